This design comes from an exercise in tuning for small area on the open sky130 flow, not from production work. The RTL was checked by simulation tests, not by an equivalence proof against the original design. Runs are listed by start time; runs that overlapped did not see each other's results, and the first one shown may already differ from the original design. Some runs may be left out. An edit can pass the tests and still lose a function that they never use.

==> design/flow/design.v <==
module FIRFilter #(
    parameter int COEFF_LENGTH = 23,   
    parameter int BITWIDTH = 24,   
    parameter logic [COEFF_LENGTH*BITWIDTH-1:0] COEFFS = '0
) (
    input clk_i,
    input reset_i,
    input tick_i,
    output logic done_o,
    input logic signed [BITWIDTH-1:0] signal_i,
    output logic signed [BITWIDTH-1:0] signal_o
);
  localparam int CoeffBitwidth = $clog2(COEFF_LENGTH);
  localparam logic [CoeffBitwidth-1:0] CoeffLengthReduced = CoeffBitwidth'(COEFF_LENGTH - 1);
  localparam logic signed [2*BITWIDTH-1:0] AccMax = {2'b01, {(2 * BITWIDTH - 2) {1'b0}}};
  localparam logic signed [2*BITWIDTH-1:0] AccMin = {2'b11, {(2 * BITWIDTH - 2) {1'b0}}};
  localparam logic signed [BITWIDTH-1:0] OutMax = {1'b0, {(BITWIDTH - 1) {1'b1}}};
  localparam logic signed [BITWIDTH-1:0] OutMin = {1'b1, {(BITWIDTH - 1) {1'b0}}};
  logic signed [BITWIDTH-1:0] data[COEFF_LENGTH];
  logic [CoeffBitwidth-1:0] count;
  logic signed [2*BITWIDTH-1:0] acc;
  logic signed [BITWIDTH-1:0] coeff_sel;
  logic done;
  localparam logic IDLE = 0;
  localparam logic RUN = 1;
  logic state;
  always_comb begin
    coeff_sel = '0;
    for (int k = 0; k < COEFF_LENGTH; k++) begin
      if (count == CoeffBitwidth'(k)) coeff_sel = COEFFS[k*BITWIDTH+:BITWIDTH];
    end
  end
  always @(posedge clk_i) begin : capture
    integer i;
    if (reset_i) begin
      for (i = 0; i < COEFF_LENGTH; i = i + 1) begin
        data[i] <= '0;
      end
    end
    else if (tick_i) begin
      for (i = 0; i < COEFF_LENGTH - 1; i = i + 1) begin
        data[i+1] <= data[i];
      end
      data[0] <= signal_i;
    end
  end
  always @(posedge clk_i) begin
    if (reset_i) begin
      state <= IDLE;
      done <= 1'b0;
    end
    else begin
      case (state)
        IDLE: begin
          done <= 1'b0;
          if (tick_i) begin
            count <= CoeffLengthReduced;
            acc <= 0;
            state <= RUN;
          end
        end
        RUN: begin
          count <= count - 1'b1;
          acc <= acc + data[count] * coeff_sel;
          if (count == 0) begin
            state <= IDLE;
            done <= 1'b1;
          end
        end
        default: begin
          state <= IDLE;
        end
      endcase
    end
  end
  always @(posedge clk_i) begin
    if (reset_i) begin
      signal_o <= '0;
      done_o <= 1'b0;
    end
    else begin
      done_o <= done;
      if (done) begin
        if (acc >= AccMax) begin
          signal_o <= OutMax;
        end
        else if (acc < AccMin) begin
          signal_o <= OutMin;
        end
        else begin
          signal_o <= acc[2*BITWIDTH-2:BITWIDTH-1];
        end
      end
    end
  end
endmodule
module LockInAmplifier #(
    parameter int NUM_BITS = 24
) (
    input logic clk_i,
    input logic reset_i,
    input logic tick_i,
    input logic signed [NUM_BITS-1:0] ch1_i,   
    input logic signed [NUM_BITS-1:0] ch2_i,   
    output logic signed [NUM_BITS-1:0] x_o,
    output logic signed [NUM_BITS-1:0] y_o,
    output done_o
);
  logic signed [NUM_BITS-1:0] ch1_shifted;
  logic signed [NUM_BITS-1:0] ch1_delayed;
  logic signed [NUM_BITS-1:0] ch2_delayed;
  logic signed [NUM_BITS*2-1:0] ch1_delayed_mult_ch2;
  logic signed [NUM_BITS*2-1:0] ch1_shifted_mult_ch2;
  HilbertTransformer shift1 (
      .clk_i(clk_i),
      .reset_i(reset_i),
      .tick_i(tick_i),
      .signal_i(ch1_i),
      .signal_o(ch1_shifted),
      .done_o()
  );
  DelayLine delay1 (
      .clk_i(clk_i),
      .reset_i(reset_i),
      .tick_i(tick_i),
      .signal_i(ch1_i),
      .signal_o(ch1_delayed),
      .done_o()
  );
  DelayLine delay2 (
      .clk_i(clk_i),
      .reset_i(reset_i),
      .tick_i(tick_i),
      .signal_i(ch2_i),
      .signal_o(ch2_delayed),
      .done_o()
  );
  assign ch1_delayed_mult_ch2 = ch1_delayed * ch2_delayed;
  assign ch1_shifted_mult_ch2 = ch1_shifted * ch2_delayed;
  logic signed [NUM_BITS-1:0] filtered_1;
  logic signed [NUM_BITS-1:0] filtered_2;
  LockInLowPass lpf1 (
      .clk_i(clk_i),
      .reset_i(reset_i),
      .signal_i(ch1_delayed_mult_ch2[2*NUM_BITS-1:24]),
      .signal_o(filtered_1),
      .tick_i(tick_i),
      .done_o(done_o)
  );
  LockInLowPass lpf2 (
      .clk_i(clk_i),
      .reset_i(reset_i),
      .signal_i(ch1_shifted_mult_ch2[2*NUM_BITS-1:24]),
      .signal_o(filtered_2),
      .tick_i(tick_i),
      .done_o()
  );
  assign x_o = filtered_1;
  assign y_o = filtered_2;
endmodule
module HilbertTransformer (
    input clk_i,
    input reset_i,
    input tick_i,
    input logic signed [23:0] signal_i,
    output logic signed [23:0] signal_o,
    output logic done_o
);
  localparam int NumOfStages = 23;
  localparam logic [NumOfStages*24-1:0] Coeffs = {
      24'sd0, 24'sd0, 24'sd19348, 24'sd0, 24'sd121992, 24'sd0,
      24'sd442606, 24'sd0, 24'sd1310247, 24'sd0, 24'sd5164372, 24'sd0,
      -24'sd5164372, 24'sd0, -24'sd1310247, 24'sd0, -24'sd442606, 24'sd0,
      -24'sd121992, 24'sd0, -24'sd19348, 24'sd0, 24'sd0
  };
  FIRFilter #(
      .COEFF_LENGTH(NumOfStages),
      .COEFFS(Coeffs)
  ) shift1 (
      .clk_i(clk_i),
      .reset_i(reset_i),
      .tick_i(tick_i),
      .signal_i(signal_i),
      .signal_o(signal_o),
      .done_o(done_o)
  );
endmodule
module DelayLine (
    input clk_i,
    input reset_i,
    input tick_i,
    input logic signed [23:0] signal_i,
    output logic signed [23:0] signal_o,
    output logic done_o
);
  localparam int NumOfStages = 23;
  localparam logic [NumOfStages*24-1:0] Coeffs = {
      24'sd0, 24'sd0, 24'sd0, 24'sd0, 24'sd0, 24'sd0,
      24'sd0, 24'sd0, 24'sd0, 24'sd0, 24'sd0, 24'sd8388607,
      24'sd0, 24'sd0, 24'sd0, 24'sd0, 24'sd0, 24'sd0,
      24'sd0, 24'sd0, 24'sd0, 24'sd0, 24'sd0
  };
  FIRFilter #(
      .COEFF_LENGTH(NumOfStages),
      .COEFFS(Coeffs)
  ) shift1 (
      .clk_i(clk_i),
      .reset_i(reset_i),
      .tick_i(tick_i),
      .signal_i(signal_i),
      .signal_o(signal_o),
      .done_o(done_o)
  );
endmodule
module LockInLowPass (
    input clk_i,
    input reset_i,
    input tick_i,
    input logic signed [23:0] signal_i,
    output logic signed [23:0] signal_o,
    output logic done_o
);
  localparam int NumOfStages = 41;
  localparam logic [NumOfStages*24-1:0] Coeffs = {
      24'sd144, 24'sd797, 24'sd2561, 24'sd6017, 24'sd11095, 24'sd16239,
      24'sd17830, 24'sd10563, -24'sd10688, -24'sd47567, -24'sd94469, -24'sd136116,
      -24'sd148413, -24'sd103711, 24'sd20196, 24'sd229968, 24'sd509453, 24'sd818924,
      24'sd1102458, 24'sd1302031, 24'sd1373963, 24'sd1302031, 24'sd1102458, 24'sd818924,
      24'sd509453, 24'sd229968, 24'sd20196, -24'sd103711, -24'sd148413, -24'sd136116,
      -24'sd94469, -24'sd47567, -24'sd10688, 24'sd10563, 24'sd17830, 24'sd16239,
      24'sd11095, 24'sd6017, 24'sd2561, 24'sd797, 24'sd144
  };
  FIRFilter #(
      .COEFF_LENGTH(NumOfStages),
      .COEFFS(Coeffs)
  ) shift1 (
      .clk_i(clk_i),
      .reset_i(reset_i),
      .tick_i(tick_i),
      .signal_i(signal_i),
      .signal_o(signal_o),
      .done_o(done_o)
  );
endmodule
module CordicFSM #(
    parameter int BIT_WIDTH_IN = 24,
    parameter int BIT_WIDTH_OUT = 26,
    parameter int PI = 8388607,
    parameter logic [BIT_WIDTH_IN*BIT_WIDTH_IN-1:0] ANGLE_TABLE = '0
) (
    input logic clk_i,   
    input logic reset_i,   
    input logic start_i,   
    input logic signed [BIT_WIDTH_IN-1:0] sin_i,   
    input logic signed [BIT_WIDTH_IN-1:0] cos_i,   
    output logic signed [BIT_WIDTH_OUT-1:0] phi_o,   
    output logic signed [BIT_WIDTH_IN:0] r_o,   
    output logic done_o   
);
  parameter int ITERATOR_WIDTH = $clog2(BIT_WIDTH_IN);   
  typedef enum logic [2:0] {
    IDLE,   
    FLIP,   
    ITERATE,   
    DONE   
  } state_e;
  typedef struct packed {
    state_e state;
    logic [ITERATOR_WIDTH-1:0] i;   
    logic signed [BIT_WIDTH_IN:0] x;   
    logic signed [BIT_WIDTH_IN:0] y;   
    logic signed [BIT_WIDTH_OUT-1:0] phi;   
    logic signed [BIT_WIDTH_OUT-1:0] phi_final;   
    logic signed [BIT_WIDTH_IN:0] r_final;   
  } state_t;
  state_t state_d;
  state_t state_q;
  localparam logic signed [BIT_WIDTH_OUT-1:0] PiOut = BIT_WIDTH_OUT'(PI);
  logic signed [BIT_WIDTH_IN-1:0] angle;
  always_comb begin
    angle = '0;
    for (int k = 0; k < BIT_WIDTH_IN; k++) begin
      if (state_q.i == ITERATOR_WIDTH'(k)) angle = ANGLE_TABLE[k*BIT_WIDTH_IN+:BIT_WIDTH_IN];
    end
  end
  always_ff @(posedge clk_i) begin
    if (reset_i) state_q.state <= IDLE;
    else state_q <= state_d;
  end   
  always_comb begin
    state_d = state_q;
    case (state_q.state)
      IDLE: begin
        state_d.i = 0;
        state_d.x = (BIT_WIDTH_IN + 1)'(sin_i);
        state_d.y = (BIT_WIDTH_IN + 1)'(cos_i);
        state_d.phi = 0;
        if (start_i) state_d.state = FLIP;
      end
      FLIP: begin
        if ($signed(state_q.x) < 0) begin
          state_d.x = -state_q.x;
          state_d.y = -state_q.y;
          if ($signed(state_q.y) > 0) state_d.phi = PiOut;
          else state_d.phi = -PiOut;
        end
        state_d.state = ITERATE;
      end
      ITERATE: begin
        if (state_q.i == ITERATOR_WIDTH'(BIT_WIDTH_IN - 1)) begin
          state_d.state = DONE;
          state_d.phi_final = state_q.phi;
          state_d.r_final = state_q.x;
        end
        else begin
          if ($signed(state_q.y) >= 0) begin
            state_d.x = $signed(state_q.x) + ($signed(state_q.y) >>> state_q.i);
            state_d.y = $signed(state_q.y) - ($signed(state_q.x) >>> state_q.i);
            state_d.phi = state_q.phi + BIT_WIDTH_OUT'(angle);
          end
          else begin
            state_d.x = $signed(state_q.x) - ($signed(state_q.y) >>> state_q.i);
            state_d.y = $signed(state_q.y) + ($signed(state_q.x) >>> state_q.i);
            state_d.phi = state_q.phi - BIT_WIDTH_OUT'(angle);
          end
          state_d.i = state_q.i + 1;
        end
      end
      DONE: begin
        state_d.state = IDLE;
      end
      default: begin
        state_d.state = IDLE;
      end
    endcase
    phi_o = state_q.phi_final;
    r_o = state_q.r_final;
    done_o = (state_q.state == DONE);
  end   
endmodule
module OpdDemodulator (
    input logic clk,
    input logic reset,
    input logic tick_i,
    input logic signed [23:0] ref_i,   
    input logic signed [23:0] sig_i,   
    output logic signed [23:0] x_o,
    output logic signed [23:0] y_o,
    output logic signed [31:0] phi_o,
    output logic signed [24:0] r_o,
    output logic done_o
);
  localparam logic [24*24-1:0] AngleTable = {
    24'sd0, 24'sd0, 24'sd1, 24'sd2, 24'sd5, 24'sd10,
    24'sd20, 24'sd40, 24'sd81, 24'sd162, 24'sd325, 24'sd651,
    24'sd1303, 24'sd2607, 24'sd5215, 24'sd10430, 24'sd20860, 24'sd41718,
    24'sd83415, 24'sd166669, 24'sd332049, 24'sd654136, 24'sd1238020, 24'sd2097151
  };
  logic opd_done_o;
  logic signed [23:0] opd_x;
  logic signed [23:0] opd_y;
  LockInAmplifier opd_lockin (
      .clk_i(clk),
      .reset_i(reset),
      .tick_i(tick_i),
      .ch1_i(ref_i),
      .ch2_i(sig_i),
      .x_o(opd_x),
      .y_o(opd_y),
      .done_o(opd_done_o)
  );
  CordicFSM #(
      .BIT_WIDTH_IN(24),
      .BIT_WIDTH_OUT(32),
      .PI(8388607),
      .ANGLE_TABLE(AngleTable)
  ) cordic (
      .clk_i(clk),
      .start_i(opd_done_o),
      .reset_i(reset),
      .sin_i(opd_y),
      .cos_i(opd_x),
      .phi_o(phi_o),
      .r_o(r_o),
      .done_o(done_o)
  );
  assign x_o = opd_x;
  assign y_o = opd_y;
endmodule
==> design/flow/run.sh <==
#!/bin/bash
# synth_recipe.tcl (not shown) runs the flow's synth.tcl, then flattens the netlist and writes it again
# the make line also repeats each setting of config.mk as NAME=value (left out here)
make -C /OpenROAD-flow-scripts/flow DESIGN_CONFIG=/design/flow/config.mk WORK_HOME=/design/flow/orfs CLKGATE_MAP_FILE= SYNTH_SCRIPT=/design/flow/synth_recipe.tcl finish
==> design/flow/config.mk <==
export PLATFORM = sky130hd
export DESIGN_NAME = OpdDemodulator
export DESIGN_NICKNAME = OpdDemodulator
export VERILOG_FILES = /design/flow/design.v
export SDC_FILE = /design/flow/constraint.sdc
export NUM_CORES = 4
export LEC_CHECK = 0
export CAP_MARGIN = 20
export CORE_MARGIN = 2
export CORE_UTILIZATION = 45
export PLACE_DENSITY = 0.6
export SLEW_MARGIN = 20
==> design/flow/constraint.sdc <==
create_clock -name core_clock -period 15.0 [get_ports {clk}]
set_input_delay 3.0000 -clock core_clock [delete_from_list [all_inputs] [get_ports {clk}]]
set_output_delay 3.0000 -clock core_clock [all_outputs]
set_load 0.01 [all_outputs]
==> flow_summary.ini, run 1 <==
[run_status]
outcome = timing/DRC/antenna clean

[min_path]
holdCritPathClass = reg2reg

[die]
ioPinCount = 157
die_x_um = 813
start_util_pct = 45.1
fp.dieH_um = 813
dieArea_um2 = 660000
rows = 297
core-area_um2 = 653000

[sta]
rsz0062_at_grt = no
worstMarginPinSlew_ns = 1.25
post-route-period-util_pct = 86.7
setup_violations = 0
slew-limit-headroom_pct = 15.6
fin_tns_setup_ns = 0
maxSlewViolCount = 0
timing.fmax_mhz = 76.9
period_needed_ns = 13.00
hold_violations = 0
skew_ns = 0.143

[cells_and_area]
regArea_um2 = 76500
area_growth_syn_to_layout_pct = 8.21
num-fill-cells = 61000
final_nets = 35200
layout-drive-gt1-share_pct = 5.36
multi_input_area_um2 = 196000

[yosys]
synth_top_family_by_area = adder cells
synthAdderAreaFrac_pct = 31.3
ys_types = 113
synthSimpleGateAreaFrac_pct = 13.0
synth_edf_count = 411
synth_area_leaders = fa_1 26%, dfxtp_1 22%, mux2i_1 11%
syn_avg_cell_area_um2 = 9.51
yosysMostFrequentCell = inv_1
synth_compound_area_share_pct = 8.84
synth-seq-area-share_pct = 26.0
async_flop_share_pct = 0
netlist_area_um2 = 294000
synth_mux_area_share_pct = 11.2
synthTopCellsByCount = 4310 x inv_1, 3877 x fa_1, 3792 x nor2_1
ys_seq_elements = 3616
synthCells = 30900
synth_ff_type = dfxtp_1
synth_xor_area_share_pct = 1.60
yosys.area.top_type = fa_1
yosysWarnings = 7
synth.top_cell.area_share_pct = 26.4

[worst_setup_path]
crit_path_max_incr_delay_ns = 0.90
cp.required_ns = 15.73
critPathLaunchType = register
worstPathMaxFanout = 29
timing.critical_path.mode_cell = fa_1
crit_slowest_cell = nand2_1
critPathKind = reg2reg
critPathArrivalTime_ns = 13.73
critPathCaptureType = register

[cts]
clock_latency_ns = 1.13
cts-buffers-inserted = 397
holdBufCountCts = 0
cts_tree = built
cts_root_buf = clkbuf_16
clk_pin_slew_ns = 0.06
max-clock-path-buffers = 4
cts_resized = 0
cts.sinks = 3616
post-cts-setup-buffers = 0
cts_max_level = 5

[global_route]
grt_pass1_vias = 227000
grt_start_max_net_pins = 231
antenna_found_initial = 11
gr-total-overflow = 0
track_usage_pct = 27.0
grt_pass1_wl_mm = 1390

[job]
max_cap_viol_count = 0

[detailed_routing]
wire_per_inst_um = 23.1
drt-total-wl_mm = 905
vias = 222000
drt_iter0_drc = 22600
postRouteAntennaNets = 0
routed_via_density = 5.67
dr.pass1.iters = 11
remaining_drc_errors = 0

[place]
gp_congestion = 0.934
port_buffers = 156
dp_hpwl_mm = 634
## cells in the final DEF, fill, tap and decap left out, types with 400 or more instances in the layout
cell       synthesis  final
buf_4             62    504
and2_1           899    898
mux2i_1         3121   3120
edfxtp_1         411    411
nand2_1         2423   2421
clkbuf_16          0    400
dfxtp_1         3205   3179
fa_1            3877   3877
nor2_1          3792   3693
a21oi_1          658    625
a22oi_1         1243   1243
ha_1            1156   1153
inv_1           4310   4310
o21ai_0          424    423
## critical path, delay by kind of cell (launching register included)
| family | cells | cell delay, ns |
|---|---|---|
| AO/OA/AOI/OAI | 8 | 3.03 |
| buffers and inverters | 7 | 1.04 |
| multiplexers | 1 | 0.14 |
| flip-flops | 1 | 0.77 |
| AND/OR/NAND/NOR | 12 | 3.71 |
| adder cells (fa/ha/maj) | 8 | 3.90 |
## kinds of logic (layout without fill, tap and decap cells)
logic type | after synthesis | in the layout
AOI/OAI and AO/OA | 3698 | 3698
xor gates and xnor gates | 537 | 537
adders and majority gates | 5038 | 5038
buffers and inverters | 6209 | 5732
DFF | 3616 | 3616
muxes | 3219 | 3219
other | 1 | 8
and+or+nand+nor | 8617 | 8617
## through the flow
stage / instances / util (%) / worst slack [ns] / cell area (um^2) / hold slack, ns
floorplan: 30900 / - / 1.96 / 294000 / 0.424
global placement: 38400 / 46.7 / 2.22 / 305000 / 0.458
CTS: 39100 / 48.8 / 1.94 / 318000 / 0.417
global route: 39100 / 48.8 / 1.35 / 318000 / 0.459
finish: 39100 / 48.8 / 2.00 / 318000 / 0.422
detailed placement: 38400 / 46.7 / 2.13 / 305000 / 0.446
## registers in the layout, indices dropped and copies added, names as in the netlist, 5 cells and up
name	flops
cordic.state_q	146
opd_lockin.delay1.shift1.acc	48
opd_lockin.delay1.shift1.count	5
opd_lockin.delay1.shift1.data	336
opd_lockin.delay1.shift1.signal_o	24
opd_lockin.delay2.shift1.acc	48
opd_lockin.delay2.shift1.count	5
opd_lockin.delay2.shift1.data	552
opd_lockin.delay2.shift1.signal_o	24
opd_lockin.lpf1.shift1.acc	48
opd_lockin.lpf1.shift1.count	6
opd_lockin.lpf1.shift1.data	984
opd_lockin.lpf1.shift1.signal_o	24
opd_lockin.lpf2.shift1.acc	48
opd_lockin.lpf2.shift1.count	6
opd_lockin.lpf2.shift1.data	984
opd_lockin.lpf2.shift1.signal_o	24
opd_lockin.shift1.shift1.acc	48
opd_lockin.shift1.shift1.count	5
opd_lockin.shift1.shift1.data	216
opd_lockin.shift1.shift1.signal_o	24
## area by class of cell
type	count	area share [%]
Multi-Input combinational cell	21100	61.4
Sequential cell	3616	24.0
Inverter	4322	5.09
Clock buffer	573	3.61
Tap cell	8671	3.41
Timing Repair Buffer	680	1.82
Clock inverter	157	0.635
Antenna cell	6	0.00472
## per-layer routing
metal  part of all wire, %  wire [um]  vias to the layer above  global-route usage, %
li1                      -          -                    99200                      -
met1                    43     386000                   112000                   36.7
met2                    46     415000                     8478                   43.8
met3                   7.1      64600                     1996                   4.00
met4                   4.4      39600                        4                   9.85
met5                 0.015        136                        -                      0
## path summary, 6_finish.rpt
check                                                  startpoint                                               to  slack, ns  cells past startpoint
setup / recovery    opd_lockin.lpf2.shift1.count[2]$_SDFFCE_PN0P_     opd_lockin.lpf2.shift1.acc[43]$_SDFFCE_PN0P_       2.00                     36
hold / removal    opd_lockin.lpf1.shift1.data[35][3]$_SDFFE_PP0P_  opd_lockin.lpf1.shift1.data[36][3]$_SDFFE_PP0P_       0.42                      2
setup reg to reg    opd_lockin.lpf2.shift1.count[2]$_SDFFCE_PN0P_     opd_lockin.lpf2.shift1.acc[43]$_SDFFCE_PN0P_       2.00                     36
hold reg to reg   opd_lockin.lpf1.shift1.data[35][3]$_SDFFE_PP0P_  opd_lockin.lpf1.shift1.data[36][3]$_SDFFE_PP0P_       0.42                      2
Power of run 1 is not shown: the default activity estimate is doubtful for this run.
==> inputs of run 2 (changes only) <==
==> design/flow/design.v (replaced) <==
module OpdDemodulator (
    input logic clk,
    input logic reset,
    input logic tick_i,
    input logic signed [23:0] ref_i,   
    input logic signed [23:0] sig_i,   
    output logic signed [23:0] x_o,
    output logic signed [23:0] y_o,
    output logic signed [31:0] phi_o,
    output logic signed [24:0] r_o,
    output logic done_o
);
  localparam int W = 29;
  function automatic logic [2:0] ldig(input logic [5:0] k, input logic [3:0] j);
    case ({k, j})
      {6'd0, 4'd2}: ldig = 3'b010;
      {6'd0, 4'd3}: ldig = 3'b101;
      {6'd0, 4'd4}: ldig = 3'b010;
      {6'd1, 4'd0}: ldig = 3'b010;
      {6'd1, 4'd1}: ldig = 3'b110;
      {6'd1, 4'd2}: ldig = 3'b001;
      {6'd1, 4'd4}: ldig = 3'b110;
      {6'd1, 4'd5}: ldig = 3'b010;
      {6'd2, 4'd0}: ldig = 3'b010;
      {6'd2, 4'd4}: ldig = 3'b101;
      {6'd2, 4'd5}: ldig = 3'b110;
      {6'd2, 4'd6}: ldig = 3'b010;
      {6'd3, 4'd0}: ldig = 3'b010;
      {6'd3, 4'd3}: ldig = 3'b101;
      {6'd3, 4'd5}: ldig = 3'b001;
      {6'd3, 4'd6}: ldig = 3'b010;
      {6'd4, 4'd0}: ldig = 3'b110;
      {6'd4, 4'd1}: ldig = 3'b001;
      {6'd4, 4'd2}: ldig = 3'b010;
      {6'd4, 4'd3}: ldig = 3'b010;
      {6'd4, 4'd4}: ldig = 3'b110;
      {6'd4, 4'd5}: ldig = 3'b110;
      {6'd4, 4'd6}: ldig = 3'b110;
      {6'd4, 4'd7}: ldig = 3'b010;
      {6'd5, 4'd0}: ldig = 3'b110;
      {6'd5, 4'd2}: ldig = 3'b110;
      {6'd5, 4'd3}: ldig = 3'b001;
      {6'd5, 4'd4}: ldig = 3'b110;
      {6'd5, 4'd7}: ldig = 3'b010;
      {6'd6, 4'd0}: ldig = 3'b101;
      {6'd6, 4'd1}: ldig = 3'b001;
      {6'd6, 4'd2}: ldig = 3'b101;
      {6'd6, 4'd3}: ldig = 3'b110;
      {6'd6, 4'd4}: ldig = 3'b001;
      {6'd6, 4'd5}: ldig = 3'b010;
      {6'd6, 4'd7}: ldig = 3'b010;
      {6'd7, 4'd0}: ldig = 3'b110;
      {6'd7, 4'd1}: ldig = 3'b010;
      {6'd7, 4'd3}: ldig = 3'b010;
      {6'd7, 4'd4}: ldig = 3'b010;
      {6'd7, 4'd5}: ldig = 3'b101;
      {6'd7, 4'd6}: ldig = 3'b110;
      {6'd7, 4'd7}: ldig = 3'b010;
      {6'd8, 4'd3}: ldig = 3'b010;
      {6'd8, 4'd4}: ldig = 3'b101;
      {6'd8, 4'd5}: ldig = 3'b001;
      {6'd8, 4'd6}: ldig = 3'b010;
      {6'd8, 4'd7}: ldig = 3'b110;
      {6'd9, 4'd0}: ldig = 3'b010;
      {6'd9, 4'd2}: ldig = 3'b110;
      {6'd9, 4'd3}: ldig = 3'b010;
      {6'd9, 4'd4}: ldig = 3'b101;
      {6'd9, 4'd5}: ldig = 3'b001;
      {6'd9, 4'd7}: ldig = 3'b010;
      {6'd9, 4'd8}: ldig = 3'b110;
      {6'd10, 4'd0}: ldig = 3'b110;
      {6'd10, 4'd1}: ldig = 3'b110;
      {6'd10, 4'd4}: ldig = 3'b110;
      {6'd10, 4'd6}: ldig = 3'b010;
      {6'd10, 4'd7}: ldig = 3'b101;
      {6'd10, 4'd8}: ldig = 3'b110;
      {6'd11, 4'd1}: ldig = 3'b110;
      {6'd11, 4'd2}: ldig = 3'b010;
      {6'd11, 4'd3}: ldig = 3'b010;
      {6'd11, 4'd5}: ldig = 3'b110;
      {6'd11, 4'd6}: ldig = 3'b110;
      {6'd11, 4'd8}: ldig = 3'b001;
      {6'd11, 4'd9}: ldig = 3'b110;
      {6'd12, 4'd0}: ldig = 3'b110;
      {6'd12, 4'd1}: ldig = 3'b010;
      {6'd12, 4'd3}: ldig = 3'b010;
      {6'd12, 4'd5}: ldig = 3'b110;
      {6'd12, 4'd7}: ldig = 3'b110;
      {6'd12, 4'd8}: ldig = 3'b001;
      {6'd12, 4'd9}: ldig = 3'b110;
      {6'd13, 4'd0}: ldig = 3'b010;
      {6'd13, 4'd2}: ldig = 3'b101;
      {6'd13, 4'd4}: ldig = 3'b110;
      {6'd13, 4'd5}: ldig = 3'b110;
      {6'd13, 4'd6}: ldig = 3'b110;
      {6'd13, 4'd7}: ldig = 3'b001;
      {6'd13, 4'd8}: ldig = 3'b101;
      {6'd14, 4'd1}: ldig = 3'b010;
      {6'd14, 4'd2}: ldig = 3'b101;
      {6'd14, 4'd4}: ldig = 3'b110;
      {6'd14, 4'd6}: ldig = 3'b010;
      {6'd14, 4'd7}: ldig = 3'b010;
      {6'd15, 4'd2}: ldig = 3'b010;
      {6'd15, 4'd3}: ldig = 3'b010;
      {6'd15, 4'd4}: ldig = 3'b101;
      {6'd15, 4'd5}: ldig = 3'b010;
      {6'd15, 4'd7}: ldig = 3'b101;
      {6'd15, 4'd9}: ldig = 3'b010;
      {6'd16, 4'd0}: ldig = 3'b010;
      {6'd16, 4'd1}: ldig = 3'b110;
      {6'd16, 4'd2}: ldig = 3'b010;
      {6'd16, 4'd4}: ldig = 3'b101;
      {6'd16, 4'd5}: ldig = 3'b001;
      {6'd16, 4'd7}: ldig = 3'b110;
      {6'd16, 4'd9}: ldig = 3'b001;
      {6'd17, 4'd1}: ldig = 3'b110;
      {6'd17, 4'd2}: ldig = 3'b110;
      {6'd17, 4'd4}: ldig = 3'b110;
      {6'd17, 4'd7}: ldig = 3'b001;
      {6'd17, 4'd9}: ldig = 3'b110;
      {6'd17, 4'd10}: ldig = 3'b010;
      {6'd18, 4'd0}: ldig = 3'b101;
      {6'd18, 4'd1}: ldig = 3'b110;
      {6'd18, 4'd3}: ldig = 3'b001;
      {6'd18, 4'd4}: ldig = 3'b101;
      {6'd18, 4'd5}: ldig = 3'b010;
      {6'd18, 4'd6}: ldig = 3'b010;
      {6'd18, 4'd7}: ldig = 3'b110;
      {6'd18, 4'd8}: ldig = 3'b010;
      {6'd18, 4'd10}: ldig = 3'b010;
      {6'd19, 4'd0}: ldig = 3'b110;
      {6'd19, 4'd2}: ldig = 3'b010;
      {6'd19, 4'd4}: ldig = 3'b101;
      {6'd19, 4'd6}: ldig = 3'b001;
      {6'd19, 4'd7}: ldig = 3'b110;
      {6'd19, 4'd9}: ldig = 3'b010;
      {6'd19, 4'd10}: ldig = 3'b010;
      {6'd20, 4'd0}: ldig = 3'b110;
      {6'd20, 4'd1}: ldig = 3'b110;
      {6'd20, 4'd2}: ldig = 3'b010;
      {6'd20, 4'd4}: ldig = 3'b110;
      {6'd20, 4'd5}: ldig = 3'b001;
      {6'd20, 4'd6}: ldig = 3'b110;
      {6'd20, 4'd8}: ldig = 3'b010;
      {6'd20, 4'd9}: ldig = 3'b010;
      {6'd20, 4'd10}: ldig = 3'b010;
      {6'd21, 4'd0}: ldig = 3'b110;
      {6'd21, 4'd2}: ldig = 3'b010;
      {6'd21, 4'd4}: ldig = 3'b101;
      {6'd21, 4'd6}: ldig = 3'b001;
      {6'd21, 4'd7}: ldig = 3'b110;
      {6'd21, 4'd9}: ldig = 3'b010;
      {6'd21, 4'd10}: ldig = 3'b010;
      {6'd22, 4'd0}: ldig = 3'b101;
      {6'd22, 4'd1}: ldig = 3'b110;
      {6'd22, 4'd3}: ldig = 3'b001;
      {6'd22, 4'd4}: ldig = 3'b101;
      {6'd22, 4'd5}: ldig = 3'b010;
      {6'd22, 4'd6}: ldig = 3'b010;
      {6'd22, 4'd7}: ldig = 3'b110;
      {6'd22, 4'd8}: ldig = 3'b010;
      {6'd22, 4'd10}: ldig = 3'b010;
      {6'd23, 4'd1}: ldig = 3'b110;
      {6'd23, 4'd2}: ldig = 3'b110;
      {6'd23, 4'd4}: ldig = 3'b110;
      {6'd23, 4'd7}: ldig = 3'b001;
      {6'd23, 4'd9}: ldig = 3'b110;
      {6'd23, 4'd10}: ldig = 3'b010;
      {6'd24, 4'd0}: ldig = 3'b010;
      {6'd24, 4'd1}: ldig = 3'b110;
      {6'd24, 4'd2}: ldig = 3'b010;
      {6'd24, 4'd4}: ldig = 3'b101;
      {6'd24, 4'd5}: ldig = 3'b001;
      {6'd24, 4'd7}: ldig = 3'b110;
      {6'd24, 4'd9}: ldig = 3'b001;
      {6'd25, 4'd2}: ldig = 3'b010;
      {6'd25, 4'd3}: ldig = 3'b010;
      {6'd25, 4'd4}: ldig = 3'b101;
      {6'd25, 4'd5}: ldig = 3'b010;
      {6'd25, 4'd7}: ldig = 3'b101;
      {6'd25, 4'd9}: ldig = 3'b010;
      {6'd26, 4'd1}: ldig = 3'b010;
      {6'd26, 4'd2}: ldig = 3'b101;
      {6'd26, 4'd4}: ldig = 3'b110;
      {6'd26, 4'd6}: ldig = 3'b010;
      {6'd26, 4'd7}: ldig = 3'b010;
      {6'd27, 4'd0}: ldig = 3'b010;
      {6'd27, 4'd2}: ldig = 3'b101;
      {6'd27, 4'd4}: ldig = 3'b110;
      {6'd27, 4'd5}: ldig = 3'b110;
      {6'd27, 4'd6}: ldig = 3'b110;
      {6'd27, 4'd7}: ldig = 3'b001;
      {6'd27, 4'd8}: ldig = 3'b101;
      {6'd28, 4'd0}: ldig = 3'b110;
      {6'd28, 4'd1}: ldig = 3'b010;
      {6'd28, 4'd3}: ldig = 3'b010;
      {6'd28, 4'd5}: ldig = 3'b110;
      {6'd28, 4'd7}: ldig = 3'b110;
      {6'd28, 4'd8}: ldig = 3'b001;
      {6'd28, 4'd9}: ldig = 3'b110;
      {6'd29, 4'd1}: ldig = 3'b110;
      {6'd29, 4'd2}: ldig = 3'b010;
      {6'd29, 4'd3}: ldig = 3'b010;
      {6'd29, 4'd5}: ldig = 3'b110;
      {6'd29, 4'd6}: ldig = 3'b110;
      {6'd29, 4'd8}: ldig = 3'b001;
      {6'd29, 4'd9}: ldig = 3'b110;
      {6'd30, 4'd0}: ldig = 3'b110;
      {6'd30, 4'd1}: ldig = 3'b110;
      {6'd30, 4'd4}: ldig = 3'b110;
      {6'd30, 4'd6}: ldig = 3'b010;
      {6'd30, 4'd7}: ldig = 3'b101;
      {6'd30, 4'd8}: ldig = 3'b110;
      {6'd31, 4'd0}: ldig = 3'b010;
      {6'd31, 4'd2}: ldig = 3'b110;
      {6'd31, 4'd3}: ldig = 3'b010;
      {6'd31, 4'd4}: ldig = 3'b101;
      {6'd31, 4'd5}: ldig = 3'b001;
      {6'd31, 4'd7}: ldig = 3'b010;
      {6'd31, 4'd8}: ldig = 3'b110;
      {6'd32, 4'd3}: ldig = 3'b010;
      {6'd32, 4'd4}: ldig = 3'b101;
      {6'd32, 4'd5}: ldig = 3'b001;
      {6'd32, 4'd6}: ldig = 3'b010;
      {6'd32, 4'd7}: ldig = 3'b110;
      {6'd33, 4'd0}: ldig = 3'b110;
      {6'd33, 4'd1}: ldig = 3'b010;
      {6'd33, 4'd3}: ldig = 3'b010;
      {6'd33, 4'd4}: ldig = 3'b010;
      {6'd33, 4'd5}: ldig = 3'b101;
      {6'd33, 4'd6}: ldig = 3'b110;
      {6'd33, 4'd7}: ldig = 3'b010;
      {6'd34, 4'd0}: ldig = 3'b101;
      {6'd34, 4'd1}: ldig = 3'b001;
      {6'd34, 4'd2}: ldig = 3'b101;
      {6'd34, 4'd3}: ldig = 3'b110;
      {6'd34, 4'd4}: ldig = 3'b001;
      {6'd34, 4'd5}: ldig = 3'b010;
      {6'd34, 4'd7}: ldig = 3'b010;
      {6'd35, 4'd0}: ldig = 3'b110;
      {6'd35, 4'd2}: ldig = 3'b110;
      {6'd35, 4'd3}: ldig = 3'b001;
      {6'd35, 4'd4}: ldig = 3'b110;
      {6'd35, 4'd7}: ldig = 3'b010;
      {6'd36, 4'd0}: ldig = 3'b110;
      {6'd36, 4'd1}: ldig = 3'b001;
      {6'd36, 4'd2}: ldig = 3'b010;
      {6'd36, 4'd3}: ldig = 3'b010;
      {6'd36, 4'd4}: ldig = 3'b110;
      {6'd36, 4'd5}: ldig = 3'b110;
      {6'd36, 4'd6}: ldig = 3'b110;
      {6'd36, 4'd7}: ldig = 3'b010;
      {6'd37, 4'd0}: ldig = 3'b010;
      {6'd37, 4'd3}: ldig = 3'b101;
      {6'd37, 4'd5}: ldig = 3'b001;
      {6'd37, 4'd6}: ldig = 3'b010;
      {6'd38, 4'd0}: ldig = 3'b010;
      {6'd38, 4'd4}: ldig = 3'b101;
      {6'd38, 4'd5}: ldig = 3'b110;
      {6'd38, 4'd6}: ldig = 3'b010;
      {6'd39, 4'd0}: ldig = 3'b010;
      {6'd39, 4'd1}: ldig = 3'b110;
      {6'd39, 4'd2}: ldig = 3'b001;
      {6'd39, 4'd4}: ldig = 3'b110;
      {6'd39, 4'd5}: ldig = 3'b010;
      {6'd40, 4'd2}: ldig = 3'b010;
      {6'd40, 4'd3}: ldig = 3'b101;
      {6'd40, 4'd4}: ldig = 3'b010;
      default: ldig = 3'b000;
    endcase
  endfunction
  function automatic logic [2:0] hdig(input logic [3:0] k, input logic [3:0] j);
    case ({k, j})
      {4'd1, 4'd1}: hdig = 3'b110;
      {4'd1, 4'd2}: hdig = 3'b110;
      {4'd1, 4'd3}: hdig = 3'b001;
      {4'd1, 4'd5}: hdig = 3'b010;
      {4'd1, 4'd6}: hdig = 3'b110;
      {4'd1, 4'd7}: hdig = 3'b110;
      {4'd2, 4'd1}: hdig = 3'b101;
      {4'd2, 4'd3}: hdig = 3'b001;
      {4'd2, 4'd4}: hdig = 3'b110;
      {4'd2, 4'd5}: hdig = 3'b010;
      {4'd2, 4'd6}: hdig = 3'b101;
      {4'd2, 4'd7}: hdig = 3'b010;
      {4'd2, 4'd8}: hdig = 3'b101;
      {4'd3, 4'd0}: hdig = 3'b101;
      {4'd3, 4'd1}: hdig = 3'b010;
      {4'd3, 4'd2}: hdig = 3'b010;
      {4'd3, 4'd4}: hdig = 3'b110;
      {4'd3, 4'd7}: hdig = 3'b010;
      {4'd3, 4'd8}: hdig = 3'b010;
      {4'd3, 4'd9}: hdig = 3'b101;
      {4'd4, 4'd0}: hdig = 3'b010;
      {4'd4, 4'd1}: hdig = 3'b101;
      {4'd4, 4'd2}: hdig = 3'b001;
      {4'd4, 4'd3}: hdig = 3'b110;
      {4'd4, 4'd4}: hdig = 3'b001;
      {4'd4, 4'd9}: hdig = 3'b110;
      {4'd4, 4'd10}: hdig = 3'b110;
      {4'd5, 4'd1}: hdig = 3'b110;
      {4'd5, 4'd2}: hdig = 3'b110;
      {4'd5, 4'd3}: hdig = 3'b110;
      {4'd5, 4'd4}: hdig = 3'b110;
      {4'd5, 4'd5}: hdig = 3'b010;
      {4'd5, 4'd6}: hdig = 3'b110;
      {4'd5, 4'd7}: hdig = 3'b010;
      {4'd5, 4'd8}: hdig = 3'b010;
      {4'd5, 4'd10}: hdig = 3'b110;
      {4'd5, 4'd11}: hdig = 3'b110;
      {4'd6, 4'd1}: hdig = 3'b010;
      {4'd6, 4'd2}: hdig = 3'b010;
      {4'd6, 4'd3}: hdig = 3'b010;
      {4'd6, 4'd4}: hdig = 3'b010;
      {4'd6, 4'd5}: hdig = 3'b110;
      {4'd6, 4'd6}: hdig = 3'b010;
      {4'd6, 4'd7}: hdig = 3'b110;
      {4'd6, 4'd8}: hdig = 3'b110;
      {4'd6, 4'd10}: hdig = 3'b010;
      {4'd6, 4'd11}: hdig = 3'b010;
      {4'd7, 4'd0}: hdig = 3'b110;
      {4'd7, 4'd1}: hdig = 3'b001;
      {4'd7, 4'd2}: hdig = 3'b101;
      {4'd7, 4'd3}: hdig = 3'b010;
      {4'd7, 4'd4}: hdig = 3'b101;
      {4'd7, 4'd9}: hdig = 3'b010;
      {4'd7, 4'd10}: hdig = 3'b010;
      {4'd8, 4'd0}: hdig = 3'b101;
      {4'd8, 4'd2}: hdig = 3'b110;
      {4'd8, 4'd4}: hdig = 3'b010;
      {4'd8, 4'd7}: hdig = 3'b110;
      {4'd8, 4'd8}: hdig = 3'b110;
      {4'd8, 4'd9}: hdig = 3'b001;
      {4'd9, 4'd1}: hdig = 3'b101;
      {4'd9, 4'd2}: hdig = 3'b010;
      {4'd9, 4'd3}: hdig = 3'b101;
      {4'd9, 4'd4}: hdig = 3'b010;
      {4'd9, 4'd5}: hdig = 3'b110;
      {4'd9, 4'd6}: hdig = 3'b001;
      {4'd9, 4'd7}: hdig = 3'b110;
      {4'd9, 4'd8}: hdig = 3'b001;
      {4'd10, 4'd1}: hdig = 3'b010;
      {4'd10, 4'd2}: hdig = 3'b010;
      {4'd10, 4'd3}: hdig = 3'b101;
      {4'd10, 4'd5}: hdig = 3'b110;
      {4'd10, 4'd6}: hdig = 3'b010;
      {4'd10, 4'd7}: hdig = 3'b010;
      default: hdig = 3'b000;
    endcase
  endfunction
  function automatic logic [23:0] fdel(input logic [23:0] v);
    if (!v[23] && (|v[22:0])) fdel = v - 24'd1;
    else if (v[23] && !(|v[22:0])) fdel = v + 24'd1;
    else fdel = v;
  endfunction
  function automatic logic [24:0] angle(input logic [4:0] i);
    case (i)
      5'd0: angle = 25'd2097151;
      5'd1: angle = 25'd1238020;
      5'd2: angle = 25'd654136;
      5'd3: angle = 25'd332049;
      5'd4: angle = 25'd166669;
      5'd5: angle = 25'd83415;
      5'd6: angle = 25'd41718;
      5'd7: angle = 25'd20860;
      5'd8: angle = 25'd10430;
      5'd9: angle = 25'd5215;
      5'd10: angle = 25'd2607;
      5'd11: angle = 25'd1303;
      5'd12: angle = 25'd651;
      5'd13: angle = 25'd325;
      5'd14: angle = 25'd162;
      5'd15: angle = 25'd81;
      5'd16: angle = 25'd40;
      5'd17: angle = 25'd20;
      5'd18: angle = 25'd10;
      5'd19: angle = 25'd5;
      5'd20: angle = 25'd2;
      5'd21: angle = 25'd1;
      default: angle = 25'd0;
    endcase
  endfunction
  typedef enum logic [3:0] {
    S_IDLE, S_INS, S_CLOAD, S_CITER, S_DONE, S_HIL, S_HSAT, S_PROD, S_PQ, S_LP, S_LPF
  } st_e;
  st_e st;
  logic [5:0] m;   
  logic [3:0] j;   
  logic [5:0] K;   
  logic par;   
  logic ins_r, ins_s, ins_pq, cap_a, cap_b;
  logic [5:0] cp;   
  logic [3:0] cr0, cr1;   
  logic [3:0] cs;   
  logic [39:0][22:0] pring, qring;
  logic [10:0][23:0] rring0, rring1;
  logic [11:0][23:0] sring;
  logic signed [W-1:0] accx, accy;
  logic [23:0] T, U;
  logic [24:0] PHI;
  wire [22:0] ptap = pring[39];
  wire [22:0] qtap = qring[39];
  wire [23:0] r0tap = rring0[10];
  wire [23:0] r1tap = rring1[10];
  wire [23:0] stap = sring[11];
  wire ins_p_now = ins_pq && (cp == 6'd39);
  wire ins_r0_now = ins_r && !par && (cr0 == 4'd10);
  wire ins_r1_now = ins_r && par && (cr1 == 4'd10);
  wire ins_s_now = ins_s && (cs == 4'd11);
  always_ff @(posedge clk) begin
    pring <= {pring[38:0], ins_p_now ? T[22:0] : ptap};
    qring <= {qring[38:0], ins_p_now ? U[22:0] : qtap};
    rring0 <= {rring0[9:0], ins_r0_now ? T : r0tap};
    rring1 <= {rring1[9:0], ins_r1_now ? T : r1tap};
    sring <= {sring[10:0], ins_s_now ? fdel(U) : stap};
  end
  always_ff @(posedge clk) begin
    if (reset) begin
      cp <= '0;
      cr0 <= '0;
      cr1 <= '0;
      cs <= '0;
    end else begin
      cp <= (cp == 6'd39) ? (ins_p_now ? 6'd1 : 6'd0) : cp + 6'd1;
      cr0 <= (cr0 == 4'd10) ? (ins_r0_now ? 4'd1 : 4'd0) : cr0 + 4'd1;
      cr1 <= (cr1 == 4'd10) ? (ins_r1_now ? 4'd1 : 4'd0) : cr1 + 4'd1;
      cs <= (cs == 4'd11) ? (ins_s_now ? 4'd1 : 4'd0) : cs + 4'd1;
    end
  end
  logic [1:0] asel;   
  logic signed [W-1:0] bx, by;
  logic [2:0] dx, dy;   
  wire signed [24:0] shx = $signed(accy[24:0]) >>> m[4:0];   
  wire signed [24:0] shy = $signed(accx[24:0]) >>> m[4:0];
  wire [23:0] rtap_h = par ? r1tap : r0tap;   
  wire [23:0] rtap_a = par ? r0tap : r1tap;   
  wire [3:0] cr_h = par ? cr1 : cr0;
  wire [3:0] cr_a = par ? cr0 : cr1;
  wire [5:0] kl = (m == 6'd40) ? 6'd0 : cp + 6'd1;   
  wire [2:0] ld = (kl < K) ? ldig(kl, j) : 3'b000;
  wire [2:0] hd = ({1'b0, cr_h, 1'b0} < K) ? hdig(cr_h, j) : 3'b000;
  logic [2:0] pd;
  always_comb begin
    case (PHI[2:0])
      3'b001, 3'b010: pd = 3'b010;
      3'b011: pd = 3'b001;
      3'b100: pd = 3'b101;
      3'b101, 3'b110: pd = 3'b110;
      default: pd = 3'b000;
    endcase
  end
  wire flip = accy[24];
  wire sig_c = !accy[24];   
  always_comb begin
    asel = 2'd2;
    bx = '0;
    by = '0;
    dx = 3'b000;
    dy = 3'b000;
    case (st)
      S_CLOAD: begin
        asel = 2'd0;
        bx = W'(shx);
        by = W'(shy);
        dx = {flip, 2'b10};
        dy = {flip, 2'b10};
      end
      S_CITER: begin
        bx = W'(shx);
        by = W'(shy);
        dx = {!sig_c, 2'b10};
        dy = {sig_c, 2'b10};
      end
      S_HIL: begin
        asel = (m == 6'd0) ? ((j == 4'd0) ? 2'd0 : 2'd1) : 2'd2;
        bx = W'($signed(rtap_h));
        dx = hd;
      end
      S_PROD: begin
        asel = (j == 4'd0) ? 2'd0 : 2'd1;
        bx = W'($signed(T));
        by = W'($signed(U));
        dx = (j == 4'd12) ? 3'b000 : pd;
        dy = (j == 4'd12) ? 3'b000 : pd;
      end
      S_LP: begin
        asel = (m == 6'd0) ? ((j == 4'd0) ? 2'd0 : 2'd1) : 2'd2;
        bx = (m == 6'd40) ? W'($signed(T[22:0])) : W'($signed(ptap));
        by = (m == 6'd40) ? W'($signed(U[22:0])) : W'($signed(qtap));
        dx = ld;
        dy = ld;
      end
      S_LPF: asel = 2'd1;
      default: ;
    endcase
  end
  function automatic logic signed [W-1:0] lane(input logic [1:0] as, input logic signed [W-1:0] acc,
                                               input logic signed [W-1:0] b, input logic [2:0] d);
    logic signed [W-1:0] a, bs, sh;
    sh = acc >>> 2;
    a = (as == 2'd0) ? '0 : (as == 2'd1) ? sh : acc;
    bs = d[0] ? (b <<< 1) : (d[1] ? b : '0);
    lane = a + (d[2] ? ~bs : bs) + W'(d[2]);
  endfunction
  wire signed [W-1:0] nx = lane(asel, accx, bx, dx);
  wire signed [W-1:0] ny = lane(asel, accy, by, dy);
  wire hpos = !accx[W-1] && (|accx[W-2:24]);
  wire hneg = accx[W-1] && !(&accx[W-2:24]);
  wire [23:0] hsat = hpos ? 24'h7fffff : hneg ? 24'h800000 : accx[24:1];
  wire xpos = !accx[24] && (|accx[23:1]);
  always_ff @(posedge clk) begin
    if (reset) begin
      accx <= '0;
      accy <= '0;
    end else begin
      accx <= nx;
      accy <= ny;
    end
  end
  always_ff @(posedge clk) begin
    if (reset) begin
      st <= S_IDLE;
      K <= '0;
      par <= 1'b0;
      ins_r <= 1'b0;
      ins_s <= 1'b0;
      ins_pq <= 1'b0;
      cap_a <= 1'b0;
      cap_b <= 1'b0;
      m <= '0;
      j <= '0;
    end else begin
      if (ins_p_now) ins_pq <= 1'b0;
      if (ins_r0_now || ins_r1_now) ins_r <= 1'b0;
      if (ins_s_now) ins_s <= 1'b0;
      case (st)
        S_IDLE: begin
          if (tick_i) begin
            T <= ref_i;
            U <= sig_i;
            m <= 6'd1;
            ins_r <= 1'b1;
            ins_s <= 1'b1;
            par <= !par;
            if (K != 6'd63) K <= K + 6'd1;
            st <= S_INS;
          end
        end
        S_INS: begin
          if (!ins_r && !ins_s) st <= S_CLOAD;
        end
        S_CLOAD: begin
          T <= accx[24:1];
          U <= accy[24:1];
          PHI <= flip ? (xpos ? 25'sd8388607 : -25'sd8388607) : 25'sd0;
          m <= '0;
          st <= S_CITER;
        end
        S_CITER: begin
          PHI <= sig_c ? PHI + angle(m[4:0]) : PHI - angle(m[4:0]);
          m <= m + 6'd1;
          if (m == 6'd22) st <= S_DONE;
        end
        S_DONE: begin
          cap_a <= 1'b1;
          cap_b <= 1'b1;
          m <= '0;
          j <= '0;
          st <= S_HIL;
        end
        S_HIL: begin
          if (m == 6'd10) begin
            m <= '0;
            j <= j + 4'd1;
            if (j == 4'd11) st <= S_HSAT;
          end else m <= m + 6'd1;
        end
        S_HSAT: begin
          U <= hsat;
          j <= '0;
          st <= S_PROD;
        end
        S_PROD: begin
          PHI <= $signed(PHI) >>> 2;
          j <= j + 4'd1;
          if (j == 4'd12) st <= S_PQ;
        end
        S_PQ: begin
          T <= 24'($signed(accx[22:0]));
          U <= 24'($signed(accy[22:0]));
          m <= '0;
          j <= '0;
          st <= S_LP;
        end
        S_LP: begin
          if (m == 6'd40) begin
            m <= '0;
            j <= j + 4'd1;
            if (j == 4'd10) st <= S_LPF;
          end else m <= m + 6'd1;
        end
        S_LPF: begin
          ins_pq <= 1'b1;
          st <= S_IDLE;
        end
        default: st <= S_IDLE;
      endcase
      if (st == S_HIL) begin
        if (cap_a && cr_a == 4'd5) begin
          T <= (K > 6'd11) ? fdel(rtap_a) : 24'd0;
          cap_a <= 1'b0;
        end
        if (cap_b && cs == 4'd11) begin
          PHI <= {(K > 6'd11) ? stap : 24'd0, 1'b0};
          cap_b <= 1'b0;
        end
      end
    end
  end
  assign done_o = (st == S_DONE);
  assign x_o = T;
  assign y_o = U;
  assign r_o = accx[24:0];
  assign phi_o = 32'($signed(PHI));
endmodule
==> run 2 against run 1 <==
  * Worst setup slack better by 4.3 ns
  * Global-route usage is 6.5 points lower
  * Die area down 73%
  * Register-to-register slack better by 4.3 ns
  * Clock skew fell by 0.087 ns
  * Critical path type unchanged
  * Area after synthesis decreased by 74%
  * Sequential share of layout area increased by 40 points
  * Highest routed layer is now met4
  * First-iteration DRC count decreased by 83%
==> flow_summary.ini, run 2 <==
[run_status]
outcome = timing/DRC/antenna clean

[cts]
cts_tree = built
max-clock-path-buffers = 4
cts_max_level = 5
cts.sinks = 2852
post-cts-setup-buffers = 0
clk_pin_slew_ns = 0.06
cts_root_buf = clkbuf_16
cts_resized = 0
holdBufCountCts = 0
clock_latency_ns = 0.91
cts-buffers-inserted = 278

[place]
port_buffers = 156
dp_hpwl_mm = 121
post-place-cells = 8078
gp_congestion = 0.919

[sta]
worstMarginPinSlew_ns = 1.19
hold_violations = 0
timing.fmax_mhz = 114
period_needed_ns = 8.75
setup_violations = 0
rsz0062_at_grt = no
post-route-period-util_pct = 58.3
slew-limit-headroom_pct = 20.7
maxSlewViolCount = 0
fin_tns_setup_ns = 0
skew_ns = 0.0561

[cells_and_area]
most-common-layout-cells = 2771 x dfxtp_1, 300 x nand2_1, 290 x clkbuf_16
stdcell_count = 8556
final_nets = 6219
final_common_cell = dfxtp_1
area_growth_syn_to_layout_pct = 16.6
layout-drive-gt1-share_pct = 11.6
num-fill-cells = 14300
largestRegisters = pring x920, qring x920, sring x288

[yosys]
yosys.area.top_type = dfxtp_1
netlist_area_um2 = 77500
yosysMostFrequentCell = dfxtp_1
synth_area_leaders = dfxtp_1 72%, edfxtp_1 2.8%, ha_1 1.9%
synth.top_cell.area_share_pct = 71.8
synth-seq-area-share_pct = 74.6
yosysWarnings = 1
ys_types = 95
syn_avg_cell_area_um2 = 13.3
async_flop_share_pct = 0
synth_ff_type = dfxtp_1
synth_edf_count = 73
synthTopCellsByCount = 2779 x dfxtp_1, 300 x nand2_1, 273 x nor2_1
ys_seq_elements = 2852
synthCells = 5806

[detailed_routing]
dr.pass1.iters = 10
postRouteAntennaNets = 0
drt-total-wl_mm = 182
vias = 43300
routed_via_density = 5.06
remaining_drc_errors = 0
wire_per_inst_um = 21.3
drt_iter0_drc = 3755

[worst_setup_path]
critPathArrivalTime_ns = 9.48
crit_slowest_cell = buf_4
critPathKind = reg2reg
r2r-start = m[1]$_SDFFE_PP0P_
critPathCaptureType = register
crit_path_max_incr_delay_ns = 0.60
worstPathMaxFanout = 61
cp.required_ns = 15.73
rr_worst_depth = 31
timing.critical_path.mode_cell = nand2_1
reg2reg_slack_ns = 6.25
critPathLaunchType = register
r2r-end = accy[28]$_SDFF_PP0_

[global_route]
grt_pass1_vias = 42100
gr-total-overflow = 0
grt_pass1_wl_mm = 269
antenna_found_initial = 4
grt_start_max_net_pins = 69
track_usage_pct = 20.5

[min_path]
holdCritPathClass = reg2reg
min_path_cells = 0
min_to = pring[337]$_DFF_P_
min_from = pring[314]$_DFF_P_

[die]
dieArea_um2 = 176000
rows = 152
start_util_pct = 45.2
die_x_um = 419
ioPinCount = 157
core-area_um2 = 171000
fp.dieH_um = 419

[job]
max_cap_viol_count = 0
run 2: cell types whose count changed in the layout (fill, tap and decap cells not counted), moves of 885 or more:
| cell | delta |
|---|---|
| ha_1 | -1037 |
| fa_1 | -3874 |
| nand2_1 | -2121 |
| mux2i_1 | -2998 |
| and2_1 | -885 |
| nor2_1 | -3423 |
| inv_1 | -4244 |
| a22oi_1 | -1233 |
run 2: cell families after synthesis:
group / share of synthesized area, %
AO/OA/AOI/OAI: 9.09
adder cells (fa/ha/maj): 2.00
buffers and inverters: 1.88
XOR/XNOR: 2.19
multiplexers: 4.24
AND/OR/NAND/NOR: 5.98
flip-flops: 74.6
run 2: layout make-up:
cell class,instances,area (um^2),area share [%]
Sequential cell,2852,57800,64.0
Timing Repair Buffer,238,2170,2.40
Antenna cell,3,7.51,0.00831
Clock buffer,394,8150,9.01
Inverter,72,270,0.299
Clock inverter,81,736,0.814
Multi-Input combinational cell,2606,18300,20.3
Tap cell,2310,2890,3.20
run 2: metrics by stage:
stage	area, um^2	hold slack, ns	util [%]	setup slack, ns
floorplan	77500	0.310	-	7.42
global placement	81500	0.310	47.6	6.37
detailed placement	81500	0.312	47.6	6.34
CTS	90400	0.274	52.7	6.29
global route	90400	0.284	52.7	5.50
finish	90400	0.273	52.7	6.25
run 2: how the worst max path moves through the flow:
stage                      start             endpoint  slack (ns)  depth (start not counted)
2_1_floorplan  m[1]$_SDFFE_PP0P_  accx[21]$_SDFF_PP0_        7.42                         35
3_3_place_gp    cp[0]$_SDFF_PP0_  accx[28]$_SDFF_PP0_        6.37                         29
3_5_place_dp   m[1]$_SDFFE_PP0P_  accy[28]$_SDFF_PP0_        6.34                         31
4_1_cts        m[1]$_SDFFE_PP0P_  accy[28]$_SDFF_PP0_        6.29                         31
5_1_grt         cp[0]$_SDFF_PP0_  accy[28]$_SDFF_PP0_        5.50                         29
6_report       m[1]$_SDFFE_PP0P_  accy[28]$_SDFF_PP0_        6.25                         31
run 2: worst max-delay path, delay by kind of cell (launching register included):
kind | cells | cell delay, ns
compound gates | 12 | 3.21
xor+xnor | 2 | 0.41
fa+ha+maj | 3 | 1.09
buf+inv | 3 | 0.88
flops | 1 | 0.31
simple gates | 11 | 2.63
run 2: metal layers:
metal	part of all wire [%]	track usage, %
met1	44	27.2
met2	44	31.1
met3	5.9	3.78
met4	6.0	12.6
met5	0	0
Power of run 2 is not shown: the default activity estimate is doubtful for this run.
==> inputs of run 3 (changes only) <==
==> design/flow/design.v (replaced) <==
module OpdDemodulator (
    input logic clk,
    input logic reset,
    input logic tick_i,
    input logic signed [23:0] ref_i,   
    input logic signed [23:0] sig_i,   
    output logic signed [23:0] x_o,
    output logic signed [23:0] y_o,
    output logic signed [31:0] phi_o,
    output logic signed [24:0] r_o,
    output logic done_o
);
  localparam int W = 29;
  function automatic logic [2:0] ldig(input logic [4:0] k, input logic [3:0] j);
    case ({k, j})
      {5'd0, 4'd2}: ldig = 3'b010;
      {5'd0, 4'd3}: ldig = 3'b101;
      {5'd0, 4'd4}: ldig = 3'b010;
      {5'd1, 4'd0}: ldig = 3'b010;
      {5'd1, 4'd1}: ldig = 3'b110;
      {5'd1, 4'd2}: ldig = 3'b001;
      {5'd1, 4'd4}: ldig = 3'b110;
      {5'd1, 4'd5}: ldig = 3'b010;
      {5'd2, 4'd0}: ldig = 3'b010;
      {5'd2, 4'd4}: ldig = 3'b101;
      {5'd2, 4'd5}: ldig = 3'b110;
      {5'd2, 4'd6}: ldig = 3'b010;
      {5'd3, 4'd0}: ldig = 3'b010;
      {5'd3, 4'd3}: ldig = 3'b101;
      {5'd3, 4'd5}: ldig = 3'b001;
      {5'd3, 4'd6}: ldig = 3'b010;
      {5'd4, 4'd0}: ldig = 3'b110;
      {5'd4, 4'd1}: ldig = 3'b001;
      {5'd4, 4'd2}: ldig = 3'b010;
      {5'd4, 4'd3}: ldig = 3'b010;
      {5'd4, 4'd4}: ldig = 3'b110;
      {5'd4, 4'd5}: ldig = 3'b110;
      {5'd4, 4'd6}: ldig = 3'b110;
      {5'd4, 4'd7}: ldig = 3'b010;
      {5'd5, 4'd0}: ldig = 3'b110;
      {5'd5, 4'd2}: ldig = 3'b110;
      {5'd5, 4'd3}: ldig = 3'b001;
      {5'd5, 4'd4}: ldig = 3'b110;
      {5'd5, 4'd7}: ldig = 3'b010;
      {5'd6, 4'd0}: ldig = 3'b101;
      {5'd6, 4'd1}: ldig = 3'b001;
      {5'd6, 4'd2}: ldig = 3'b101;
      {5'd6, 4'd3}: ldig = 3'b110;
      {5'd6, 4'd4}: ldig = 3'b001;
      {5'd6, 4'd5}: ldig = 3'b010;
      {5'd6, 4'd7}: ldig = 3'b010;
      {5'd7, 4'd0}: ldig = 3'b110;
      {5'd7, 4'd1}: ldig = 3'b010;
      {5'd7, 4'd3}: ldig = 3'b010;
      {5'd7, 4'd4}: ldig = 3'b010;
      {5'd7, 4'd5}: ldig = 3'b101;
      {5'd7, 4'd6}: ldig = 3'b110;
      {5'd7, 4'd7}: ldig = 3'b010;
      {5'd8, 4'd3}: ldig = 3'b010;
      {5'd8, 4'd4}: ldig = 3'b101;
      {5'd8, 4'd5}: ldig = 3'b001;
      {5'd8, 4'd6}: ldig = 3'b010;
      {5'd8, 4'd7}: ldig = 3'b110;
      {5'd9, 4'd0}: ldig = 3'b010;
      {5'd9, 4'd2}: ldig = 3'b110;
      {5'd9, 4'd3}: ldig = 3'b010;
      {5'd9, 4'd4}: ldig = 3'b101;
      {5'd9, 4'd5}: ldig = 3'b001;
      {5'd9, 4'd7}: ldig = 3'b010;
      {5'd9, 4'd8}: ldig = 3'b110;
      {5'd10, 4'd0}: ldig = 3'b110;
      {5'd10, 4'd1}: ldig = 3'b110;
      {5'd10, 4'd4}: ldig = 3'b110;
      {5'd10, 4'd6}: ldig = 3'b010;
      {5'd10, 4'd7}: ldig = 3'b101;
      {5'd10, 4'd8}: ldig = 3'b110;
      {5'd11, 4'd1}: ldig = 3'b110;
      {5'd11, 4'd2}: ldig = 3'b010;
      {5'd11, 4'd3}: ldig = 3'b010;
      {5'd11, 4'd5}: ldig = 3'b110;
      {5'd11, 4'd6}: ldig = 3'b110;
      {5'd11, 4'd8}: ldig = 3'b001;
      {5'd11, 4'd9}: ldig = 3'b110;
      {5'd12, 4'd0}: ldig = 3'b110;
      {5'd12, 4'd1}: ldig = 3'b010;
      {5'd12, 4'd3}: ldig = 3'b010;
      {5'd12, 4'd5}: ldig = 3'b110;
      {5'd12, 4'd7}: ldig = 3'b110;
      {5'd12, 4'd8}: ldig = 3'b001;
      {5'd12, 4'd9}: ldig = 3'b110;
      {5'd13, 4'd0}: ldig = 3'b010;
      {5'd13, 4'd2}: ldig = 3'b101;
      {5'd13, 4'd4}: ldig = 3'b110;
      {5'd13, 4'd5}: ldig = 3'b110;
      {5'd13, 4'd6}: ldig = 3'b110;
      {5'd13, 4'd7}: ldig = 3'b001;
      {5'd13, 4'd8}: ldig = 3'b101;
      {5'd14, 4'd1}: ldig = 3'b010;
      {5'd14, 4'd2}: ldig = 3'b101;
      {5'd14, 4'd4}: ldig = 3'b110;
      {5'd14, 4'd6}: ldig = 3'b010;
      {5'd14, 4'd7}: ldig = 3'b010;
      {5'd15, 4'd2}: ldig = 3'b010;
      {5'd15, 4'd3}: ldig = 3'b010;
      {5'd15, 4'd4}: ldig = 3'b101;
      {5'd15, 4'd5}: ldig = 3'b010;
      {5'd15, 4'd7}: ldig = 3'b101;
      {5'd15, 4'd9}: ldig = 3'b010;
      {5'd16, 4'd0}: ldig = 3'b010;
      {5'd16, 4'd1}: ldig = 3'b110;
      {5'd16, 4'd2}: ldig = 3'b010;
      {5'd16, 4'd4}: ldig = 3'b101;
      {5'd16, 4'd5}: ldig = 3'b001;
      {5'd16, 4'd7}: ldig = 3'b110;
      {5'd16, 4'd9}: ldig = 3'b001;
      {5'd17, 4'd1}: ldig = 3'b110;
      {5'd17, 4'd2}: ldig = 3'b110;
      {5'd17, 4'd4}: ldig = 3'b110;
      {5'd17, 4'd7}: ldig = 3'b001;
      {5'd17, 4'd9}: ldig = 3'b110;
      {5'd17, 4'd10}: ldig = 3'b010;
      {5'd18, 4'd0}: ldig = 3'b101;
      {5'd18, 4'd1}: ldig = 3'b110;
      {5'd18, 4'd3}: ldig = 3'b001;
      {5'd18, 4'd4}: ldig = 3'b101;
      {5'd18, 4'd5}: ldig = 3'b010;
      {5'd18, 4'd6}: ldig = 3'b010;
      {5'd18, 4'd7}: ldig = 3'b110;
      {5'd18, 4'd8}: ldig = 3'b010;
      {5'd18, 4'd10}: ldig = 3'b010;
      {5'd19, 4'd0}: ldig = 3'b110;
      {5'd19, 4'd2}: ldig = 3'b010;
      {5'd19, 4'd4}: ldig = 3'b101;
      {5'd19, 4'd6}: ldig = 3'b001;
      {5'd19, 4'd7}: ldig = 3'b110;
      {5'd19, 4'd9}: ldig = 3'b010;
      {5'd19, 4'd10}: ldig = 3'b010;
      {5'd20, 4'd0}: ldig = 3'b110;
      {5'd20, 4'd1}: ldig = 3'b110;
      {5'd20, 4'd2}: ldig = 3'b010;
      {5'd20, 4'd4}: ldig = 3'b110;
      {5'd20, 4'd5}: ldig = 3'b001;
      {5'd20, 4'd6}: ldig = 3'b110;
      {5'd20, 4'd8}: ldig = 3'b010;
      {5'd20, 4'd9}: ldig = 3'b010;
      {5'd20, 4'd10}: ldig = 3'b010;
      default: ldig = 3'b000;
    endcase
  endfunction
  function automatic logic [2:0] hdig(input logic [3:0] k, input logic [3:0] j);
    case ({k, j})
      {4'd1, 4'd1}: hdig = 3'b110;
      {4'd1, 4'd2}: hdig = 3'b110;
      {4'd1, 4'd3}: hdig = 3'b001;
      {4'd1, 4'd5}: hdig = 3'b010;
      {4'd1, 4'd6}: hdig = 3'b110;
      {4'd1, 4'd7}: hdig = 3'b110;
      {4'd2, 4'd1}: hdig = 3'b101;
      {4'd2, 4'd3}: hdig = 3'b001;
      {4'd2, 4'd4}: hdig = 3'b110;
      {4'd2, 4'd5}: hdig = 3'b010;
      {4'd2, 4'd6}: hdig = 3'b101;
      {4'd2, 4'd7}: hdig = 3'b010;
      {4'd2, 4'd8}: hdig = 3'b101;
      {4'd3, 4'd0}: hdig = 3'b101;
      {4'd3, 4'd1}: hdig = 3'b010;
      {4'd3, 4'd2}: hdig = 3'b010;
      {4'd3, 4'd4}: hdig = 3'b110;
      {4'd3, 4'd7}: hdig = 3'b010;
      {4'd3, 4'd8}: hdig = 3'b010;
      {4'd3, 4'd9}: hdig = 3'b101;
      {4'd4, 4'd0}: hdig = 3'b010;
      {4'd4, 4'd1}: hdig = 3'b101;
      {4'd4, 4'd2}: hdig = 3'b001;
      {4'd4, 4'd3}: hdig = 3'b110;
      {4'd4, 4'd4}: hdig = 3'b001;
      {4'd4, 4'd9}: hdig = 3'b110;
      {4'd4, 4'd10}: hdig = 3'b110;
      {4'd5, 4'd1}: hdig = 3'b110;
      {4'd5, 4'd2}: hdig = 3'b110;
      {4'd5, 4'd3}: hdig = 3'b110;
      {4'd5, 4'd4}: hdig = 3'b110;
      {4'd5, 4'd5}: hdig = 3'b010;
      {4'd5, 4'd6}: hdig = 3'b110;
      {4'd5, 4'd7}: hdig = 3'b010;
      {4'd5, 4'd8}: hdig = 3'b010;
      {4'd5, 4'd10}: hdig = 3'b110;
      {4'd5, 4'd11}: hdig = 3'b110;
      {4'd6, 4'd1}: hdig = 3'b010;
      {4'd6, 4'd2}: hdig = 3'b010;
      {4'd6, 4'd3}: hdig = 3'b010;
      {4'd6, 4'd4}: hdig = 3'b010;
      {4'd6, 4'd5}: hdig = 3'b110;
      {4'd6, 4'd6}: hdig = 3'b010;
      {4'd6, 4'd7}: hdig = 3'b110;
      {4'd6, 4'd8}: hdig = 3'b110;
      {4'd6, 4'd10}: hdig = 3'b010;
      {4'd6, 4'd11}: hdig = 3'b010;
      {4'd7, 4'd0}: hdig = 3'b110;
      {4'd7, 4'd1}: hdig = 3'b001;
      {4'd7, 4'd2}: hdig = 3'b101;
      {4'd7, 4'd3}: hdig = 3'b010;
      {4'd7, 4'd4}: hdig = 3'b101;
      {4'd7, 4'd9}: hdig = 3'b010;
      {4'd7, 4'd10}: hdig = 3'b010;
      {4'd8, 4'd0}: hdig = 3'b101;
      {4'd8, 4'd2}: hdig = 3'b110;
      {4'd8, 4'd4}: hdig = 3'b010;
      {4'd8, 4'd7}: hdig = 3'b110;
      {4'd8, 4'd8}: hdig = 3'b110;
      {4'd8, 4'd9}: hdig = 3'b001;
      {4'd9, 4'd1}: hdig = 3'b101;
      {4'd9, 4'd2}: hdig = 3'b010;
      {4'd9, 4'd3}: hdig = 3'b101;
      {4'd9, 4'd4}: hdig = 3'b010;
      {4'd9, 4'd5}: hdig = 3'b110;
      {4'd9, 4'd6}: hdig = 3'b001;
      {4'd9, 4'd7}: hdig = 3'b110;
      {4'd9, 4'd8}: hdig = 3'b001;
      {4'd10, 4'd1}: hdig = 3'b010;
      {4'd10, 4'd2}: hdig = 3'b010;
      {4'd10, 4'd3}: hdig = 3'b101;
      {4'd10, 4'd5}: hdig = 3'b110;
      {4'd10, 4'd6}: hdig = 3'b010;
      {4'd10, 4'd7}: hdig = 3'b010;
      default: hdig = 3'b000;
    endcase
  endfunction
  function automatic logic [23:0] fdel(input logic [23:0] v);
    if (!v[23] && (|v[22:0])) fdel = v - 24'd1;
    else if (v[23] && !(|v[22:0])) fdel = v + 24'd1;
    else fdel = v;
  endfunction
  function automatic logic [24:0] angle(input logic [4:0] i);   
    case (i)
      5'd1: angle = 25'd2097151;
      5'd2: angle = 25'd1238020;
      5'd3: angle = 25'd654136;
      5'd4: angle = 25'd332049;
      5'd5: angle = 25'd166669;
      5'd6: angle = 25'd83415;
      5'd7: angle = 25'd41718;
      5'd8: angle = 25'd20860;
      5'd9: angle = 25'd10430;
      5'd10: angle = 25'd5215;
      5'd11: angle = 25'd2607;
      5'd12: angle = 25'd1303;
      5'd13: angle = 25'd651;
      5'd14: angle = 25'd325;
      5'd15: angle = 25'd162;
      5'd16: angle = 25'd81;
      5'd17: angle = 25'd40;
      5'd18: angle = 25'd20;
      5'd19: angle = 25'd10;
      5'd20: angle = 25'd5;
      5'd21: angle = 25'd2;
      5'd22: angle = 25'd1;
      default: angle = 25'd0;
    endcase
  endfunction
  typedef enum logic [3:0] {
    S_IDLE, S_INS, S_CLOAD, S_CITER, S_DONE, S_HIL, S_HSAT, S_PROD, S_PQ, S_LP, S_LPF
  } st_e;
  st_e st;
  logic [5:0] m;   
  logic [3:0] j;   
  logic [5:0] K;   
  logic par;   
  logic ins_r, ins_s, ins_pq, cap_a, cap_b;
  logic [5:0] cp;   
  logic [3:0] cr0, cr1;   
  logic [3:0] cs;   
  logic [39:0][22:0] pring, qring;
  logic [10:0][23:0] rring0, rring1;
  logic [11:0][23:0] sring;
  logic signed [W-1:0] accx, accy;
  logic [23:0] T, U;
  logic [24:0] PHI;
  wire [22:0] ptap = pring[39];
  wire [22:0] qtap = qring[39];
  wire [23:0] r0tap = rring0[10];
  wire [23:0] r1tap = rring1[10];
  wire [23:0] stap = sring[11];
  wire ins_p_now = ins_pq && (cp == 6'd39);
  wire ins_r0_now = ins_r && !par && (cr0 == 4'd10);
  wire ins_r1_now = ins_r && par && (cr1 == 4'd10);
  wire ins_s_now = ins_s && (cs == 4'd11);
  always_ff @(posedge clk) begin
    pring <= {pring[38:0], ins_p_now ? T[22:0] : ptap};
    qring <= {qring[38:0], ins_p_now ? U[22:0] : qtap};
    rring0 <= {rring0[9:0], ins_r0_now ? T : r0tap};
    rring1 <= {rring1[9:0], ins_r1_now ? T : r1tap};
    sring <= {sring[10:0], ins_s_now ? fdel(U) : stap};
  end
  always_ff @(posedge clk) begin
    if (reset) begin
      cp <= '0;
      cr0 <= '0;
      cr1 <= '0;
      cs <= '0;
    end else begin
      cp <= (cp == 6'd39) ? (ins_p_now ? 6'd1 : 6'd0) : cp + 6'd1;
      cr0 <= (cr0 == 4'd10) ? (ins_r0_now ? 4'd1 : 4'd0) : cr0 + 4'd1;
      cr1 <= (cr1 == 4'd10) ? (ins_r1_now ? 4'd1 : 4'd0) : cr1 + 4'd1;
      cs <= (cs == 4'd11) ? (ins_s_now ? 4'd1 : 4'd0) : cs + 4'd1;
    end
  end
  logic [1:0] asel;   
  logic signed [24:0] srcx, srcy;
  logic [4:0] sa;
  logic [2:0] dx, dy;   
  wire [23:0] rtap_h = par ? r1tap : r0tap;   
  wire [23:0] rtap_a = par ? r0tap : r1tap;   
  wire [3:0] cr_h = par ? cr1 : cr0;
  wire [3:0] cr_a = par ? cr0 : cr1;
  wire [5:0] kl = (m == 6'd40) ? 6'd0 : cp + 6'd1;   
  wire [5:0] klf = (kl > 6'd20) ? 6'd40 - kl : kl;   
  wire [2:0] ld = (kl < K) ? ldig(klf[4:0], j) : 3'b000;
  wire [2:0] hd = ({1'b0, cr_h, 1'b0} < K) ? hdig(cr_h, j) : 3'b000;
  logic [2:0] pd;
  always_comb begin
    case (PHI[2:0])
      3'b001, 3'b010: pd = 3'b010;
      3'b011: pd = 3'b001;
      3'b100: pd = 3'b101;
      3'b101, 3'b110: pd = 3'b110;
      default: pd = 3'b000;
    endcase
  end
  wire flip = accy[24];
  wire sig_c = !accy[24];   
  always_comb begin
    asel = 2'd2;
    srcx = '0;
    srcy = '0;
    dx = 3'b000;
    dy = 3'b000;
    sa = 5'd0;
    case (st)
      S_CLOAD: begin
        asel = 2'd0;
        srcx = accy[24:0];
        srcy = accx[24:0];
        dx = {flip, 2'b10};
        dy = {flip, 2'b10};
        sa = m[4:0];
      end
      S_CITER: begin
        srcx = accy[24:0];
        srcy = accx[24:0];
        dx = {!sig_c, 2'b10};
        dy = {sig_c, 2'b10};
        sa = m[4:0];
      end
      S_HIL: begin
        asel = (m == 6'd0) ? ((j == 4'd0) ? 2'd0 : 2'd1) : 2'd2;
        srcx = 25'($signed(rtap_h));
        dx = hd;
      end
      S_PROD: begin
        asel = (j == 4'd0) ? 2'd0 : 2'd1;
        srcx = 25'($signed(T));
        srcy = 25'($signed(U));
        dx = (j == 4'd12) ? 3'b000 : pd;
        dy = (j == 4'd12) ? 3'b000 : pd;
      end
      S_LP: begin
        asel = (m == 6'd0) ? ((j == 4'd0) ? 2'd0 : 2'd1) : 2'd2;
        srcx = (m == 6'd40) ? 25'($signed(T[22:0])) : 25'($signed(ptap));
        srcy = (m == 6'd40) ? 25'($signed(U[22:0])) : 25'($signed(qtap));
        dx = ld;
        dy = ld;
      end
      S_LPF: asel = 2'd1;
      default: ;
    endcase
    if (st != S_CLOAD && st != S_CITER) sa = {4'd0, !dx[0]};   
  end
  function automatic logic [W-1:0] rca(input logic [W-1:0] a, input logic [W-1:0] b, input logic cin);
    logic c;
    c = cin;
    for (int i = 0; i < W; i++) begin
      rca[i] = a[i] ^ b[i] ^ c;
      c = (a[i] & b[i]) | (c & (a[i] ^ b[i]));
    end
  endfunction
  function automatic logic [24:0] rca25(input logic [24:0] a, input logic [24:0] b, input logic cin);
    logic c;
    c = cin;
    for (int i = 0; i < 25; i++) begin
      rca25[i] = a[i] ^ b[i] ^ c;
      c = (a[i] & b[i]) | (c & (a[i] ^ b[i]));
    end
  endfunction
  function automatic logic signed [W-1:0] lane(input logic [1:0] as, input logic signed [W-1:0] acc,
                                               input logic signed [24:0] src, input logic [4:0] sa,
                                               input logic z, input logic neg);
    logic signed [W-1:0] a, b, sh;
    logic signed [25:0] v;
    sh = acc >>> 2;
    a = (as == 2'd0) ? '0 : (as == 2'd1) ? sh : acc;
    v = $signed({src, 1'b0}) >>> sa;   
    b = z ? '0 : W'(v);
    lane = rca(a, neg ? ~b : b, neg);
  endfunction
  wire signed [W-1:0] nx = lane(asel, accx, srcx, sa, dx[2:1] == 2'b00 && !dx[0], dx[2]);
  wire signed [W-1:0] ny = lane(asel, accy, srcy, sa, dy[2:1] == 2'b00 && !dy[0], dy[2]);
  wire hpos = !accx[W-1] && (|accx[W-2:24]);
  wire hneg = accx[W-1] && !(&accx[W-2:24]);
  wire [23:0] hsat = hpos ? 24'h7fffff : hneg ? 24'h800000 : accx[24:1];
  wire xpos = !accx[24] && (|accx[23:1]);
  always_ff @(posedge clk) begin
    if (reset) begin
      accx <= '0;
      accy <= '0;
    end else begin
      accx <= nx;
      accy <= ny;
    end
  end
  always_ff @(posedge clk) begin
    if (reset) begin
      st <= S_IDLE;
      K <= '0;
      par <= 1'b0;
      ins_r <= 1'b0;
      ins_s <= 1'b0;
      ins_pq <= 1'b0;
      cap_a <= 1'b0;
      cap_b <= 1'b0;
      m <= '0;
      j <= '0;
    end else begin
      if (ins_p_now) ins_pq <= 1'b0;
      if (ins_r0_now || ins_r1_now) ins_r <= 1'b0;
      if (ins_s_now) ins_s <= 1'b0;
      case (st)
        S_IDLE: begin
          if (tick_i) begin
            T <= ref_i;
            U <= sig_i;
            m <= 6'd2;
            ins_r <= 1'b1;
            ins_s <= 1'b1;
            par <= !par;
            if (K != 6'd63) K <= K + 6'd1;
            st <= S_INS;
          end
        end
        S_INS: begin
          if (!ins_r && !ins_s) st <= S_CLOAD;
        end
        S_CLOAD: begin
          T <= accx[24:1];
          U <= accy[24:1];
          PHI <= flip ? (xpos ? 25'sd8388607 : -25'sd8388607) : 25'sd0;
          m <= 6'd1;
          st <= S_CITER;
        end
        S_CITER: begin
          PHI <= rca25(PHI, sig_c ? angle(m[4:0]) : ~angle(m[4:0]), !sig_c);
          m <= m + 6'd1;
          if (m == 6'd23) st <= S_DONE;
        end
        S_DONE: begin
          cap_a <= 1'b1;
          cap_b <= 1'b1;
          m <= '0;
          j <= '0;
          st <= S_HIL;
        end
        S_HIL: begin
          if (m == 6'd10) begin
            m <= '0;
            j <= j + 4'd1;
            if (j == 4'd11) st <= S_HSAT;
          end else m <= m + 6'd1;
        end
        S_HSAT: begin
          U <= hsat;
          j <= '0;
          st <= S_PROD;
        end
        S_PROD: begin
          PHI <= $signed(PHI) >>> 2;
          j <= j + 4'd1;
          if (j == 4'd12) st <= S_PQ;
        end
        S_PQ: begin
          T <= 24'($signed(accx[22:0]));
          U <= 24'($signed(accy[22:0]));
          m <= '0;
          j <= '0;
          st <= S_LP;
        end
        S_LP: begin
          if (m == 6'd40) begin
            m <= '0;
            j <= j + 4'd1;
            if (j == 4'd10) st <= S_LPF;
          end else m <= m + 6'd1;
        end
        S_LPF: begin
          ins_pq <= 1'b1;
          st <= S_IDLE;
        end
        default: st <= S_IDLE;
      endcase
      if (st == S_HIL) begin
        if (cap_a && cr_a == 4'd5) begin
          T <= (K > 6'd11) ? fdel(rtap_a) : 24'd0;
          cap_a <= 1'b0;
        end
        if (cap_b && cs == 4'd11) begin
          PHI <= {(K > 6'd11) ? stap : 24'd0, 1'b0};
          cap_b <= 1'b0;
        end
      end
    end
  end
  assign done_o = (st == S_DONE);
  assign x_o = T;
  assign y_o = U;
  assign r_o = accx[24:0];
  assign phi_o = 32'($signed(PHI));
endmodule
--- a/design/flow/config.mk
+++ b/design/flow/config.mk
@@ -8,5 +8,8 @@
 export CAP_MARGIN = 20
 export CORE_MARGIN = 2
 export CORE_UTILIZATION = 45
+export CTS_BUF_LIST = sky130_fd_sc_hd__clkbuf_16
+export CTS_CLUSTER_DIAMETER = 60
+export CTS_CLUSTER_SIZE = 30
 export PLACE_DENSITY = 0.6
 export SLEW_MARGIN = 20
==> run 3 against run 2 <==
  * Routed wire length down 3.8%
  * Worst setup slack worse by 5.8 ns
  * Count of clock-buffer cells in the layout shrank 246
  * Cell count is 7.5% lower
  * Cell area shrank 5.2%
  * Critical path type unchanged
  * Critical endpoint unchanged
  * Largest cell class unchanged
==> flow_summary.ini, run 3 <==
[detailed_routing]
wire_per_inst_um = 22.1
dr.pass1.iters = 9
postRouteAntennaNets = 0
remaining_drc_errors = 0
vias = 39600
drt-total-wl_mm = 175
drt_iter0_drc = 3830
routed_via_density = 5.01

[yosys]
synth_edf_count = 73
yosys.area.top_type = dfxtp_1
ys_seq_elements = 2852
netlist_area_um2 = 74700
async_flop_share_pct = 0
synthCells = 5278
synthTopCellsByCount = 2779 x dfxtp_1, 282 x nand2_1, 199 x o21ai_0
yosysMostFrequentCell = dfxtp_1
synth_area_leaders = dfxtp_1 75%, edfxtp_1 2.9%, mux2i_1 2.5%
synth.top_cell.area_share_pct = 74.5
syn_avg_cell_area_um2 = 14.1
synth_ff_type = dfxtp_1
yosysWarnings = 1
synth-seq-area-share_pct = 77.4
ys_types = 101

[cts]
cts_root_buf = clkbuf_16
cts-buffers-inserted = 148
clk_pin_slew_ns = 0.10
cts_tree = built
cts_max_level = 4
cts.sinks = 2852
holdBufCountCts = 0
clock_latency_ns = 0.83
max-clock-path-buffers = 3

[worst_setup_path]
worstPathMaxFanout = 6
critPathArrivalTime_ns = 15.23
critPathCaptureType = register
crit_family = adder cells
critPathKind = reg2reg
crit_buf_inv = 9
critPathLaunchType = register
timing.critical_path.mode_cell = fa_2
crit_slowest_cell = fa_1
cp.required_ns = 15.69
crit_path_max_incr_delay_ns = 0.41

[sta]
maxSlewViolCount = 0
post-route-period-util_pct = 97.0
worst_slack_ns = 0.453
timing.fmax_mhz = 68.7
skew_ns = 0.0757
hold_violations = 0
worstMarginPinSlew_ns = 1.03
holdWs_ns = 0.298
setup_violations = 0
period_needed_ns = 14.55
slew-limit-headroom_pct = 31.1
rsz0062_at_grt = no

[cells_and_area]
regArea_um2 = 57800
layout-drive-gt1-share_pct = 13.1
most-common-layout-cells = 2778 x dfxtp_1, 278 x nand2_1, 273 x buf_4
largestRegisters = pring x920, qring x920, sring x288
final_common_cell = dfxtp_1
area_growth_syn_to_layout_pct = 14.7
final_nets = 5797
multi_input_area_um2 = 15900
num-fill-cells = 13900

[global_route]
grt_pass1_vias = 38700
grt_pass1_wl_mm = 257
gr-total-overflow = 0
grt_start_max_net_pins = 56
track_usage_pct = 20.5
antenna_found_initial = 9

[place]
port_buffers = 156
dp_hpwl_mm = 122
post-place-ws_ns = -0.282
gp_congestion = 0.961

[die]
ioPinCount = 157
start_util_pct = 45.3
dieArea_um2 = 169000
rows = 149
fp.dieH_um = 411
core-area_um2 = 165000
die_x_um = 411

[run_status]
outcome = timing/DRC/antenna clean

[min_path]
holdCritPathClass = reg2reg

[job]
max_cap_viol_count = 0
==> run 3: final cells by class <==
cell class                 count  share of cell area [%]
clock buffer                 148                    4.32
clock inverter                95                    1.70
tap                         2189                    3.20
sequential                  2852                    67.5
inverter                      56                   0.245
timing repair buffer         438                    4.45
multi-input combinational   2131                    18.5
antenna                        6                  0.0175
==> run 3: kinds of logic (layout without fill, tap and decap cells) <==
family	count (synthesis)	in the layout	synth area share [%]
AOI/OAI and AO/OA	801	801	7.50
xor gates and xnor gates	99	99	1.17
adders and majority gates	119	119	2.77
buffers and inverters	295	737	1.76
DFF	2852	2852	77.4
muxes	302	302	4.27
other	0	6	0
and+or+nand+nor	810	810	5.09
==> run 3: per-layer routing <==
metal	vias to the layer above	global-route usage (%)	part of all wire [%]
li1	18600	-	-
met1	19300	29.2	46
met2	1392	31.1	44
met3	319	4.33	7.0
met4	4	6.83	3.1
met5	-	0	0.0080
==> run 3: worst register-to-register path, delay by kind of cell (launching register included) <==
kind                     cells  cell delay, ns
AO/OA/AOI/OAI                9            1.64
adder cells (fa/ha/maj)     29           10.10
XOR/XNOR                     2            0.31
AND/OR/NAND/NOR              6            0.73
flip-flops                   1            0.35
buffers and inverters        9            1.23
multiplexers                 1            0.14
==> run 3: worst paths after layout <==
check	from	endpoint	depth (start not counted)	slack [ns]
hold / removal	rring1[122]$_DFF_P_	rring1[146]$_DFF_P_	0	0.30
setup reg to reg	m[0]$_SDFFE_PP0P_	accy[28]$_SDFF_PP0_	56	0.45
hold reg to reg	rring1[122]$_DFF_P_	rring1[146]$_DFF_P_	0	0.30
setup / recovery	m[0]$_SDFFE_PP0P_	accy[28]$_SDFF_PP0_	56	0.45
==> run 3: repair_timing <==
| item | in CTS | in global routing |
|---|---|---|
| buffers inserted | 5 | 3 |
| gates resized for setup | 16 | 47 |
| gates cloned | 1 | 0 |
| pin swaps | 5 | 18 |
| endpoints found under the setup margin | 5 | 7 |
==> run 3: through the flow <==
stage	instance area (um^2)	setup TNS, ns	std cells	utilization, %
4_1_cts	85400	0	7906	51.8
5_1_grt	85600	0	7909	52.0
2_1_floorplan	74700	0	5278	-
6_report	85600	0	7915	52.0
3_3_place_gp	80100	-0.354	7657	48.6
3_5_place_dp	80100	-0.859	7657	48.6
Power of run 3 is not shown: the default activity estimate is doubtful for this run.
==> inputs of run 4 (changes only) <==
==> design/flow/design.v (replaced) <==
module OpdDemodulator (
    input logic clk,
    input logic reset,
    input logic tick_i,
    input logic signed [23:0] ref_i,   
    input logic signed [23:0] sig_i,   
    output logic signed [23:0] x_o,
    output logic signed [23:0] y_o,
    output logic signed [31:0] phi_o,
    output logic signed [24:0] r_o,
    output logic done_o
);
  localparam int W = 29;
  function automatic logic [2:0] ldig(input logic [4:0] k, input logic [3:0] j);
    case ({k, j})
      {5'd0, 4'd2}: ldig = 3'b010;
      {5'd0, 4'd3}: ldig = 3'b111;
      {5'd0, 4'd4}: ldig = 3'b010;
      {5'd1, 4'd0}: ldig = 3'b010;
      {5'd1, 4'd1}: ldig = 3'b110;
      {5'd1, 4'd2}: ldig = 3'b011;
      {5'd1, 4'd4}: ldig = 3'b110;
      {5'd1, 4'd5}: ldig = 3'b010;
      {5'd2, 4'd0}: ldig = 3'b010;
      {5'd2, 4'd4}: ldig = 3'b111;
      {5'd2, 4'd5}: ldig = 3'b110;
      {5'd2, 4'd6}: ldig = 3'b010;
      {5'd3, 4'd0}: ldig = 3'b010;
      {5'd3, 4'd3}: ldig = 3'b111;
      {5'd3, 4'd5}: ldig = 3'b011;
      {5'd3, 4'd6}: ldig = 3'b010;
      {5'd4, 4'd0}: ldig = 3'b110;
      {5'd4, 4'd1}: ldig = 3'b011;
      {5'd4, 4'd2}: ldig = 3'b010;
      {5'd4, 4'd3}: ldig = 3'b010;
      {5'd4, 4'd4}: ldig = 3'b110;
      {5'd4, 4'd5}: ldig = 3'b110;
      {5'd4, 4'd6}: ldig = 3'b110;
      {5'd4, 4'd7}: ldig = 3'b010;
      {5'd5, 4'd0}: ldig = 3'b110;
      {5'd5, 4'd2}: ldig = 3'b110;
      {5'd5, 4'd3}: ldig = 3'b011;
      {5'd5, 4'd4}: ldig = 3'b110;
      {5'd5, 4'd7}: ldig = 3'b010;
      {5'd6, 4'd0}: ldig = 3'b111;
      {5'd6, 4'd1}: ldig = 3'b011;
      {5'd6, 4'd2}: ldig = 3'b111;
      {5'd6, 4'd3}: ldig = 3'b110;
      {5'd6, 4'd4}: ldig = 3'b011;
      {5'd6, 4'd5}: ldig = 3'b010;
      {5'd6, 4'd7}: ldig = 3'b010;
      {5'd7, 4'd0}: ldig = 3'b110;
      {5'd7, 4'd1}: ldig = 3'b010;
      {5'd7, 4'd3}: ldig = 3'b010;
      {5'd7, 4'd4}: ldig = 3'b010;
      {5'd7, 4'd5}: ldig = 3'b111;
      {5'd7, 4'd6}: ldig = 3'b110;
      {5'd7, 4'd7}: ldig = 3'b010;
      {5'd8, 4'd3}: ldig = 3'b010;
      {5'd8, 4'd4}: ldig = 3'b111;
      {5'd8, 4'd5}: ldig = 3'b011;
      {5'd8, 4'd6}: ldig = 3'b010;
      {5'd8, 4'd7}: ldig = 3'b110;
      {5'd9, 4'd0}: ldig = 3'b010;
      {5'd9, 4'd2}: ldig = 3'b110;
      {5'd9, 4'd3}: ldig = 3'b010;
      {5'd9, 4'd4}: ldig = 3'b111;
      {5'd9, 4'd5}: ldig = 3'b011;
      {5'd9, 4'd7}: ldig = 3'b010;
      {5'd9, 4'd8}: ldig = 3'b110;
      {5'd10, 4'd0}: ldig = 3'b110;
      {5'd10, 4'd1}: ldig = 3'b110;
      {5'd10, 4'd4}: ldig = 3'b110;
      {5'd10, 4'd6}: ldig = 3'b010;
      {5'd10, 4'd7}: ldig = 3'b111;
      {5'd10, 4'd8}: ldig = 3'b110;
      {5'd11, 4'd1}: ldig = 3'b110;
      {5'd11, 4'd2}: ldig = 3'b010;
      {5'd11, 4'd3}: ldig = 3'b010;
      {5'd11, 4'd5}: ldig = 3'b110;
      {5'd11, 4'd6}: ldig = 3'b110;
      {5'd11, 4'd8}: ldig = 3'b011;
      {5'd11, 4'd9}: ldig = 3'b110;
      {5'd12, 4'd0}: ldig = 3'b110;
      {5'd12, 4'd1}: ldig = 3'b010;
      {5'd12, 4'd3}: ldig = 3'b010;
      {5'd12, 4'd5}: ldig = 3'b110;
      {5'd12, 4'd7}: ldig = 3'b110;
      {5'd12, 4'd8}: ldig = 3'b011;
      {5'd12, 4'd9}: ldig = 3'b110;
      {5'd13, 4'd0}: ldig = 3'b010;
      {5'd13, 4'd2}: ldig = 3'b111;
      {5'd13, 4'd4}: ldig = 3'b110;
      {5'd13, 4'd5}: ldig = 3'b110;
      {5'd13, 4'd6}: ldig = 3'b110;
      {5'd13, 4'd7}: ldig = 3'b011;
      {5'd13, 4'd8}: ldig = 3'b111;
      {5'd14, 4'd1}: ldig = 3'b010;
      {5'd14, 4'd2}: ldig = 3'b111;
      {5'd14, 4'd4}: ldig = 3'b110;
      {5'd14, 4'd6}: ldig = 3'b010;
      {5'd14, 4'd7}: ldig = 3'b010;
      {5'd15, 4'd2}: ldig = 3'b010;
      {5'd15, 4'd3}: ldig = 3'b010;
      {5'd15, 4'd4}: ldig = 3'b111;
      {5'd15, 4'd5}: ldig = 3'b010;
      {5'd15, 4'd7}: ldig = 3'b111;
      {5'd15, 4'd9}: ldig = 3'b010;
      {5'd16, 4'd0}: ldig = 3'b010;
      {5'd16, 4'd1}: ldig = 3'b110;
      {5'd16, 4'd2}: ldig = 3'b010;
      {5'd16, 4'd4}: ldig = 3'b111;
      {5'd16, 4'd5}: ldig = 3'b011;
      {5'd16, 4'd7}: ldig = 3'b110;
      {5'd16, 4'd9}: ldig = 3'b011;
      {5'd17, 4'd1}: ldig = 3'b110;
      {5'd17, 4'd2}: ldig = 3'b110;
      {5'd17, 4'd4}: ldig = 3'b110;
      {5'd17, 4'd7}: ldig = 3'b011;
      {5'd17, 4'd9}: ldig = 3'b110;
      {5'd17, 4'd10}: ldig = 3'b010;
      {5'd18, 4'd0}: ldig = 3'b111;
      {5'd18, 4'd1}: ldig = 3'b110;
      {5'd18, 4'd3}: ldig = 3'b011;
      {5'd18, 4'd4}: ldig = 3'b111;
      {5'd18, 4'd5}: ldig = 3'b010;
      {5'd18, 4'd6}: ldig = 3'b010;
      {5'd18, 4'd7}: ldig = 3'b110;
      {5'd18, 4'd8}: ldig = 3'b010;
      {5'd18, 4'd10}: ldig = 3'b010;
      {5'd19, 4'd0}: ldig = 3'b110;
      {5'd19, 4'd2}: ldig = 3'b010;
      {5'd19, 4'd4}: ldig = 3'b111;
      {5'd19, 4'd6}: ldig = 3'b011;
      {5'd19, 4'd7}: ldig = 3'b110;
      {5'd19, 4'd9}: ldig = 3'b010;
      {5'd19, 4'd10}: ldig = 3'b010;
      {5'd20, 4'd0}: ldig = 3'b110;
      {5'd20, 4'd1}: ldig = 3'b110;
      {5'd20, 4'd2}: ldig = 3'b010;
      {5'd20, 4'd4}: ldig = 3'b110;
      {5'd20, 4'd5}: ldig = 3'b011;
      {5'd20, 4'd6}: ldig = 3'b110;
      {5'd20, 4'd8}: ldig = 3'b010;
      {5'd20, 4'd9}: ldig = 3'b010;
      {5'd20, 4'd10}: ldig = 3'b010;
      default: ldig = 3'b000;
    endcase
  endfunction
  function automatic logic [2:0] hdig(input logic [3:0] k, input logic [3:0] j);
    case ({k, j})
      {4'd1, 4'd1}: hdig = 3'b110;
      {4'd1, 4'd2}: hdig = 3'b110;
      {4'd1, 4'd3}: hdig = 3'b011;
      {4'd1, 4'd5}: hdig = 3'b010;
      {4'd1, 4'd6}: hdig = 3'b110;
      {4'd1, 4'd7}: hdig = 3'b110;
      {4'd2, 4'd1}: hdig = 3'b111;
      {4'd2, 4'd3}: hdig = 3'b011;
      {4'd2, 4'd4}: hdig = 3'b110;
      {4'd2, 4'd5}: hdig = 3'b010;
      {4'd2, 4'd6}: hdig = 3'b111;
      {4'd2, 4'd7}: hdig = 3'b010;
      {4'd2, 4'd8}: hdig = 3'b111;
      {4'd3, 4'd0}: hdig = 3'b111;
      {4'd3, 4'd1}: hdig = 3'b010;
      {4'd3, 4'd2}: hdig = 3'b010;
      {4'd3, 4'd4}: hdig = 3'b110;
      {4'd3, 4'd7}: hdig = 3'b010;
      {4'd3, 4'd8}: hdig = 3'b010;
      {4'd3, 4'd9}: hdig = 3'b111;
      {4'd4, 4'd0}: hdig = 3'b010;
      {4'd4, 4'd1}: hdig = 3'b111;
      {4'd4, 4'd2}: hdig = 3'b011;
      {4'd4, 4'd3}: hdig = 3'b110;
      {4'd4, 4'd4}: hdig = 3'b011;
      {4'd4, 4'd9}: hdig = 3'b110;
      {4'd4, 4'd10}: hdig = 3'b110;
      {4'd5, 4'd1}: hdig = 3'b110;
      {4'd5, 4'd2}: hdig = 3'b110;
      {4'd5, 4'd3}: hdig = 3'b110;
      {4'd5, 4'd4}: hdig = 3'b110;
      {4'd5, 4'd5}: hdig = 3'b010;
      {4'd5, 4'd6}: hdig = 3'b110;
      {4'd5, 4'd7}: hdig = 3'b010;
      {4'd5, 4'd8}: hdig = 3'b010;
      {4'd5, 4'd10}: hdig = 3'b110;
      {4'd5, 4'd11}: hdig = 3'b110;
      {4'd6, 4'd1}: hdig = 3'b010;
      {4'd6, 4'd2}: hdig = 3'b010;
      {4'd6, 4'd3}: hdig = 3'b010;
      {4'd6, 4'd4}: hdig = 3'b010;
      {4'd6, 4'd5}: hdig = 3'b110;
      {4'd6, 4'd6}: hdig = 3'b010;
      {4'd6, 4'd7}: hdig = 3'b110;
      {4'd6, 4'd8}: hdig = 3'b110;
      {4'd6, 4'd10}: hdig = 3'b010;
      {4'd6, 4'd11}: hdig = 3'b010;
      {4'd7, 4'd0}: hdig = 3'b110;
      {4'd7, 4'd1}: hdig = 3'b011;
      {4'd7, 4'd2}: hdig = 3'b111;
      {4'd7, 4'd3}: hdig = 3'b010;
      {4'd7, 4'd4}: hdig = 3'b111;
      {4'd7, 4'd9}: hdig = 3'b010;
      {4'd7, 4'd10}: hdig = 3'b010;
      {4'd8, 4'd0}: hdig = 3'b111;
      {4'd8, 4'd2}: hdig = 3'b110;
      {4'd8, 4'd4}: hdig = 3'b010;
      {4'd8, 4'd7}: hdig = 3'b110;
      {4'd8, 4'd8}: hdig = 3'b110;
      {4'd8, 4'd9}: hdig = 3'b011;
      {4'd9, 4'd1}: hdig = 3'b111;
      {4'd9, 4'd2}: hdig = 3'b010;
      {4'd9, 4'd3}: hdig = 3'b111;
      {4'd9, 4'd4}: hdig = 3'b010;
      {4'd9, 4'd5}: hdig = 3'b110;
      {4'd9, 4'd6}: hdig = 3'b011;
      {4'd9, 4'd7}: hdig = 3'b110;
      {4'd9, 4'd8}: hdig = 3'b011;
      {4'd10, 4'd1}: hdig = 3'b010;
      {4'd10, 4'd2}: hdig = 3'b010;
      {4'd10, 4'd3}: hdig = 3'b111;
      {4'd10, 4'd5}: hdig = 3'b110;
      {4'd10, 4'd6}: hdig = 3'b010;
      {4'd10, 4'd7}: hdig = 3'b010;
      default: hdig = 3'b000;
    endcase
  endfunction
  function automatic logic [23:0] fdel(input logic [23:0] v);
    if (!v[23] && (|v[22:0])) fdel = v - 24'd1;
    else if (v[23] && !(|v[22:0])) fdel = v + 24'd1;
    else fdel = v;
  endfunction
  function automatic logic [24:0] angle(input logic [4:0] i);   
    case (i)
      5'd0: angle = 25'd8388607;
      5'd1: angle = 25'd2097151;
      5'd2: angle = 25'd1238020;
      5'd3: angle = 25'd654136;
      5'd4: angle = 25'd332049;
      5'd5: angle = 25'd166669;
      5'd6: angle = 25'd83415;
      5'd7: angle = 25'd41718;
      5'd8: angle = 25'd20860;
      5'd9: angle = 25'd10430;
      5'd10: angle = 25'd5215;
      5'd11: angle = 25'd2607;
      5'd12: angle = 25'd1303;
      5'd13: angle = 25'd651;
      5'd14: angle = 25'd325;
      5'd15: angle = 25'd162;
      5'd16: angle = 25'd81;
      5'd17: angle = 25'd40;
      5'd18: angle = 25'd20;
      5'd19: angle = 25'd10;
      5'd20: angle = 25'd5;
      5'd21: angle = 25'd2;
      5'd22: angle = 25'd1;
      default: angle = 25'd0;
    endcase
  endfunction
  typedef enum logic [3:0] {
    S_IDLE, S_INS, S_CLOAD, S_CITER, S_PHASE, S_DONE, S_HIL, S_HSAT, S_PROD, S_PQ, S_LP, S_LPF
  } st_e;
  st_e st, st_n;
  logic [5:0] m, m_n;   
  logic [3:0] j, j_n;   
  logic [5:0] K, K_n;   
  logic par, par_n;   
  logic ins_r, ins_s, ins_pq, cap_a, cap_b;
  logic [5:0] cp, cp_n;   
  logic [3:0] cr0, cr1, cr0_n, cr1_n;   
  logic [3:0] cs, cs_n;   
  logic [39:0][22:0] pring, qring;
  logic [10:0][23:0] rring0, rring1;
  logic [11:0][23:0] sring;
  logic signed [W-1:0] accx, accy;
  logic [23:0] T, U;
  logic [24:0] PHI, PHI_n;
  wire [22:0] ptap = pring[39];
  wire [22:0] qtap = qring[39];
  wire [23:0] r0tap = rring0[10];
  wire [23:0] r1tap = rring1[10];
  wire [23:0] stap = sring[11];
  wire ins_p_now = ins_pq && (cp == 6'd39);
  wire ins_r0_now = ins_r && !par && (cr0 == 4'd10);
  wire ins_r1_now = ins_r && par && (cr1 == 4'd10);
  wire ins_s_now = ins_s && (cs == 4'd11);
  always_ff @(posedge clk) begin
    pring <= {pring[38:0], ins_p_now ? T[22:0] : ptap};
    qring <= {qring[38:0], ins_p_now ? U[22:0] : qtap};
    rring0 <= {rring0[9:0], ins_r0_now ? T : r0tap};
    rring1 <= {rring1[9:0], ins_r1_now ? T : r1tap};
    sring <= {sring[10:0], ins_s_now ? fdel(U) : stap};
  end
  always_comb begin
    if (reset) begin
      cp_n = '0;
      cr0_n = '0;
      cr1_n = '0;
      cs_n = '0;
    end else begin
      cp_n = (cp == 6'd39) ? (ins_p_now ? 6'd1 : 6'd0) : cp + 6'd1;
      cr0_n = (cr0 == 4'd10) ? (ins_r0_now ? 4'd1 : 4'd0) : cr0 + 4'd1;
      cr1_n = (cr1 == 4'd10) ? (ins_r1_now ? 4'd1 : 4'd0) : cr1 + 4'd1;
      cs_n = (cs == 4'd11) ? (ins_s_now ? 4'd1 : 4'd0) : cs + 4'd1;
    end
  end
  always_ff @(posedge clk) begin
    cp <= cp_n;
    cr0 <= cr0_n;
    cr1 <= cr1_n;
    cs <= cs_n;
  end
  localparam logic [1:0] A_ZERO = 2'd0, A_SHR2 = 2'd1, A_HOLD = 2'd2;
  localparam logic [1:0] B_RING = 2'd0, B_TU = 2'd1, B_CROSS = 2'd2, B_AUX = 2'd3;
  logic [1:0] c_asx, c_asy, c_bx, c_by;   
  logic [2:0] c_dx, c_dy;   
  logic [4:0] c_sa;   
  logic [1:0] asx, asy, bxs, bys;
  logic [2:0] dx, dy;
  logic [4:0] sa;
  wire [23:0] rtap_h = par ? r1tap : r0tap;   
  wire [23:0] rtap_a = par ? r0tap : r1tap;   
  wire [3:0] cr_a = par ? cr0 : cr1;
  wire [3:0] cr_hn = par_n ? cr1_n : cr0_n;
  wire [5:0] kl = (m_n == 6'd40) ? 6'd0 : cp_n + 6'd1;   
  wire [5:0] klf = (kl > 6'd20) ? 6'd40 - kl : kl;   
  wire [2:0] ld = (kl < K_n) ? ldig(klf[4:0], j_n) : 3'b000;
  wire [2:0] hd = ({1'b0, cr_hn, 1'b0} < K_n) ? hdig(cr_hn, j_n) : 3'b000;
  logic [2:0] pd;
  always_comb begin
    case (PHI_n[2:0])
      3'b001, 3'b010: pd = 3'b010;
      3'b011: pd = 3'b011;
      3'b100: pd = 3'b111;
      3'b101, 3'b110: pd = 3'b110;
      default: pd = 3'b000;
    endcase
  end
  wire signed [W-1:0] nx, ny;
  wire flip_n = ny[24];   
  always_comb begin
    asx = A_HOLD;
    asy = A_HOLD;
    bxs = B_RING;
    bys = B_RING;
    dx = 3'b000;
    dy = 3'b000;
    sa = 5'd0;
    case (st_n)
      S_CLOAD, S_CITER: begin
        if (st_n == S_CLOAD) begin
          asx = A_ZERO;
          asy = A_ZERO;
        end
        bxs = B_CROSS;
        bys = B_CROSS;
        dx = {flip_n, 2'b10};
        dy = {(st_n == S_CLOAD) ? flip_n : !flip_n, 2'b10};
        sa = m_n[4:0];
      end
      S_PHASE: begin
        asy = (m_n == 6'd0) ? A_ZERO : A_HOLD;
        bys = B_AUX;
        dy = (m_n == 6'd0) ? {PHI_n[0], PHI_n[1], 1'b0} : {!PHI_n[0], 2'b10};
        sa = 5'd1;
      end
      S_HIL: begin
        asx = (m_n == 6'd0) ? ((j_n == 4'd0) ? A_ZERO : A_SHR2) : A_HOLD;
        bxs = B_AUX;
        dx = hd;
        sa = {4'd0, !hd[0]};
      end
      S_PROD: begin
        asx = (j_n == 4'd0) ? A_ZERO : A_SHR2;
        asy = asx;
        bxs = B_TU;
        bys = B_TU;
        dx = (j_n == 4'd12) ? 3'b000 : pd;
        dy = dx;
        sa = {4'd0, !dx[0]};
      end
      S_LP: begin
        asx = (m_n == 6'd0) ? ((j_n == 4'd0) ? A_ZERO : A_SHR2) : A_HOLD;
        asy = asx;
        bxs = (m_n == 6'd40) ? B_TU : B_RING;
        bys = bxs;
        dx = ld;
        dy = ld;
        sa = {4'd0, !ld[0]};
      end
      S_LPF: begin
        asx = A_SHR2;
        asy = A_SHR2;
      end
      default: ;
    endcase
  end
  always_ff @(posedge clk) begin
    c_asx <= asx;
    c_asy <= asy;
    c_bx <= bxs;
    c_by <= bys;
    c_dx <= dx;
    c_dy <= dy;
    c_sa <= sa;
  end
  logic signed [24:0] srcx, srcy;
  always_comb begin
    case (c_bx)
      B_RING: srcx = 25'($signed(ptap));
      B_TU: srcx = 25'($signed(T));
      B_CROSS: srcx = accy[24:0];
      default: srcx = 25'($signed(rtap_h));
    endcase
    case (c_by)
      B_RING: srcy = 25'($signed(qtap));
      B_TU: srcy = 25'($signed(U));
      B_CROSS: srcy = accx[24:0];
      default: srcy = angle(m[4:0]);
    endcase
  end
  function automatic logic [W-1:0] rca(input logic [W-1:0] a, input logic [W-1:0] b, input logic cin);
    logic c;
    c = cin;
    for (int i = 0; i < W; i++) begin
      rca[i] = a[i] ^ b[i] ^ c;
      c = (a[i] & b[i]) | (c & (a[i] ^ b[i]));
    end
  endfunction
  function automatic logic signed [W-1:0] lane(input logic [1:0] as, input logic signed [W-1:0] acc,
                                               input logic signed [24:0] src, input logic [4:0] sa,
                                               input logic z, input logic neg);
    logic signed [W-1:0] a, b, sh;
    logic signed [25:0] v;
    sh = acc >>> 2;
    a = (as == A_ZERO) ? '0 : (as == A_SHR2) ? sh : acc;
    v = $signed({src, 1'b0}) >>> sa;   
    b = z ? '0 : W'(v);
    lane = rca(a, neg ? ~b : b, neg);
  endfunction
  assign nx = lane(c_asx, accx, srcx, c_sa, !c_dx[1], c_dx[2]);
  assign ny = lane(c_asy, accy, srcy, c_sa, !c_dy[1], c_dy[2]);
  wire hpos = !accx[W-1] && (|accx[W-2:24]);
  wire hneg = accx[W-1] && !(&accx[W-2:24]);
  wire [23:0] hsat = hpos ? 24'h7fffff : hneg ? 24'h800000 : accx[24:1];
  wire xpos = !accx[24] && (|accx[23:1]);
  wire sig_c = !accy[24];   
  always_ff @(posedge clk) begin
    if (reset) begin
      accx <= '0;
      accy <= '0;
    end else begin
      accx <= nx;
      accy <= ny;
    end
  end
  always_comb begin
    st_n = st;
    m_n = m;
    j_n = j;
    K_n = K;
    par_n = par;
    PHI_n = PHI;
    case (st)
      S_IDLE: begin
        if (tick_i) begin
          m_n = 6'd2;
          par_n = !par;
          if (K != 6'd63) K_n = K + 6'd1;
          st_n = S_INS;
        end
      end
      S_INS: begin
        if (!ins_r && !ins_s) st_n = S_CLOAD;
      end
      S_CLOAD: begin
        PHI_n = {accy[24], !xpos, 23'd0};   
        m_n = 6'd1;
        st_n = S_CITER;
      end
      S_CITER: begin
        PHI_n = {sig_c, PHI[24:1]};   
        m_n = m + 6'd1;
        if (m == 6'd23) begin
          m_n = '0;
          st_n = S_PHASE;
        end
      end
      S_PHASE: begin
        PHI_n = (m == 6'd0) ? {2'b00, PHI[24:2]} : {1'b0, PHI[24:1]};
        m_n = m + 6'd1;
        if (m == 6'd23) st_n = S_DONE;
      end
      S_DONE: begin
        m_n = '0;
        j_n = '0;
        st_n = S_HIL;
      end
      S_HIL: begin
        if (m == 6'd10) begin
          m_n = '0;
          j_n = j + 4'd1;
          if (j == 4'd11) st_n = S_HSAT;
        end else m_n = m + 6'd1;
        if (cap_b && cs == 4'd11) PHI_n = {(K > 6'd11) ? stap : 24'd0, 1'b0};
      end
      S_HSAT: begin
        j_n = '0;
        st_n = S_PROD;
      end
      S_PROD: begin
        PHI_n = $signed(PHI) >>> 2;
        j_n = j + 4'd1;
        if (j == 4'd12) st_n = S_PQ;
      end
      S_PQ: begin
        m_n = '0;
        j_n = '0;
        st_n = S_LP;
      end
      S_LP: begin
        if (m == 6'd40) begin
          m_n = '0;
          j_n = j + 4'd1;
          if (j == 4'd10) st_n = S_LPF;
        end else m_n = m + 6'd1;
      end
      S_LPF: st_n = S_IDLE;
      default: st_n = S_IDLE;
    endcase
    if (reset) begin
      st_n = S_IDLE;
      K_n = '0;
      par_n = 1'b0;
      m_n = '0;
      j_n = '0;
    end
  end
  always_ff @(posedge clk) begin
    st <= st_n;
    m <= m_n;
    j <= j_n;
    K <= K_n;
    par <= par_n;
    PHI <= PHI_n;
  end
  always_ff @(posedge clk) begin
    if (reset) begin
      ins_r <= 1'b0;
      ins_s <= 1'b0;
      ins_pq <= 1'b0;
      cap_a <= 1'b0;
      cap_b <= 1'b0;
    end else begin
      if (ins_p_now) ins_pq <= 1'b0;
      if (ins_r0_now || ins_r1_now) ins_r <= 1'b0;
      if (ins_s_now) ins_s <= 1'b0;
      case (st)
        S_IDLE: begin
          if (tick_i) begin
            T <= ref_i;
            U <= sig_i;
            ins_r <= 1'b1;
            ins_s <= 1'b1;
          end
        end
        S_CLOAD: begin
          T <= accx[24:1];
          U <= accy[24:1];
        end
        S_DONE: begin
          cap_a <= 1'b1;
          cap_b <= 1'b1;
        end
        S_HSAT: U <= hsat;
        S_PQ: begin
          T <= 24'($signed(accx[22:0]));
          U <= 24'($signed(accy[22:0]));
        end
        S_LPF: ins_pq <= 1'b1;
        default: ;
      endcase
      if (st == S_HIL) begin
        if (cap_a && cr_a == 4'd5) begin
          T <= (K > 6'd11) ? fdel(rtap_a) : 24'd0;
          cap_a <= 1'b0;
        end
        if (cap_b && cs == 4'd11) cap_b <= 1'b0;
      end
    end
  end
  assign done_o = (st == S_DONE);
  assign x_o = T;
  assign y_o = U;
  assign r_o = accx[24:0];
  assign phi_o = 32'($signed(accy[24:0]));
endmodule
==> run 4 against run 3 <==
  * Still clean on timing, DRC and antenna
  * Worst setup slack better by 0.0094 ns
  * Sequential share of layout area up 1.6 points
  * Cell count down 1.5%
==> flow_summary.ini, run 4 <==
[cts]
cts_root_buf = clkbuf_16
cts_max_level = 4
holdBufCountCts = 0
cts-buffers-inserted = 145
clock_latency_ns = 0.82
clk_pin_slew_ns = 0.10
cts.sinks = 2870
max-clock-path-buffers = 3
cts_tree = built

[global_route]
grt_pass1_vias = 36800
grt_pass1_wl_mm = 244
grt_start_max_net_pins = 73
track_usage_pct = 19.4
gr-total-overflow = 0
antenna_found_initial = 8

[worst_setup_path]
reg2reg_slack_ns = 0.46
critPathArrivalTime_ns = 15.24
worstSetupStartpoint = c_by[0]$_SDFF_PN0_
rr_worst_depth = 41
critPathKind = reg2reg
r2r-start = c_by[0]$_SDFF_PN0_
worstPathMaxFanout = 7
crit_path_max_incr_delay_ns = 0.54
crit_path_end = accy[28]$_SDFF_PP0_
r2r-end = accy[28]$_SDFF_PP0_
cp.required_ns = 15.70
critPathCaptureType = register
timing.critical_path.mode_cell = fa_1
crit_slowest_cell = mux4_2
critPathLaunchType = register

[detailed_routing]
top_layer_used = met5
dr_wl_met3_mm = 11.2
routed_via_density = 4.90
wl_met2_mm = 72.7
postRouteAntennaNets = 0
drt-total-wl_mm = 167
dr.pass1.iters = 9
wl_met1_mm = 77.3
remaining_drc_errors = 0
drt_iter0_drc = 3317
wire_per_inst_um = 21.4
vias = 38200

[cells_and_area]
area_growth_syn_to_layout_pct = 12.2
regArea_um2 = 58200
most-common-layout-cells = 2794 x dfxtp_1, 383 x nand2_1, 249 x nor2_1
num-fill-cells = 14100
final_nets = 5657
largestRegisters = pring x920, qring x920, sring x288
final_common_cell = dfxtp_1
multi_input_area_um2 = 15400
layout-drive-gt1-share_pct = 10.3

[sta]
period_needed_ns = 14.54
slew-limit-headroom_pct = 21.7
fin_tns_setup_ns = 0
worstMarginPinSlew_ns = 1.17
setup_violations = 0
rsz0062_at_grt = no
timing.fmax_mhz = 68.8
skew_ns = 0.0577
maxSlewViolCount = 0
worst_slack_ns = 0.462
post-route-period-util_pct = 96.9
hold_violations = 0

[die]
dieArea_um2 = 170000
core-area_um2 = 165000
rows = 149
die_x_um = 412
start_util_pct = 45.4
ioPinCount = 157
fp.dieH_um = 412

[yosys]
synthCells = 5348
yosysMostFrequentCell = dfxtp_1
synth_edf_count = 70
synthTopCellsByCount = 2800 x dfxtp_1, 384 x nand2_1, 253 x nor2_1
yosys.area.top_type = dfxtp_1
yosysWarnings = 1
synth_area_leaders = dfxtp_1 75%, edfxtp_1 2.8%, mux2i_1 2.0%
ys_seq_elements = 2870
synth.top_cell.area_share_pct = 74.8
async_flop_share_pct = 0
netlist_area_um2 = 75000
ys_types = 95
syn_avg_cell_area_um2 = 14.0
synth_ff_type = dfxtp_1
synth-seq-area-share_pct = 77.6

[place]
dp_hpwl_mm = 117
port_buffers = 156
post-place-ws_ns = 0.162
gp_congestion = 0.924

[min_path]
holdCritPathClass = reg2reg

[job]
max_cap_viol_count = 0

[run_status]
outcome = timing/DRC/antenna clean
[run 4: stage by stage]
stage               cell area, um^2  cells  utilization (%)  hold WS (ns)
global placement              79100   7556             47.9         0.310
floorplan                     75000   5348                -         0.310
finish                        84100   7795             50.9         0.289
detailed placement            79100   7556             47.9         0.312
CTS                           84000   7788             50.9         0.281
global route                  84100   7792             50.9         0.290
[run 4: metal layers]
layer | vias to the layer above | track usage (%)
met5 | - | 0
met4 | 6 | 6.81
li1 | 18200 | -
met1 | 18600 | 27.2
met2 | 1085 | 29.6
met3 | 273 | 4.45
[run 4: kinds of logic (layout without fill, tap and decap cells)]
logic type      after synthesis  after routing  share of synthesized area, %
flops                      2870           2870                          77.6
xor+xnor                    125            125                          1.46
mux                         307            307                          5.12
buf+inv                     346            600                          2.09
compound gates              691            691                          6.15
fa+ha+maj                    89             89                          2.03
simple gates                920            920                          5.58
other cells                   0              4                             0
[run 4: worst min-delay path by stage]
stage                              startpoint                   to  slack [ns]  cells after the start
final                      qring[118]$_DFF_P_   qring[141]$_DFF_P_        0.29                      0
after global routing       pring[622]$_DFF_P_   pring[645]$_DFF_P_        0.29                      0
after CTS                  qring[118]$_DFF_P_   qring[141]$_DFF_P_        0.28                      0
after detailed placement    pring[77]$_DFF_P_   pring[100]$_DFF_P_        0.31                      0
after global placement    rring1[214]$_DFF_P_  rring1[238]$_DFF_P_        0.31                      0
after floorplan             pring[77]$_DFF_P_   pring[100]$_DFF_P_        0.31                      0
[run 4: final cells by class]
class,instances,share of cell area (%)
tap,2189,3.26
antenna,4,0.0119
clock buffer,149,4.43
inverter,79,0.352
clock inverter,83,1.44
timing repair buffer,289,3.11
multi-input combinational,2132,18.3
sequential,2870,69.1
[run 4: critical path, delay by kind of cell (launching register included)]
family                   cells  cell delay [ns]
XOR/XNOR                     2             0.32
multiplexers                 5             1.39
adder cells (fa/ha/maj)     27            11.48
AND/OR/NAND/NOR              2             0.18
buffers and inverters        3             0.30
AO/OA/AOI/OAI                2             0.35
flip-flops                   1             0.40
[run 4: what timing repair did]
action / in CTS / in global routing
gates resized for setup: 0 / 12
setup buffers: 0 / 1
setup endpoints to repair: 0 / 1
Power of run 4 is not shown: the default activity estimate is doubtful for this run.
==> inputs of run 5 (changes only) <==
==> design/flow/flow/run.sh (new file) <==
#!/bin/bash
# Own layout flow: the standard layout (standard.sh, standard synthesis included) with two
# changes to how the layout is made:
#  - the clock tree is built without dummy balancing loads (CTS -dont_use_dummy_load), with the
#    same sink clustering and buffer list as config.mk asks for;
#  - the port buffers that the standard flow puts on every input and output are buf_1 cells.
# make's full output goes to standard.log here; ORFS keeps each step's log under orfs/logs.
set -euo pipefail
cd "$(dirname "$0")/.."
cat >> config.mk <<'EOT'
export CTS_ARGS = -sink_clustering_enable -repair_clock_nets -sink_clustering_size 30 -sink_clustering_max_diameter 60 -buf_list sky130_fd_sc_hd__clkbuf_16 -dont_use_dummy_load
export BUFFER_PORTS_ARGS = -buffer_cell sky130_fd_sc_hd__buf_1
EOT
bash standard.sh finish > standard.log 2>&1
==> design/flow/standard.sh (new file) <==
#!/bin/bash
# synth_recipe.tcl (not shown) runs the flow's synth.tcl, then flattens the netlist and writes it again
# the make line also repeats each setting of config.mk as NAME=value (left out here)
make -C /OpenROAD-flow-scripts/flow DESIGN_CONFIG=/design/flow/config.mk WORK_HOME=/design/flow/orfs CLKGATE_MAP_FILE= SYNTH_SCRIPT=/design/flow/synth_recipe.tcl "${@:-finish}"
--- a/design/flow/config.mk
+++ b/design/flow/config.mk
@@ -7,9 +7,11 @@
 export LEC_CHECK = 0
 export CAP_MARGIN = 20
 export CORE_MARGIN = 2
-export CORE_UTILIZATION = 45
+export CORE_UTILIZATION = 60
 export CTS_BUF_LIST = sky130_fd_sc_hd__clkbuf_16
 export CTS_CLUSTER_DIAMETER = 60
 export CTS_CLUSTER_SIZE = 30
-export PLACE_DENSITY = 0.6
+export PLACE_DENSITY = 0.7
 export SLEW_MARGIN = 20
+export CTS_ARGS = -sink_clustering_enable -repair_clock_nets -sink_clustering_size 30 -sink_clustering_max_diameter 60 -buf_list sky130_fd_sc_hd__clkbuf_16 -dont_use_dummy_load
+export BUFFER_PORTS_ARGS = -buffer_cell sky130_fd_sc_hd__buf_1
removed: design/flow/run.sh
==> run 5 against run 4 <==
  * First-iteration DRC count grew 10%
  * Synthesized cell count is the same
  * Sequential share of layout area grew 3.0 points
  * Critical path depth is the same
  * Critical path type unchanged
  * Fmax grew 0.65%
==> flow_summary.ini, run 5 <==
[run_status]
outcome = timing/DRC/antenna clean

[cts]
post-cts-setup-buffers = 0
holdBufCountCts = 0
cts_max_level = 4
cts.sinks = 2870
max-clock-path-buffers = 3
clock_latency_ns = 0.81
clk_pin_slew_ns = 0.10
cts-buffers-inserted = 133
cts_tree = built
cts_root_buf = clkbuf_16

[yosys]
yosysWarnings = 1
yosys.area.top_type = dfxtp_1
async_flop_share_pct = 0
synthTopCellsByCount = 2800 x dfxtp_1, 384 x nand2_1, 253 x nor2_1
synthCells = 5348
synth_ff_type = dfxtp_1
ys_types = 95
synth_area_leaders = dfxtp_1 75%, edfxtp_1 2.8%, mux2i_1 2.0%
yosysMostFrequentCell = dfxtp_1
synth_edf_count = 70
synth-seq-area-share_pct = 77.6
synth.top_cell.area_share_pct = 74.8
ys_seq_elements = 2870
syn_avg_cell_area_um2 = 14.0
netlist_area_um2 = 75000

[worst_setup_path]
crit_path_max_incr_delay_ns = 0.55
r2r-start = c_by[0]$_SDFF_PN0_
critPathArrivalTime_ns = 15.05
timing.critical_path.mode_cell = fa_1
critPathKind = reg2reg
crit_slowest_cell = mux4_2
worstSetupStartpoint = c_by[0]$_SDFF_PN0_
worstPathMaxFanout = 10
critPathLaunchType = register
cp.required_ns = 15.61
critPathCaptureType = register

[global_route]
grt_pass1_wl_mm = 237
grt_pass1_vias = 36500
track_usage_pct = 25.2
antenna_found_initial = 11
gr-total-overflow = 0
grt_start_max_net_pins = 75

[sta]
hold_violations = 0
maxSlewViolCount = 0
timing.fmax_mhz = 69.2
post-route-period-util_pct = 96.3
fin_tns_setup_ns = 0
rsz0062_at_grt = no
slew-limit-headroom_pct = 22.2
period_needed_ns = 14.44
setup_violations = 0
skew_ns = 0.114
worstMarginPinSlew_ns = 1.17

[cells_and_area]
regArea_um2 = 58200
final_area_um2 = 80700
largestRegisters = pring x920, qring x920, sring x288
most-common-layout-cells = 2794 x dfxtp_1, 383 x nand2_1, 249 x nor2_1
num-fill-cells = 8979
final_common_cell = dfxtp_1
area_growth_syn_to_layout_pct = 7.62
layout-drive-gt1-share_pct = 8.59
multi_input_area_um2 = 15300
final_nets = 5627

[die]
dieArea_um2 = 128000
core-area_um2 = 124000
fp.dieH_um = 357
die_x_um = 357
ioPinCount = 157
rows = 129
start_util_pct = 60.6

[detailed_routing]
wire_per_inst_um = 22.8
postRouteAntennaNets = 0
routed_via_density = 5.35
vias = 38100
drt-total-wl_mm = 162
remaining_drc_errors = 0
dr.pass1.iters = 9
drt_iter0_drc = 3662

[place]
gp_congestion = 0.980
port_buffers = 156
dp_hpwl_mm = 112
place_area_um2 = 77300

[min_path]
min_from = pring[405]$_DFF_P_
holdCritPathClass = reg2reg

[job]
max_cap_viol_count = 0
## run 5: cell counts after synthesis
No cell type changed its count.
## run 5: cell type report
cell class                 instances  area share (%)
sequential                      2870            72.1
multi-input combinational       2132            19.0
clock buffer                     133            4.12
tap                             1637            2.54
timing repair buffer             271            1.85
inverter                          79           0.368
antenna                            3         0.00930
## run 5: critical path, delay by kind of cell (launching register included)
| family | cells | cell delay [ns] |
|---|---|---|
| adders and majority gates | 27 | 11.29 |
| muxes | 5 | 1.36 |
| DFF | 1 | 0.41 |
| AOI/OAI and AO/OA | 2 | 0.40 |
| buffers and inverters | 3 | 0.32 |
| xor gates and xnor gates | 2 | 0.31 |
| and+or+nand+nor | 2 | 0.16 |
## run 5: kinds of logic after synthesis
group                    after synthesis  synth area share, %
XOR/XNOR                             125                 1.46
flip-flops                          2870                 77.6
multiplexers                         307                 5.12
AND/OR/NAND/NOR                      920                 5.58
AO/OA/AOI/OAI                        691                 6.15
adder cells (fa/ha/maj)               89                 2.03
buffers and inverters                346                 2.09
## run 5: per-stage QoR
step                      setup WS [ns]  hold slack, ns  utilization (%)  std cells
after floorplan                   0.342           0.310                -       5348
after global placement            0.451           0.310             62.4       6987
after CTS                         0.270           0.254             65.1       7121
after detailed placement          0.313           0.312             62.4       6988
final                             0.556           0.256             65.2       7125
after global routing             0.0289           0.260             65.2       7123
## run 5: per-layer routing
metal | GRT usage, % | part of all wire, % | vias up
li1 | - | - | 18000
met1 | 35.6 | 45 | 18400
met2 | 38.4 | 44 | 1346
met3 | 5.60 | 7.6 | 308
met4 | 9.25 | 3.7 | 8
met5 | 0 | 0.028 | -
## run 5: repair_timing
item	CTS	global route
hold endpoints to repair	0	0
resized for setup	0	9
setup endpoints to repair	0	1
## run 5: path summary, 6_finish.rpt
path                         end  slack (ns)  cells after the start
max          accy[28]$_SDFF_PP0_        0.56                     41
max reg2reg  accy[28]$_SDFF_PP0_        0.56                     41
min reg2reg   pring[428]$_DFF_P_        0.26                      0
min           pring[428]$_DFF_P_        0.26                      0
Power of run 5 is not shown: the default activity estimate is doubtful for this run.
==> inputs of run 6 (changes only) <==
--- a/design/flow/flow/run.sh
+++ b/design/flow/flow/run.sh
@@ -8,7 +8,7 @@
 set -euo pipefail
 cd "$(dirname "$0")/.."
 cat >> config.mk <<'EOT'
-export CTS_ARGS = -sink_clustering_enable -repair_clock_nets -sink_clustering_size 30 -sink_clustering_max_diameter 60 -buf_list sky130_fd_sc_hd__clkbuf_16 -dont_use_dummy_load
+export CTS_ARGS = -sink_clustering_enable -repair_clock_nets -sink_clustering_size 20 -sink_clustering_max_diameter 50 -buf_list sky130_fd_sc_hd__clkbuf_8 -dont_use_dummy_load
 export BUFFER_PORTS_ARGS = -buffer_cell sky130_fd_sc_hd__buf_1
 EOT
 bash standard.sh finish > standard.log 2>&1
==> design/flow/config.mk (replaced) <==
export PLATFORM = sky130hd
export DESIGN_NAME = OpdDemodulator
export DESIGN_NICKNAME = OpdDemodulator
export VERILOG_FILES = /design/flow/design.v
export SDC_FILE = /design/flow/constraint.sdc
export NUM_CORES = 4
export LEC_CHECK = 0
export CAP_MARGIN = 20
export CORE_MARGIN = 2
export CORE_UTILIZATION = 60
export CTS_BUF_LIST = sky130_fd_sc_hd__clkbuf_8
export CTS_CLUSTER_DIAMETER = 50
export CTS_CLUSTER_SIZE = 20
export PLACE_DENSITY = 0.7
export SLEW_MARGIN = 20
export CTS_ARGS = -sink_clustering_enable -repair_clock_nets -sink_clustering_size 20 -sink_clustering_max_diameter 50 -buf_list sky130_fd_sc_hd__clkbuf_8 -dont_use_dummy_load
export BUFFER_PORTS_ARGS = -buffer_cell sky130_fd_sc_hd__buf_1
==> run 6 against run 5 <==
  * Still clean on timing, DRC and antenna
  * Count of clock-buffer cells in the layout up 49
  * Via count about the same
  * Area after synthesis stayed put
  * Clock skew decreased by 0.011 ns
  * Global-route usage shrank 0.40 points
  * Largest cell class unchanged
==> flow_summary.ini, run 6 <==
[sta]
rsz0062_at_grt = no
slew-limit-headroom_pct = 27.2
setup_violations = 0
post-route-period-util_pct = 96.0
period_needed_ns = 14.40
hold_violations = 0
worstMarginPinSlew_ns = 1.09
fin_tns_setup_ns = 0
timing.fmax_mhz = 69.4
maxSlewViolCount = 0
worst_slack_ns = 0.601
skew_ns = 0.102

[cts]
cts_root_buf = clkbuf_8
post-cts-setup-buffers = 0
clk_pin_slew_ns = 0.11
clock_latency_ns = 0.95
cts_resized = 0
cts.sinks = 2870
cts_tree = built
holdBufCountCts = 0
cts-buffers-inserted = 182
cts_max_level = 4
max-clock-path-buffers = 3

[place]
place_area_um2 = 77300
port_buffers = 156
gp_congestion = 0.980
dp_hpwl_mm = 112
post-place-ws_ns = 0.313

[global_route]
grt_start_max_net_pins = 75
grt_pass1_vias = 36600
gr-total-overflow = 0
grt_pass1_wl_mm = 234
track_usage_pct = 24.8
antenna_found_initial = 12

[die]
ioPinCount = 157
core-area_um2 = 124000
start_util_pct = 60.6
die_x_um = 357
fp.dieH_um = 357
rows = 129
dieArea_um2 = 128000

[yosys]
synth_area_leaders = dfxtp_1 75%, edfxtp_1 2.8%, mux2i_1 2.0%
syn_avg_cell_area_um2 = 14.0
synth-seq-area-share_pct = 77.6
synth_ff_type = dfxtp_1
ys_types = 95
yosys.area.top_type = dfxtp_1
ys_seq_elements = 2870
yosysWarnings = 1
yosysMostFrequentCell = dfxtp_1
netlist_area_um2 = 75000
synth.top_cell.area_share_pct = 74.8
synthCells = 5348
synthTopCellsByCount = 2800 x dfxtp_1, 384 x nand2_1, 253 x nor2_1
synth_edf_count = 70
async_flop_share_pct = 0

[worst_setup_path]
crit_path_max_incr_delay_ns = 0.55
timing.critical_path.mode_cell = fa_1
cp.required_ns = 15.76
critPathCaptureType = register
crit_slowest_cell = mux4_2
critPathArrivalTime_ns = 15.16
worstPathMaxFanout = 10
crit_buf_inv = 3
critPathKind = reg2reg
critPathLaunchType = register
crit_family = adder cells

[detailed_routing]
wire_per_inst_um = 22.3
postRouteAntennaNets = 0
routed_via_density = 5.31
vias = 38100
drt_iter0_drc = 3797
drt-total-wl_mm = 160
dr.pass1.iters = 7
remaining_drc_errors = 0

[cells_and_area]
layout-drive-gt1-share_pct = 9.40
final_common_cell = dfxtp_1
most-common-layout-cells = 2794 x dfxtp_1, 383 x nand2_1, 249 x nor2_1
final_nets = 5676
num-fill-cells = 9139
area_growth_syn_to_layout_pct = 6.53
final_area_um2 = 79900
largestRegisters = pring x920, qring x920, sring x288

[min_path]
holdCritPathClass = reg2reg

[job]
max_cap_viol_count = 0

[run_status]
outcome = timing/DRC/antenna clean
==> run 6: cell counts after synthesis <==
Identical to the previous run, type by type.
==> run 6: through the flow <==
stage	instances	hold WS (ns)	utilization (%)
after CTS	7170	0.244	64.5
final	7175	0.245	64.5
after global routing	7173	0.252	64.5
after detailed placement	6988	0.312	62.4
after floorplan	5348	0.310	-
after global placement	6987	0.310	62.4
==> run 6: cell type report <==
class / count / area (um^2) / share of cell area [%]
flip-flops and latches: 2870 / 58200 / 72.8
inverters: 79 / 297 / 0.371
multi-input cells: 2132 / 15300 / 19.2
clock buffers: 182 / 2500 / 3.14
repair buffers: 271 / 1490 / 1.87
diodes: 4 / 10.0 / 0.0125
well taps: 1637 / 2050 / 2.56
==> run 6: path summary, 6_finish.rpt <==
path | cells past startpoint | startpoint | end | slack, ns
min reg2reg | 0 | pring[162]$_DFF_P_ | pring[185]$_DFF_P_ | 0.25
min | 0 | pring[162]$_DFF_P_ | pring[185]$_DFF_P_ | 0.25
max | 41 | c_by[0]$_SDFF_PN0_ | accy[28]$_SDFF_PP0_ | 0.60
max reg2reg | 41 | c_by[0]$_SDFF_PN0_ | accy[28]$_SDFF_PP0_ | 0.60
==> run 6: per-layer routing <==
metal	vias to the layer above	wire length (um)	global-route usage [%]
met5	-	82	0
met4	6	5560	9.39
met3	279	12500	5.49
met2	1371	69100	37.4
met1	18400	72600	35.4
li1	18100	-	-
==> run 6: cell families after synthesis <==
logic type,after synthesis,share of synthesized area (%)
XOR/XNOR,125,1.46
AO/OA/AOI/OAI,691,6.15
multiplexers,307,5.12
buffers and inverters,346,2.09
AND/OR/NAND/NOR,920,5.58
flip-flops,2870,77.6
adder cells (fa/ha/maj),89,2.03
Power of run 6 is not shown: the default activity estimate is doubtful for this run.
==> inputs of run 7 (changes only) <==
--- a/design/flow/design.v
+++ b/design/flow/design.v
@@ -277,6 +277,7 @@
   logic signed [W-1:0] accx, accy;
   logic [23:0] T, U;
   logic [24:0] PHI, PHI_n;
+  logic pprev, pprev_n;   
   wire [22:0] ptap = pring[39];
   wire [22:0] qtap = qring[39];
   wire [23:0] r0tap = rring0[10];
@@ -330,7 +331,7 @@
   wire [2:0] hd = ({1'b0, cr_hn, 1'b0} < K_n) ? hdig(cr_hn, j_n) : 3'b000;
   logic [2:0] pd;
   always_comb begin
-    case (PHI_n[2:0])
+    case ({PHI_n[1:0], pprev_n})
       3'b001, 3'b010: pd = 3'b010;
       3'b011: pd = 3'b011;
       3'b100: pd = 3'b111;
@@ -377,7 +378,7 @@
         asy = asx;
         bxs = B_TU;
         bys = B_TU;
-        dx = (j_n == 4'd12) ? 3'b000 : pd;
+        dx = pd;
         dy = dx;
         sa = {4'd0, !dx[0]};
       end
@@ -463,6 +464,7 @@
     K_n = K;
     par_n = par;
     PHI_n = PHI;
+    pprev_n = 1'b0;
     case (st)
       S_IDLE: begin
         if (tick_i) begin
@@ -512,6 +514,7 @@
       end
       S_PROD: begin
         PHI_n = $signed(PHI) >>> 2;
+        pprev_n = PHI[1];
         j_n = j + 4'd1;
         if (j == 4'd12) st_n = S_PQ;
       end
@@ -545,6 +548,7 @@
     K <= K_n;
     par <= par_n;
     PHI <= PHI_n;
+    pprev <= pprev_n;
   end
   always_ff @(posedge clk) begin
     if (reset) begin
@@ -576,8 +580,8 @@
         end
         S_HSAT: U <= hsat;
         S_PQ: begin
-          T <= 24'($signed(accx[22:0]));
-          U <= 24'($signed(accy[22:0]));
+          T <= accx[24:1];
+          U <= accy[24:1];
         end
         S_LPF: ins_pq <= 1'b1;
         default: ;
--- a/design/flow/flow/run.sh
+++ b/design/flow/flow/run.sh
@@ -8,7 +8,7 @@
 set -euo pipefail
 cd "$(dirname "$0")/.."
 cat >> config.mk <<'EOT'
-export CTS_ARGS = -sink_clustering_enable -repair_clock_nets -sink_clustering_size 20 -sink_clustering_max_diameter 50 -buf_list sky130_fd_sc_hd__clkbuf_8 -dont_use_dummy_load
+export CTS_ARGS = -sink_clustering_enable -repair_clock_nets -sink_clustering_size 18 -sink_clustering_max_diameter 45 -buf_list sky130_fd_sc_hd__clkbuf_8 -dont_use_dummy_load
 export BUFFER_PORTS_ARGS = -buffer_cell sky130_fd_sc_hd__buf_1
 EOT
 bash standard.sh finish > standard.log 2>&1
==> design/flow/config.mk (replaced) <==
export PLATFORM = sky130hd
export DESIGN_NAME = OpdDemodulator
export DESIGN_NICKNAME = OpdDemodulator
export VERILOG_FILES = /design/flow/design.v
export SDC_FILE = /design/flow/constraint.sdc
export NUM_CORES = 4
export LEC_CHECK = 0
export CAP_MARGIN = 20
export CORE_MARGIN = 2
export CORE_UTILIZATION = 60
export CTS_BUF_LIST = sky130_fd_sc_hd__clkbuf_8
export CTS_CLUSTER_DIAMETER = 45
export CTS_CLUSTER_SIZE = 18
export PLACE_DENSITY = 0.7
export SLEW_MARGIN = 20
export CTS_ARGS = -sink_clustering_enable -repair_clock_nets -sink_clustering_size 18 -sink_clustering_max_diameter 45 -buf_list sky130_fd_sc_hd__clkbuf_8 -dont_use_dummy_load
export BUFFER_PORTS_ARGS = -buffer_cell sky130_fd_sc_hd__buf_1
==> run 7 against run 6 <==
  * Still clean
  * Cell area hardly changed
  * Via count shrank 2.3%
  * Worst setup slack worse by 0.015 ns
  * Die area shrank 0.30%
  * Clock skew down 0.0045 ns
  * Sequential share of layout area rose by 0.074 points
==> flow_summary.ini, run 7 <==
[sta]
skew_ns = 0.0980
rsz0062_at_grt = no
slew-limit-headroom_pct = 22.0
worstMarginPinSlew_ns = 1.16
period_needed_ns = 14.41
hold_violations = 0
maxSlewViolCount = 0
setup_violations = 0
timing.fmax_mhz = 69.4
fin_tns_setup_ns = 0
post-route-period-util_pct = 96.1

[min_path]
holdCritPathClass = reg2reg

[worst_setup_path]
crit_buf_inv = 4
critPathArrivalTime_ns = 15.15
crit_path_max_incr_delay_ns = 0.50
critPathCaptureType = register
timing.critical_path.mode_cell = fa_1
crit_family = adder cells
crit_slowest_cell = mux4_2
critPathKind = reg2reg
worstPathMaxFanout = 9
cp.required_ns = 15.74
critPathLaunchType = register

[place]
gp_congestion = 0.917
dp_hpwl_mm = 102
place_area_um2 = 76900
port_buffers = 156
post-place-cells = 6911

[die]
start_util_pct = 60.5
ioPinCount = 157
core-area_um2 = 124000
fp.dieH_um = 357
rows = 129
dieArea_um2 = 127000
die_x_um = 357

[cells_and_area]
final_area_um2 = 79800
multi_input_area_um2 = 15100
final_common_cell = dfxtp_1
area_growth_syn_to_layout_pct = 6.76
regArea_um2 = 58200
largestRegisters = pring x920, qring x920, sring x288
layout-drive-gt1-share_pct = 9.99
most-common-layout-cells = 2792 x dfxtp_1, 362 x nand2_1, 211 x o21ai_0
num-fill-cells = 9009
final_nets = 5625
stdcell_count = 7124

[cts]
cts.sinks = 2870
max-clock-path-buffers = 3
cts_root_buf = clkbuf_8
cts_max_level = 4
holdBufCountCts = 0
clk_pin_slew_ns = 0.11
cts-buffers-inserted = 204
cts_tree = built
clock_latency_ns = 0.94

[run_status]
outcome = timing/DRC/antenna clean

[global_route]
grt_start_max_net_pins = 76
grt_pass1_vias = 36200
gr-total-overflow = 0
grt_pass1_wl_mm = 222
antenna_found_initial = 7
track_usage_pct = 23.2

[yosys]
yosysMostFrequentCell = dfxtp_1
async_flop_share_pct = 0
yosysWarnings = 1
netlist_area_um2 = 74700
synthCells = 5291
ys_types = 99
ys_seq_elements = 2870
synth_area_leaders = dfxtp_1 75%, edfxtp_1 2.9%, mux2_2 2.1%
synth_edf_count = 71
synth-seq-area-share_pct = 77.8
yosys.area.top_type = dfxtp_1
synth.top_cell.area_share_pct = 75.0
synthTopCellsByCount = 2799 x dfxtp_1, 364 x nand2_1, 212 x o21ai_0
synth_ff_type = dfxtp_1
syn_avg_cell_area_um2 = 14.1

[detailed_routing]
postRouteAntennaNets = 0
drt_iter0_drc = 3103
drt-total-wl_mm = 148
routed_via_density = 5.23
remaining_drc_errors = 0
dr.pass1.iters = 7
wire_per_inst_um = 20.8
vias = 37200

[job]
max_cap_viol_count = 0
[run 7: cell types whose count changed after synthesis, moves of 15 or more]
| cell | change |
|---|---|
| a21oi_1 | +36 |
| nand3_1 | +37 |
| clkbuf_1 | -20 |
| mux2_2 | +28 |
| a222oi_1 | -25 |
| nand2_1 | -20 |
| a22oi_1 | -34 |
| xnor2_1 | -15 |
| nor2_1 | -47 |
| a31oi_1 | -29 |
| a21boi_0 | -24 |
| a22o_1 | +27 |
[run 7: cell families after synthesis]
logic type | synth area share (%)
buffers and inverters | 2.16
adders and majority gates | 2.05
and+or+nand+nor | 5.51
DFF | 77.8
AOI/OAI and AO/OA | 5.66
muxes | 5.45
xor gates and xnor gates | 1.37
[run 7: final timing paths]
kind | cells after the start | startpoint | slack, ns | end
worst max-delay path | 41 | c_by[0]$_SDFF_PN0_ | 0.59 | accy[28]$_SDFF_PP0_
worst min-delay path | 0 | sring[144]$_DFF_P_ | 0.26 | sring[168]$_DFF_P_
worst max register to register | 41 | c_by[0]$_SDFF_PN0_ | 0.59 | accy[28]$_SDFF_PP0_
worst min register to register | 0 | sring[144]$_DFF_P_ | 0.26 | sring[168]$_DFF_P_
[run 7: area by class of cell]
class,instances,area share (%)
Multi-Input combinational cell,2076,18.9
Clock buffer,204,3.52
Antenna cell,4,0.0125
Timing Repair Buffer,253,1.74
Tap cell,1637,2.57
Inverter,80,0.376
Sequential cell,2870,72.9
[run 7: layer usage]
metal	up-vias	global-route usage [%]	share of wire [%]	wire length, um
li1	17900	-	-	-
met4	0	9.56	3.8	5710
met3	299	4.34	6.2	9250
met2	1161	35.0	44	64700
met5	-	0	0	0
met1	17900	33.4	46	68800
[run 7: stage by stage]
step                      utilization [%]  setup slack (ns)  hold WS [ns]
final                                64.5             0.585         0.260
after floorplan                         -             0.342         0.310
after detailed placement             62.2             0.244         0.312
after global placement               62.2             0.282         0.310
after CTS                            64.5             0.213         0.245
after global routing                 64.5            0.0600         0.255
[run 7: repair_timing]
item	CTS	global route
endpoints found under the setup margin	0	1
setup buffers	0	4
resized for setup	0	10
Power of run 7 is not shown: the default activity estimate is doubtful for this run.
==> inputs of run 8 (changes only) <==
--- a/design/flow/design.v
+++ b/design/flow/design.v
@@ -260,7 +260,7 @@
     endcase
   endfunction
   typedef enum logic [3:0] {
-    S_IDLE, S_INS, S_CLOAD, S_CITER, S_PHASE, S_DONE, S_HIL, S_HSAT, S_PROD, S_PQ, S_LP, S_LPF
+    S_IDLE, S_INS, S_CL1, S_CL2, S_CITER, S_PHASE, S_DONE, S_HIL, S_HSAT, S_PROD, S_PQ, S_LP, S_LPF
   } st_e;
   st_e st, st_n;
   logic [5:0] m, m_n;   
@@ -313,12 +313,14 @@
     cr1 <= cr1_n;
     cs <= cs_n;
   end
-  localparam logic [1:0] A_ZERO = 2'd0, A_SHR2 = 2'd1, A_HOLD = 2'd2;
   localparam logic [1:0] B_RING = 2'd0, B_TU = 2'd1, B_CROSS = 2'd2, B_AUX = 2'd3;
-  logic [1:0] c_asx, c_asy, c_bx, c_by;   
+  logic c_shx, c_shy;   
+  logic c_clrx, c_clry;   
+  logic [1:0] c_bx, c_by;   
   logic [2:0] c_dx, c_dy;   
   logic [4:0] c_sa;   
-  logic [1:0] asx, asy, bxs, bys;
+  logic shx, shy, clrx, clry;
+  logic [1:0] bxs, bys;
   logic [2:0] dx, dy;
   logic [4:0] sa;
   wire [23:0] rtap_h = par ? r1tap : r0tap;   
@@ -342,49 +344,67 @@
   wire signed [W-1:0] nx, ny;
   wire flip_n = ny[24];   
   always_comb begin
-    asx = A_HOLD;
-    asy = A_HOLD;
+    shx = 1'b0;
+    shy = 1'b0;
+    clrx = 1'b0;
+    clry = 1'b0;
     bxs = B_RING;
     bys = B_RING;
     dx = 3'b000;
     dy = 3'b000;
     sa = 5'd0;
     case (st_n)
-      S_CLOAD, S_CITER: begin
-        if (st_n == S_CLOAD) begin
-          asx = A_ZERO;
-          asy = A_ZERO;
-        end
+      S_CL1: begin
+        clrx = 1'b1;
+        clry = 1'b1;
+      end
+      S_CL2: begin
+        bxs = B_TU;
+        bys = B_TU;
+        dx = {PHI_n[24], 2'b10};
+        dy = {PHI_n[24], 2'b10};
+        sa = 5'd1;
+      end
+      S_CITER: begin
         bxs = B_CROSS;
         bys = B_CROSS;
         dx = {flip_n, 2'b10};
-        dy = {(st_n == S_CLOAD) ? flip_n : !flip_n, 2'b10};
+        dy = {!flip_n, 2'b10};
         sa = m_n[4:0];
+        clry = (m_n == 6'd23);   
       end
       S_PHASE: begin
-        asy = (m_n == 6'd0) ? A_ZERO : A_HOLD;
         bys = B_AUX;
         dy = (m_n == 6'd0) ? {PHI_n[0], PHI_n[1], 1'b0} : {!PHI_n[0], 2'b10};
         sa = 5'd1;
       end
+      S_DONE: clrx = 1'b1;
       S_HIL: begin
-        asx = (m_n == 6'd0) ? ((j_n == 4'd0) ? A_ZERO : A_SHR2) : A_HOLD;
+        shx = (m_n == 6'd0) && (j_n != 4'd0);
         bxs = B_AUX;
         dx = hd;
         sa = {4'd0, !hd[0]};
       end
+      S_HSAT: begin
+        clrx = 1'b1;
+        clry = 1'b1;
+      end
       S_PROD: begin
-        asx = (j_n == 4'd0) ? A_ZERO : A_SHR2;
-        asy = asx;
+        shx = (j_n != 4'd0);
+        shy = shx;
         bxs = B_TU;
         bys = B_TU;
         dx = pd;
         dy = dx;
         sa = {4'd0, !dx[0]};
       end
+      S_PQ: begin
+        clrx = 1'b1;
+        clry = 1'b1;
+      end
       S_LP: begin
-        asx = (m_n == 6'd0) ? ((j_n == 4'd0) ? A_ZERO : A_SHR2) : A_HOLD;
-        asy = asx;
+        shx = (m_n == 6'd0) && (j_n != 4'd0);
+        shy = shx;
         bxs = (m_n == 6'd40) ? B_TU : B_RING;
         bys = bxs;
         dx = ld;
@@ -392,15 +412,17 @@
         sa = {4'd0, !ld[0]};
       end
       S_LPF: begin
-        asx = A_SHR2;
-        asy = A_SHR2;
+        shx = 1'b1;
+        shy = 1'b1;
       end
       default: ;
     endcase
   end
   always_ff @(posedge clk) begin
-    c_asx <= asx;
-    c_asy <= asy;
+    c_shx <= shx;
+    c_shy <= shy;
+    c_clrx <= clrx;
+    c_clry <= clry;
     c_bx <= bxs;
     c_by <= bys;
     c_dx <= dx;
@@ -430,32 +452,27 @@
       c = (a[i] & b[i]) | (c & (a[i] ^ b[i]));
     end
   endfunction
-  function automatic logic signed [W-1:0] lane(input logic [1:0] as, input logic signed [W-1:0] acc,
+  function automatic logic signed [W-1:0] lane(input logic shr, input logic signed [W-1:0] acc,
                                                input logic signed [24:0] src, input logic [4:0] sa,
                                                input logic z, input logic neg);
     logic signed [W-1:0] a, b, sh;
     logic signed [25:0] v;
     sh = acc >>> 2;
-    a = (as == A_ZERO) ? '0 : (as == A_SHR2) ? sh : acc;
+    a = shr ? sh : acc;
     v = $signed({src, 1'b0}) >>> sa;   
     b = z ? '0 : W'(v);
     lane = rca(a, neg ? ~b : b, neg);
   endfunction
-  assign nx = lane(c_asx, accx, srcx, c_sa, !c_dx[1], c_dx[2]);
-  assign ny = lane(c_asy, accy, srcy, c_sa, !c_dy[1], c_dy[2]);
+  assign nx = lane(c_shx, accx, srcx, c_sa, !c_dx[1], c_dx[2]);
+  assign ny = lane(c_shy, accy, srcy, c_sa, !c_dy[1], c_dy[2]);
   wire hpos = !accx[W-1] && (|accx[W-2:24]);
   wire hneg = accx[W-1] && !(&accx[W-2:24]);
   wire [23:0] hsat = hpos ? 24'h7fffff : hneg ? 24'h800000 : accx[24:1];
   wire xpos = !accx[24] && (|accx[23:1]);
   wire sig_c = !accy[24];   
   always_ff @(posedge clk) begin
-    if (reset) begin
-      accx <= '0;
-      accy <= '0;
-    end else begin
-      accx <= nx;
-      accy <= ny;
-    end
+    accx <= (reset || c_clrx) ? '0 : nx;
+    accy <= (reset || c_clry) ? '0 : ny;
   end
   always_comb begin
     st_n = st;
@@ -468,17 +485,19 @@
     case (st)
       S_IDLE: begin
         if (tick_i) begin
-          m_n = 6'd2;
           par_n = !par;
           if (K != 6'd63) K_n = K + 6'd1;
           st_n = S_INS;
         end
       end
       S_INS: begin
-        if (!ins_r && !ins_s) st_n = S_CLOAD;
+        if (!ins_r && !ins_s) st_n = S_CL1;
       end
-      S_CLOAD: begin
+      S_CL1: begin
         PHI_n = {accy[24], !xpos, 23'd0};   
+        st_n = S_CL2;
+      end
+      S_CL2: begin
         m_n = 6'd1;
         st_n = S_CITER;
       end
@@ -570,25 +589,25 @@
             ins_s <= 1'b1;
           end
         end
-        S_CLOAD: begin
-          T <= accx[24:1];
-          U <= accy[24:1];
+        S_CL1: begin
+          T <= accy[24:1];   
+          U <= accx[24:1];   
         end
         S_DONE: begin
           cap_a <= 1'b1;
           cap_b <= 1'b1;
         end
-        S_HSAT: U <= hsat;
+        S_HSAT: T <= hsat;   
         S_PQ: begin
-          T <= accx[24:1];
-          U <= accy[24:1];
+          T <= accy[24:1];   
+          U <= accx[24:1];   
         end
         S_LPF: ins_pq <= 1'b1;
         default: ;
       endcase
       if (st == S_HIL) begin
         if (cap_a && cr_a == 4'd5) begin
-          T <= (K > 6'd11) ? fdel(rtap_a) : 24'd0;
+          U <= (K > 6'd11) ? fdel(rtap_a) : 24'd0;   
           cap_a <= 1'b0;
         end
         if (cap_b && cs == 4'd11) cap_b <= 1'b0;
@@ -596,8 +615,8 @@
     end
   end
   assign done_o = (st == S_DONE);
-  assign x_o = T;
-  assign y_o = U;
+  assign x_o = U;
+  assign y_o = T;
   assign r_o = accx[24:0];
   assign phi_o = 32'($signed(accy[24:0]));
 endmodule
==> run 8 against run 7 <==
  * Non-clock buffer count rose by 47
  * Synthesized cell count down 2.9%
  * Largest cell class unchanged
  * Routed wire length up 4.7%
  * Critical path type unchanged
  * Die area is 0.20% lower
  * Sequential cell count unchanged
  * Fmax down 0.12%
  * Global-route usage rose by 1.1 points
  * Cell count fell by 1.1%
  * Critical path depth grew 1
  * Register-to-register slack lost 0.02 ns
  * Hold slack got worse by 0.023 ns
==> flow_summary.ini, run 8 <==
[global_route]
grt_pass1_vias = 35800
track_usage_pct = 24.4
grt_start_max_net_pins = 70
gr-total-overflow = 0
antenna_found_initial = 15
grt_pass1_wl_mm = 229

[cells_and_area]
area_growth_syn_to_layout_pct = 7.33
final_area_um2 = 80100
final_common_cell = dfxtp_1
layout-drive-gt1-share_pct = 12.5
most-common-layout-cells = 2795 x dfxtp_1, 211 x nand2_1, 201 x mux2_2, 201 x clkbuf_8, 185 x o21ai_0
largestRegisters = pring x920, qring x920, sring x288
final_nets = 5541

[sta]
period_needed_ns = 14.43
skew_ns = 0.113
worst_slack_ns = 0.568
setup_violations = 0
hold_violations = 0
maxSlewViolCount = 0
timing.fmax_mhz = 69.3
slew-limit-headroom_pct = 27.5
post-route-period-util_pct = 96.2
worstMarginPinSlew_ns = 1.08

[worst_setup_path]
crit_path_max_incr_delay_ns = 0.54
r2r-end = accy[28]$_SDFF_PP0_
crit_slowest_cell = mux4_2
timing.critical_path.mode_cell = fa_1
r2r-start = c_by[0]$_SDFF_PN0_
reg2reg_slack_ns = 0.57
critPathCaptureType = register
critPathLaunchType = register
worstPathMaxFanout = 9
critPathKind = reg2reg
critPathArrivalTime_ns = 15.27
cp.required_ns = 15.84
rr_worst_depth = 42

[detailed_routing]
dr.pass1.iters = 8
routed_via_density = 5.26
drt_iter0_drc = 3262
remaining_drc_errors = 0
vias = 37100
postRouteAntennaNets = 0
wire_per_inst_um = 22.1
drt-total-wl_mm = 155

[yosys]
synth_ff_type = dfxtp_1
synth.top_cell.area_share_pct = 75.1
ys_types = 106
synth_edf_count = 70
synthCells = 5138
synth_top_family_by_area = multiplexers
async_flop_share_pct = 0
synth_compound_area_share_pct = 5.30
synth_xor_area_share_pct = 1.41
synth-seq-area-share_pct = 78.0
syn_avg_cell_area_um2 = 14.5
synthAdderAreaFrac_pct = 2.06
synthTopCellsByCount = 2800 x dfxtp_1, 212 x nand2_1, 201 x mux2_2
yosysMostFrequentCell = dfxtp_1
yosysWarnings = 1
synth_area_leaders = dfxtp_1 75%, mux2_2 3.0%, edfxtp_1 2.8%
ys_seq_elements = 2870
netlist_area_um2 = 74600
synthSimpleGateAreaFrac_pct = 5.02
synth_mux_area_share_pct = 6.19
yosys.area.top_type = dfxtp_1

[place]
post-place-ws_ns = -0.315
port_buffers = 156
place_area_um2 = 77200
gp_congestion = 0.928
dp_hpwl_mm = 108

[cts]
cts-buffers-inserted = 201
cts_root_buf = clkbuf_8
clock_latency_ns = 0.94
cts_max_level = 4
max-clock-path-buffers = 3
cts_tree = built
holdBufCountCts = 0
cts.sinks = 2870
clk_pin_slew_ns = 0.09

[die]
start_util_pct = 60.4
core-area_um2 = 123000
fp.dieH_um = 357
rows = 129
dieArea_um2 = 127000
die_x_um = 357
ioPinCount = 157

[run_status]
outcome = timing/DRC/antenna clean

[min_path]
min_path_cells = 0
min_to = pring[618]$_DFF_P_
min_from = pring[595]$_DFF_P_
holdCritPathClass = reg2reg

[job]
max_cap_viol_count = 0
==> run 8: cell count changes after synthesis, moves of 25 or more <==
| cell | delta |
|---|---|
| nand2_1 | -152 |
| mux2_2 | +64 |
| and2_1 | +46 |
| nor2b_1 | -31 |
| o21ai_0 | -25 |
| a21oi_1 | -39 |
| xor2_1 | -26 |
| xnor2_1 | +27 |
| nor2_1 | -37 |
==> run 8: worst max-delay path by stage <==
stage,depth (start not counted),start,end
final,42,c_by[0]$_SDFF_PN0_,accy[28]$_SDFF_PP0_
after global routing,42,c_by[0]$_SDFF_PN0_,accy[28]$_SDFF_PP0_
after CTS,40,c_by[0]$_SDFF_PN0_,accy[28]$_SDFF_PP0_
after detailed placement,42,c_by[0]$_SDFF_PN0_,accy[28]$_SDFF_PP0_
after global placement,42,c_by[0]$_SDFF_PN0_,accy[28]$_SDFF_PP0_
after floorplan,42,c_by[0]$_SDFF_PN0_,accy[28]$_SDFF_PP0_
==> run 8: what timing repair did <==
item | 4_1_cts | 5_1_grt
buffers inserted | 1 | 2
endpoints found under the setup margin | 2 | 3
pin swaps | 0 | 1
gates resized for setup | 7 | 12
cloned | 1 | 0
==> run 8: layer usage <==
layer	part of all wire, %	vias up	global-route usage, %
li1	-	17600	-
met1	46	18000	35.1
met2	43	1122	36.1
met3	6.1	328	4.78
met4	4.2	16	10.3
met5	0.063	-	0
==> run 8: logic make-up after synthesis <==
logic type,count (synthesis)
DFF,2870
and+or+nand+nor,762
AOI/OAI and AO/OA,596
muxes,373
buffers and inverters,327
xor gates and xnor gates,119
adders and majority gates,91
==> run 8: final cells by class <==
class,instances,area (um^2)
Fill cell,8928,43400
Clock buffer,201,2770
Multi-Input combinational cell,1941,15000
Timing Repair Buffer,300,1740
Tap cell,1637,2050
Antenna cell,8,20.0
Sequential cell,2870,58200
Inverter,87,327
==> run 8: critical path, delay by kind of cell (launching register included) <==
| family | cells | cell delay [ns] |
|---|---|---|
| buffers and inverters | 4 | 0.63 |
| flip-flops | 1 | 0.38 |
| XOR/XNOR | 2 | 0.30 |
| multiplexers | 4 | 1.14 |
| adder cells (fa/ha/maj) | 27 | 11.13 |
| AND/OR/NAND/NOR | 2 | 0.26 |
| AO/OA/AOI/OAI | 3 | 0.58 |
==> run 8: through the flow <==
stage	cells	util [%]	TNS [ns]	hold slack, ns
6_report	7044	64.8	0	0.237
3_5_place_dp	6831	62.5	-0.368	0.312
3_3_place_gp	6831	62.5	-0.178	0.309
5_1_grt	7041	64.8	-0.00260	0.223
2_1_floorplan	5138	-	0	0.310
4_1_cts	7034	64.8	0	0.222
Power of run 8 is not shown: the default activity estimate is doubtful for this run.
==> inputs of run 9 (changes only) <==
==> design/flow/design.v: back to that of run 7 <==
--- a/design/flow/config.mk
+++ b/design/flow/config.mk
@@ -5,6 +5,7 @@
 export SDC_FILE = /design/flow/constraint.sdc
 export NUM_CORES = 4
 export LEC_CHECK = 0
+export ABC_AREA = 1
 export CAP_MARGIN = 20
 export CORE_MARGIN = 2
 export CORE_UTILIZATION = 60
==> run 9 against run 8 <==
  * Die area down 0.58%
  * Critical path depth up 5
  * Cell area down 1.2%
  * Fmax up 1.5%
  * First-iteration DRC count up 19%
  * Sequential cell count unchanged
  * Worst setup slack better by 0.21 ns
  * Clock skew down 0.0020 ns
  * Sequential share of layout area up 0.88 points
  * Count of clock-buffer cells in the layout up 5
  * Non-clock buffer count down 77
  * Critical endpoint unchanged
==> flow_summary.ini, run 9 <==
[run_status]
outcome = timing/DRC/antenna clean

[sta]
skew_ns = 0.111
maxSlewViolCount = 0
holdWs_ns = 0.273
timing.fmax_mhz = 70.3
setup_violations = 0
post-route-period-util_pct = 94.8
worstMarginPinSlew_ns = 1.21
slew-limit-headroom_pct = 19.1
rsz0062_at_grt = no
hold_violations = 0
fin_tns_setup_ns = 0
period_needed_ns = 14.22

[cells_and_area]
final_nets = 6295
num-fill-cells = 9201
area_growth_syn_to_layout_pct = 6.68
most-common-layout-cells = 2796 x dfxtp_1, 772 x nand2_1, 438 x inv_1
multi_input_area_um2 = 13200
layout-drive-gt1-share_pct = 5.87
regArea_um2 = 58200
final_common_cell = dfxtp_1
largestRegisters = pring x920, qring x920, sring x288

[yosys]
synth_edf_count = 71
netlist_area_um2 = 74200
synthAdderAreaFrac_pct = 2.05
synth.top_cell.area_share_pct = 75.6
synthTopCellsByCount = 2799 x dfxtp_1, 773 x nand2_1, 439 x inv_1
synth_ff_type = dfxtp_1
synth_mux_area_share_pct = 0.452
ys_seq_elements = 2870
synth-seq-area-share_pct = 78.4
yosysMostFrequentCell = dfxtp_1
async_flop_share_pct = 0
yosys.area.top_type = dfxtp_1
synthSimpleGateAreaFrac_pct = 7.60
synth_compound_area_share_pct = 6.62
yosysWarnings = 1
syn_avg_cell_area_um2 = 12.5
ys_types = 61
synthCells = 5950
synth_area_leaders = dfxtp_1 76%, nand2_1 3.9%, edfxtp_1 2.9%
synth_top_family_by_area = simple AND/OR/NAND/NOR gates
synth_xor_area_share_pct = 1.02

[detailed_routing]
drt-total-wl_mm = 159
wire_per_inst_um = 20.5
vias = 39800
remaining_drc_errors = 0
routed_via_density = 5.12
postRouteAntennaNets = 0
dr.pass1.iters = 8
drt_iter0_drc = 3893

[global_route]
use_met3_pct = 6.24
grt_pass1_wl_mm = 234
grt_start_max_net_pins = 81
grtUsageMet1_pct = 37.3
grt_pass1_vias = 37600
gr-total-overflow = 0
grt-busiest-layer = met1
track_usage_pct = 25.0
use_met2_pct = 36.0
antenna_found_initial = 19

[worst_setup_path]
r2r-end = accy[28]$_SDFF_PP0_
r2r-start = c_by[1]$_SDFF_PN0_
reg2reg_slack_ns = 0.78
crit_path_max_incr_delay_ns = 0.48
critPathKind = reg2reg
rr_worst_depth = 47
crit_slowest_cell = fa_1
critPathArrivalTime_ns = 15.06
worstPathMaxFanout = 19
critPathCaptureType = register
cp.required_ns = 15.84
timing.critical_path.mode_cell = fa_1
critPathLaunchType = register

[place]
gp_congestion = 0.952
port_buffers = 156
dp_hpwl_mm = 115

[cts]
holdBufCountCts = 0
clk_pin_slew_ns = 0.10
cts_root_buf = clkbuf_8
cts_max_level = 4
max-clock-path-buffers = 3
cts-buffers-inserted = 206
cts_tree = built
clock_latency_ns = 0.93
cts.sinks = 2870

[die]
die_x_um = 356
core-area_um2 = 122000
dieArea_um2 = 126000
rows = 128
ioPinCount = 157
fp.dieH_um = 356
start_util_pct = 60.7

[min_path]
min_from = pring[101]$_DFF_P_
min_path_cells = 0
holdCritPathClass = reg2reg
min_to = pring[124]$_DFF_P_

[job]
max_cap_viol_count = 0
[run 9: changes by cell type after synthesis, moves of 45 or more]
cell and delta:
inv_1 +358, xnor2_1 -80, nand3_1 +81, nor2_1 +113, nand2_1 +561, mux2i_1 -100, and2_1 -67, mux2_2 -189
xor2_1 +45, mux4_2 -49, o22ai_1 +65, o21ai_0 +225
[run 9: stage by stage]
step	std cells	util (%)	setup slack, ns	cell area [um^2]
after floorplan	5950	-	1.07	74200
final	7785	64.7	0.780	79100
after global routing	7779	64.7	0.0443	79100
after detailed placement	7568	62.4	0.195	76200
after CTS	7774	64.7	0.229	79000
after global placement	7568	62.4	0.332	76200
[run 9: critical path: cells and delay by family (launching register included)]
kind	cells	cell delay [ns]
buffers and inverters	3	0.34
adder cells (fa/ha/maj)	27	11.30
AND/OR/NAND/NOR	7	0.86
AO/OA/AOI/OAI	8	0.92
flip-flops	1	0.39
XOR/XNOR	1	0.19
multiplexers	1	0.21
[run 9: worst max path at each step]
stage / start / to / slack, ns / cells past startpoint
floorplan: c_by[1]$_SDFF_PN0_ / accy[28]$_SDFF_PP0_ / 1.07 / 48
global placement: c_by[1]$_SDFF_PN0_ / accy[28]$_SDFF_PP0_ / 0.33 / 45
detailed placement: c_by[1]$_SDFF_PN0_ / accy[28]$_SDFF_PP0_ / 0.19 / 45
CTS: c_by[1]$_SDFF_PN0_ / accy[28]$_SDFF_PP0_ / 0.23 / 45
global route: c_by[0]$_SDFF_PN0_ / accy[28]$_SDFF_PP0_ / 0.04 / 52
finish: c_by[1]$_SDFF_PN0_ / accy[28]$_SDFF_PP0_ / 0.78 / 47
[run 9: area by class of cell]
cell class / instances / share of cell area [%]
Multi-Input combinational cell: 2397 / 16.7
Clock buffer: 206 / 3.58
Inverter: 457 / 2.17
Tap cell: 1625 / 2.57
Timing Repair Buffer: 223 / 1.43
Antenna cell: 7 / 0.0221
Sequential cell: 2870 / 73.5
[run 9: timing repair]
| item | in CTS | in global routing |
|---|---|---|
| setup endpoints to repair | 0 | 3 |
| setup buffers | 0 | 4 |
| resized for setup | 0 | 16 |
[run 9: kinds of logic (layout without fill, tap and decap cells)]
family,after synthesis,after routing
flops,2870,2870
mux,32,32
buf+inv,683,886
fa+ha+maj,89,89
simple gates,1350,1350
compound gates,842,842
other cells,0,7
xor+xnor,84,84
[run 9: layer usage]
layer | share of wire [%] | vias to the layer above
met1 | 47 | 18900
met2 | 42 | 1335
met3 | 8.3 | 293
li1 | - | 19300
met4 | 2.9 | 4
met5 | 0.013 | -
Power of run 9 is not shown: the default activity estimate is doubtful for this run.
==> inputs of run 10 (changes only) <==
==> design/flow/config.mk (replaced) <==
export PLATFORM = sky130hd
export DESIGN_NAME = OpdDemodulator
export DESIGN_NICKNAME = OpdDemodulator
export VERILOG_FILES = /design/flow/design.v
export SDC_FILE = /design/flow/constraint.sdc
export NUM_CORES = 4
export LEC_CHECK = 0
export CAP_MARGIN = 20
export CORE_MARGIN = 2
export CORE_UTILIZATION = 70
export CTS_BUF_LIST = sky130_fd_sc_hd__clkbuf_8
export CTS_CLUSTER_DIAMETER = 45
export CTS_CLUSTER_SIZE = 18
export PLACE_DENSITY = 0.8
export SLEW_MARGIN = 20
export CTS_ARGS = -sink_clustering_enable -repair_clock_nets -sink_clustering_size 18 -sink_clustering_max_diameter 45 -buf_list sky130_fd_sc_hd__clkbuf_8 -dont_use_dummy_load
export BUFFER_PORTS_ARGS = -buffer_cell sky130_fd_sc_hd__buf_1
==> run 10 against run 9 <==
  * Cell area is 0.31% higher
  * Synthesized cell count fell by 11%
  * Hold slack improved by 0.014 ns
  * Via count shrank 4.5%
  * Clock skew grew 0.0013 ns
  * Non-clock buffer count up 26
  * Routed wire length increased by 2.3%
  * Area after synthesis is 0.79% higher
  * First-iteration DRC count down 11%
  * Critical path type unchanged
  * Critical endpoint unchanged
==> flow_summary.ini, run 10 <==
[run_status]
outcome = timing/DRC/antenna clean

[worst_setup_path]
crit_slowest_cell = mux4_2
r2r-start = c_by[0]$_SDFF_PN0_
rr_worst_depth = 41
critPathKind = reg2reg
worstPathMaxFanout = 6
critPathLaunchType = register
critPathArrivalTime_ns = 15.32
cp.required_ns = 15.73
timing.critical_path.mode_cell = fa_1
r2r-end = accy[28]$_SDFF_PP0_
crit_path_max_incr_delay_ns = 0.53
critPathCaptureType = register
reg2reg_slack_ns = 0.41

[job]
max_cap_viol_count = 0

[yosys]
synth_edf_count = 71
synth_ff_type = dfxtp_1
synth-seq-area-share_pct = 77.8
async_flop_share_pct = 0
yosysWarnings = 1
yosysMostFrequentCell = dfxtp_1
synth.top_cell.area_share_pct = 75.0
synthCells = 5291
synthTopCellsByCount = 2799 x dfxtp_1, 364 x nand2_1, 212 x o21ai_0
yosys.area.top_type = dfxtp_1
netlist_area_um2 = 74700
ys_seq_elements = 2870
ys_types = 99
synth_area_leaders = dfxtp_1 75%, edfxtp_1 2.9%, mux2_2 2.1%
syn_avg_cell_area_um2 = 14.1

[die]
die_x_um = 331
core-area_um2 = 106000
dieArea_um2 = 109000
rows = 119
ioPinCount = 157
fp.dieH_um = 331
start_util_pct = 70.8

[detailed_routing]
drt-total-wl_mm = 163
remaining_drc_errors = 0
wire_per_inst_um = 23.7
routed_via_density = 5.54
postRouteAntennaNets = 0
drt_iter0_drc = 3482
vias = 38100
dr.pass1.iters = 8

[min_path]
min_to = qring[873]$_DFF_P_
min_from = qring[850]$_DFF_P_
holdCritPathClass = reg2reg
min_path_cells = 0

[place]
dp_hpwl_mm = 109
gp_congestion = 0.905
port_buffers = 156

[sta]
setup_violations = 0
skew_ns = 0.113
fin_tns_setup_ns = 0
rsz0062_at_grt = no
timing.fmax_mhz = 68.5
hold_violations = 0
slew-limit-headroom_pct = 21.4
period_needed_ns = 14.59
maxSlewViolCount = 0
post-route-period-util_pct = 97.3
worstMarginPinSlew_ns = 1.16

[cts]
cts-buffers-inserted = 198
cts_max_level = 4
cts_tree = built
cts.sinks = 2870
max-clock-path-buffers = 3
clk_pin_slew_ns = 0.09
clock_latency_ns = 0.94
cts_root_buf = clkbuf_8

[cells_and_area]
final_common_cell = dfxtp_1
layout-drive-gt1-share_pct = 9.78
area_growth_syn_to_layout_pct = 6.17
largestRegisters = pring x920, qring x920, sring x288
most-common-layout-cells = 2792 x dfxtp_1, 362 x nand2_1, 211 x o21ai_0
num-fill-cells = 6029
final_nets = 5615

[global_route]
track_usage_pct = 29.8
grt_pass1_wl_mm = 241
grt_start_max_net_pins = 75
grt_pass1_vias = 38500
gr-total-overflow = 0
antenna_found_initial = 9
==> run 10: cell count changes after synthesis, sizes merged, moves of 105 or more <==
cell	previous run	this run
nand3	180	75
nand2	790	364
mux2i	20	140
mux2	12	137
o21ai	423	217
inv	453	75
==> run 10: through the flow <==
stage / util (%) / hold WS [ns] / setup WS, ns / std cells / instance area (um^2)
detailed placement: 72.5 / 0.312 / 0.204 / 6664 / 76500
CTS: 75.1 / 0.253 / 0.186 / 6862 / 79300
global placement: 72.5 / 0.310 / 0.289 / 6664 / 76500
floorplan: - / 0.310 / 0.342 / 5291 / 74700
global route: 75.2 / 0.269 / 0.0167 / 6869 / 79400
finish: 75.2 / 0.287 / 0.412 / 6870 / 79400
==> run 10: worst max path at each step <==
stage | slack, ns | start | end
4_1_cts | 0.19 | c_by[0]$_SDFF_PN0_ | accy[28]$_SDFF_PP0_
3_5_place_dp | 0.20 | c_by[0]$_SDFF_PN0_ | accy[28]$_SDFF_PP0_
5_1_grt | 0.02 | c_by[0]$_SDFF_PN0_ | accy[28]$_SDFF_PP0_
6_report | 0.41 | c_by[0]$_SDFF_PN0_ | accy[28]$_SDFF_PP0_
3_3_place_gp | 0.29 | c_by[0]$_SDFF_PN0_ | accy[28]$_SDFF_PP0_
2_1_floorplan | 0.34 | c_by[0]$_SDFF_PN0_ | accy[28]$_SDFF_PP0_
==> run 10: layout make-up <==
type / count / area [um^2] / share of cell area [%]
tap: 1391 / 1740 / 2.19
sequential: 2870 / 58200 / 73.3
timing repair buffer: 249 / 1350 / 1.70
multi-input combinational: 2076 / 15100 / 19.0
inverter: 80 / 300 / 0.378
clock buffer: 198 / 2730 / 3.43
antenna: 6 / 15.0 / 0.0189
==> run 10: timing repair <==
action	4_1_cts	5_1_grt
hold buffers	0	0
gates resized for setup	0	6
hold endpoints to repair	0	0
setup endpoints to repair	0	1
buffers inserted	0	0
==> run 10: cell families after synthesis <==
group,count (synthesis),synth area share [%]
flops,2870,77.8
buf+inv,345,2.16
xor+xnor,117,1.37
simple gates,888,5.51
mux,327,5.45
compound gates,654,5.66
fa+ha+maj,90,2.05
==> run 10: worst max-delay path, delay by kind of cell (launching register included) <==
kind | cells | cell delay (ns)
buffers and inverters | 3 | 0.33
multiplexers | 3 | 1.09
flip-flops | 1 | 0.42
adder cells (fa/ha/maj) | 27 | 11.45
AND/OR/NAND/NOR | 2 | 0.12
AO/OA/AOI/OAI | 3 | 0.59
XOR/XNOR | 3 | 0.43
==> run 10: per-layer routing <==
layer / share of wire, % / vias to the layer above / global-route usage [%]
li1: - / 17800 / -
met1: 42 / 18400 / 40.1
met2: 47 / 1482 / 48.0
met3: 7.1 / 346 / 5.80
met4: 4.1 / 0 / 12.0
met5: 0 / - / 0
Power of run 10 is not shown: the default activity estimate is doubtful for this run.
==> inputs of run 11 (changes only) <==
--- a/design/flow/config.mk
+++ b/design/flow/config.mk
@@ -5,6 +5,7 @@
 export SDC_FILE = /design/flow/constraint.sdc
 export NUM_CORES = 4
 export LEC_CHECK = 0
+export ABC_AREA = 1
 export CAP_MARGIN = 20
 export CORE_MARGIN = 2
 export CORE_UTILIZATION = 70
==> run 11 against run 10 <==
  * Register-to-register slack improved by 0.28 ns
  * Global-route usage grew 3.5 points
  * Routed wire length is 11% higher
  * Worst setup slack improved by 0.28 ns
  * First-iteration DRC count grew 40%
  * Sequential cell count unchanged
  * Non-clock buffer count is 27 lower
  * Cell area fell by 0.77%
  * Cell count increased by 9.8%
  * Die area is 0.78% lower
  * Area after synthesis fell by 0.79%
==> flow_summary.ini, run 11 <==
[yosys]
ys_types = 61
yosys.area.top_type = dfxtp_1
synth_ff_type = dfxtp_1
synth-seq-area-share_pct = 78.4
synth_edf_count = 71
synthTopCellsByCount = 2799 x dfxtp_1, 773 x nand2_1, 439 x inv_1
synth_area_leaders = dfxtp_1 76%, nand2_1 3.9%, edfxtp_1 2.9%
async_flop_share_pct = 0
synth.top_cell.area_share_pct = 75.6
synthCells = 5950
yosysMostFrequentCell = dfxtp_1
syn_avg_cell_area_um2 = 12.5
netlist_area_um2 = 74200
ys_seq_elements = 2870
yosysWarnings = 1

[cells_and_area]
multi_input_area_um2 = 13200
largestRegisters = pring x920, qring x920, sring x288
regArea_um2 = 58200
num-fill-cells = 6180
final_nets = 6286
most-common-layout-cells = 2796 x dfxtp_1, 771 x nand2_1, 438 x inv_1
layout-drive-gt1-share_pct = 5.78
stdcell_count = 7540
final_common_cell = dfxtp_1
utilization_pct = 74.9
area_growth_syn_to_layout_pct = 6.18

[worst_setup_path]
worstPathMaxFanout = 8
crit_path_max_incr_delay_ns = 0.47
r2r-start = c_by[0]$_SDFF_PN0_
worstSetupStartpoint = c_by[0]$_SDFF_PN0_
critPathLaunchType = register
critPathKind = reg2reg
crit_slowest_cell = fa_1
cp.required_ns = 15.82
critPathArrivalTime_ns = 15.13
critPathCaptureType = register
timing.critical_path.mode_cell = fa_1

[detailed_routing]
wire_per_inst_um = 24.1
routed_via_density = 5.58
remaining_drc_errors = 0
drt_iter0_drc = 4863
dr.pass1.iters = 14
vias = 42100
drt-total-wl_mm = 182
postRouteAntennaNets = 0

[cts]
clk_pin_slew_ns = 0.10
cts.sinks = 2870
max-clock-path-buffers = 3
cts_max_level = 4
cts-buffers-inserted = 198
clock_latency_ns = 0.93
cts_tree = built
cts_root_buf = clkbuf_8

[global_route]
track_usage_pct = 33.3
gr-total-overflow = 0
grt_start_max_net_pins = 81
grt_pass1_wl_mm = 263
antenna_found_initial = 19
grt_pass1_vias = 42100

[place]
gp_congestion = 0.966
port_buffers = 156
dp_hpwl_mm = 130
post-place-cells = 7333

[min_path]
holdCritPathClass = reg2reg
min_from = rring1[33]$_DFF_P_

[die]
rows = 119
start_util_pct = 70.5
ioPinCount = 157
die_x_um = 329
core-area_um2 = 105000
fp.dieH_um = 329
dieArea_um2 = 109000

[sta]
post-route-period-util_pct = 95.4
rsz0062_at_grt = no
worstMarginPinSlew_ns = 1.16
hold_violations = 0
setup_violations = 0
maxSlewViolCount = 0
timing.fmax_mhz = 69.9
period_needed_ns = 14.31
skew_ns = 0.120
slew-limit-headroom_pct = 22.9

[job]
max_cap_viol_count = 0

[run_status]
outcome = timing/DRC/antenna clean
run 11: metal layers:
metal,up-vias,GRT usage (%),wire length [um]
met1,20100,43.3,72700
met3,554,8.02,16600
met4,2,15.4,9090
met5,-,0,12
met2,2142,53.2,83100
li1,19300,-,-
run 11: final timing paths:
| path | endpoint | slack [ns] | cells after the start |
|---|---|---|---|
| max | accy[28]$_SDFF_PP0_ | 0.69 | 45 |
| min | rring1[57]$_DFF_P_ | 0.27 | 0 |
| max reg2reg | accy[28]$_SDFF_PP0_ | 0.69 | 45 |
| min reg2reg | rring1[57]$_DFF_P_ | 0.27 | 0 |
run 11: timing repair:
item,4_1_cts,5_1_grt
hold endpoints to repair,0,0
gates resized for setup,1,32
gates cloned,0,1
pin swaps,0,4
setup buffers,0,2
endpoints found under the setup margin,1,5
hold buffers,0,0
run 11: per-stage QoR:
| step | hold WS, ns | area (um^2) | TNS, ns | setup WS [ns] |
|---|---|---|---|---|
| floorplan | 0.310 | 74200 | 0 | 1.07 |
| global placement | 0.310 | 75900 | 0 | 0.238 |
| detailed placement | 0.312 | 75900 | -0.0461 | -0.0461 |
| CTS | 0.262 | 78600 | 0 | 0.0980 |
| global route | 0.272 | 78700 | 0 | 0.00289 |
| finish | 0.269 | 78700 | 0 | 0.692 |
run 11: layout make-up:
type                            instances  area share [%]
Multi-Input combinational cell       2397            16.8
Sequential cell                      2870            73.9
Tap cell                             1391            2.21
Timing Repair Buffer                  222            1.44
Inverter                              457            2.18
Clock buffer                          198            3.46
Antenna cell                            5          0.0159
run 11: cell families (layout without fill, tap and decap cells):
family | count (synthesis) | count (layout) | synth area share [%]
AOI/OAI and AO/OA | 842 | 842 | 6.62
adders and majority gates | 89 | 89 | 2.05
muxes | 32 | 32 | 0.452
and+or+nand+nor | 1350 | 1350 | 7.60
other | 0 | 5 | 0
DFF | 2870 | 2870 | 78.4
xor gates and xnor gates | 84 | 84 | 1.02
buffers and inverters | 683 | 877 | 3.83
run 11: worst max-delay path: cells and delay by family, from the launching register on:
family          cells  cell delay (ns)
fa+ha+maj          27            11.41
simple gates        5             0.86
compound gates      7             0.75
buf+inv             4             0.42
flops               1             0.40
mux                 1             0.20
xor+xnor            1             0.18
Power of run 11 is not shown: the default activity estimate is doubtful for this run.
==> inputs of run 12 (changes only) <==
==> design/flow/design.v: back to that of run 8 <==
--- a/design/flow/config.mk
+++ b/design/flow/config.mk
@@ -8,11 +8,11 @@
 export ABC_AREA = 1
 export CAP_MARGIN = 20
 export CORE_MARGIN = 2
-export CORE_UTILIZATION = 70
+export CORE_UTILIZATION = 60
 export CTS_BUF_LIST = sky130_fd_sc_hd__clkbuf_8
 export CTS_CLUSTER_DIAMETER = 45
 export CTS_CLUSTER_SIZE = 18
-export PLACE_DENSITY = 0.8
+export PLACE_DENSITY = 0.7
 export SLEW_MARGIN = 20
 export CTS_ARGS = -sink_clustering_enable -repair_clock_nets -sink_clustering_size 18 -sink_clustering_max_diameter 45 -buf_list sky130_fd_sc_hd__clkbuf_8 -dont_use_dummy_load
 export BUFFER_PORTS_ARGS = -buffer_cell sky130_fd_sc_hd__buf_1
==> run 12 against run 11 <==
  * Cell count grew 5.1%
  * Sequential share of layout area decreased by 1.1 points
  * Die area up 16%
  * Sequential cell count unchanged
  * Global-route usage decreased by 6.7 points
  * Still clean
  * Fmax decreased by 1.2%
  * Register-to-register slack lost 0.18 ns
  * Via count decreased by 3.9%
==> flow_summary.ini, run 12 <==
[run_status]
outcome = timing/DRC/antenna clean

[detailed_routing]
postRouteAntennaNets = 0
drt_iter0_drc = 3889
drt-total-wl_mm = 169
remaining_drc_errors = 0
vias = 40400
wire_per_inst_um = 21.3
routed_via_density = 5.10
dr.pass1.iters = 8

[place]
port_buffers = 156
dp_hpwl_mm = 122
gp_congestion = 1.02
post-place-ws_ns = -0.217

[global_route]
antenna_found_initial = 10
grt_start_max_net_pins = 86
track_usage_pct = 26.6
gr-total-overflow = 0
grt_pass1_vias = 39400
grt_pass1_wl_mm = 247

[die]
start_util_pct = 60.7
rows = 128
core-area_um2 = 122000
ioPinCount = 157
dieArea_um2 = 126000
die_x_um = 356
fp.dieH_um = 356

[sta]
timing.fmax_mhz = 69.0
slew-limit-headroom_pct = 21.9
worst_slack_ns = 0.511
rsz0062_at_grt = no
maxSlewViolCount = 0
fin_tns_setup_ns = 0
skew_ns = 0.115
worstMarginPinSlew_ns = 1.17
setup_violations = 0
holdWs_ns = 0.250
hold_violations = 0
post-route-period-util_pct = 96.6
period_needed_ns = 14.49

[yosys]
ys_seq_elements = 2870
yosys.area.top_type = dfxtp_1
yosysMostFrequentCell = dfxtp_1
syn_avg_cell_area_um2 = 12.4
synth_ff_type = dfxtp_1
synth.top_cell.area_share_pct = 75.6
synth_edf_count = 70
netlist_area_um2 = 74200
synth-seq-area-share_pct = 78.4
synth_area_leaders = dfxtp_1 76%, nand2_1 4.2%, o21ai_0 2.9%
synthTopCellsByCount = 2800 x dfxtp_1, 827 x nand2_1, 439 x inv_1
ys_types = 64
yosysWarnings = 1
synthCells = 5992
async_flop_share_pct = 0

[worst_setup_path]
crit_path_max_incr_delay_ns = 0.61
worstPathMaxFanout = 12
critPathKind = reg2reg
crit_slowest_cell = dfxtp_1
critPathArrivalTime_ns = 15.28
timing.critical_path.mode_cell = fa_1
cp.required_ns = 15.79
critPathLaunchType = register
rr_worst_depth = 45
reg2reg_slack_ns = 0.51
critPathCaptureType = register

[cts]
cts.sinks = 2870
clk_pin_slew_ns = 0.10
cts_tree = built
max-clock-path-buffers = 3
cts_root_buf = clkbuf_8
cts-buffers-inserted = 200
clock_latency_ns = 0.93
cts_max_level = 4

[min_path]
min_path_cells = 0
holdCritPathClass = reg2reg

[cells_and_area]
regArea_um2 = 58200
largestRegisters = pring x920, qring x920, sring x288
most-common-layout-cells = 2795 x dfxtp_1, 826 x nand2_1, 438 x inv_1
final_nets = 6435
layout-drive-gt1-share_pct = 7.36
final_common_cell = dfxtp_1
multi_input_area_um2 = 13300
num-fill-cells = 8951
area_growth_syn_to_layout_pct = 7.72

[job]
max_cap_viol_count = 0
## run 12: cell types whose count changed after synthesis, moves of 16 or more
cell / before / now
a22oi_1: 29 / 7
nor2_1: 282 / 302
o22ai_1: 92 / 45
o211ai_1: 40 / 59
nand2_1: 773 / 827
o21ai_0: 412 / 433
nor3_1: 21 / 37
nand3_1: 176 / 156
## run 12: final timing paths
| path | start | to |
|---|---|---|
| hold reg to reg | pring[26]$_DFF_P_ | pring[49]$_DFF_P_ |
| hold / removal | pring[26]$_DFF_P_ | pring[49]$_DFF_P_ |
| setup / recovery | c_bx[1]$_SDFF_PN0_ | accx[28]$_SDFF_PP0_ |
| setup reg to reg | c_bx[1]$_SDFF_PN0_ | accx[28]$_SDFF_PP0_ |
## run 12: through the flow
stage	cell area [um^2]	std cells	utilization (%)
3_3_place_gp	77000	7710	63.0
2_1_floorplan	74200	5992	-
6_report	79900	7926	65.4
3_5_place_dp	77000	7710	63.0
4_1_cts	79800	7912	65.3
5_1_grt	79900	7920	65.4
## run 12: what timing repair did
item	CTS	global route
pin swaps	0	4
endpoints found under the setup margin	1	4
setup buffers	2	6
hold buffers	0	0
gates resized for setup	17	23
gates cloned	0	0
## run 12: cell type report
| class | instances | share of cell area [%] |
|---|---|---|
| inverter | 454 | 2.14 |
| antenna | 8 | 0.0251 |
| sequential | 2870 | 72.8 |
| tap | 1625 | 2.54 |
| multi-input combinational | 2442 | 16.6 |
| clock buffer | 200 | 3.45 |
| timing repair buffer | 327 | 2.41 |
## run 12: cell families after synthesis
family	share of synthesized area (%)
flops	78.4
fa+ha+maj	2.05
xor+xnor	1.02
simple gates	7.80
compound gates	6.52
buf+inv	3.78
mux	0.420
## run 12: critical path, delay by kind of cell (launching register included)
family | cells | cell delay (ns)
simple gates | 5 | 0.48
xor+xnor | 3 | 0.51
buf+inv | 3 | 0.53
fa+ha+maj | 27 | 11.01
compound gates | 7 | 1.26
flops | 1 | 0.61
## run 12: routing by layer
layer | wire, um | share of wire, % | track usage [%]
met1 | 79200 | 47 | 38.8
met2 | 73400 | 44 | 40.3
met3 | 10500 | 6.2 | 4.60
met4 | 5490 | 3.3 | 9.14
met5 | 0 | 0 | 0
Power of run 12 is not shown: the default activity estimate is doubtful for this run.
==> inputs of run 13 (changes only) <==
==> design/flow/design.v: back to that of run 7 <==
--- a/design/flow/flow/run.sh
+++ b/design/flow/flow/run.sh
@@ -8,7 +8,7 @@
 set -euo pipefail
 cd "$(dirname "$0")/.."
 cat >> config.mk <<'EOT'
-export CTS_ARGS = -sink_clustering_enable -repair_clock_nets -sink_clustering_size 18 -sink_clustering_max_diameter 45 -buf_list sky130_fd_sc_hd__clkbuf_8 -dont_use_dummy_load
+export CTS_ARGS = -sink_clustering_enable -repair_clock_nets -sink_clustering_size 20 -sink_clustering_max_diameter 45 -buf_list sky130_fd_sc_hd__clkbuf_8 -dont_use_dummy_load
 export BUFFER_PORTS_ARGS = -buffer_cell sky130_fd_sc_hd__buf_1
 EOT
 bash standard.sh finish > standard.log 2>&1
--- a/design/flow/config.mk
+++ b/design/flow/config.mk
@@ -11,8 +11,8 @@
 export CORE_UTILIZATION = 60
 export CTS_BUF_LIST = sky130_fd_sc_hd__clkbuf_8
 export CTS_CLUSTER_DIAMETER = 45
-export CTS_CLUSTER_SIZE = 18
+export CTS_CLUSTER_SIZE = 20
 export PLACE_DENSITY = 0.7
 export SLEW_MARGIN = 20
-export CTS_ARGS = -sink_clustering_enable -repair_clock_nets -sink_clustering_size 18 -sink_clustering_max_diameter 45 -buf_list sky130_fd_sc_hd__clkbuf_8 -dont_use_dummy_load
+export CTS_ARGS = -sink_clustering_enable -repair_clock_nets -sink_clustering_size 20 -sink_clustering_max_diameter 45 -buf_list sky130_fd_sc_hd__clkbuf_8 -dont_use_dummy_load
 export BUFFER_PORTS_ARGS = -buffer_cell sky130_fd_sc_hd__buf_1
==> run 13 against run 12 <==
  * Die area barely moved
  * Sequential cell count is the same
  * Area after synthesis about the same
  * Worst setup slack better by 0.21 ns
  * Highest routed layer is now met5
  * Cell count decreased by 2.0%
  * Count of clock-buffer cells in the layout decreased by 8
  * Critical path type unchanged
  * Utilization down 0.80 points
  * Synthesized cell count down 0.70%
  * Hold slack improved by 0.023 ns
  * Non-clock buffer count decreased by 104
  * First-iteration DRC count rose by 2.8%
==> flow_summary.ini, run 13 <==
[run_status]
outcome = timing/DRC/antenna clean

[detailed_routing]
routed_via_density = 5.10
wire_per_inst_um = 20.4
vias = 39600
drt-total-wl_mm = 158
drt_iter0_drc = 3998
dr.pass1.iters = 8
remaining_drc_errors = 0
postRouteAntennaNets = 0

[sta]
fin_tns_setup_ns = 0
slew-limit-headroom_pct = 20.3
skew_ns = 0.110
post-route-period-util_pct = 95.2
worstMarginPinSlew_ns = 1.19
period_needed_ns = 14.28
setup_violations = 0
timing.fmax_mhz = 70.0
hold_violations = 0
maxSlewViolCount = 0

[cells_and_area]
final_area_um2 = 78900
stdcell_count = 7770
largestRegisters = pring x920, qring x920, sring x288
most-common-layout-cells = 2796 x dfxtp_1, 772 x nand2_1, 438 x inv_1
layout-drive-gt1-share_pct = 5.65
area_growth_syn_to_layout_pct = 6.42
final_nets = 6281
final_common_cell = dfxtp_1

[yosys]
synth-seq-area-share_pct = 78.4
synthCells = 5950
synth.top_cell.area_share_pct = 75.6
synthTopCellsByCount = 2799 x dfxtp_1, 773 x nand2_1, 439 x inv_1
yosys.area.top_type = dfxtp_1
async_flop_share_pct = 0
synth_edf_count = 71
yosysWarnings = 1
yosysMostFrequentCell = dfxtp_1
synth_area_leaders = dfxtp_1 76%, nand2_1 3.9%, edfxtp_1 2.9%
ys_types = 61
netlist_area_um2 = 74200
syn_avg_cell_area_um2 = 12.5
synth_ff_type = dfxtp_1
ys_seq_elements = 2870

[worst_setup_path]
critPathKind = reg2reg
critPathCaptureType = register
crit_slowest_cell = fa_1
cp.required_ns = 15.84
worstPathMaxFanout = 19
timing.critical_path.mode_cell = fa_1
rr_worst_depth = 47
critPathLaunchType = register
critPathArrivalTime_ns = 15.12
crit_path_max_incr_delay_ns = 0.48

[cts]
cts.sinks = 2870
cts_max_level = 4
clk_pin_slew_ns = 0.11
cts_tree = built
clock_latency_ns = 0.93
cts_root_buf = clkbuf_8
cts-buffers-inserted = 192
max-clock-path-buffers = 3

[die]
ioPinCount = 157
start_util_pct = 60.7
dieArea_um2 = 126000
fp.dieH_um = 356
core-area_um2 = 122000
die_x_um = 356
rows = 128

[global_route]
track_usage_pct = 24.9
grtUsageMet1_pct = 37.3
antenna_found_initial = 20
use_met3_pct = 5.96
grt_pass1_wl_mm = 233
use_met2_pct = 36.0
grt-busiest-layer = met1
grt_start_max_net_pins = 81
grt_pass1_vias = 37400
gr-total-overflow = 0

[place]
dp_hpwl_mm = 115
gp_congestion = 0.952
place_area_um2 = 76200
post-place-cells = 7568
port_buffers = 156

[min_path]
holdCritPathClass = reg2reg
min_path_cells = 0

[job]
max_cap_viol_count = 0
[run 13: cell count changes after synthesis, moves of 8 or more]
cell / change
nand3_1: +20
buf_1: +8
o22ai_1: +47
a221oi_1: +12
nor2_1: -20
nand2_1: -54
o21ai_0: -21
a211oi_1: -8
nor3_1: -16
o211ai_1: -19
xor2_1: -9
clkbuf_1: -10
a22oi_1: +22
[run 13: metrics by stage]
stage | worst slack (ns) | hold slack [ns] | utilization, %
after floorplan | 1.07 | 0.310 | -
after global placement | 0.332 | 0.309 | 62.4
after detailed placement | 0.195 | 0.312 | 62.4
after CTS | 0.232 | 0.268 | 64.5
after global routing | -0.0394 | 0.271 | 64.6
final | 0.724 | 0.272 | 64.6
[run 13: repair_timing]
action | CTS | global route
resized for setup | 0 | 19
buffers inserted | 0 | 4
hold buffers | 0 | 0
setup endpoints to repair | 0 | 3
[run 13: cell families (layout without fill, tap and decap cells)]
| kind of cell | count (synthesis) | count (layout) | synth area share [%] |
|---|---|---|---|
| mux | 32 | 32 | 0.452 |
| other cells | 0 | 6 | 0 |
| buf+inv | 683 | 872 | 3.83 |
| fa+ha+maj | 89 | 89 | 2.05 |
| compound gates | 842 | 842 | 6.62 |
| xor+xnor | 84 | 84 | 1.02 |
| flops | 2870 | 2870 | 78.4 |
| simple gates | 1350 | 1350 | 7.60 |
[run 13: final timing paths]
kind	startpoint	end	slack, ns
setup / recovery	c_by[0]$_SDFF_PN0_	accy[28]$_SDFF_PP0_	0.72
hold / removal	qring[726]$_DFF_P_	qring[749]$_DFF_P_	0.27
setup reg to reg	c_by[0]$_SDFF_PN0_	accy[28]$_SDFF_PP0_	0.72
hold reg to reg	qring[726]$_DFF_P_	qring[749]$_DFF_P_	0.27
[run 13: cell type report]
| type | instances | area (um^2) |
|---|---|---|
| Clock buffer | 192 | 2640 |
| Fill cell | 9228 | 43300 |
| Tap cell | 1625 | 2030 |
| Inverter | 457 | 1720 |
| Timing Repair Buffer | 223 | 1130 |
| Multi-Input combinational cell | 2397 | 13200 |
| Antenna cell | 6 | 15.0 |
| Sequential cell | 2870 | 58200 |
[run 13: layer usage]
metal,up-vias,wire (um)
met5,-,12
met4,2,4050
met3,241,12800
met2,1337,66000
met1,18800,75300
li1,19200,-
[run 13: critical path, delay by kind of cell, from the launching register on]
family	cells	cell delay [ns]
adders and majority gates	27	11.37
AOI/OAI and AO/OA	8	0.92
and+or+nand+nor	7	0.83
DFF	1	0.38
buffers and inverters	3	0.34
muxes	1	0.21
xor gates and xnor gates	1	0.19
Power of run 13 is not shown: the default activity estimate is doubtful for this run.
==> inputs of run 14 (changes only) <==
--- a/design/flow/flow/run.sh
+++ b/design/flow/flow/run.sh
@@ -8,7 +8,7 @@
 set -euo pipefail
 cd "$(dirname "$0")/.."
 cat >> config.mk <<'EOT'
-export CTS_ARGS = -sink_clustering_enable -repair_clock_nets -sink_clustering_size 20 -sink_clustering_max_diameter 45 -buf_list sky130_fd_sc_hd__clkbuf_8 -dont_use_dummy_load
+export CTS_ARGS = -sink_clustering_enable -repair_clock_nets -sink_clustering_size 18 -sink_clustering_max_diameter 45 -buf_list sky130_fd_sc_hd__clkbuf_8 -dont_use_dummy_load
 export BUFFER_PORTS_ARGS = -buffer_cell sky130_fd_sc_hd__buf_1
 EOT
 bash standard.sh finish > standard.log 2>&1
==> design/flow/config.mk (replaced) <==
export PLATFORM = sky130hd
export DESIGN_NAME = OpdDemodulator
export DESIGN_NICKNAME = OpdDemodulator
export VERILOG_FILES = /design/flow/design.v
export SDC_FILE = /design/flow/constraint.sdc
export NUM_CORES = 4
export LEC_CHECK = 0
export ABC_AREA = 1
export CAP_MARGIN = 20
export CORE_MARGIN = 2
export CORE_UTILIZATION = 65
export CTS_BUF_LIST = sky130_fd_sc_hd__clkbuf_8
export CTS_CLUSTER_DIAMETER = 45
export CTS_CLUSTER_SIZE = 18
export PLACE_DENSITY = 0.75
export SLEW_MARGIN = 20
export CTS_ARGS = -sink_clustering_enable -repair_clock_nets -sink_clustering_size 18 -sink_clustering_max_diameter 45 -buf_list sky130_fd_sc_hd__clkbuf_8 -dont_use_dummy_load
export BUFFER_PORTS_ARGS = -buffer_cell sky130_fd_sc_hd__buf_1
==> run 14 against run 13 <==
  * First-iteration DRC count decreased by 5.0%
  * Fmax decreased by 0.92%
  * Hold slack got worse by 0.0026 ns
  * Largest cell class unchanged
  * Highest routed layer unchanged
==> flow_summary.ini, run 14 <==
[global_route]
antenna_found_initial = 16
track_usage_pct = 28.4
grt_pass1_wl_mm = 244
grt_pass1_vias = 39300
grt_start_max_net_pins = 81
gr-total-overflow = 0

[detailed_routing]
drt-total-wl_mm = 166
routed_via_density = 5.25
postRouteAntennaNets = 0
dr.pass1.iters = 6
drt_iter0_drc = 3798
vias = 40100
remaining_drc_errors = 0
wire_per_inst_um = 21.8

[cts]
clk_pin_slew_ns = 0.11
clock_latency_ns = 0.92
cts.sinks = 2870
cts_max_level = 4
max-clock-path-buffers = 3
cts-buffers-inserted = 198
cts_tree = built
holdBufCountCts = 0
cts_root_buf = clkbuf_8

[yosys]
netlist_area_um2 = 74200
yosysMostFrequentCell = dfxtp_1
synth_ff_type = dfxtp_1
synth_area_leaders = dfxtp_1 76%, nand2_1 3.9%, edfxtp_1 2.9%
synth.top_cell.area_share_pct = 75.6
synthCells = 5950
syn_avg_cell_area_um2 = 12.5
yosys.area.top_type = dfxtp_1
synthTopCellsByCount = 2799 x dfxtp_1, 773 x nand2_1, 439 x inv_1
ys_types = 61
synth-seq-area-share_pct = 78.4
yosysWarnings = 1
async_flop_share_pct = 0
synth_edf_count = 71
ys_seq_elements = 2870

[worst_setup_path]
worstPathMaxFanout = 12
crit_path_max_incr_delay_ns = 0.48
critPathArrivalTime_ns = 15.24
critPathCaptureType = register
crit_slowest_cell = fa_1
reg2reg_slack_ns = 0.59
cp.required_ns = 15.83
timing.critical_path.mode_cell = fa_1
critPathLaunchType = register
cp.depth = 46
r2r-end = accy[28]$_SDFF_PP0_
crit_family = adder cells
critPathKind = reg2reg
crit_buf_inv = 5
rr_worst_depth = 46
r2r-start = c_by[0]$_SDFF_PN0_

[cells_and_area]
layout-drive-gt1-share_pct = 5.64
final_common_cell = dfxtp_1
largestRegisters = pring x920, qring x920, sring x288
most-common-layout-cells = 2796 x dfxtp_1, 771 x nand2_1, 438 x inv_1
num-fill-cells = 7636
stdcell_count = 7640
utilization_pct = 69.8
final_nets = 6279
area_growth_syn_to_layout_pct = 6.25

[die]
dieArea_um2 = 117000
fp.dieH_um = 342
core-area_um2 = 113000
start_util_pct = 65.7
ioPinCount = 157
rows = 123
die_x_um = 342

[sta]
hold_violations = 0
slew-limit-headroom_pct = 20.6
skew_ns = 0.106
post-route-period-util_pct = 96.1
setup_violations = 0
timing.fmax_mhz = 69.4
fin_tns_setup_ns = 0
period_needed_ns = 14.41
maxSlewViolCount = 0
worstMarginPinSlew_ns = 1.19
rsz0062_at_grt = no

[place]
post-place-cells = 7438
port_buffers = 156
dp_hpwl_mm = 121
gp_congestion = 0.955

[min_path]
min_path_cells = 0
holdCritPathClass = reg2reg
min_from = rring0[126]$_DFF_P_
min_to = rring0[150]$_DFF_P_

[job]
max_cap_viol_count = 0

[run_status]
outcome = timing/DRC/antenna clean
[run 14: changes by cell type in the layout (fill, tap and decap cells not counted), sizes merged]
| cell | delta |
|---|---|
| buf | -8 |
| diode | -3 |
| clkbuf | +6 |
[run 14: layer usage]
| layer | GRT usage [%] | part of all wire, % | vias up |
|---|---|---|---|
| li1 | - | - | 19200 |
| met1 | 41.0 | 45 | 19200 |
| met2 | 43.3 | 44 | 1413 |
| met3 | 5.97 | 7.6 | 287 |
| met4 | 8.76 | 2.9 | 2 |
| met5 | 0 | 0.0078 | - |
[run 14: cell type report]
cell class / count / area [um^2] / area share (%)
diodes: 3 / 7.51 / 0.00953
clock buffers: 198 / 2730 / 3.46
inverters: 457 / 1720 / 2.18
multi-input cells: 2397 / 13200 / 16.8
flip-flops and latches: 2870 / 58200 / 73.8
well taps: 1500 / 1880 / 2.38
repair buffers: 215 / 1060 / 1.35
[run 14: worst max path at each step]
stage | to | startpoint
2_1_floorplan | accy[28]$_SDFF_PP0_ | c_by[1]$_SDFF_PN0_
3_3_place_gp | accy[28]$_SDFF_PP0_ | c_by[1]$_SDFF_PN0_
3_5_place_dp | accy[28]$_SDFF_PP0_ | c_by[1]$_SDFF_PN0_
4_1_cts | accy[28]$_SDFF_PP0_ | c_by[1]$_SDFF_PN0_
5_1_grt | accy[28]$_SDFF_PP0_ | c_by[0]$_SDFF_PN0_
6_report | accy[28]$_SDFF_PP0_ | c_by[0]$_SDFF_PN0_
[run 14: cell families after synthesis]
family                     Yosys count  synth area share [%]
AOI/OAI and AO/OA                  842                  6.62
buffers and inverters              683                  3.83
and+or+nand+nor                   1350                  7.60
adders and majority gates           89                  2.05
muxes                               32                 0.452
DFF                               2870                  78.4
xor gates and xnor gates            84                  1.02
[run 14: repair_timing]
| item | in CTS | in global routing |
|---|---|---|
| setup endpoints to repair | 0 | 3 |
| buffers inserted | 0 | 1 |
| resized for setup | 0 | 18 |
[run 14: metrics by stage]
| stage | worst slack [ns] | hold WS [ns] | instance area, um^2 |
|---|---|---|---|
| after global placement | 0.442 | 0.309 | 76000 |
| after floorplan | 1.07 | 0.310 | 74200 |
| final | 0.592 | 0.269 | 78800 |
| after detailed placement | 0.130 | 0.312 | 76000 |
| after global routing | 0.000128 | 0.269 | 78800 |
| after CTS | 0.208 | 0.276 | 78700 |
Power of run 14 is not shown: the default activity estimate is doubtful for this run.

static timing again, ports no longer ideal:
The results above use ideal ports. As a check the final layouts listed here were re-extracted and re-timed, cells and wires unchanged.
Step 1: set_driving_cell puts a clkbuf_16 on clk and a buf_2 on each other input, an assumption about the parent block.
Step 2, shift: input delay + t, output delay - t, t = (earliest + latest rising clock arrival at the registers) / 2. This alone moves slack from input paths to output paths.
Slacks: ideal ports / drivers / drivers and shift; pairs: ideal ports / drivers.
run | t (ns) | setup WS [ns] | worst setup path at the end | cell pins on the clock port's net
run 1 | 1.191 | 1.996 / 1.996 / 1.996 | register to register | 1
run 2 | 0.970 | 6.250 / 6.250 / 6.250 | register to register | 1
run 3 | 0.877 | 0.453 / 0.453 / 0.453 | register to register | 1
run 4 | 0.871 | 0.462 / 0.462 / 0.462 | register to register | 1
run 5 | 0.835 | 0.556 / 0.556 / 0.556 | register to register | 1
run 6 | 0.972 | 0.601 / 0.601 / 0.601 | register to register | 1
run 7 | 0.961 | 0.585 / 0.585 / 0.585 | register to register | 1
run 8 | 0.950 | 0.568 / 0.568 / 0.568 | register to register | 1
run 9 | 0.948 | 0.780 / 0.780 / 0.780 | register to register | 1
run 10 | 0.960 | 0.412 / 0.412 / 0.412 | register to register | 1
run 11 | 0.946 | 0.692 / 0.692 / 0.692 | register to register | 1
run 12 | 0.953 | 0.511 / 0.511 / 0.511 | register to register | 1
run 13 | 0.952 | 0.724 / 0.724 / 0.724 | register to register | 1
run 14 | 0.937 | 0.592 / 0.592 / 0.592 | register to register | 1
After both steps setup and hold are still met in every run listed.
